Source: an optimization exercise on an open RTL-to-GDS flow (aim: small area). Production flows keep margins and buffers that such runs may drop. The RTL was checked by simulation tests, not by an equivalence proof against the original design. Order is by start time. A run may have started before the one above it ended, and the first run may already hold edits. Some runs may be left out. An edit can pass the tests and still lose a function that they never use. No driver is modelled on the clock port, so clocking that relies on it looks cheaper here than on a real chip. Power and IR drop assume default switching activity.

--- design/flow/design.v ---
`timescale 1ns / 1ps
module top(
    input          clk     ,  
    input          rst_n   ,  
    output         trig    ,  
    input          echo    ,  
    output [3:0]   sel     ,  
    output [7:0]   seg     ,  
    output [2:0]   led     ,
    input          key     ,
    output [3:0]   sel_1   ,
    output [7:0]   seg_1   
    );
    wire [13:0]   distance  ;  
    wire             key_value   ;
   key_debounce  key_debounce(
    	.sys_clk     (clk),           
    	.sys_rst_n  (rst_n),         
    	.key           (key),               
    	.key_flag   (),          
	.key_value (key_value)          
    );  
    tube tube_0(
        .clk    (clk)  ,
        .rst_n  (rst_n)  ,
        .dis_data(distance),
        .sel_reg     (sel)   ,
        .seg_reg     (seg)
    );
    super_dis super_dis_0(
        .clk    (clk)    ,
        .rst_n  (rst_n)  ,
        .trig   (trig)   ,
        .echo   (echo)   ,
        .distance(distance)
    );
    speed_top speed_top(
        .clk     (clk),
        .rst_n   (rst_n),
        .key     (key_value),
        .distance(distance),
        .led      (led      ) ,
        .sel   (sel_1),
        .seg   (seg_1)
    );
endmodule
module key_debounce(
    input            sys_clk,           
    input            sys_rst_n,         
    input            key,               
    output reg       key_flag,          
    output reg       key_value          
    );
reg [10:0] delay_cnt;
reg        key_reg;
always @(posedge sys_clk or negedge sys_rst_n) begin
    if (!sys_rst_n) begin
        key_reg   <= 1'b1;
        delay_cnt <= 11'd0;
    end
    else begin
        key_reg <= key;
        if(key_reg != key)              
            delay_cnt <= 11'd2000;      
        else if(key_reg == key) begin   
                 if(delay_cnt > 11'd0)
                     delay_cnt <= delay_cnt - 1'b1;
                 else
                     delay_cnt <= delay_cnt;
             end
    end
end
always @(posedge sys_clk or negedge sys_rst_n) begin
    if (!sys_rst_n) begin
        key_flag  <= 1'b0;
        key_value <= 1'b1;
    end
    else begin
        if(delay_cnt == 11'd1) begin    
            key_flag  <= 1'b1;          
            key_value <= key;           
        end
        else begin
            key_flag  <= 1'b0;
            key_value <= key_value;
        end
    end
end
endmodule
`timescale 1ns / 1ps
module tube(
    input         clk     ,
    input         rst_n   ,
    input [13:0]  dis_data,  
    output [3:0]  sel_reg     , 
    output [7:0]  seg_reg       
    );
    wire [3:0]    dis_g   ; 
    wire [3:0]    dis_s   ;
    wire [3:0]    dis_b   ;
    wire [3:0]    dis_q   ;
    reg [6:0]     cnt0    ;
    wire          add_cnt0;
    wire          end_cnt0;
    reg [1:0]     cnt1    ;
    wire          add_cnt1;
    wire          end_cnt1;
    reg [3:0]     data    ; 
    reg [3:0]     sel     ;
    reg [7:0]     seg     ;
    assign sel_reg = ~sel ;
    assign seg_reg = ~seg ;
    assign dis_g = dis_data%10;
    assign dis_s = (dis_data/10)%10;
    assign dis_b = (dis_data/100)%10;
    assign dis_q = (dis_data/1000)%10;
    always@(posedge clk or negedge rst_n)begin 
        if(!rst_n)begin 
            cnt0 <= 1'b0 ;
        end
        else if(add_cnt0)begin 
            if(end_cnt0)
                cnt0 <= 1'b0 ;
            else 
                cnt0 <= cnt0 + 1'b1;
        end
    end
    assign add_cnt0 = 1 ;
    assign end_cnt0 = add_cnt0 && cnt0==100-1 ; 
    always@(posedge clk or negedge rst_n)begin
        if(!rst_n)begin 
            cnt1 <= 1'b0; 
        end
        else if(add_cnt1)begin 
            if(end_cnt1)
                cnt1 <= 1'b0 ;
            else 
                cnt1 <= cnt1 + 1'b1 ;
        end
    end
    assign add_cnt1 = end_cnt0 ;
    assign end_cnt1 = add_cnt1 && cnt1==4-1 ; 
    always@(*)begin 
        case(cnt1)
            0:begin 
                sel = 4'b1110 ;
                data = dis_q ;
            end 
            1:begin 
                sel = 4'b1101 ;
                data = dis_b ;
            end
            2:begin 
                sel = 4'b1011 ;
                data = dis_s ;
            end 
            default:begin 
                sel = 4'b0111 ;
                data = dis_g ;
            end        
        endcase
    end 
    always  @(*)begin
        if(sel==4'b1011)begin 
            case(data)
                0:seg = 8'b01000000;
                1:seg = 8'b01111001;
                2:seg = 8'b00100100;
                3:seg = 8'b00110000;
                4:seg = 8'b00011001;
                5:seg = 8'b00010010;
                6:seg = 8'b00000010;
                7:seg = 8'b01111000;
                8:seg = 8'b00000000;
                9:seg = 8'b00010000;
                default:seg = 8'b00000000;
            endcase
        end
        else begin  
            case(data)
                0:seg = 8'b11000000;
                1:seg = 8'b11111001;
                2:seg = 8'b10100100;
                3:seg = 8'b10110000;
                4:seg = 8'b10011001;
                5:seg = 8'b10010010;
                6:seg = 8'b10000010;
                7:seg = 8'b11111000;
                8:seg = 8'b10000000;
                9:seg = 8'b10010000;
                default:seg = 8'b10000000;
            endcase
        end 
    end
endmodule
`timescale 1ns / 1ps
module super_dis(
    input            clk     ,  
    input            rst_n   ,  
    output           trig    ,  
    input            echo    ,  
    output reg [13:0]    distance  
    );
    reg [13:0]        cnt        ;
    wire              add_cnt    ;
    wire              end_cnt    ; 
    reg [2:0]         cnt_d      ;
    wire              add_cnt_d  ;
    wire              end_cnt_d  ;
    reg [16:0]        cnt_echo   ;
    wire              add_cnt_echo;
    wire              end_cnt_echo; 
    reg [20:0]        distance_1  ;
    always@(posedge clk or negedge rst_n)begin 
        if(!rst_n)
            cnt <= 1'b0;
        else if(add_cnt)begin 
            if(end_cnt)
                cnt <= 1'b0;
            else 
                cnt <= cnt + 1'b1;
        end
    end
    assign add_cnt = 1;
    assign end_cnt = add_cnt && cnt==10_000-1 ;  
    assign trig = (cnt>=1&&cnt<=2) ? 1'b1 : 1'b0 ;  
    always@(posedge clk or negedge rst_n)begin 
        if(!rst_n)
            cnt_d <= 1'b0 ;
        else if(add_cnt_d)begin 
            if(end_cnt_d)
                cnt_d <= 1'b0 ;
            else 
                cnt_d <= cnt_d + 1'b1 ;
        end
    end
    assign add_cnt_d = end_cnt ;
    assign end_cnt_d = add_cnt_d && cnt_d==5-1 ;
    always@(posedge clk or negedge rst_n)begin 
        if(!rst_n)
            cnt_echo <= 1'b0;
        else if(echo)
            cnt_echo <= cnt_echo + 1'b1;
        else if(end_cnt)
            cnt_echo <= 1'b0;
    end 
    always@(posedge clk or negedge rst_n)begin  
        if(!rst_n)
            distance_1 <= 1'b0;
        else if(cnt==10_000-5)
            distance_1 <= (cnt_echo*17)/10 + distance_1; 
        else if(end_cnt_d)begin 
            distance_1 <= 0 ;
        end
    end
    always@(posedge clk or negedge rst_n)begin 
        if(!rst_n)
            distance <= 1'b0 ;
        else if(cnt_d==4&&cnt==10_000-4)begin 
            distance <= distance_1 / 5 ;
        end 
        else 
            distance <= distance ;
    end
endmodule
`timescale 1ns / 1ps
module speed_gen(
    input     clk     ,
    input     rst_n   ,
    input     key     ,
    input [13:0]   distance  ,
    output [2:0]   led    ,
    output reg [13:0]   tube_data    
    );
    reg          key_1       ;
    reg          key_2       ;
    wire         key_neg     ;
    reg [2:0]    state       ;
    reg [13:0]   data_1      ;
    reg [13:0]   data_2      ;
    reg [20:0]   dis_time    ;
    wire [30:0]   speed_data  ; 
    assign led = state ;
    always@(posedge clk or negedge rst_n)begin 
        if(!rst_n)begin 
            key_1 <= 0 ;
            key_2 <= 0 ;
        end 
        else begin 
            key_1 <= key ;
            key_2 <= key_1 ;
        end 
    end 
    assign key_neg = key_1==0 && key_2==1 ;
    always@(posedge clk or negedge rst_n)begin 
        if(!rst_n)begin 
            state <= 0 ;
            data_1 <= 0 ;
            data_2 <= 0 ;
        end 
        else begin 
            case(state)
                0:begin 
                    if(key_neg)begin 
                        data_1 <= distance ;
                        state <= 1 ;
                    end 
                    else begin 
                        state <= 0 ;
                    end 
                end 
                1:begin 
                    if(key_neg)begin 
                        data_2 <= distance ;
                        state <= 2 ;
                    end 
                    else begin 
                        state <= 1 ;
                    end 
                end 
                2:begin 
                    if(key_neg)begin
                        state <= 0 ;
                    end 
                    else begin 
                        state <= 2 ; 
                    end 
                end 
            endcase 
        end 
    end 
    always@(posedge clk or negedge rst_n)begin 
        if(!rst_n)begin 
            dis_time <= 0 ;
        end 
        else if(state==1)begin 
            dis_time <= dis_time + 1 ;
        end 
        else if(state==0&&key_neg)begin 
            dis_time <= 0  ;
        end 
        else begin 
            dis_time <= dis_time ;
        end 
    end 
    wire [13:0]    time_data    ;
    assign time_data = dis_time / 10_000 ;
    reg [13:0]   data_cha   ;
    always@(posedge clk or negedge rst_n)begin  
        if(!rst_n)begin 
            data_cha <= 0 ;
        end 
        else if(data_2>=data_1)begin 
            data_cha <= data_2 - data_1 ;
        end 
        else begin 
            data_cha <= data_1 - data_2 ;
        end 
    end 
    assign speed_data = (time_data == 0) ? 31'd0 : data_cha / time_data ;
    always@(posedge clk or negedge rst_n)begin  
        if(!rst_n)begin 
            tube_data <= 0 ;
        end 
        else if(state==0)begin 
            tube_data <= speed_data[13:0] ;
        end 
        else if(state==1)begin 
            tube_data <= data_1 ;
        end 
        else if(state==2)begin 
            tube_data <= data_2 ;
        end 
    end 
endmodule
`timescale 1ns / 1ps
module speed_top(
    input     clk     ,
    input     rst_n   ,
    input     key     ,
    input [13:0]   distance  ,
    output [2:0]   led    ,
    output [3:0]   sel   ,
    output [7:0]   seg   
    );
    wire [13:0]   tube_data   ;
    speed_gen speed_gen(
        .clk      (clk      ) ,
        .rst_n    (rst_n    ) ,
        .key      (key      ) ,
        .distance (distance ) ,
        .led      (led      ) ,
        .tube_data(tube_data)    
    );
    tube tube_0(
         .clk    (clk)  ,
         .rst_n  (rst_n)  ,
         .dis_data(tube_data),
         .sel_reg     (sel)   ,
         .seg_reg     (seg)
        );
endmodule
--- design/flow/run.sh ---
#!/bin/bash
# synth_recipe.tcl (not shown) runs the flow's synth.tcl, then flattens the netlist and writes it again
# the make line also repeats each setting of config.mk as NAME=value (left out here)
make -C /OpenROAD-flow-scripts/flow DESIGN_CONFIG=/design/flow/config.mk WORK_HOME=/design/flow/orfs CLKGATE_MAP_FILE= SYNTH_SCRIPT=/design/flow/synth_recipe.tcl finish
--- design/flow/config.mk ---
export PLATFORM = sky130hd
export DESIGN_NAME = top
export DESIGN_NICKNAME = top
export VERILOG_FILES = /design/flow/design.v
export SDC_FILE = /design/flow/constraint.sdc
export NUM_CORES = 8
export LEC_CHECK = 0
export CAP_MARGIN = 20
export CORE_MARGIN = 2
export CORE_UTILIZATION = 40
export SLEW_MARGIN = 20
--- design/flow/constraint.sdc ---
create_clock -name core_clock -period 120.0 [get_ports {clk}]
set_input_delay 24.0000 -clock core_clock [delete_from_list [all_inputs] [get_ports {clk}]]
set_output_delay 24.0000 -clock core_clock [all_outputs]
set_load 0.01 [all_outputs]
==> results.py, run 1 <==
metrics = {
    "timing": {
        "setup_slack_ns": 13.71,
        "fmax_mhz": 9.41,
        "timing.final.crit_period_ns": 106.29,
        "relSlewSlack_pct": 27.0,
        "grt_setup_unrepaired": "false",
        "max_slew.worst_pin.slew_ns": 1.09,
        "report.final.hold_viol_count": 0,
        "skew_ns": 0.0173,
        "timing.setup.tns_ns": 0,
        "final.period_utilization_pct": 88.6,
        "final_max_slew_viol_count": 0,
        "finalSetupViolCount": 0,
    },
    "critical_path": {
        "critPathMostFrequentCell": "sky130_fd_sc_hd__ha_1",
        "worstPathArrival_ns": 82.29,
        "worstPathRequired_ns": 96.00,
        "worst_setup_ep_type": "primary output",
        "setup.worst_path.start_class": "flip-flop",
        "crit_path_max_fanout": 33,
        "crit_path_top_delay_cell": "sky130_fd_sc_hd__or3_1",
        "worstRegToRegCells": 437,
        "worst-setup-path-type": "reg2out",
        "critical-path-max-stage-delay_ns": 0.79,
    },
    "grt": {
        "vias_in_the_first_global_route": 79886,
        "first_pass_grt_wire_length_mm": 409,
        "maximum_number_of_pins_on_one_net_before_global_route_repair": 69,
        "gr-usage-all-layers_pct": 23.9,
        "globalRouteOverflowTotal": 0,
        "antenna_violations_before_repair": 3,
    },
    "die": {
        "start_util_pct": 40.3,
        "design.portCount": 32,
        "chipWidth_um": 448,
        "design.die.area_mm2": 0.201,
        "rows": 162,
        "core_region_area_mm2": 0.195,
        "fp.dieH_um": 448,
    },
    "clock_network": {
        "cts.reportedPaths.clkPinSlew_ns": 0.08,
        "htree_num_levels": 4,
        "worstSkewPairLatency_ns": 0.52,
        "tritoncts_num_sinks": 181,
        "holdBufCountCts": 0,
        "cts.root.buffer_cell": "sky130_fd_sc_hd__clkbuf_16",
        "cts_post_setup_buffers_inserted": 0,
        "cts_tree": "yes",
        "cts-root-to-sink-buffers": 2,
        "number_of_buffers_added_by_the_clock_tree_synthesis_step": 17,
        "cts_repair_resize_count": 0,
    },
    "layout": {
        "layout-drive-gt1-share_pct": 8.53,
        "layout-area-overhead-vs-synth_pct": 4.29,
        "nNetsFinal": 11876,
        "post_layout_nonfiller_instances": 13731,
        "biggestRegsByFlops": "speed_top.speed_gen.dis_time x21, super_dis_0.distance_1 x21, super_dis_0.cnt_echo x17",
        "utilization_pct": 42.0,
    },
    "synth": {
        "synth.top_cells.by_count": "sky130_fd_sc_hd__nor2_1 (1214), sky130_fd_sc_hd__nand2_1 (1028), sky130_fd_sc_hd__a21oi_1 (775), sky130_fd_sc_hd__ha_1 (775), sky130_fd_sc_hd__o21ai_0 (697)",
        "synth_edf_count": 0,
        "avgSynthCellArea_um2": 7.00,
        "synthDominantAreaCellType": "sky130_fd_sc_hd__ha_1",
        "synth_register_bits": 181,
        "ys.warnings.count": 4,
        "biggest_area_contributors_in_the_synthesized_netlist": "sky130_fd_sc_hd__ha_1 (12%), sky130_fd_sc_hd__nor2_1 (5.8%), sky130_fd_sc_hd__xnor2_1 (5.8%), sky130_fd_sc_hd__dfrtp_1 (5.7%), sky130_fd_sc_hd__a21oi_1 (4.9%)",
        "postSynth.topFlopCell": "sky130_fd_sc_hd__dfrtp_1",
        "synth_area_mm2": 0.0788,
        "synth_cell_types": 198,
        "synthMostInstantiatedCell": "sky130_fd_sc_hd__nor2_1",
        "synth-seq-area-share_pct": 5.75,
        "yosys.area.top_type_share_pct": 12.3,
        "postSynthCellCount": 11259,
        "synth_async_sr_flop_share_pct": 100,
    },
    "placed_design": {
        "detailedPlace.worstSlack_ns": 15.41,
        "placement.io_buffers": 30,
        "dp_hpwl_mm": 201,
        "placed_cells_incl_taps": 13697,
        "routabilityCongestion": 0.929,
    },
    "detailed_routing": {
        "drt_drc_violations_left": 0,
        "routed_wirelength_mm": 250,
        "drt.antenna.violating_nets": 0,
        "post_drt_wl_per_cell_um": 18.2,
        "dr_total_vias": 85130,
        "route.detailed.vias_per_inst": 6.20,
        "dr.pass1.iters": 8,
        "number_of_drc_markers_in_iteration_0": 6133,
    },
    "run_status": {
        "outcome": "finished clean",
    },
    "job": {
        "maxCapViolations": 0,
    },
    "hold_path": {
        "min_delay_path_depth": 0,
        "holdCritPathClass": "reg2reg",
    },
}
[critical path: cells and delay by family, from the launching register on]
kind,cells,cell delay [ns]
compound gates,119,30.13
xor+xnor,4,0.87
fa+ha+maj,31,10.49
buf+inv,16,2.66
flops,1,0.46
mux,11,3.99
simple gates,117,32.98
[area by class of cell]
| class | instances | area, um2 |
|---|---|---|
| clock buffers | 17 | 425 |
| diodes | 1 | 2.50 |
| inverters | 434 | 1630 |
| well taps | 2624 | 3280 |
| fillers | 20293 | 113000 |
| clock inverters | 15 | 199 |
| multi-input cells | 10349 | 71200 |
| repair buffers | 110 | 902 |
| flip-flops and latches | 181 | 4530 |
[through the flow]
stage	cell area, um2	hold WS [ns]
6_report	82200	0.380
2_1_floorplan	79000	0.354
4_1_cts	82100	0.382
5_1_grt	82200	0.387
3_5_place_dp	81500	0.371
3_3_place_gp	81500	0.364
[final timing paths]
path | from | to | slack (ns)
worst max-delay path | tube_0.cnt1[0] | seg[4] | 13.71
worst min-delay path | speed_top.speed_gen.key_1 | speed_top.speed_gen.key_2 | 0.38
worst max register to register | speed_top.speed_gen.dis_time[13] | speed_top.speed_gen.tube_data[0] | 18.56
worst min register to register | speed_top.speed_gen.key_1 | speed_top.speed_gen.key_2 | 0.38
max in group asynchronous | rst_n | speed_top.speed_gen.tube_data[0] | 94.37
min in group asynchronous | rst_n | super_dis_0.cnt_echo[16] | 23.47
[cells in the final DEF, fill, tap and decap left out, types with 147 or more instances in the layout]
cell type,synthesis,final
sky130_fd_sc_hd__a21o_1,185,185
sky130_fd_sc_hd__a21oi_1,775,772
sky130_fd_sc_hd__a31oi_1,147,147
sky130_fd_sc_hd__dfrtp_1,179,179
sky130_fd_sc_hd__ha_1,775,767
sky130_fd_sc_hd__inv_1,428,428
sky130_fd_sc_hd__mux2_2,194,194
sky130_fd_sc_hd__mux2i_1,242,242
sky130_fd_sc_hd__nand2_1,1028,1027
sky130_fd_sc_hd__nand2b_1,158,158
sky130_fd_sc_hd__nand3_1,352,352
sky130_fd_sc_hd__nand4_1,155,155
sky130_fd_sc_hd__nor2_1,1214,1213
sky130_fd_sc_hd__nor2b_1,150,150
sky130_fd_sc_hd__nor3_1,472,469
sky130_fd_sc_hd__o21a_1,314,314
sky130_fd_sc_hd__o21ai_0,697,697
sky130_fd_sc_hd__xnor2_1,518,518
sky130_fd_sc_hd__xor2_1,284,284
[cell families (layout without fill, tap and decap cells)]
kind of cell               Yosys count  count (layout)  share of synthesized area, %
buffers and inverters              782             576                          4.32
DFF                                181             181                          5.75
adders and majority gates          801             801                          12.7
and+or+nand+nor                   4649            4649                          30.3
muxes                              453             453                          6.15
AOI/OAI and AO/OA                 3583            3583                          31.7
other                                1              55                       0.00476
xor gates and xnor gates           809             809                          9.08
[layer usage]
metal	GRT usage (%)	wire [um]	vias to the layer above
li1	-	-	42014
met1	31.6	116000	40650
met2	41.9	118000	2115
met3	1.36	9500	351
met4	6.05	6000	0
met5	0	0	-
Power of run 1 is left out: the tool's default activity adds up to more than one toggle a clock period on the data nets, which glitch-free logic cannot reach.
==> run 2, diff against run 1 <==
==> design/flow/design.v (replaced) <==
`timescale 1ns / 1ps
module top(
    input          clk     ,
    input          rst_n   ,
    output         trig    ,
    input          echo    ,
    output [3:0]   sel     ,
    output [7:0]   seg     ,
    output [2:0]   led     ,
    input          key     ,
    output [3:0]   sel_1   ,
    output [7:0]   seg_1
    );
    reg [6:0] lo;
    reg [1:0] k;
    reg [4:0] hh;
    reg [2:0] wd;
    wire lo_end  = lo == 7'd99;
    wire last    = (hh == 5'd24) & (k == 2'd3);
    wire win_end = last & lo_end;
    wire c9995   = last & (lo == 7'd95);
    wire c9996   = last & (lo == 7'd96);
    wire grp     = wd == 3'd4;
    always @(posedge clk or negedge rst_n) begin
        if (!rst_n) begin
            lo <= 7'd0; k <= 2'd0; hh <= 5'd0; wd <= 3'd0;
        end else begin
            lo <= lo_end ? 7'd0 : lo + 7'd1;
            if (lo_end) k <= k + 2'd1;
            if (lo_end & (k == 2'd3)) hh <= (hh == 5'd24) ? 5'd0 : hh + 5'd1;
            if (win_end) wd <= grp ? 3'd0 : wd + 3'd1;
        end
    end
    assign trig = (hh == 5'd0) & (k == 2'd0) & ((lo == 7'd1) | (lo == 7'd2));
    reg [5:0]  j;
    reg [15:0] G;
    reg        jinc;
    reg [2:0]  jh;
    always @(*) begin
    case (j)
      6'd0: begin jinc = 1'b0; jh = 3'd0; end
      6'd1: begin jinc = 1'b0; jh = 3'd1; end
      6'd2: begin jinc = 1'b1; jh = 3'd3; end
      6'd3: begin jinc = 1'b0; jh = 3'd0; end
      6'd4: begin jinc = 1'b0; jh = 3'd1; end
      6'd5: begin jinc = 1'b1; jh = 3'd3; end
      6'd6: begin jinc = 1'b0; jh = 3'd0; end
      6'd7: begin jinc = 1'b0; jh = 3'd1; end
      6'd8: begin jinc = 1'b1; jh = 3'd3; end
      6'd9: begin jinc = 1'b0; jh = 3'd0; end
      6'd10: begin jinc = 1'b0; jh = 3'd2; end
      6'd11: begin jinc = 1'b1; jh = 3'd3; end
      6'd12: begin jinc = 1'b0; jh = 3'd0; end
      6'd13: begin jinc = 1'b0; jh = 3'd2; end
      6'd14: begin jinc = 1'b1; jh = 3'd3; end
      6'd15: begin jinc = 1'b0; jh = 3'd0; end
      6'd16: begin jinc = 1'b0; jh = 3'd2; end
      6'd17: begin jinc = 1'b1; jh = 3'd3; end
      6'd18: begin jinc = 1'b0; jh = 3'd0; end
      6'd19: begin jinc = 1'b0; jh = 3'd2; end
      6'd20: begin jinc = 1'b1; jh = 3'd4; end
      6'd21: begin jinc = 1'b0; jh = 3'd0; end
      6'd22: begin jinc = 1'b0; jh = 3'd2; end
      6'd23: begin jinc = 1'b1; jh = 3'd4; end
      6'd24: begin jinc = 1'b0; jh = 3'd0; end
      6'd25: begin jinc = 1'b0; jh = 3'd2; end
      6'd26: begin jinc = 1'b1; jh = 3'd4; end
      6'd27: begin jinc = 1'b0; jh = 3'd0; end
      6'd28: begin jinc = 1'b0; jh = 3'd2; end
      6'd29: begin jinc = 1'b1; jh = 3'd4; end
      6'd30: begin jinc = 1'b0; jh = 3'd1; end
      6'd31: begin jinc = 1'b0; jh = 3'd2; end
      6'd32: begin jinc = 1'b1; jh = 3'd4; end
      6'd33: begin jinc = 1'b0; jh = 3'd1; end
      6'd34: begin jinc = 1'b0; jh = 3'd2; end
      6'd35: begin jinc = 1'b1; jh = 3'd4; end
      6'd36: begin jinc = 1'b0; jh = 3'd1; end
      6'd37: begin jinc = 1'b0; jh = 3'd2; end
      6'd38: begin jinc = 1'b1; jh = 3'd4; end
      6'd39: begin jinc = 1'b0; jh = 3'd1; end
      6'd40: begin jinc = 1'b0; jh = 3'd3; end
      6'd41: begin jinc = 1'b1; jh = 3'd4; end
      6'd42: begin jinc = 1'b0; jh = 3'd1; end
      6'd43: begin jinc = 1'b0; jh = 3'd3; end
      6'd44: begin jinc = 1'b1; jh = 3'd4; end
      6'd45: begin jinc = 1'b0; jh = 3'd1; end
      6'd46: begin jinc = 1'b0; jh = 3'd3; end
      6'd47: begin jinc = 1'b1; jh = 3'd4; end
      6'd48: begin jinc = 1'b0; jh = 3'd1; end
      6'd49: begin jinc = 1'b1; jh = 3'd3; end
      default: begin jinc = 1'b0; jh = 3'd0; end
    endcase
    end
    wire ewrap = (j == 6'd21) & (G == 16'd44564);
    always @(posedge clk or negedge rst_n) begin
        if (!rst_n) begin
            j <= 6'd0; G <= 16'd0;
        end else if (echo) begin
            if (ewrap) begin
                j <= 6'd0; G <= 16'd0;
            end else begin
                j <= (j == 6'd49) ? 6'd0 : j + 6'd1;
                G <= G + {15'd0, jinc};
            end
        end else if (win_end) begin
            j <= 6'd0; G <= 16'd0;
        end
    end
    reg [13:0] Q;
    reg [2:0]  R;
    reg [13:0] dreg;
    wire [3:0] rh = {1'b0, R} + {1'b0, jh};
    wire       cy = rh >= 4'd5;
    always @(posedge clk or negedge rst_n) begin
        if (!rst_n) begin
            Q <= 14'd0; R <= 3'd0; dreg <= 14'd0;
        end else begin
            if (c9995) begin
                Q <= Q + G[13:0] + {13'd0, cy};
                R <= cy ? rh[2:0] - 3'd5 : rh[2:0];
            end else if (win_end & grp) begin
                Q <= 14'd0; R <= 3'd0;
            end
            if (c9996 & grp) dreg <= Q;
        end
    end
    reg        key_reg, key_value;
    reg [10:0] L;
    wire       lone = L == 11'b10000000000;
    wire       lfb  = (L[10] ^ L[8]) & ~lone;
    always @(posedge clk or negedge rst_n) begin
        if (!rst_n) begin
            key_reg <= 1'b1; key_value <= 1'b1; L <= 11'd0;
        end else begin
            key_reg <= key;
            L <= (key_reg != key) ? 11'd13 : {L[9:0], lfb};
            if (lone) key_value <= key;
        end
    end
    reg        k1, k2;
    wire       kneg = ~k1 & k2;
    reg [1:0]  st, sd;
    reg [13:0] s;
    reg [13:0] d1, d2;
    reg [7:0]  u;
    always @(posedge clk or negedge rst_n) begin
        if (!rst_n) begin
            k1 <= 1'b0; k2 <= 1'b0; st <= 2'd0; sd <= 2'd0;
        end else begin
            k1 <= key_value; k2 <= k1;
            sd <= st;
            if (kneg) st <= (st == 2'd2) ? 2'd0 : st + 2'd1;
        end
    end
    wire        sfb   = ~(s[13] ^ s[0]);
    wire [13:0] snext = {s[12:0], sfb};
    wire        s9999 = s == 14'd13647;
    wire        s7151 = s == 14'd12571;
    wire [3:0]  dc    = d1[11:8];
    wire [8:0]  P     = {d1[7:0], s[13]};
    wire [9:0]  df    = {1'b0, P} - {2'b0, u};
    wire        nb    = ~df[9] & (u != 8'd0);
    wire [13:0] ad    = (d2 >= d1) ? d2 - d1 : d1 - d2;
    always @(posedge clk or negedge rst_n) begin
        if (!rst_n) begin
            s <= 14'd0;
        end else if (st == 2'd1) begin
            if (sd == 2'd0) s <= 14'd1;
            else if ((u == 8'd209) & s7151) s <= 14'd0;
            else if (s9999) s <= 14'd0;
            else s <= snext;
        end else if (st == 2'd2) begin
            if (sd == 2'd1) s <= ad;
            else if (dc != 4'd14) s <= {s[12:0], nb};
        end
    end
    always @(posedge clk) begin
        if (st == 2'd1) begin
            if (sd == 2'd0) u <= 8'd0;
            else if ((u == 8'd209) & s7151) u <= 8'd0;
            else if (s9999) u <= u + 8'd1;
        end
    end
    always @(posedge clk) begin
        if (st == 2'd0) begin
            if (kneg) d1 <= dreg;
        end else if (st == 2'd2) begin
            if (sd == 2'd1) begin
                d1[7:0] <= 8'd0; d1[11:8] <= 4'd0;
            end else if (dc != 4'd14) begin
                d1[7:0]  <= nb ? df[7:0] : P[7:0];
                d1[11:8] <= dc + 4'd1;
            end
        end
        if ((st == 2'd1) & kneg) d2 <= dreg;
    end
    assign led = {1'b0, st};
    wire [13:0] v1 = (sd == 2'd1) ? d1 : (sd == 2'd2) ? d2 : s;
    function [3:0] digit;
        input [13:0] v;
        input [1:0]  kk;
        reg [7:0] hi, p;
        reg [6:0] lo2;
        reg [4:0] t;
        begin
            hi  = v / 100;
            lo2 = v % 100;
            p   = kk[1] ? {1'b0, lo2} : hi;
            t   = p / 10;
            if (kk[0]) digit = p % 10;
            else       digit = (t >= 5'd10) ? t - 5'd10 : t[3:0];
        end
    endfunction
    function [6:0] seg7;
        input [3:0] d;
        begin
            case (d)
                4'd0: seg7 = 7'b0111111;
                4'd1: seg7 = 7'b0000110;
                4'd2: seg7 = 7'b1011011;
                4'd3: seg7 = 7'b1001111;
                4'd4: seg7 = 7'b1100110;
                4'd5: seg7 = 7'b1101101;
                4'd6: seg7 = 7'b1111101;
                4'd7: seg7 = 7'b0000111;
                4'd8: seg7 = 7'b1111111;
                4'd9: seg7 = 7'b1101111;
                default: seg7 = 7'b1111111;
            endcase
        end
    endfunction
    wire [3:0] selv = 4'b0001 << k;
    assign sel   = selv;
    assign sel_1 = selv;
    assign seg   = {k == 2'd2, seg7(digit(dreg, k))};
    assign seg_1 = {k == 2'd2, seg7(digit(v1, k))};
endmodule
==> results.py, run 2 <==
metrics = {
    "critical_path": {
        "critical-path-max-stage-delay_ns": 0.87,
        "crit_path_max_fanout": 27,
        "timing.rr.start": "d1[2]",
        "crit_path_start": "sd[0]",
        "worst-setup-path-type": "reg2out",
        "worst_setup_ep_type": "primary output",
        "reg2reg_slack_ns": 112.96,
        "setup.worst_path.start_class": "flip-flop",
        "worstRegToRegCells": 31,
        "crit_end": "seg_1[4]",
        "critical_path.reg2reg.endpoint": "s[13]",
        "worstPathArrival_ns": 15.13,
        "worstPathRequired_ns": 96.00,
        "crit_path_top_delay_cell": "sky130_fd_sc_hd__a2bb2oi_1",
    },
    "clock_network": {
        "worstSkewPairLatency_ns": 0.42,
        "cts.root.buffer_cell": "sky130_fd_sc_hd__clkbuf_16",
        "cts-root-to-sink-buffers": 2,
        "cts_tree": "yes",
        "htree_num_levels": 4,
        "cts_repair_resize_count": 0,
        "number_of_buffers_added_by_the_clock_tree_synthesis_step": 17,
        "holdBufCountCts": 0,
        "cts.reportedPaths.clkPinSlew_ns": 0.07,
        "cts_post_setup_buffers_inserted": 0,
        "tritoncts_num_sinks": 139,
    },
    "die": {
        "core_region_area_mm2": 0.0386,
        "fp.dieH_um": 202,
        "design.portCount": 32,
        "start_util_pct": 40.6,
        "design.die.area_mm2": 0.0408,
        "rows": 72,
        "chipWidth_um": 202,
    },
    "pwr": {
        "vdd.ir_drop.worst_mv": 0.0179,
        "power_per_cell_area_mw_per_mm2": 21.1,
        "static-leakage-power_nw": 6.92,
        "power_w": 0.000355,
    },
    "layout": {
        "layout-area-overhead-vs-synth_pct": 7.38,
        "layout.cells.most_common_list": "sky130_fd_sc_hd__nand2_1 (191), sky130_fd_sc_hd__o21ai_0 (164), sky130_fd_sc_hd__nor2_1 (136), sky130_fd_sc_hd__ha_1 (106), sky130_fd_sc_hd__inv_1 (104)",
        "layout.cells.most_common": "sky130_fd_sc_hd__nand2_1",
        "largest_reg_flops": 16,
        "antenna_cells_inserted": 0,
        "largest_register": "G",
        "layout-drive-gt1-share_pct": 9.71,
        "nNetsFinal": 2018,
        "utilization_pct": 43.6,
    },
    "timing": {
        "fmax_mhz": 25.6,
        "finalSetupViolCount": 0,
        "final_max_slew_viol_count": 0,
        "timing.final.crit_period_ns": 39.13,
        "timing.setup.tns_ns": 0,
        "report.final.hold_viol_count": 0,
        "max_slew.worst_pin.slew_ns": 1.08,
        "final.period_utilization_pct": 32.6,
        "grt_setup_unrepaired": "false",
        "fin_worst_hold_slack_ns": 0.381,
        "relSlewSlack_pct": 28.1,
        "setup_slack_ns": 80.87,
        "skew_ns": 0.0125,
    },
    "synth": {
        "synthMostInstantiatedCell": "sky130_fd_sc_hd__nand2_1",
        "ys.warnings.count": 1,
        "synth_compound_area_share_pct": 30.6,
        "synth_register_bits": 139,
        "synthDominantAreaCellType": "sky130_fd_sc_hd__dfrtp_1",
        "postSynth.topFlopCell": "sky130_fd_sc_hd__dfrtp_1",
        "synth_cell_types": 128,
        "synthXorXnorAreaFrac_pct": 5.08,
        "biggest_area_contributors_in_the_synthesized_netlist": "sky130_fd_sc_hd__dfrtp_1 (16%), sky130_fd_sc_hd__ha_1 (8.5%), sky130_fd_sc_hd__edfxtp_1 (6.9%), sky130_fd_sc_hd__o21ai_0 (5.2%), sky130_fd_sc_hd__nand2_1 (4.6%)",
        "synth-seq-area-share_pct": 23.4,
        "yosys.area_share.adder_pct": 9.36,
        "multiplexer_area_fraction_after_synthesis_pct": 3.54,
        "postSynthCellCount": 1939,
        "synth_edf_count": 36,
        "synth_async_sr_flop_share_pct": 74.1,
        "avgSynthCellArea_um2": 8.08,
        "dominant_combinational_cell_family_by_area_after_synthesis": "compound AO/OA/AOI/OAI gates",
        "synthSimpleGateAreaFrac_pct": 22.3,
        "synth_area_mm2": 0.0157,
        "yosys.area.top_type_share_pct": 16.1,
        "synth.top_cells.by_count": "sky130_fd_sc_hd__nand2_1 (191), sky130_fd_sc_hd__o21ai_0 (164), sky130_fd_sc_hd__nor2_1 (136), sky130_fd_sc_hd__ha_1 (106), sky130_fd_sc_hd__inv_1 (104)",
    },
    "run_status": {
        "outcome": "finished clean",
    },
    "grt": {
        "maximum_number_of_pins_on_one_net_before_global_route_repair": 53,
        "globalRouteOverflowTotal": 0,
        "gr-usage-all-layers_pct": 21.6,
        "vias_in_the_first_global_route": 14463,
        "antenna_violations_before_repair": 1,
        "first_pass_grt_wire_length_mm": 74.1,
    },
    "detailed_routing": {
        "number_of_drc_markers_in_iteration_0": 1214,
        "dr_wl_met2_mm": 21.2,
        "route.detailed.vias_per_inst": 6.16,
        "post_drt_wl_per_cell_um": 18.2,
        "drt_drc_violations_left": 0,
        "routed_wirelength_mm": 44.2,
        "wl_met3_mm": 2.06,
        "met1Wirelength_mm": 20.2,
        "drt.antenna.violating_nets": 0,
        "maxUsedRoutingLayer": "met4",
        "dr_total_vias": 14988,
        "dr.pass1.iters": 5,
    },
    "placed_design": {
        "placement.io_buffers": 30,
        "dp_hpwl_mm": 33.9,
        "routabilityCongestion": 0.951,
        "detailedPlace.worstSlack_ns": 81.77,
    },
    "hold_path": {
        "min-delay-start": "k1",
        "holdCritPathClass": "reg2reg",
    },
    "job": {
        "maxCapViolations": 0,
    },
}
-- run 2: cell families after synthesis --
| group | after synthesis |
|---|---|
| fa+ha+maj | 114 |
| simple gates | 674 |
| buf+inv | 209 |
| mux | 51 |
| other cells | 1 |
| compound gates | 664 |
| xor+xnor | 87 |
| flops | 139 |
-- run 2: how the worst min path moves through the flow --
| stage | cells after the start | to | slack (ns) |
|---|---|---|---|
| 2_1_floorplan | 0 | k2 | 0.35 |
| 3_3_place_gp | 0 | k2 | 0.37 |
| 3_5_place_dp | 0 | k2 | 0.37 |
| 4_1_cts | 0 | k2 | 0.38 |
| 5_1_grt | 0 | k2 | 0.39 |
| 6_report | 0 | k2 | 0.38 |
-- run 2: final cells by class --
cell class | count | area (um2)
clock buffers | 19 | 453
repair buffers | 47 | 425
inverters | 106 | 398
multi-input cells | 1591 | 11100
fillers | 3843 | 21800
clock inverters | 13 | 120
well taps | 518 | 648
flip-flops and latches | 139 | 3660
-- run 2: metrics by stage --
stage / std cells / instance area [um2]
floorplan: 1939 / 15700
global placement: 2401 / 16300
detailed placement: 2401 / 16300
CTS: 2433 / 16800
global route: 2433 / 16800
finish: 2433 / 16800
-- run 2: critical path: cells and delay by family, from the launching register on --
kind | cells | cell delay (ns)
xor+xnor | 3 | 0.85
simple gates | 19 | 4.42
flops | 1 | 0.70
fa+ha+maj | 6 | 1.58
compound gates | 18 | 6.22
mux | 1 | 0.16
buf+inv | 2 | 0.72
-- run 2: power breakdown --
part	switching, W	internal, W
Sequential	0.00000317	0.0000502
Clock	0.0000229	0.0000286
Combinational	0.000156	0.0000947
Total	0.000182	0.000173
-- run 2: routing by layer --
layer,track usage (%),vias up
met2,37.0,464
met5,0,-
met1,28.9,7257
li1,-,7210
met3,2.47,57
met4,5.78,0
==> run 3, diff against run 2 <==
--- a/design/flow/design.v
+++ b/design/flow/design.v
@@ -16,21 +16,27 @@
     reg [4:0] hh;
     reg [2:0] wd;
-    wire lo_end  = lo == 7'd99;
-    wire last    = (hh == 5'd24) & (k == 2'd3);
+    wire lo_end = lo[6] & ~lo[5] & ~lo[4] & lo[3] & ~lo[2] & lo[1] & lo[0];     
+    wire lo_95  = ~lo[6] & ~lo[5] & lo[3] & lo[2] & ~lo[1] & ~lo[0];            
+    wire lo_96  = ~lo[6] & lo[4] & lo[3] & ~lo[2] & ~lo[1] & lo[0];             
+    wire lo_1   = ~lo[6] & ~lo[5] & ~lo[3] & ~lo[2] & ~lo[1] & lo[0];           
+    wire lo_2   = ~lo[6] & ~lo[4] & ~lo[3] & ~lo[2] & lo[1] & lo[0];            
+    wire hh_0   = ~hh[3] & ~hh[2] & ~hh[1] & ~hh[0];                            
+    wire hh_24  = hh[4] & ~hh[3] & ~hh[1] & ~hh[0];                             
+    wire grp    = wd[2] & wd[0];                                                 
+    wire last    = hh_24 & (k == 2'd3);
     wire win_end = last & lo_end;
-    wire c9995   = last & (lo == 7'd95);
-    wire c9996   = last & (lo == 7'd96);
-    wire grp     = wd == 3'd4;
+    wire c9995   = last & lo_95;
+    wire c9996   = last & lo_96;
     always @(posedge clk or negedge rst_n) begin
         if (!rst_n) begin
             lo <= 7'd0; k <= 2'd0; hh <= 5'd0; wd <= 3'd0;
         end else begin
-            lo <= lo_end ? 7'd0 : lo + 7'd1;
+            lo <= lo_end ? 7'd0 : {lo[5:0], ~(lo[6] ^ lo[5])};
             if (lo_end) k <= k + 2'd1;
-            if (lo_end & (k == 2'd3)) hh <= (hh == 5'd24) ? 5'd0 : hh + 5'd1;
-            if (win_end) wd <= grp ? 3'd0 : wd + 3'd1;
-        end
-    end
-    assign trig = (hh == 5'd0) & (k == 2'd0) & ((lo == 7'd1) | (lo == 7'd2));
+            if (lo_end & (k == 2'd3)) hh <= hh_24 ? 5'd0 : {hh[3:0], ~(hh[4] ^ hh[2])};
+            if (win_end) wd <= grp ? 3'd0 : {wd[1:0], ~(wd[2] ^ wd[1])};
+        end
+    end
+    assign trig = hh_0 & (k == 2'd0) & (lo_1 | lo_2);
     reg [5:0]  j;
     reg [15:0] G;
@@ -92,5 +98,5 @@
     endcase
     end
-    wire ewrap = (j == 6'd21) & (G == 16'd44564);
+    wire ewrap = G[15] & G[13] & G[11] & G[10] & G[9] & G[4] & G[2];
     always @(posedge clk or negedge rst_n) begin
         if (!rst_n) begin
@@ -127,5 +133,5 @@
     reg        key_reg, key_value;
     reg [10:0] L;
-    wire       lone = L == 11'b10000000000;
+    wire       lone = L[10] & ~L[9] & ~L[8] & ~L[7] & ~L[6] & ~L[5] & ~L[4] & ~L[3] & ~L[2] & ~L[1] & ~L[0];
     wire       lfb  = (L[10] ^ L[8]) & ~lone;
     always @(posedge clk or negedge rst_n) begin
@@ -143,5 +149,6 @@
     reg [13:0] s;
     reg [13:0] d1, d2;
-    reg [7:0]  u;
+    reg [7:0]  nu;           
+    reg        p2;
     always @(posedge clk or negedge rst_n) begin
         if (!rst_n) begin
@@ -153,45 +160,53 @@
         end
     end
+    wire        st0 = (st == 2'd0), st1 = (st == 2'd1), st2 = (st == 2'd2);
     wire        sfb   = ~(s[13] ^ s[0]);
-    wire [13:0] snext = {s[12:0], sfb};
-    wire        s9999 = s == 14'd13647;
-    wire        s7151 = s == 14'd12571;
+    wire        s9999 = s[13] & s[12] & ~s[11] & s[10] & ~s[9] & s[8] & s[6] & ~s[5] & ~s[4] & s[2] & s[1] & s[0];
+    wire        s7151 = s[13] & s[12] & ~s[10] & ~s[9] & s[8] & ~s[7] & ~s[6] & ~s[5] & s[4] & s[3] & ~s[2] & s[1];
+    wire        u209  = ~nu[7] & ~nu[6] & ~nu[4] & ~nu[0];
+    wire        twrap = u209 & s7151;
+    wire        pass1 = st2 & (sd == 2'd1);
+    wire        pass2 = st2 & p2;
+    wire [14:0] ad    = {1'b0, d2} + {1'b0, ~d1} + {14'd0, pass1 | s[0]};
     wire [3:0]  dc    = d1[11:8];
-    wire [8:0]  P     = {d1[7:0], s[13]};
-    wire [9:0]  df    = {1'b0, P} - {2'b0, u};
-    wire        nb    = ~df[9] & (u != 8'd0);
-    wire [13:0] ad    = (d2 >= d1) ? d2 - d1 : d1 - d2;
+    wire        dcend = dc[3] & ~dc[2] & ~dc[1] & ~dc[0];
+    wire        dbit  = s[13] ^ ~d1[12];
+    wire [8:0]  P     = {d1[7:0], dbit};
+    wire [9:0]  df    = {1'b0, P} + {2'b01, nu} + 10'd1;
+    wire        nb    = df[9] & ~(&nu);
+    wire        dstep = st2 & ~pass1 & ~pass2 & ~dcend;
+    always @(posedge clk) begin
+        p2 <= pass1;
+    end
     always @(posedge clk or negedge rst_n) begin
         if (!rst_n) begin
             s <= 14'd0;
-        end else if (st == 2'd1) begin
+        end else if (st1) begin
             if (sd == 2'd0) s <= 14'd1;
-            else if ((u == 8'd209) & s7151) s <= 14'd0;
-            else if (s9999) s <= 14'd0;
-            else s <= snext;
-        end else if (st == 2'd2) begin
-            if (sd == 2'd1) s <= ad;
-            else if (dc != 4'd14) s <= {s[12:0], nb};
+            else if (twrap | s9999) s <= 14'd0;
+            else s <= {s[12:0], sfb};
+        end else if (pass1 | pass2) begin
+            s <= pass1 ? {ad[13:1], ad[14]} : ad[13:0];
+        end else if (dstep) begin
+            s <= {s[12:0], nb};
         end
     end
     always @(posedge clk) begin
-        if (st == 2'd1) begin
-            if (sd == 2'd0) u <= 8'd0;
-            else if ((u == 8'd209) & s7151) u <= 8'd0;
-            else if (s9999) u <= u + 8'd1;
+        if (st1) begin
+            if ((sd == 2'd0) | twrap) nu <= 8'hff;
+            else if (s9999) nu <= nu - 8'd1;
         end
     end
     always @(posedge clk) begin
-        if (st == 2'd0) begin
-            if (kneg) d1 <= dreg;
-        end else if (st == 2'd2) begin
-            if (sd == 2'd1) begin
-                d1[7:0] <= 8'd0; d1[11:8] <= 4'd0;
-            end else if (dc != 4'd14) begin
-                d1[7:0]  <= nb ? df[7:0] : P[7:0];
-                d1[11:8] <= dc + 4'd1;
-            end
-        end
-        if ((st == 2'd1) & kneg) d2 <= dreg;
+        if (st0 & kneg) d1 <= dreg;
+        else if (pass2) begin
+            d1[7:0]  <= 8'd0;
+            d1[11:8] <= 4'd0;
+            d1[12]   <= s[0];
+        end else if (dstep) begin
+            d1[7:0]  <= nb ? df[7:0] : P[7:0];
+            d1[11:8] <= {dc[2:0], ~(dc[3] ^ dc[2])};
+        end
+        if (st1 & kneg) d2 <= dreg;
     end
     assign led = {1'b0, st};
@@ -230,8 +245,8 @@
         end
     endfunction
-    wire [3:0] selv = 4'b0001 << k;
+    wire [3:0] selv = {k == 2'd3, k == 2'd2, k == 2'd1, k == 2'd0};
     assign sel   = selv;
     assign sel_1 = selv;
-    assign seg   = {k == 2'd2, seg7(digit(dreg, k))};
-    assign seg_1 = {k == 2'd2, seg7(digit(v1, k))};
+    assign seg   = {selv[2], seg7(digit(dreg, k))};
+    assign seg_1 = {selv[2], seg7(digit(v1, k))};
 endmodule
==> design/flow/flow/run.sh (new file) <==
#!/bin/bash
# Own layout flow: the standard flow, except that the synthesis maps the
# logic with an area-only ABC script and without yosys's adder extraction.
# The registers are those of the standard synthesis (checked below); if they
# differ, the standard synthesis is used instead.
set -euo pipefail
W=$PWD
F=$W/flow
R=$W/orfs/results/$FLOW_PLATFORM/top/base

bash standard.sh synth > std_synth.log 2>&1
cp $R/1_2_yosys.v std_1_2_yosys.v

# 2. own synthesis: same script, area-only mapping
sed "s#SYNTH_SCRIPT=[^ ]*#SYNTH_SCRIPT=$F/my_synth.tcl ADDER_MAP_FILE=#" standard.sh > my_standard.sh
bash $F/mksynth.sh $W/synth_mod.tcl
export MY_SYNTH_TCL=$W/synth_mod.tcl
export MY_ABC_SCRIPT=$F/area.abc
rm -f $R/1_2_yosys.v $R/1_2_yosys.sdc $R/1_synth.odb $R/1_synth.sdc
if bash my_standard.sh synth > my_synth.log 2>&1 && \
   python3 $F/flops.py std_1_2_yosys.v $R/1_2_yosys.v > flops_check.log 2>&1; then
    echo "own synthesis used" >> flops_check.log
else
    echo "own synthesis failed or changed the registers: standard synthesis used" >> flops_check.log
    rm -f $R/1_synth.odb $R/1_synth.sdc
    cp std_1_2_yosys.v $R/1_2_yosys.v
    touch $R/1_2_yosys.v
    bash standard.sh synth > std_synth2.log 2>&1
fi

# 3. the rest of the standard flow
bash my_standard.sh > my_flow.log 2>&1
==> design/flow/flow/area.abc (new file) <==
strash
&get -n
&deepsyn -T 20
&put
dch -f
amap
topo
==> design/flow/flow/flops.py (new file) <==
import re, sys
def flops(path):
    txt = open(path).read()
    res = {}
    for m in re.finditer(r'^\s*(sky130_fd_sc_hd__\w+)\s+(\S+)\s*\(', txt, re.M):
        cell, inst = m.group(1), m.group(2)
        base = re.sub(r'_\d+$', '', cell.replace('sky130_fd_sc_hd__', ''))
        if base.startswith(('df', 'edf', 'sdf', 'dl', 'sedf')):
            res[inst] = base
    return res
a, b = flops(sys.argv[1]), flops(sys.argv[2])
bad = 0
for k in sorted(set(a) | set(b)):
    if a.get(k) != b.get(k):
        bad += 1
        if bad <= 10: print("DIFF", k, a.get(k), b.get(k))
print("flops", len(a), len(b), "mismatches", bad)
sys.exit(1 if bad else 0)
==> design/flow/flow/mksynth.sh (new file) <==
#!/bin/bash
# writes $1 (a copy of ORFS synth.tcl whose abc step runs $MY_ABC_SCRIPT for area only)
sed 's#log_cmd abc {\*}$abc_args#log_cmd abc -script $::env(MY_ABC_SCRIPT) {*}$lib_args {*}$lib_dont_use_args#' \
    $FLOW_HOME/scripts/synth.tcl > $1
grep -q 'MY_ABC_SCRIPT' $1
==> design/flow/flow/my_synth.tcl (new file) <==
# The standard flow's synthesis (synth_recipe.tcl) with only the abc mapping step changed
proc synth {args} { yosys synth -nofsm -noshare {*}$args }
source $::env(MY_SYNTH_TCL)
# left out here: clear keep_hierarchy, flatten, clean up, hide names made inside functions, write 1_2_yosys.v
==> design/flow/standard.sh (new file) <==
#!/bin/bash
# synth_recipe.tcl (not shown) runs the flow's synth.tcl, then flattens the netlist and writes it again
# the make line also repeats each setting of config.mk as NAME=value (left out here)
make -C /OpenROAD-flow-scripts/flow DESIGN_CONFIG=/design/flow/config.mk WORK_HOME=/design/flow/orfs CLKGATE_MAP_FILE= SYNTH_SCRIPT=/design/flow/synth_recipe.tcl "${@:-finish}"
removed: design/flow/run.sh
==> results.py, run 3 <==
metrics = {
    "run_status": {
        "outcome": "finished clean",
    },
    "synth": {
        "synth_register_bits": 140,
        "yosys.area_share.adder_pct": 0,
        "synthXorXnorAreaFrac_pct": 0.0990,
        "dominant_combinational_cell_family_by_area_after_synthesis": "compound AO/OA/AOI/OAI gates",
        "synth.top_cells.by_count": "sky130_fd_sc_hd__nor2_1 (196), sky130_fd_sc_hd__clkinv_1 (181), sky130_fd_sc_hd__o21ai_0 (119), sky130_fd_sc_hd__dfrtp_1 (101), sky130_fd_sc_hd__nand2_1 (81)",
        "synthDominantAreaCellType": "sky130_fd_sc_hd__dfrtp_1",
        "synth_compound_area_share_pct": 29.1,
        "postSynth.topFlopCell": "sky130_fd_sc_hd__dfrtp_1",
        "ys.warnings.count": 1,
        "synth-seq-area-share_pct": 41.6,
        "synth_cell_types": 50,
        "synthMostInstantiatedCell": "sky130_fd_sc_hd__nor2_1",
        "yosys.area.top_type_share_pct": 28.6,
        "postSynthCellCount": 1144,
        "multiplexer_area_fraction_after_synthesis_pct": 0,
        "synthSimpleGateAreaFrac_pct": 20.7,
        "synth_async_sr_flop_share_pct": 73.6,
        "synth_edf_count": 36,
        "avgSynthCellArea_um2": 7.73,
        "biggest_area_contributors_in_the_synthesized_netlist": "sky130_fd_sc_hd__dfrtp_1 (29%), sky130_fd_sc_hd__edfxtp_1 (12%), sky130_fd_sc_hd__nor2_1 (8.3%), sky130_fd_sc_hd__clkinv_1 (7.7%), sky130_fd_sc_hd__o21ai_0 (6.7%)",
        "synth_area_mm2": 0.00884,
    },
    "layout": {
        "antenna_cells_inserted": 0,
        "utilization_pct": 46.5,
        "fin_area_mm2": 0.0101,
        "layout-area-overhead-vs-synth_pct": 14.5,
        "layout.cells.most_common_list": "sky130_fd_sc_hd__nor2_1 (196), sky130_fd_sc_hd__clkinv_1 (181), sky130_fd_sc_hd__o21ai_0 (119), sky130_fd_sc_hd__dfrtp_1 (101), sky130_fd_sc_hd__nand2_1 (81)",
        "nNetsFinal": 1194,
        "largest_register": "G",
        "layout-drive-gt1-share_pct": 3.74,
        "layout.cells.most_common": "sky130_fd_sc_hd__nor2_1",
        "largest_reg_flops": 16,
        "post_layout_nonfiller_instances": 1483,
    },
    "die": {
        "core_region_area_mm2": 0.0218,
        "design.die.area_mm2": 0.0233,
        "chipWidth_um": 153,
        "start_util_pct": 40.6,
        "rows": 54,
        "fp.dieH_um": 153,
        "design.portCount": 32,
    },
    "clock_network": {
        "number_of_buffers_added_by_the_clock_tree_synthesis_step": 17,
        "cts_repair_resize_count": 0,
        "cts.reportedPaths.clkPinSlew_ns": 0.07,
        "tritoncts_num_sinks": 140,
        "htree_num_levels": 4,
        "cts_post_setup_buffers_inserted": 0,
        "cts.root.buffer_cell": "sky130_fd_sc_hd__clkbuf_16",
        "cts-root-to-sink-buffers": 2,
        "holdBufCountCts": 0,
        "cts_tree": "yes",
        "worstSkewPairLatency_ns": 0.44,
    },
    "detailed_routing": {
        "post_drt_wl_per_cell_um": 15.7,
        "route.detailed.vias_per_inst": 5.64,
        "drt_drc_violations_left": 0,
        "dr_total_vias": 8369,
        "routed_wirelength_mm": 23.3,
        "drt.antenna.violating_nets": 0,
        "number_of_drc_markers_in_iteration_0": 601,
        "dr.pass1.iters": 7,
    },
    "placed_design": {
        "placed_cells_incl_taps": 1451,
        "dp_hpwl_mm": 17.8,
        "routabilityCongestion": 0.897,
        "detailed_place.area_mm2": 0.00950,
        "placement.io_buffers": 30,
    },
    "timing": {
        "timing.final.crit_period_ns": 39.66,
        "final_max_slew_viol_count": 0,
        "report.final.hold_viol_count": 0,
        "finalSetupViolCount": 0,
        "grt_setup_unrepaired": "false",
        "max_slew.worst_pin.slew_ns": 0.987,
        "fmax_mhz": 25.2,
        "timing.setup.tns_ns": 0,
        "relSlewSlack_pct": 33.5,
        "final.period_utilization_pct": 33.0,
        "skew_ns": 0.0232,
    },
    "critical_path": {
        "critical-path-max-stage-delay_ns": 0.77,
        "worstPathArrival_ns": 15.66,
        "crit_path_max_fanout": 14,
        "worstPathRequired_ns": 96.00,
        "cp_num_buf_inv": 14,
        "worstRegToRegCells": 46,
        "cp.depth": 75,
        "crit_path_top_delay_cell": "sky130_fd_sc_hd__nor2_1",
        "critPathTopFamily": "simple AND/OR/NAND/NOR gates",
        "critPathMostFrequentCell": "sky130_fd_sc_hd__nor2_1",
        "worst_setup_ep_type": "primary output",
        "setup.worst_path.start_class": "flip-flop",
        "worst-setup-path-type": "reg2out",
    },
    "pwr": {
        "static-leakage-power_nw": 3.81,
        "vdd.ir_drop.worst_mv": 0.0202,
        "power_per_cell_area_mw_per_mm2": 26.6,
    },
    "grt": {
        "globalRouteOverflowTotal": 0,
        "maximum_number_of_pins_on_one_net_before_global_route_repair": 62,
        "gr-usage-all-layers_pct": 20.5,
        "first_pass_grt_wire_length_mm": 39.0,
        "vias_in_the_first_global_route": 7873,
        "antenna_violations_before_repair": 0,
    },
    "hold_path": {
        "holdCritPathClass": "reg2reg",
        "min_delay_path_depth": 0,
    },
    "job": {
        "maxCapViolations": 0,
    },
}
## run 3: kinds of logic after synthesis
| kind of cell | Yosys count |
|---|---|
| compound gates | 397 |
| xor+xnor | 1 |
| buf+inv | 191 |
| flops | 140 |
| other cells | 1 |
| simple gates | 414 |
## run 3: power by group
part | internal, W | switching (W)
logic | 0.0000585 | 0.000100
registers | 0.0000531 | 0.00000339
clock network | 0.0000320 | 0.0000227
total | 0.000144 | 0.000126
## run 3: through the flow
step                      power (W)  setup slack, ns  hold WS (ns)
final                      0.000270            80.34         0.381
after global routing       0.000295            78.01         0.402
after detailed placement   0.000213            81.10         0.368
after global placement     0.000211            81.64         0.366
after CTS                  0.000269            80.60         0.386
after floorplan            0.000170            83.39         0.354
## run 3: layout make-up
type,instances,area [um2]
fill,2189,11600
multi-input combinational,813,4450
sequential,140,3680
inverter,181,679
clock buffer,18,439
timing repair buffer,37,350
tap,280,350
clock inverter,14,176
## run 3: routing by layer
layer  global-route usage, %  share of wire [%]
met5                       0                  0
met4                    7.67                2.5
met3                    3.24                4.2
met2                    33.3                 46
met1                    27.7                 48
## run 3: final timing paths
check	startpoint	endpoint	slack [ns]
worst max-delay path	sd[1]	seg_1[3]	80.34
worst min-delay path	k1	k2	0.38
worst max register to register	j[0]	Q[13]	112.80
worst min register to register	k1	k2	0.38
max in group asynchronous	rst_n	k[0]	95.23
min in group asynchronous	rst_n	s[12]	23.55
==> run 4, diff against run 3 <==
--- a/design/flow/flow/run.sh
+++ b/design/flow/flow/run.sh
@@ -13,5 +13,8 @@
 
 # 2. own synthesis: same script, area-only mapping
-sed "s#SYNTH_SCRIPT=[^ ]*#SYNTH_SCRIPT=$F/my_synth.tcl ADDER_MAP_FILE=#" standard.sh > my_standard.sh
+# layout options: small clock buffers without dummy loads, small port buffers
+EXTRA="CTS_ARGS='-sink_clustering_enable -repair_clock_nets -buf_list sky130_fd_sc_hd__clkbuf_8 -dont_use_dummy_load'"
+EXTRA="$EXTRA BUFFER_PORTS_ARGS='-buffer_cell sky130_fd_sc_hd__buf_1'"
+sed "s#SYNTH_SCRIPT=[^ ]*#SYNTH_SCRIPT=$F/my_synth.tcl ADDER_MAP_FILE= $EXTRA#" standard.sh > my_standard.sh
 bash $F/mksynth.sh $W/synth_mod.tcl
 export MY_SYNTH_TCL=$W/synth_mod.tcl
==> results.py, run 4 <==
metrics = {
    "placed_design": {
        "placement.io_buffers": 30,
        "dp_hpwl_mm": 17.6,
        "detailedPlace.worstSlack_ns": 81.41,
        "routabilityCongestion": 0.897,
        "detailed_place.area_mm2": 0.00931,
    },
    "critical_path": {
        "setup.worst_path.start_class": "flip-flop",
        "critPathMostFrequentCell": "sky130_fd_sc_hd__nor2_1",
        "worst-setup-path-type": "reg2out",
        "worst_setup_ep_type": "primary output",
        "worstPathRequired_ns": 96.00,
        "worstPathArrival_ns": 15.28,
        "critical-path-max-stage-delay_ns": 0.76,
        "crit_path_max_fanout": 14,
        "crit_path_top_delay_cell": "sky130_fd_sc_hd__nor2_1",
    },
    "die": {
        "design.portCount": 32,
        "design.die.area_mm2": 0.0233,
        "start_util_pct": 40.6,
        "fp.dieH_um": 153,
        "chipWidth_um": 153,
        "core_region_area_mm2": 0.0218,
        "rows": 54,
    },
    "timing": {
        "grt_setup_unrepaired": "false",
        "final_max_slew_viol_count": 0,
        "setup_slack_ns": 80.72,
        "report.final.hold_viol_count": 0,
        "timing.final.crit_period_ns": 39.28,
        "relSlewSlack_pct": 37.3,
        "fin_worst_hold_slack_ns": 0.394,
        "final.period_utilization_pct": 32.7,
        "skew_ns": 0.0368,
        "max_slew.worst_pin.slew_ns": 0.917,
        "finalSetupViolCount": 0,
        "fmax_mhz": 25.5,
        "timing.setup.tns_ns": 0,
    },
    "layout": {
        "nNetsFinal": 1193,
        "layout-drive-gt1-share_pct": 2.44,
        "layout-area-overhead-vs-synth_pct": 8.06,
        "layout.cells.most_common_list": "sky130_fd_sc_hd__nor2_1 (196), sky130_fd_sc_hd__clkinv_1 (181), sky130_fd_sc_hd__o21ai_0 (119), sky130_fd_sc_hd__dfrtp_1 (101), sky130_fd_sc_hd__nand2_1 (81)",
        "largest_register": "G",
        "fin_area_mm2": 0.00956,
        "largest_reg_flops": 16,
        "layout.cells.most_common": "sky130_fd_sc_hd__nor2_1",
        "antenna_cells_inserted": 0,
    },
    "synth": {
        "postSynth.topFlopCell": "sky130_fd_sc_hd__dfrtp_1",
        "synth-seq-area-share_pct": 41.6,
        "synthDominantAreaCellType": "sky130_fd_sc_hd__dfrtp_1",
        "avgSynthCellArea_um2": 7.73,
        "synth_area_mm2": 0.00884,
        "ys.warnings.count": 1,
        "synth.top_cells.by_count": "sky130_fd_sc_hd__nor2_1 (196), sky130_fd_sc_hd__clkinv_1 (181), sky130_fd_sc_hd__o21ai_0 (119), sky130_fd_sc_hd__dfrtp_1 (101), sky130_fd_sc_hd__nand2_1 (81)",
        "synth_register_bits": 140,
        "yosys.area.top_type_share_pct": 28.6,
        "synthMostInstantiatedCell": "sky130_fd_sc_hd__nor2_1",
        "postSynthCellCount": 1144,
        "synth_edf_count": 36,
        "synth_async_sr_flop_share_pct": 73.6,
        "biggest_area_contributors_in_the_synthesized_netlist": "sky130_fd_sc_hd__dfrtp_1 (29%), sky130_fd_sc_hd__edfxtp_1 (12%), sky130_fd_sc_hd__nor2_1 (8.3%), sky130_fd_sc_hd__clkinv_1 (7.7%), sky130_fd_sc_hd__o21ai_0 (6.7%)",
        "synth_cell_types": 50,
    },
    "clock_network": {
        "cts_repair_resize_count": 0,
        "tritoncts_num_sinks": 140,
        "holdBufCountCts": 0,
        "cts_post_setup_buffers_inserted": 0,
        "cts-root-to-sink-buffers": 2,
        "worstSkewPairLatency_ns": 0.46,
        "cts.root.buffer_cell": "sky130_fd_sc_hd__clkbuf_8",
        "cts.reportedPaths.clkPinSlew_ns": 0.06,
        "htree_num_levels": 4,
        "number_of_buffers_added_by_the_clock_tree_synthesis_step": 17,
        "cts_tree": "yes",
    },
    "run_status": {
        "outcome": "finished clean",
    },
    "grt": {
        "maximum_number_of_pins_on_one_net_before_global_route_repair": 69,
        "first_pass_grt_wire_length_mm": 38.0,
        "globalRouteOverflowTotal": 0,
        "gr-usage-all-layers_pct": 19.9,
        "antenna_violations_before_repair": 0,
        "vias_in_the_first_global_route": 7787,
    },
    "hold_path": {
        "holdCritPathClass": "reg2reg",
    },
    "detailed_routing": {
        "post_drt_wl_per_cell_um": 15.6,
        "routed_wirelength_mm": 22.9,
        "drt.antenna.violating_nets": 0,
        "drt_drc_violations_left": 0,
        "number_of_drc_markers_in_iteration_0": 619,
        "dr_total_vias": 8356,
        "dr.pass1.iters": 8,
        "route.detailed.vias_per_inst": 5.70,
    },
    "job": {
        "maxCapViolations": 0,
    },
    "pwr": {
        "power_w": 0.000233,
        "power_per_cell_area_mw_per_mm2": 24.3,
        "vdd.ir_drop.worst_mv": 0.0180,
        "static-leakage-power_nw": 3.55,
    },
}
run 4: area by class of cell:
class | instances | area (um2)
Fill cell | 2211 | 12200
Multi-Input combinational cell | 813 | 4450
Sequential cell | 140 | 3680
Inverter | 181 | 679
Tap cell | 280 | 350
Clock buffer | 17 | 234
Timing Repair Buffer | 36 | 161
run 4: path summary, 6_finish.rpt:
kind,startpoint,endpoint,slack [ns],depth (start not counted)
hold / removal,k1,k2,0.39,0
setup reg to reg,j[0],Q[13],112.64,46
hold reg to reg,k1,k2,0.39,0
min in group asynchronous,rst_n,s[12],23.57,1
max in group asynchronous,rst_n,Q[2],95.18,2
setup / recovery,sd[1],seg_1[3],80.72,72
run 4: logic make-up after synthesis:
kind of cell | count (synthesis) | share of synthesized area [%]
other cells | 1 | 0.0424
xor+xnor | 1 | 0.0991
compound gates | 397 | 29.1
flops | 140 | 41.6
simple gates | 414 | 20.7
buf+inv | 191 | 8.40
run 4: report_power, final:
group          leakage [nW]  total (W)  internal [W]  switching, W
Sequential             1.72  0.0000565     0.0000531    0.00000339
Combinational          1.70   0.000148     0.0000484     0.0000992
Clock                 0.122  0.0000285     0.0000125     0.0000160
Total                  3.55   0.000233      0.000114      0.000119
run 4: metal layers:
layer	routed length [um]	vias up	GRT usage, %
li1	-	4232	-
met1	11000	3898	27.0
met2	10400	184	31.9
met3	865	42	3.58
met4	651	0	7.14
met5	0	-	0
run 4: stage by stage:
step	util, %	instances
final	43.9	1467
after global routing	43.9	1467
after CTS	43.9	1467
after detailed placement	42.8	1450
after global placement	42.8	1450
after floorplan	-	1144
run 4: critical path, delay by kind of cell, from the launching register on:
kind / cells / cell delay [ns]
AND/OR/NAND/NOR: 40 / 7.87
AO/OA/AOI/OAI: 20 / 4.55
buffers and inverters: 12 / 2.09
flip-flops: 1 / 0.35
==> run 5, diff against run 4 <==
--- a/design/flow/design.v
+++ b/design/flow/design.v
@@ -116,18 +116,18 @@
     reg [2:0]  R;
     reg [13:0] dreg;
-    wire [3:0] rh = {1'b0, R} + {1'b0, jh};
+    wire       first = ~wd[2] & ~wd[0];                                         
+    wire [13:0] Qa = first ? 14'd0 : Q;
+    wire [2:0]  Ra = first ? 3'd0 : R;
+    wire [3:0] rh = {1'b0, Ra} + {1'b0, jh};
     wire       cy = rh >= 4'd5;
-    always @(posedge clk or negedge rst_n) begin
-        if (!rst_n) begin
-            Q <= 14'd0; R <= 3'd0; dreg <= 14'd0;
-        end else begin
-            if (c9995) begin
-                Q <= Q + G[13:0] + {13'd0, cy};
-                R <= cy ? rh[2:0] - 3'd5 : rh[2:0];
-            end else if (win_end & grp) begin
-                Q <= 14'd0; R <= 3'd0;
-            end
-            if (c9996 & grp) dreg <= Q;
-        end
+    always @(posedge clk) begin
+        if (c9995) begin
+            Q <= Qa + G[13:0] + {13'd0, cy};
+            R <= cy ? rh[2:0] - 3'd5 : rh[2:0];
+        end
+    end
+    always @(posedge clk or negedge rst_n) begin
+        if (!rst_n) dreg <= 14'd0;
+        else if (c9996 & grp) dreg <= Q;
     end
     reg        key_reg, key_value;
@@ -147,8 +147,7 @@
     wire       kneg = ~k1 & k2;
     reg [1:0]  st, sd;
-    reg [13:0] s;
-    reg [13:0] d1, d2;
+    reg [13:0] A, B, s;
     reg [7:0]  nu;           
-    reg        p2;
+    reg        sg;           
     always @(posedge clk or negedge rst_n) begin
         if (!rst_n) begin
@@ -161,4 +160,5 @@
     end
     wire        st0 = (st == 2'd0), st1 = (st == 2'd1), st2 = (st == 2'd2);
+    wire        moved = st != sd;
     wire        sfb   = ~(s[13] ^ s[0]);
     wire        s9999 = s[13] & s[12] & ~s[11] & s[10] & ~s[9] & s[8] & s[6] & ~s[5] & ~s[4] & s[2] & s[1] & s[0];
@@ -166,50 +166,42 @@
     wire        u209  = ~nu[7] & ~nu[6] & ~nu[4] & ~nu[0];
     wire        twrap = u209 & s7151;
-    wire        pass1 = st2 & (sd == 2'd1);
-    wire        pass2 = st2 & p2;
-    wire [14:0] ad    = {1'b0, d2} + {1'b0, ~d1} + {14'd0, pass1 | s[0]};
-    wire [3:0]  dc    = d1[11:8];
+    wire        start = st2 & (sd == 2'd1);
+    wire        ge    = B >= A;
+    wire [13:0] ad    = B + ~A + {13'd0, ge};
+    wire [3:0]  dc    = s[11:8];
     wire        dcend = dc[3] & ~dc[2] & ~dc[1] & ~dc[0];
-    wire        dbit  = s[13] ^ ~d1[12];
-    wire [8:0]  P     = {d1[7:0], dbit};
+    wire        dbit  = B[13] ^ ~sg;
+    wire [8:0]  P     = {s[7:0], dbit};
     wire [9:0]  df    = {1'b0, P} + {2'b01, nu} + 10'd1;
     wire        nb    = df[9] & ~(&nu);
-    wire        dstep = st2 & ~pass1 & ~pass2 & ~dcend;
-    always @(posedge clk) begin
-        p2 <= pass1;
-    end
-    always @(posedge clk or negedge rst_n) begin
-        if (!rst_n) begin
+    wire        dstep = st2 & (sd == 2'd2) & ~dcend;
+    always @(posedge clk) begin
+        if (st0 & kneg) begin
             s <= 14'd0;
         end else if (st1) begin
-            if (sd == 2'd0) s <= 14'd1;
-            else if (twrap | s9999) s <= 14'd0;
+            if (twrap | s9999) s <= 14'd0;
             else s <= {s[12:0], sfb};
-        end else if (pass1 | pass2) begin
-            s <= pass1 ? {ad[13:1], ad[14]} : ad[13:0];
+        end else if (start) begin
+            s[11:0] <= 12'd0;
         end else if (dstep) begin
-            s <= {s[12:0], nb};
-        end
-    end
-    always @(posedge clk) begin
-        if (st1) begin
-            if ((sd == 2'd0) | twrap) nu <= 8'hff;
-            else if (s9999) nu <= nu - 8'd1;
-        end
-    end
-    always @(posedge clk) begin
-        if (st0 & kneg) d1 <= dreg;
-        else if (pass2) begin
-            d1[7:0]  <= 8'd0;
-            d1[11:8] <= 4'd0;
-            d1[12]   <= s[0];
-        end else if (dstep) begin
-            d1[7:0]  <= nb ? df[7:0] : P[7:0];
-            d1[11:8] <= {dc[2:0], ~(dc[3] ^ dc[2])};
-        end
-        if (st1 & kneg) d2 <= dreg;
+            s[7:0]  <= nb ? df[7:0] : P[7:0];
+            s[11:8] <= {dc[2:0], ~(dc[3] ^ dc[2])};
+        end
+    end
+    always @(posedge clk) begin
+        if ((st0 & kneg) | (st1 & twrap)) nu <= 8'hff;
+        else if (st1 & s9999) nu <= nu - 8'd1;
+    end
+    always @(posedge clk) begin
+        if (kneg & ~st2) B <= dreg;
+        else if (start) B <= ad;
+        else if (dstep) B <= {B[12:0], nb};
+        if (start) sg <= ge;
+    end
+    always @(posedge clk or negedge rst_n) begin
+        if (!rst_n) A <= 14'd0;
+        else if (moved) A <= B;
     end
     assign led = {1'b0, st};
-    wire [13:0] v1 = (sd == 2'd1) ? d1 : (sd == 2'd2) ? d2 : s;
     function [3:0] digit;
         input [13:0] v;
@@ -249,4 +241,4 @@
     assign sel_1 = selv;
     assign seg   = {selv[2], seg7(digit(dreg, k))};
-    assign seg_1 = {selv[2], seg7(digit(v1, k))};
+    assign seg_1 = {selv[2], seg7(digit(A, k))};
 endmodule
--- a/design/flow/flow/run.sh
+++ b/design/flow/flow/run.sh
@@ -16,5 +16,5 @@
 EXTRA="CTS_ARGS='-sink_clustering_enable -repair_clock_nets -buf_list sky130_fd_sc_hd__clkbuf_8 -dont_use_dummy_load'"
 EXTRA="$EXTRA BUFFER_PORTS_ARGS='-buffer_cell sky130_fd_sc_hd__buf_1'"
-sed "s#SYNTH_SCRIPT=[^ ]*#SYNTH_SCRIPT=$F/my_synth.tcl ADDER_MAP_FILE= $EXTRA#" standard.sh > my_standard.sh
+sed "s#SYNTH_SCRIPT=[^ ]*#SYNTH_SCRIPT=$F/my_synth.tcl ADDER_MAP_FILE= SYNTH_OPERATIONS_ARGS=-noshare $EXTRA#" standard.sh > my_standard.sh
 bash $F/mksynth.sh $W/synth_mod.tcl
 export MY_SYNTH_TCL=$W/synth_mod.tcl
==> design/flow/flow/area.abc (replaced) <==
strash
&get -n
&deepsyn -T 60
&put
dch -f
amap
topo
==> design/flow/flow/mksynth.sh (replaced) <==
#!/bin/bash
# writes $1: a copy of ORFS synth.tcl whose abc step runs $MY_ABC_SCRIPT for
# area only (the adder extraction is switched off by ADDER_MAP_FILE= on the make line)
sed 's#log_cmd abc {\*}$abc_args#log_cmd abc -script $::env(MY_ABC_SCRIPT) {*}$lib_args {*}$lib_dont_use_args#' \
    $FLOW_HOME/scripts/synth.tcl > $1
grep -q 'MY_ABC_SCRIPT' $1
==> results.py, run 5 <==
metrics = {
    "clock_network": {
        "cts_tree": "yes",
        "cts.reportedPaths.clkPinSlew_ns": 0.10,
        "cts-root-to-sink-buffers": 2,
        "tritoncts_num_sinks": 140,
        "cts_post_setup_buffers_inserted": 0,
        "worstSkewPairLatency_ns": 0.46,
        "htree_num_levels": 4,
        "cts.root.buffer_cell": "sky130_fd_sc_hd__clkbuf_8",
        "number_of_buffers_added_by_the_clock_tree_synthesis_step": 17,
        "cts_repair_resize_count": 0,
        "holdBufCountCts": 0,
    },
    "timing": {
        "final.period_utilization_pct": 31.0,
        "max_slew.worst_pin.slew_ns": 0.903,
        "fin_worst_hold_slack_ns": 0.369,
        "final_max_slew_viol_count": 0,
        "timing.setup.tns_ns": 0,
        "relSlewSlack_pct": 39.1,
        "skew_ns": 0.0444,
        "grt_setup_unrepaired": "false",
        "finalSetupViolCount": 0,
        "report.final.hold_viol_count": 0,
        "fmax_mhz": 26.9,
        "timing.final.crit_period_ns": 37.17,
    },
    "synth": {
        "yosys.area.top_type_share_pct": 24.2,
        "synthDominantAreaCellType": "sky130_fd_sc_hd__dfrtp_1",
        "synth_edf_count": 32,
        "biggest_area_contributors_in_the_synthesized_netlist": "sky130_fd_sc_hd__dfrtp_1 (24%), sky130_fd_sc_hd__nor2_1 (11%), sky130_fd_sc_hd__edfxtp_1 (11%), sky130_fd_sc_hd__clkinv_1 (6.5%), sky130_fd_sc_hd__a21oi_1 (6.4%)",
        "synth.top_cells.by_count": "sky130_fd_sc_hd__nor2_1 (257), sky130_fd_sc_hd__clkinv_1 (150), sky130_fd_sc_hd__a21oi_1 (111), sky130_fd_sc_hd__nand2_1 (96), sky130_fd_sc_hd__o21ai_0 (93)",
        "synth-seq-area-share_pct": 40.9,
        "avgSynthCellArea_um2": 7.34,
        "synth_async_sr_flop_share_pct": 61.4,
        "synth_cell_types": 52,
        "postSynthCellCount": 1185,
        "synth_area_mm2": 0.00870,
        "ys.warnings.count": 1,
        "synthMostInstantiatedCell": "sky130_fd_sc_hd__nor2_1",
        "postSynth.topFlopCell": "sky130_fd_sc_hd__dfrtp_1",
        "synth_register_bits": 140,
    },
    "grt": {
        "first_pass_grt_wire_length_mm": 35.2,
        "antenna_violations_before_repair": 0,
        "globalRouteOverflowTotal": 0,
        "maximum_number_of_pins_on_one_net_before_global_route_repair": 59,
        "gr-usage-all-layers_pct": 18.9,
        "vias_in_the_first_global_route": 7492,
    },
    "critical_path": {
        "critical-path-max-stage-delay_ns": 0.62,
        "crit_path_top_delay_cell": "sky130_fd_sc_hd__o311ai_1",
        "worst_setup_ep_type": "primary output",
        "critPathMostFrequentCell": "sky130_fd_sc_hd__nor2_1",
        "worst-setup-path-type": "reg2out",
        "worstPathArrival_ns": 13.17,
        "cp.depth": 64,
        "cp_num_buf_inv": 11,
        "crit_path_max_fanout": 6,
        "worstPathRequired_ns": 96.00,
        "worstRegToRegCells": 47,
        "setup.worst_path.start_class": "flip-flop",
        "critPathTopFamily": "compound AO/OA/AOI/OAI gates",
    },
    "layout": {
        "largest_register": "G",
        "layout-area-overhead-vs-synth_pct": 8.05,
        "layout.cells.most_common": "sky130_fd_sc_hd__nor2_1",
        "nNetsFinal": 1235,
        "layout.filler_cells": 2158,
        "layout.cells.most_common_list": "sky130_fd_sc_hd__nor2_1 (257), sky130_fd_sc_hd__clkinv_1 (150), sky130_fd_sc_hd__a21oi_1 (111), sky130_fd_sc_hd__nand2_1 (96), sky130_fd_sc_hd__o21ai_0 (92)",
        "layout-drive-gt1-share_pct": 2.44,
        "antenna_cells_inserted": 0,
        "fin_area_mm2": 0.00940,
        "largest_reg_flops": 16,
        "post_layout_nonfiller_instances": 1504,
    },
    "placed_design": {
        "routabilityCongestion": 0.879,
        "dp_hpwl_mm": 15.8,
        "detailed_place.area_mm2": 0.00917,
        "placed_cells_incl_taps": 1487,
        "placement.io_buffers": 30,
    },
    "hold_path": {
        "holdCritPathClass": "reg2reg",
        "min_delay_path_depth": 0,
    },
    "die": {
        "fp.dieH_um": 151,
        "start_util_pct": 41.1,
        "rows": 53,
        "design.portCount": 32,
        "core_region_area_mm2": 0.0212,
        "chipWidth_um": 151,
        "design.die.area_mm2": 0.0229,
    },
    "run_status": {
        "outcome": "finished clean",
    },
    "detailed_routing": {
        "route.detailed.vias_per_inst": 5.42,
        "drt_drc_violations_left": 0,
        "dr.pass1.iters": 5,
        "drt.antenna.violating_nets": 0,
        "routed_wirelength_mm": 20.6,
        "number_of_drc_markers_in_iteration_0": 427,
        "dr_total_vias": 8159,
        "post_drt_wl_per_cell_um": 13.7,
    },
    "job": {
        "maxCapViolations": 0,
    },
}
==> run 5: changes by cell type after synthesis, moves of 15 or more <==
| cell | change |
|---|---|
| sky130_fd_sc_hd__clkinv_1 | -31 |
| sky130_fd_sc_hd__nor3_1 | +16 |
| sky130_fd_sc_hd__o21ai_0 | -26 |
| sky130_fd_sc_hd__nand2_1 | +15 |
| sky130_fd_sc_hd__dfxtp_1 | +21 |
| sky130_fd_sc_hd__dfrtp_1 | -17 |
| sky130_fd_sc_hd__a21oi_1 | +53 |
| sky130_fd_sc_hd__a22oi_1 | -23 |
| sky130_fd_sc_hd__nor2_1 | +61 |
==> run 5: cell families (layout without fill, tap and decap cells) <==
kind of cell / after synthesis / count (layout) / share of synthesized area [%]
simple gates: 510 / 510 / 25.7
xor+xnor: 1 / 1 / 0.101
other cells: 1 / 1 / 0.0431
compound gates: 373 / 373 / 26.1
flops: 140 / 140 / 40.9
buf+inv: 160 / 204 / 7.21
==> run 5: area by class of cell <==
type                       instances  area (um2)  share of cell area [%]
clock buffer                      17         234                    2.49
inverter                         150         563                    5.99
multi-input combinational        885        4530                    48.2
sequential                       140        3560                    37.8
tap                              275         344                    3.66
timing repair buffer              37         169                    1.80
==> run 5: final timing paths <==
path / to / from / slack, ns
min in group asynchronous: L[7] / rst_n / 23.47
max in group asynchronous: A[6] / rst_n / 95.37
max reg2reg: Q[13] / j[1] / 112.32
min reg2reg: lo[3] / lo[2] / 0.37
min: lo[3] / lo[2] / 0.37
max: seg[3] / dreg[10] / 82.83
==> run 5: worst register-to-register path: cells and delay by family (launching register included) <==
kind	cells	cell delay, ns
AOI/OAI and AO/OA	18	3.89
buffers and inverters	3	0.37
DFF	1	0.38
and+or+nand+nor	26	2.80
==> run 5: per-stage QoR <==
step	util [%]	setup slack (ns)
final	44.4	82.83
after global routing	44.4	81.06
after CTS	44.4	82.75
after detailed placement	43.3	83.27
after global placement	43.3	83.47
after floorplan	-	85.04
==> run 5: per-layer routing <==
| metal | global-route usage (%) | wire [um] | up-vias |
|---|---|---|---|
| met5 | 0 | 0 | - |
| met4 | 4.49 | 159 | 0 |
| met3 | 3.26 | 620 | 12 |
| met2 | 32.9 | 10000 | 145 |
| met1 | 24.6 | 9770 | 3703 |
| li1 | - | - | 4299 |
Power of run 5 is not shown: the default activity estimate is doubtful for this run.
==> run 6, diff against run 5 <==
--- a/design/flow/design.v
+++ b/design/flow/design.v
@@ -39,76 +39,24 @@
     end
     assign trig = hh_0 & (k == 2'd0) & (lo_1 | lo_2);
-    reg [5:0]  j;
+    reg [3:0]  jr;
+    reg [2:0]  jh;
     reg [15:0] G;
-    reg        jinc;
-    reg [2:0]  jh;
-    always @(*) begin
-    case (j)
-      6'd0: begin jinc = 1'b0; jh = 3'd0; end
-      6'd1: begin jinc = 1'b0; jh = 3'd1; end
-      6'd2: begin jinc = 1'b1; jh = 3'd3; end
-      6'd3: begin jinc = 1'b0; jh = 3'd0; end
-      6'd4: begin jinc = 1'b0; jh = 3'd1; end
-      6'd5: begin jinc = 1'b1; jh = 3'd3; end
-      6'd6: begin jinc = 1'b0; jh = 3'd0; end
-      6'd7: begin jinc = 1'b0; jh = 3'd1; end
-      6'd8: begin jinc = 1'b1; jh = 3'd3; end
-      6'd9: begin jinc = 1'b0; jh = 3'd0; end
-      6'd10: begin jinc = 1'b0; jh = 3'd2; end
-      6'd11: begin jinc = 1'b1; jh = 3'd3; end
-      6'd12: begin jinc = 1'b0; jh = 3'd0; end
-      6'd13: begin jinc = 1'b0; jh = 3'd2; end
-      6'd14: begin jinc = 1'b1; jh = 3'd3; end
-      6'd15: begin jinc = 1'b0; jh = 3'd0; end
-      6'd16: begin jinc = 1'b0; jh = 3'd2; end
-      6'd17: begin jinc = 1'b1; jh = 3'd3; end
-      6'd18: begin jinc = 1'b0; jh = 3'd0; end
-      6'd19: begin jinc = 1'b0; jh = 3'd2; end
-      6'd20: begin jinc = 1'b1; jh = 3'd4; end
-      6'd21: begin jinc = 1'b0; jh = 3'd0; end
-      6'd22: begin jinc = 1'b0; jh = 3'd2; end
-      6'd23: begin jinc = 1'b1; jh = 3'd4; end
-      6'd24: begin jinc = 1'b0; jh = 3'd0; end
-      6'd25: begin jinc = 1'b0; jh = 3'd2; end
-      6'd26: begin jinc = 1'b1; jh = 3'd4; end
-      6'd27: begin jinc = 1'b0; jh = 3'd0; end
-      6'd28: begin jinc = 1'b0; jh = 3'd2; end
-      6'd29: begin jinc = 1'b1; jh = 3'd4; end
-      6'd30: begin jinc = 1'b0; jh = 3'd1; end
-      6'd31: begin jinc = 1'b0; jh = 3'd2; end
-      6'd32: begin jinc = 1'b1; jh = 3'd4; end
-      6'd33: begin jinc = 1'b0; jh = 3'd1; end
-      6'd34: begin jinc = 1'b0; jh = 3'd2; end
-      6'd35: begin jinc = 1'b1; jh = 3'd4; end
-      6'd36: begin jinc = 1'b0; jh = 3'd1; end
-      6'd37: begin jinc = 1'b0; jh = 3'd2; end
-      6'd38: begin jinc = 1'b1; jh = 3'd4; end
-      6'd39: begin jinc = 1'b0; jh = 3'd1; end
-      6'd40: begin jinc = 1'b0; jh = 3'd3; end
-      6'd41: begin jinc = 1'b1; jh = 3'd4; end
-      6'd42: begin jinc = 1'b0; jh = 3'd1; end
-      6'd43: begin jinc = 1'b0; jh = 3'd3; end
-      6'd44: begin jinc = 1'b1; jh = 3'd4; end
-      6'd45: begin jinc = 1'b0; jh = 3'd1; end
-      6'd46: begin jinc = 1'b0; jh = 3'd3; end
-      6'd47: begin jinc = 1'b1; jh = 3'd4; end
-      6'd48: begin jinc = 1'b0; jh = 3'd1; end
-      6'd49: begin jinc = 1'b1; jh = 3'd3; end
-      default: begin jinc = 1'b0; jh = 3'd0; end
-    endcase
-    end
-    wire ewrap = G[15] & G[13] & G[11] & G[10] & G[9] & G[4] & G[2];
+    wire       df2  = jr >= 4'd3;                       
+    wire [3:0] hs   = {1'b0, jh} + {2'b0, df2, ~df2};   
+    wire       jinc = hs >= 4'd5;
+    wire       ewrap = G[15] & G[13] & G[11] & G[10] & G[9] & G[4] & G[2];
     always @(posedge clk or negedge rst_n) begin
         if (!rst_n) begin
-            j <= 6'd0; G <= 16'd0;
+            jr <= 4'd0; jh <= 3'd0; G <= 16'd0;
         end else if (echo) begin
             if (ewrap) begin
-                j <= 6'd0; G <= 16'd0;
+                jr <= 4'd0; jh <= 3'd0; G <= 16'd0;
             end else begin
-                j <= (j == 6'd49) ? 6'd0 : j + 6'd1;
-                G <= G + {15'd0, jinc};
+                jr <= df2 ? jr - 4'd3 : jr + 4'd7;
+                jh <= jinc ? hs[2:0] - 3'd5 : hs[2:0];
+                G  <= G + {15'd0, jinc};
             end
         end else if (win_end) begin
-            j <= 6'd0; G <= 16'd0;
+            jr <= 4'd0; jh <= 3'd0; G <= 16'd0;
         end
     end
@@ -144,7 +92,8 @@
         end
     end
-    reg        k1, k2;
-    wire       kneg = ~k1 & k2;
-    reg [1:0]  st, sd;
+    reg        k1, k2, k3;
+    wire       kneg  = ~k1 & k2;
+    wire       moved = ~k2 & k3;     
+    reg [1:0]  st;
     reg [13:0] A, B, s;
     reg [7:0]  nu;           
@@ -152,13 +101,11 @@
     always @(posedge clk or negedge rst_n) begin
         if (!rst_n) begin
-            k1 <= 1'b0; k2 <= 1'b0; st <= 2'd0; sd <= 2'd0;
+            k1 <= 1'b0; k2 <= 1'b0; k3 <= 1'b0; st <= 2'd0;
         end else begin
-            k1 <= key_value; k2 <= k1;
-            sd <= st;
+            k1 <= key_value; k2 <= k1; k3 <= k2;
             if (kneg) st <= (st == 2'd2) ? 2'd0 : st + 2'd1;
         end
     end
     wire        st0 = (st == 2'd0), st1 = (st == 2'd1), st2 = (st == 2'd2);
-    wire        moved = st != sd;
     wire        sfb   = ~(s[13] ^ s[0]);
     wire        s9999 = s[13] & s[12] & ~s[11] & s[10] & ~s[9] & s[8] & s[6] & ~s[5] & ~s[4] & s[2] & s[1] & s[0];
@@ -166,5 +113,5 @@
     wire        u209  = ~nu[7] & ~nu[6] & ~nu[4] & ~nu[0];
     wire        twrap = u209 & s7151;
-    wire        start = st2 & (sd == 2'd1);
+    wire        start = st2 & moved;
     wire        ge    = B >= A;
     wire [13:0] ad    = B + ~A + {13'd0, ge};
@@ -175,5 +122,5 @@
     wire [9:0]  df    = {1'b0, P} + {2'b01, nu} + 10'd1;
     wire        nb    = df[9] & ~(&nu);
-    wire        dstep = st2 & (sd == 2'd2) & ~dcend;
+    wire        dstep = st2 & ~moved & ~dcend;
     always @(posedge clk) begin
         if (st0 & kneg) begin
==> design/flow/flow/run.sh (replaced) <==
#!/bin/bash
# Own layout flow: the standard flow with three changes.
#  - Synthesis: the same yosys script as the standard flow's, except that the logic is
#    mapped by an area-only ABC script (area.abc), without yosys's adder
#    extraction and without the Kogge-Stone carry map. It runs for several
#    ABC seeds and keeps the smallest netlist whose registers (names and cell
#    types) equal those of the standard synthesis, which runs first; if none
#    does, the standard synthesis is used.
#  - Clock tree: clkbuf_8 buffers only, no dummy loads.
#  - Port buffers: buf_1.
# Each tool's output goes to a log file in the work folder.
set -euo pipefail
W=$PWD
F=$W/flow
R=$W/orfs/results/$FLOW_PLATFORM/top/base
RB=results/$FLOW_PLATFORM/top/base
NS=6

bash standard.sh synth > std_synth.log 2>&1
cp $R/1_2_yosys.v std_1_2_yosys.v

# 2. own synthesis
EXTRA="CTS_ARGS='-sink_clustering_enable -repair_clock_nets -buf_list sky130_fd_sc_hd__clkbuf_8 -dont_use_dummy_load'"
EXTRA="$EXTRA BUFFER_PORTS_ARGS='-buffer_cell sky130_fd_sc_hd__buf_1'"
sed "s#SYNTH_SCRIPT=[^ ]*#SYNTH_SCRIPT=$F/my_synth.tcl ADDER_MAP_FILE= SYNTH_OPERATIONS_ARGS=-noshare $EXTRA#" standard.sh > my_standard.sh
bash $F/mksynth.sh $W/synth_mod.tcl
export MY_SYNTH_TCL=$W/synth_mod.tcl
for i in $(seq 1 $NS); do
    sed "s/-S 1\b/-S $i/" $F/area.abc > $W/area_$i.abc
    sed "s#WORK_HOME=[^ ]*#WORK_HOME=$W/try$i#" my_standard.sh > try_$i.sh
    (MY_ABC_SCRIPT=$W/area_$i.abc bash try_$i.sh synth > try_$i.log 2>&1 || true) &
done
wait
best=""
bestarea=""
: > flops_check.log
for i in $(seq 1 $NS); do
    f=$W/try$i/$RB/1_2_yosys.v
    st=$W/try$i/reports/$FLOW_PLATFORM/top/base/synth_stat.txt
    [[ -f $f && -f $st ]] || continue
    python3 $F/flops.py std_1_2_yosys.v $f >> flops_check.log 2>&1 || continue
    a=$(grep "Chip area" $st | awk '{print $NF}')
    echo "try $i: area $a" >> flops_check.log
    if [[ -z $best ]] || python3 -c "import sys; sys.exit(0 if $a < $bestarea else 1)"; then
        best=$i
        bestarea=$a
    fi
done
if [[ -n $best ]]; then
    cp $W/try$best/$RB/1_2_yosys.v $R/1_2_yosys.v
    echo "own synthesis used: try $best, area $bestarea" >> flops_check.log
else
    cp std_1_2_yosys.v $R/1_2_yosys.v
    echo "standard synthesis used" >> flops_check.log
fi
rm -f $R/1_synth.odb $R/1_synth.sdc
touch $R/1_2_yosys.v
bash standard.sh synth > odb_synth.log 2>&1

# 3. the rest of the flow
bash my_standard.sh > my_flow.log 2>&1
==> design/flow/flow/area.abc (replaced) <==
strash
&get -n
&deepsyn -T 60 -S 1
&put
dch -f
amap
topo
==> results.py, run 6 <==
metrics = {
    "placed_design": {
        "routabilityCongestion": 0.829,
        "placed_cells_incl_taps": 1451,
        "placement.io_buffers": 30,
        "dp_hpwl_mm": 15.1,
    },
    "die": {
        "rows": 53,
        "design.portCount": 32,
        "fp.dieH_um": 150,
        "chipWidth_um": 150,
        "start_util_pct": 40.6,
        "design.die.area_mm2": 0.0225,
        "core_region_area_mm2": 0.0210,
    },
    "detailed_routing": {
        "drt.antenna.violating_nets": 0,
        "drt_drc_violations_left": 0,
        "dr.pass1.iters": 5,
        "post_drt_wl_per_cell_um": 13.3,
        "number_of_drc_markers_in_iteration_0": 430,
        "route.detailed.vias_per_inst": 5.33,
        "dr_total_vias": 7819,
        "routed_wirelength_mm": 19.6,
    },
    "layout": {
        "utilization_pct": 43.9,
        "multi_input_area_mm2": 0.00437,
        "antenna_cells_inserted": 0,
        "layout-area-overhead-vs-synth_pct": 7.98,
        "largest_register": "G",
        "layout.cells.most_common": "sky130_fd_sc_hd__nor2_1",
        "seqCellArea_mm2": 0.00356,
        "largest_reg_flops": 16,
        "layout.filler_cells": 2141,
        "post_layout_nonfiller_instances": 1468,
        "layout-drive-gt1-share_pct": 2.26,
        "layout.cells.most_common_list": "sky130_fd_sc_hd__nor2_1 (227), sky130_fd_sc_hd__clkinv_1 (149), sky130_fd_sc_hd__nand2_1 (125), sky130_fd_sc_hd__o21ai_0 (96), sky130_fd_sc_hd__a21oi_1 (88)",
        "nNetsFinal": 1199,
    },
    "grt": {
        "vias_in_the_first_global_route": 7167,
        "antenna_violations_before_repair": 0,
        "gr-usage-all-layers_pct": 18.2,
        "first_pass_grt_wire_length_mm": 33.4,
        "globalRouteOverflowTotal": 0,
        "maximum_number_of_pins_on_one_net_before_global_route_repair": 56,
    },
    "timing": {
        "grt_setup_unrepaired": "false",
        "finalSetupViolCount": 0,
        "skew_ns": 0.0374,
        "timing.final.crit_period_ns": 37.20,
        "relSlewSlack_pct": 48.7,
        "final_max_slew_viol_count": 0,
        "fmax_mhz": 26.9,
        "report.final.hold_viol_count": 0,
        "final.period_utilization_pct": 31.0,
        "timing.setup.tns_ns": 0,
        "max_slew.worst_pin.slew_ns": 0.768,
    },
    "clock_network": {
        "cts-root-to-sink-buffers": 2,
        "cts.root.buffer_cell": "sky130_fd_sc_hd__clkbuf_8",
        "htree_num_levels": 4,
        "cts_tree": "yes",
        "worstSkewPairLatency_ns": 0.46,
        "number_of_buffers_added_by_the_clock_tree_synthesis_step": 17,
        "holdBufCountCts": 0,
        "cts.reportedPaths.clkPinSlew_ns": 0.06,
        "cts_repair_resize_count": 0,
        "tritoncts_num_sinks": 140,
        "cts_post_setup_buffers_inserted": 0,
    },
    "critical_path": {
        "crit_path_top_delay_cell": "sky130_fd_sc_hd__a222oi_1",
        "critPathMostFrequentCell": "sky130_fd_sc_hd__nor2_1",
        "critical-path-max-stage-delay_ns": 0.57,
        "worstPathRequired_ns": 96.00,
        "worstPathArrival_ns": 13.20,
        "setup.worst_path.start_class": "flip-flop",
        "worst-setup-path-type": "reg2out",
        "worst_setup_ep_type": "primary output",
        "crit_path_max_fanout": 7,
    },
    "synth": {
        "synth_area_mm2": 0.00854,
        "postSynthCellCount": 1150,
        "ys.warnings.count": 1,
        "avgSynthCellArea_um2": 7.43,
    },
    "pwr": {
        "static-leakage-power_nw": 3.53,
        "vdd.ir_drop.worst_mv": 0.0180,
        "power_per_cell_area_mw_per_mm2": 25.7,
    },
    "job": {
        "maxCapViolations": 0,
    },
    "run_status": {
        "outcome": "finished clean",
    },
    "hold_path": {
        "holdCritPathClass": "reg2reg",
    },
}
[run 6: metal layers]
layer	part of all wire (%)	vias up	GRT usage (%)	wire, um
li1	-	4135	-	-
met1	48	3554	24.1	9480
met2	48	108	31.0	9300
met3	2.7	22	2.76	522
met4	1.3	0	5.33	257
met5	0	-	0	0
[run 6: layout make-up]
type / count / share of cell area, %
clock buffer: 17 / 2.54
inverter: 149 / 6.06
multi-input combinational: 851 / 47.4
sequential: 140 / 38.6
tap: 275 / 3.73
timing repair buffer: 36 / 1.75
[run 6: critical path: cells and delay by family, from the launching register on]
kind	cells	cell delay [ns]
simple gates	31	5.00
flops	1	0.40
compound gates	27	6.23
buf+inv	8	1.10
[run 6: power breakdown]
part | internal [W] | switching [W]
Sequential | 0.0000558 | 0.00000529
Clock | 0.0000125 | 0.0000156
Combinational | 0.0000528 | 0.0000947
Total | 0.000121 | 0.000116
[run 6: through the flow]
stage	total power [W]	hold WS [ns]	worst slack, ns	instance area (um2)
2_1_floorplan	0.000177	0.355	85.60	8540
3_3_place_gp	0.000207	0.365	83.51	8990
3_5_place_dp	0.000208	0.368	83.31	8990
4_1_cts	0.000237	0.383	82.78	9220
5_1_grt	0.000263	0.387	80.86	9220
6_report	0.000237	0.381	82.80	9220
[run 6: worst paths after layout]
| check | from | to | slack [ns] | cells after the start |
|---|---|---|---|---|
| min reg2reg | k2 | k3 | 0.38 | 0 |
| min in group asynchronous | rst_n | L[3] | 23.51 | 1 |
| min | k2 | k3 | 0.38 | 0 |
| max | dreg[10] | seg[3] | 82.80 | 66 |
| max reg2reg | wd[2] | Q[13] | 112.75 | 61 |
| max in group asynchronous | rst_n | A[8] | 95.40 | 2 |
==> run 7, diff against run 6 <==
--- a/design/flow/config.mk
+++ b/design/flow/config.mk
@@ -8,4 +8,4 @@
 export CAP_MARGIN = 20
 export CORE_MARGIN = 2
-export CORE_UTILIZATION = 40
+export CORE_UTILIZATION = 60
 export SLEW_MARGIN = 20
==> results.py, run 7 <==
metrics = {
    "grt": {
        "vias_in_the_first_global_route": 7275,
        "globalRouteOverflowTotal": 0,
        "gr-usage-all-layers_pct": 27.2,
        "maximum_number_of_pins_on_one_net_before_global_route_repair": 71,
        "first_pass_grt_wire_length_mm": 33.1,
        "globalRouteMet3Util_pct": 5.35,
        "grt_use_met2_pct": 46.5,
        "antenna_violations_before_repair": 0,
        "grt-busiest-layer": "met2",
        "grtUsageMet1_pct": 35.5,
    },
    "clock_network": {
        "number_of_buffers_added_by_the_clock_tree_synthesis_step": 17,
        "holdBufCountCts": 0,
        "cts-root-to-sink-buffers": 2,
        "tritoncts_num_sinks": 140,
        "htree_num_levels": 4,
        "cts_post_setup_buffers_inserted": 0,
        "cts.reportedPaths.clkPinSlew_ns": 0.08,
        "cts.root.buffer_cell": "sky130_fd_sc_hd__clkbuf_8",
        "worstSkewPairLatency_ns": 0.44,
        "cts_tree": "yes",
        "cts_repair_resize_count": 0,
    },
    "critical_path": {
        "crit_path_top_delay_cell": "sky130_fd_sc_hd__a222oi_1",
        "worstPathArrival_ns": 13.07,
        "critPathMostFrequentCell": "sky130_fd_sc_hd__nor2_1",
        "worst_setup_ep_type": "primary output",
        "worstPathRequired_ns": 96.00,
        "setup.worst_path.start_class": "flip-flop",
        "worst-setup-path-type": "reg2out",
        "critical-path-max-stage-delay_ns": 0.57,
        "crit_path_max_fanout": 7,
    },
    "die": {
        "design.portCount": 32,
        "design.die.area_mm2": 0.0152,
        "rows": 43,
        "core_region_area_mm2": 0.0139,
        "chipWidth_um": 123,
        "fp.dieH_um": 123,
        "start_util_pct": 61.5,
    },
    "placed_design": {
        "routabilityCongestion": 0.923,
        "placement.io_buffers": 30,
        "dp_hpwl_mm": 14.9,
    },
    "timing": {
        "grt_setup_unrepaired": "false",
        "max_slew.worst_pin.slew_ns": 0.905,
        "final.period_utilization_pct": 30.9,
        "report.final.hold_viol_count": 0,
        "skew_ns": 0.0285,
        "fmax_mhz": 27.0,
        "final_max_slew_viol_count": 0,
        "finalSetupViolCount": 0,
        "timing.setup.tns_ns": 0,
        "timing.final.crit_period_ns": 37.07,
        "relSlewSlack_pct": 39.7,
    },
    "layout": {
        "utilization_pct": 65.6,
        "layout-drive-gt1-share_pct": 2.26,
        "layout-area-overhead-vs-synth_pct": 6.59,
        "layout.cells.most_common_list": "sky130_fd_sc_hd__nor2_1 (227), sky130_fd_sc_hd__clkinv_1 (149), sky130_fd_sc_hd__nand2_1 (125), sky130_fd_sc_hd__o21ai_0 (96), sky130_fd_sc_hd__a21oi_1 (88)",
        "largest_reg_flops": 16,
        "antenna_cells_inserted": 0,
        "layout.cells.most_common": "sky130_fd_sc_hd__nor2_1",
        "nNetsFinal": 1199,
        "largest_register": "G",
    },
    "detailed_routing": {
        "drt_drc_violations_left": 0,
        "routed_wirelength_mm": 19.6,
        "number_of_drc_markers_in_iteration_0": 583,
        "route.detailed.vias_per_inst": 5.85,
        "dr_total_vias": 8032,
        "post_drt_wl_per_cell_um": 14.3,
        "drt.antenna.violating_nets": 0,
        "dr.pass1.iters": 7,
    },
    "synth": {
        "synth_area_mm2": 0.00854,
        "avgSynthCellArea_um2": 7.43,
        "ys.warnings.count": 1,
        "postSynthCellCount": 1150,
    },
    "pwr": {
        "static-leakage-power_nw": 3.53,
        "vdd.ir_drop.worst_mv": 0.0211,
        "power_per_cell_area_mw_per_mm2": 26.0,
    },
    "job": {
        "maxCapViolations": 0,
    },
    "run_status": {
        "outcome": "finished clean",
    },
    "hold_path": {
        "holdCritPathClass": "reg2reg",
    },
}
-- run 7: metal layers --
layer	vias to the layer above	part of all wire [%]
met1	3700	46
met2	165	48
met4	0	1.7
met3	26	4.4
li1	4141	-
met5	-	0
-- run 7: area by class of cell --
type | count | area, um2
Tap cell | 180 | 225
Sequential cell | 140 | 3560
Inverter | 149 | 559
Timing Repair Buffer | 36 | 161
Fill cell | 1265 | 4780
Multi-Input combinational cell | 851 | 4370
Clock buffer | 17 | 234
-- run 7: worst max-delay path, delay by kind of cell (launching register included) --
| family | cells | cell delay [ns] |
|---|---|---|
| buffers and inverters | 8 | 1.08 |
| AO/OA/AOI/OAI | 28 | 6.21 |
| flip-flops | 1 | 0.40 |
| AND/OR/NAND/NOR | 30 | 4.92 |
-- run 7: worst paths after layout --
path,start,end,slack (ns),depth (start not counted)
max,dreg[10],seg[3],82.93,66
min,lo[2],lo[3],0.38,0
max reg2reg,wd[2],Q[13],112.77,61
min reg2reg,lo[2],lo[3],0.38,0
max in group asynchronous,rst_n,A[4],95.37,2
min in group asynchronous,rst_n,jr[1],23.44,1
-- run 7: per-stage QoR --
step | setup slack (ns) | instances | total power, W | instance area, um2 | hold slack [ns]
6_report | 82.93 | 1373 | 0.000237 | 9100 | 0.381
5_1_grt | 80.95 | 1373 | 0.000262 | 9100 | 0.402
4_1_cts | 83.03 | 1373 | 0.000236 | 9100 | 0.383
3_5_place_dp | 83.51 | 1356 | 0.000208 | 8870 | 0.367
3_3_place_gp | 83.65 | 1356 | 0.000206 | 8870 | 0.365
2_1_floorplan | 85.60 | 1150 | 0.000177 | 8540 | 0.355
-- run 7: where the power goes --
part	switching (W)	leakage (nW)	internal (W)
registers	0.00000539	1.60	0.0000558
logic	0.0000955	1.81	0.0000527
clock network	0.0000149	0.122	0.0000125
total	0.000116	3.53	0.000121
==> run 8, diff against run 7 <==
--- a/design/flow/config.mk
+++ b/design/flow/config.mk
@@ -8,4 +8,5 @@
 export CAP_MARGIN = 20
 export CORE_MARGIN = 2
-export CORE_UTILIZATION = 60
+export CORE_UTILIZATION = 75
+export PLACE_DENSITY = 0.85
 export SLEW_MARGIN = 20
==> results.py, run 8 <==
metrics = {
    "run_status": {
        "outcome": "finished clean",
    },
    "timing": {
        "timing.final.crit_period_ns": 37.60,
        "relSlewSlack_pct": 47.1,
        "final.period_utilization_pct": 31.3,
        "max_slew.worst_pin.slew_ns": 0.790,
        "fin_worst_hold_slack_ns": 0.387,
        "fmax_mhz": 26.6,
        "final_max_slew_viol_count": 0,
        "grt_setup_unrepaired": "false",
        "report.final.hold_viol_count": 0,
        "finalSetupViolCount": 0,
        "skew_ns": 0.0316,
        "timing.setup.tns_ns": 0,
    },
    "pwr": {
        "power_w": 0.000236,
        "power_per_cell_area_mw_per_mm2": 26.1,
        "vdd.ir_drop.worst_mv": 0.0550,
        "static-leakage-power_nw": 3.53,
        "combPwrFrac_pct": 62.4,
        "p_int_w": 0.000121,
        "swShare_pct": 48.7,
        "power_frac_clock_pct": 11.7,
        "seq_power_share_pct": 25.9,
        "p_switching_w": 0.000115,
    },
    "clock_network": {
        "cts-root-to-sink-buffers": 2,
        "htree_num_levels": 4,
        "tritoncts_num_sinks": 140,
        "cts_post_setup_buffers_inserted": 0,
        "cts.reportedPaths.clkPinSlew_ns": 0.07,
        "cts_repair_resize_count": 0,
        "cts_tree": "yes",
        "holdBufCountCts": 0,
        "worstSkewPairLatency_ns": 0.45,
        "number_of_buffers_added_by_the_clock_tree_synthesis_step": 17,
        "cts.root.buffer_cell": "sky130_fd_sc_hd__clkbuf_8",
    },
    "critical_path": {
        "worst-setup-path-type": "reg2out",
        "critical-path-max-stage-delay_ns": 0.58,
        "timing.rr.start": "wd[2]",
        "worst_setup_ep_type": "primary output",
        "crit_path_max_fanout": 7,
        "crit_path_start": "dreg[10]",
        "worstPathRequired_ns": 96.00,
        "critPathMostFrequentCell": "sky130_fd_sc_hd__nor2_1",
        "worstPathArrival_ns": 13.60,
        "worstRegToRegCells": 61,
        "crit_path_top_delay_cell": "sky130_fd_sc_hd__a222oi_1",
        "reg2reg_slack_ns": 112.39,
        "critical_path.reg2reg.endpoint": "Q[13]",
        "setup.worst_path.start_class": "flip-flop",
        "crit_end": "seg[0]",
    },
    "layout": {
        "layout.filler_cells": 740,
        "layout.cells.most_common_list": "sky130_fd_sc_hd__nor2_1 (227), sky130_fd_sc_hd__clkinv_1 (149), sky130_fd_sc_hd__nand2_1 (125), sky130_fd_sc_hd__o21ai_0 (96), sky130_fd_sc_hd__a21oi_1 (88)",
        "layout.cells.most_common": "sky130_fd_sc_hd__nor2_1",
        "layout-area-overhead-vs-synth_pct": 5.96,
        "antenna_cells_inserted": 0,
        "fin_area_mm2": 0.00905,
        "layout-drive-gt1-share_pct": 2.18,
        "nNetsFinal": 1198,
        "largest_register": "G",
        "largest_reg_flops": 16,
        "post_layout_nonfiller_instances": 1332,
    },
    "detailed_routing": {
        "route.detailed.vias_per_inst": 6.24,
        "drt_drc_violations_left": 0,
        "routed_wirelength_mm": 20.1,
        "dr.pass1.iters": 6,
        "post_drt_wl_per_cell_um": 15.1,
        "drt.antenna.violating_nets": 0,
        "dr_total_vias": 8314,
        "number_of_drc_markers_in_iteration_0": 789,
    },
    "die": {
        "start_util_pct": 77.8,
        "design.die.area_mm2": 0.0123,
        "fp.dieH_um": 111,
        "design.portCount": 32,
        "rows": 38,
        "chipWidth_um": 111,
        "core_region_area_mm2": 0.0110,
    },
    "grt": {
        "vias_in_the_first_global_route": 7526,
        "antenna_violations_before_repair": 0,
        "maximum_number_of_pins_on_one_net_before_global_route_repair": 87,
        "gr-usage-all-layers_pct": 33.8,
        "first_pass_grt_wire_length_mm": 34.4,
        "globalRouteOverflowTotal": 0,
    },
    "placed_design": {
        "placed_cells_incl_taps": 1315,
        "detailed_place.area_mm2": 0.00881,
        "routabilityCongestion": 0.944,
        "dp_hpwl_mm": 14.7,
        "placement.io_buffers": 30,
    },
    "hold_path": {
        "holdCritPathClass": "reg2reg",
    },
    "synth": {
        "ys.warnings.count": 1,
        "synth_area_mm2": 0.00854,
        "postSynthCellCount": 1150,
        "avgSynthCellArea_um2": 7.43,
    },
    "job": {
        "maxCapViolations": 0,
    },
}
## run 8: cell type report
type	count	area, um2	share of cell area [%]
clock buffer	17	234	2.59
inverter	149	559	6.18
multi-input combinational	851	4370	48.3
sequential	140	3560	39.3
tap	140	175	1.94
timing repair buffer	35	158	1.74
## run 8: critical path, delay by kind of cell (launching register included)
kind / cells / cell delay, ns
simple gates: 31 / 5.16
buf+inv: 7 / 1.03
compound gates: 28 / 6.56
flops: 1 / 0.41
## run 8: stage by stage
stage | util (%) | worst slack, ns
after floorplan | - | 85.60
after global placement | 80.2 | 83.56
after detailed placement | 80.2 | 83.23
after CTS | 82.4 | 82.68
after global routing | 82.4 | 80.80
final | 82.4 | 82.40
## run 8: worst min-delay path by stage
stage,from,end,slack [ns],depth (start not counted)
floorplan,k1,k2,0.35,0
detailed placement,k2,k3,0.37,0
global placement,lo[2],lo[3],0.36,0
global route,k2,k3,0.40,0
finish,k2,k3,0.39,0
CTS,lo[4],lo[5],0.39,0
## run 8: per-layer routing
metal  vias to the layer above  share of wire (%)  global-route usage, %
met2                       285                 50                   58.2
met4                         0                2.7                   12.3
met5                         -                  0                      0
met3                        62                5.7                   7.27
met1                      3827                 42                   42.3
li1                       4140                  -                      -
## run 8: power by group through the flow
stage,Sequential [W],Combinational (W),Clock (W)
final,0.0000612,0.000147,0.0000277
after global placement,0.0000616,0.000139,0
after CTS,0.0000610,0.000145,0.0000278
after global routing,0.0000619,0.000168,0.0000298
after detailed placement,0.0000619,0.000144,0
after floorplan,0.0000606,0.000117,0
==> run 9, diff against run 8 <==
--- a/design/flow/flow/run.sh
+++ b/design/flow/flow/run.sh
@@ -21,5 +21,5 @@
 
 # 2. own synthesis
-EXTRA="CTS_ARGS='-sink_clustering_enable -repair_clock_nets -buf_list sky130_fd_sc_hd__clkbuf_8 -dont_use_dummy_load'"
+EXTRA="CTS_ARGS='-sink_clustering_enable -repair_clock_nets -buf_list sky130_fd_sc_hd__clkbuf_4 -dont_use_dummy_load'"
 EXTRA="$EXTRA BUFFER_PORTS_ARGS='-buffer_cell sky130_fd_sc_hd__buf_1'"
 sed "s#SYNTH_SCRIPT=[^ ]*#SYNTH_SCRIPT=$F/my_synth.tcl ADDER_MAP_FILE= SYNTH_OPERATIONS_ARGS=-noshare $EXTRA#" standard.sh > my_standard.sh
--- a/design/flow/config.mk
+++ b/design/flow/config.mk
@@ -8,5 +8,5 @@
 export CAP_MARGIN = 20
 export CORE_MARGIN = 2
-export CORE_UTILIZATION = 75
-export PLACE_DENSITY = 0.85
+export CORE_UTILIZATION = 85
+export PLACE_DENSITY = 0.95
 export SLEW_MARGIN = 20
==> results.py, run 9 <==
metrics = {
    "synth": {
        "postSynthCellCount": 1150,
        "ys.warnings.count": 1,
        "synth_area_mm2": 0.00854,
        "avgSynthCellArea_um2": 7.43,
    },
    "die": {
        "chipWidth_um": 104,
        "start_util_pct": 87.4,
        "rows": 36,
        "fp.dieH_um": 104,
    },
    "run_status": {
        "outcome": "did not finish",
        "toolErrorMsg": "[ERROR GPL-0301] Utilization 102.274 % exceeds 100%.",
        "stop_stage": "global placement without I/O",
    },
}
==> run 10, diff against run 9 <==
--- a/design/flow/flow/run.sh
+++ b/design/flow/flow/run.sh
@@ -7,5 +7,8 @@
 #    types) equal those of the standard synthesis, which runs first; if none
 #    does, the standard synthesis is used.
-#  - Clock tree: clkbuf_8 buffers only, no dummy loads.
+#  - Clock tree: built by hand before the CTS step (mycts.tcl): the clock
+#    port drives one clkbuf_4, which drives the fewest clkbuf_8 leaf buffers
+#    (k-means clusters of the placed flip-flops) that keep the estimated
+#    clock-pin slew within 110 ps.
 #  - Port buffers: buf_1.
 # Each tool's output goes to a log file in the work folder.
@@ -21,5 +24,6 @@
 
 # 2. own synthesis
-EXTRA="CTS_ARGS='-sink_clustering_enable -repair_clock_nets -buf_list sky130_fd_sc_hd__clkbuf_4 -dont_use_dummy_load'"
+export MYCTS_TCL=$F/mycts.tcl
+EXTRA="CTS_ARGS='-clk_nets clk' PRE_CTS_TCL=$F/mycts_hook.tcl"
 EXTRA="$EXTRA BUFFER_PORTS_ARGS='-buffer_cell sky130_fd_sc_hd__buf_1'"
 sed "s#SYNTH_SCRIPT=[^ ]*#SYNTH_SCRIPT=$F/my_synth.tcl ADDER_MAP_FILE= SYNTH_OPERATIONS_ARGS=-noshare $EXTRA#" standard.sh > my_standard.sh
==> design/flow/flow/mycts.tcl (new file) <==
proc mycts_kmeans { xs ys K } {
  set n [llength $xs]
  set order [lsort -indices -real $xs]
  set cx {}; set cy {}
  for {set c 0} {$c < $K} {incr c} {
    set i [lindex $order [expr {int(($c + 0.5) * $n / $K)}]]
    lappend cx [lindex $xs $i]; lappend cy [lindex $ys $i]
  }
  set asg [lrepeat $n 0]
  for {set iter 0} {$iter < 100} {incr iter} {
    for {set i 0} {$i < $n} {incr i} {
      set best 0; set bd 1e30
      for {set c 0} {$c < $K} {incr c} {
        set dx [expr {[lindex $xs $i] - [lindex $cx $c]}]
        set dy [expr {[lindex $ys $i] - [lindex $cy $c]}]
        set d [expr {$dx * $dx + $dy * $dy}]
        if {$d < $bd} { set bd $d; set best $c }
      }
      lset asg $i $best
    }
    for {set c 0} {$c < $K} {incr c} {
      set sx 0; set sy 0; set m 0
      for {set i 0} {$i < $n} {incr i} {
        if {[lindex $asg $i] == $c} { set sx [expr {$sx + [lindex $xs $i]}]; set sy [expr {$sy + [lindex $ys $i]}]; incr m }
      }
      if {$m > 0} { lset cx $c [expr {$sx / $m}]; lset cy $c [expr {$sy / $m}] }
    }
  }
  return [list $asg $cx $cy]
}

# drive the pins in iterms from K new buffers of type bufcell; returns the new
# buffers' input iterms and their positions
proc mycts_level { iterms xs ys K bufcell tag } {
  set block [ord::get_db_block]
  lassign [mycts_kmeans $xs $ys $K] asg cx cy
  set master [[ord::get_db] findMaster $bufcell]
  set ins {}; set bx {}; set by {}
  set n [llength $iterms]
  for {set c 0} {$c < $K} {incr c} {
    set buf [odb::dbInst_create $block $master "mycts_${tag}_$c"]
    set net [odb::dbNet_create $block "mycts_${tag}_net_$c"]
    $net setSigType CLOCK
    [$buf findITerm X] connect $net
    set m 0
    for {set i 0} {$i < $n} {incr i} {
      if {[lindex $asg $i] == $c} {
        set it [lindex $iterms $i]
        $it disconnect
        $it connect $net
        incr m
      }
    }
    $buf setLocation [expr {int([lindex $cx $c])}] [expr {int([lindex $cy $c])}]
    $buf setPlacementStatus PLACED
    lappend ins [$buf findITerm A]; lappend bx [lindex $cx $c]; lappend by [lindex $cy $c]
    puts "mycts: $tag buffer $c drives $m pins"
  }
  return [list $ins $bx $by]
}

proc mycts_build { K1 leafbuf K2 midbuf } {
  set block [ord::get_db_block]
  set clknet [$block findNet clk]
  set sinks {}; set xs {}; set ys {}
  foreach it [$clknet getITerms] {
    set bb [[$it getInst] getBBox]
    lappend sinks $it
    lappend xs [expr {([$bb xMin] + [$bb xMax]) / 2.0}]
    lappend ys [expr {([$bb yMin] + [$bb yMax]) / 2.0}]
  }
  lassign [mycts_level $sinks $xs $ys $K1 $leafbuf leaf] ins bx by
  if {$K2 > 0} {
    lassign [mycts_level $ins $bx $by $K2 $midbuf mid] ins bx by
  }
  foreach it $ins { $it connect $clknet }
  global_connect
}

# remove a tree made by mycts_build: clock pins back on clk, buffers deleted
proc mycts_undo { } {
  set block [ord::get_db_block]
  set clknet [$block findNet clk]
  foreach inst [$block getInsts] {
    if {![string match "mycts_*" [$inst getName]]} { continue }
    set net [[$inst findITerm X] getNet]
    foreach it [$net getITerms] {
      if {[$it getInst] == $inst} { continue }
      $it disconnect
      $it connect $clknet
    }
  }
  foreach inst [$block getInsts] {
    if {[string match "mycts_*" [$inst getName]]} {
      set net [[$inst findITerm X] getNet]
      odb::dbInst_destroy $inst
      odb::dbNet_destroy $net
    }
  }
}

proc mycts_worst_slew { } {
  set_propagated_clock [all_clocks]
  estimate_parasitics -placement
  set worst 0
  foreach p [all_registers -clock_pins] {
    foreach prop {slew_max_rise slew_max_fall} {
      if {[catch {set s [get_property $p $prop]}]} { continue }
      if {$s > $worst} { set worst $s }
    }
  }
  return $worst
}

# smallest number of leaves (from kmin) whose estimated clock-pin slew is
# within limit (ns)
proc mycts_auto { kmin kmax limit leafbuf rootbuf } {
  for {set k $kmin} {$k <= $kmax} {incr k} {
    mycts_build $k $leafbuf 1 $rootbuf
    set w [mycts_worst_slew]
    puts "mycts: $k leaves, worst clock-pin slew $w"
    if {$w <= $limit || $k == $kmax} { return $k }
    mycts_undo
  }
}
==> design/flow/flow/mycts_hook.tcl (new file) <==
# PRE_CTS_TCL hook: build the clock tree by hand (mycts.tcl) before the
# standard CTS step, whose clock_tree_synthesis call is then limited to the
# clk net, which now has a single sink and is skipped.
source $::env(MYCTS_TCL)
mycts_auto 8 24 0.110 sky130_fd_sc_hd__clkbuf_8 sky130_fd_sc_hd__clkbuf_4
--- a/design/flow/config.mk
+++ b/design/flow/config.mk
@@ -8,5 +8,4 @@
 export CAP_MARGIN = 20
 export CORE_MARGIN = 2
-export CORE_UTILIZATION = 85
-export PLACE_DENSITY = 0.95
+export CORE_UTILIZATION = 40
 export SLEW_MARGIN = 20
==> results.py, run 10 <==
metrics = {
    "die": {
        "core_region_area_mm2": 0.0210,
        "start_util_pct": 40.6,
        "chipWidth_um": 150,
        "fp.dieH_um": 150,
        "design.die.area_mm2": 0.0225,
        "design.portCount": 32,
        "rows": 53,
    },
    "timing": {
        "timing.final.crit_period_ns": 37.34,
        "skew_ns": 0.0342,
        "timing.setup.tns_ns": 0,
        "final_max_slew_viol_count": 0,
        "final.period_utilization_pct": 31.1,
        "relSlewSlack_pct": 49.2,
        "fmax_mhz": 26.8,
        "grt_setup_unrepaired": "false",
        "max_slew.worst_pin.slew_ns": 0.760,
        "report.final.hold_viol_count": 0,
        "finalSetupViolCount": 0,
    },
    "clock_network": {
        "cts_post_setup_buffers_inserted": 0,
        "cts_repair_resize_count": 0,
        "cts.reportedPaths.clkPinSlew_ns": 0.08,
        "worstSkewPairLatency_ns": 0.60,
        "holdBufCountCts": 0,
    },
    "layout": {
        "layout-area-overhead-vs-synth_pct": 7.29,
        "layout.cells.most_common_list": "sky130_fd_sc_hd__nor2_1 (227), sky130_fd_sc_hd__clkinv_1 (149), sky130_fd_sc_hd__nand2_1 (125), sky130_fd_sc_hd__o21ai_0 (96), sky130_fd_sc_hd__a21oi_1 (88)",
        "nNetsFinal": 1195,
        "largest_reg_flops": 16,
        "layout-drive-gt1-share_pct": 1.93,
        "layout.cells.most_common": "sky130_fd_sc_hd__nor2_1",
        "largest_register": "G",
    },
    "critical_path": {
        "worstPathRequired_ns": 96.00,
        "critPathMostFrequentCell": "sky130_fd_sc_hd__nor2_1",
        "crit_path_top_delay_cell": "sky130_fd_sc_hd__a222oi_1",
        "worstPathArrival_ns": 13.34,
        "setup.worst_path.start_class": "flip-flop",
        "worst_setup_ep_type": "primary output",
        "cp_num_buf_inv": 8,
        "critPathTopFamily": "compound AO/OA/AOI/OAI gates",
        "worst-setup-path-type": "reg2out",
        "crit_path_max_fanout": 7,
        "critical-path-max-stage-delay_ns": 0.55,
    },
    "detailed_routing": {
        "number_of_drc_markers_in_iteration_0": 414,
        "dr_total_vias": 7773,
        "routed_wirelength_mm": 19.4,
        "dr.pass1.iters": 5,
        "post_drt_wl_per_cell_um": 13.3,
        "route.detailed.vias_per_inst": 5.31,
        "drt_drc_violations_left": 0,
        "drt.antenna.violating_nets": 0,
    },
    "grt": {
        "antenna_violations_before_repair": 1,
        "vias_in_the_first_global_route": 7112,
        "maximum_number_of_pins_on_one_net_before_global_route_repair": 56,
        "first_pass_grt_wire_length_mm": 33.2,
        "globalRouteOverflowTotal": 0,
        "gr-usage-all-layers_pct": 17.3,
    },
    "synth": {
        "synth_area_mm2": 0.00854,
        "postSynthCellCount": 1150,
        "avgSynthCellArea_um2": 7.43,
        "ys.warnings.count": 1,
    },
    "placed_design": {
        "placement.io_buffers": 30,
        "routabilityCongestion": 0.829,
        "dp_hpwl_mm": 15.1,
    },
    "pwr": {
        "static-leakage-power_nw": 3.50,
        "power_w": 0.000233,
        "power_per_cell_area_mw_per_mm2": 25.4,
        "vdd.ir_drop.worst_mv": 0.0180,
    },
    "hold_path": {
        "holdCritPathClass": "reg2reg",
    },
    "run_status": {
        "outcome": "finished clean",
    },
    "job": {
        "maxCapViolations": 0,
    },
}
==> run 10: cell type report <==
type,count,area (um2)
Multi-Input combinational cell,851,4370
Buffer,13,173
Tap cell,275,344
Timing Repair Buffer,36,161
Antenna cell,1,2.50
Fill cell,2156,11900
Inverter,149,559
Sequential cell,140,3560
==> run 10: routing by layer <==
metal  global-route usage (%)  vias up  share of wire, %
met3                     1.30       21               3.2
met2                     30.9      116                48
met4                     2.26        0               1.5
li1                         -     4119                 -
met5                        0        -                 0
met1                     23.7     3517                47
==> run 10: worst paths after layout <==
kind                       cells past startpoint     start      to  slack [ns]
setup / recovery                              66  dreg[10]  seg[3]       82.66
hold / removal                                 0     lo[2]   lo[3]        0.39
setup reg to reg                              61     wd[2]   Q[13]      112.79
hold reg to reg                                0     lo[2]   lo[3]        0.39
max in group asynchronous                      2     rst_n    A[7]       95.54
min in group asynchronous                      1     rst_n   jh[0]       23.37
==> run 10: through the flow <==
step / util (%) / std cells / hold slack (ns) / area, um2 / worst slack, ns
final: 43.6 / 1465 / 0.388 / 9170 / 82.66
after global routing: 43.6 / 1464 / 0.397 / 9160 / 80.70
after CTS: 43.6 / 1464 / 0.389 / 9160 / 82.61
after detailed placement: 42.8 / 1451 / 0.368 / 8990 / 83.31
after global placement: 42.8 / 1451 / 0.365 / 8990 / 83.51
after floorplan: - / 1150 / 0.355 / 8540 / 85.60
==> run 10: power breakdown <==
part / switching [W] / internal [W] / total (W)
Sequential: 0.00000531 / 0.0000558 / 0.0000611
Combinational: 0.0000947 / 0.0000528 / 0.000147
Clock: 0.0000149 / 0.00000915 / 0.0000240
Total: 0.000115 / 0.000118 / 0.000233
==> run 10: worst reg2reg max path: cells and delay by family, from the launching register on <==
kind,cells,cell delay [ns]
and+or+nand+nor,41,3.65
DFF,1,0.42
buffers and inverters,3,0.71
AOI/OAI and AO/OA,17,2.16
==> run 11, diff against run 10 <==
--- a/design/flow/config.mk
+++ b/design/flow/config.mk
@@ -6,6 +6,6 @@
 export NUM_CORES = 8
 export LEC_CHECK = 0
-export CAP_MARGIN = 20
+export CAP_MARGIN = 0
 export CORE_MARGIN = 2
 export CORE_UTILIZATION = 40
-export SLEW_MARGIN = 20
+export SLEW_MARGIN = 0
==> results.py, run 11 <==
metrics = {
    "detailed_routing": {
        "number_of_drc_markers_in_iteration_0": 414,
        "drt_drc_violations_left": 0,
        "route.detailed.vias_per_inst": 5.31,
        "post_drt_wl_per_cell_um": 13.3,
        "dr.pass1.iters": 5,
        "routed_wirelength_mm": 19.4,
        "dr_total_vias": 7773,
        "drt.antenna.violating_nets": 0,
    },
    "critical_path": {
        "crit_path_top_delay_cell": "sky130_fd_sc_hd__a222oi_1",
        "critPathTopFamily": "compound AO/OA/AOI/OAI gates",
        "timing.rr.start": "wd[2]",
        "worst_setup_ep_type": "primary output",
        "worstPathRequired_ns": 96.00,
        "worst-setup-path-type": "reg2out",
        "worstPathArrival_ns": 13.34,
        "setup.worst_path.start_class": "flip-flop",
        "critPathMostFrequentCell": "sky130_fd_sc_hd__nor2_1",
        "cp_num_buf_inv": 8,
        "critical-path-max-stage-delay_ns": 0.55,
        "crit_path_max_fanout": 7,
        "crit_path_start": "dreg[10]",
    },
    "layout": {
        "layout.cells.most_common": "sky130_fd_sc_hd__nor2_1",
        "layout-area-overhead-vs-synth_pct": 7.29,
        "post_layout_nonfiller_instances": 1465,
        "layout.cells.most_common_list": "sky130_fd_sc_hd__nor2_1 (227), sky130_fd_sc_hd__clkinv_1 (149), sky130_fd_sc_hd__nand2_1 (125), sky130_fd_sc_hd__o21ai_0 (96), sky130_fd_sc_hd__a21oi_1 (88)",
        "largest_register": "G",
        "fin_area_mm2": 0.00917,
        "largest_reg_flops": 16,
        "layout-drive-gt1-share_pct": 1.93,
        "layout.filler_cells": 2156,
        "nNetsFinal": 1195,
    },
    "synth": {
        "synth_area_mm2": 0.00854,
        "avgSynthCellArea_um2": 7.43,
        "postSynthCellCount": 1150,
        "ys.warnings.count": 1,
    },
    "timing": {
        "finalSetupViolCount": 0,
        "grt_setup_unrepaired": "false",
        "setup_slack_ns": 82.66,
        "timing.final.crit_period_ns": 37.34,
        "report.final.hold_viol_count": 0,
        "relSlewSlack_pct": 49.2,
        "final.period_utilization_pct": 31.1,
        "final_max_slew_viol_count": 0,
        "fin_worst_hold_slack_ns": 0.388,
        "timing.setup.tns_ns": 0,
        "max_slew.worst_pin.slew_ns": 0.760,
        "skew_ns": 0.0342,
        "fmax_mhz": 26.8,
    },
    "placed_design": {
        "placed_cells_incl_taps": 1451,
        "routabilityCongestion": 0.829,
        "placement.io_buffers": 30,
        "detailedPlace.worstSlack_ns": 83.31,
        "dp_hpwl_mm": 15.1,
        "detailed_place.area_mm2": 0.00899,
    },
    "grt": {
        "first_pass_grt_wire_length_mm": 33.2,
        "vias_in_the_first_global_route": 7112,
        "maximum_number_of_pins_on_one_net_before_global_route_repair": 56,
        "gr-usage-all-layers_pct": 17.3,
        "globalRouteOverflowTotal": 0,
        "antenna_violations_before_repair": 1,
    },
    "clock_network": {
        "cts_repair_resize_count": 0,
        "worstSkewPairLatency_ns": 0.60,
        "holdBufCountCts": 0,
        "cts.reportedPaths.clkPinSlew_ns": 0.08,
        "cts_post_setup_buffers_inserted": 0,
    },
    "pwr": {
        "static-leakage-power_nw": 3.50,
        "vdd.ir_drop.worst_mv": 0.0180,
        "power_per_cell_area_mw_per_mm2": 25.4,
    },
    "hold_path": {
        "holdCritPathClass": "reg2reg",
        "min-delay-start": "lo[2]",
    },
    "die": {
        "core_region_area_mm2": 0.0210,
        "design.die.area_mm2": 0.0225,
        "rows": 53,
        "fp.dieH_um": 150,
        "start_util_pct": 40.6,
        "chipWidth_um": 150,
        "design.portCount": 32,
    },
    "run_status": {
        "outcome": "finished clean",
    },
    "job": {
        "maxCapViolations": 0,
    },
}
## run 11: final cells by class
class,count,area [um2],area share (%)
Multi-Input combinational cell,851,4370,47.7
Sequential cell,140,3560,38.8
Inverter,149,559,6.10
Tap cell,275,344,3.75
Buffer,13,173,1.88
Timing Repair Buffer,36,161,1.76
Antenna cell,1,2.50,0.0273
## run 11: worst paths after layout
check,to,slack [ns],cells past startpoint
worst max-delay path,seg[3],82.66,66
worst min-delay path,lo[3],0.39,0
worst max register to register,Q[13],112.79,61
worst min register to register,lo[3],0.39,0
max in group asynchronous,A[7],95.54,2
min in group asynchronous,jh[0],23.37,1
## run 11: metal layers
metal / wire (um) / vias to the layer above / track usage (%) / part of all wire, %
met4: 291 / 0 / 2.26 / 1.5
met3: 629 / 21 / 1.30 / 3.2
li1: - / 4119 / - / -
met2: 9280 / 116 / 30.9 / 48
met5: 0 / - / 0 / 0
met1: 9220 / 3517 / 23.7 / 47
## run 11: metrics by stage
| stage | power (W) | util (%) |
|---|---|---|
| 2_1_floorplan | 0.000177 | - |
| 3_3_place_gp | 0.000207 | 42.8 |
| 3_5_place_dp | 0.000208 | 42.8 |
| 4_1_cts | 0.000233 | 43.6 |
| 5_1_grt | 0.000259 | 43.6 |
| 6_report | 0.000233 | 43.6 |
## run 11: power breakdown
part / switching [W] / total (W) / internal, W
sequential: 0.00000531 / 0.0000611 / 0.0000558
combinational: 0.0000947 / 0.000147 / 0.0000528
clock: 0.0000149 / 0.0000240 / 0.00000915
==> run 12, diff against run 11 <==
--- a/design/flow/config.mk
+++ b/design/flow/config.mk
@@ -6,6 +6,7 @@
 export NUM_CORES = 8
 export LEC_CHECK = 0
-export CAP_MARGIN = 0
+export CAP_MARGIN = 20
 export CORE_MARGIN = 2
 export CORE_UTILIZATION = 40
-export SLEW_MARGIN = 0
+export GPL_TIMING_DRIVEN = 0
+export SLEW_MARGIN = 20
==> results.py, run 12 <==
metrics = {
    "pwr": {
        "power_frac_clock_pct": 10.3,
        "vdd.ir_drop.worst_mv": 0.0239,
        "swShare_pct": 49.1,
        "power_w": 0.000232,
        "static-leakage-power_nw": 3.56,
        "p_int_w": 0.000118,
        "seq_power_share_pct": 26.4,
        "power_per_cell_area_mw_per_mm2": 25.0,
        "p_switching_w": 0.000114,
        "combPwrFrac_pct": 63.3,
    },
    "placed_design": {
        "dp_hpwl_mm": 15.2,
        "placement.io_buffers": 30,
        "routabilityCongestion": 0.861,
    },
    "clock_network": {
        "worstSkewPairLatency_ns": 0.59,
        "cts_post_setup_buffers_inserted": 0,
        "holdBufCountCts": 0,
        "cts.reportedPaths.clkPinSlew_ns": 0.08,
        "cts_repair_resize_count": 0,
    },
    "layout": {
        "layout.filler_cells": 2139,
        "layout-area-overhead-vs-synth_pct": 8.63,
        "layout.cells.most_common": "sky130_fd_sc_hd__nor2_1",
        "largest_reg_flops": 16,
        "layout.cells.most_common_list": "sky130_fd_sc_hd__nor2_1 (227), sky130_fd_sc_hd__clkinv_1 (149), sky130_fd_sc_hd__nand2_1 (125), sky130_fd_sc_hd__o21ai_0 (95), sky130_fd_sc_hd__a21oi_1 (88)",
        "largest_register": "G",
        "nNetsFinal": 1205,
        "layout-drive-gt1-share_pct": 2.59,
        "seqCellArea_mm2": 0.00356,
        "multi_input_area_mm2": 0.00438,
    },
    "grt": {
        "antenna_violations_before_repair": 1,
        "first_pass_grt_wire_length_mm": 32.3,
        "vias_in_the_first_global_route": 7068,
        "gr-usage-all-layers_pct": 16.9,
        "globalRouteOverflowTotal": 0,
        "maximum_number_of_pins_on_one_net_before_global_route_repair": 30,
    },
    "die": {
        "chipWidth_um": 150,
        "start_util_pct": 40.6,
        "design.die.area_mm2": 0.0225,
        "rows": 53,
        "core_region_area_mm2": 0.0210,
        "fp.dieH_um": 150,
        "design.portCount": 32,
    },
    "critical_path": {
        "worstPathRequired_ns": 96.00,
        "setup.worst_path.start_class": "flip-flop",
        "critical-path-max-stage-delay_ns": 0.43,
        "worst_setup_ep_type": "primary output",
        "crit_path_max_fanout": 9,
        "timing.rr.start": "wd[2]",
        "crit_path_top_delay_cell": "sky130_fd_sc_hd__o21ai_0",
        "critPathMostFrequentCell": "sky130_fd_sc_hd__nor2_1",
        "crit_path_start": "A[9]",
        "worstPathArrival_ns": 13.71,
        "worst-setup-path-type": "reg2out",
    },
    "detailed_routing": {
        "drt.antenna.violating_nets": 0,
        "routed_wirelength_mm": 19.2,
        "drt_drc_violations_left": 0,
        "dr_total_vias": 7734,
        "post_drt_wl_per_cell_um": 13.0,
        "number_of_drc_markers_in_iteration_0": 296,
        "route.detailed.vias_per_inst": 5.24,
        "dr.pass1.iters": 5,
    },
    "hold_path": {
        "min-delay-start": "k2",
        "holdCritPathClass": "reg2reg",
    },
    "run_status": {
        "outcome": "finished clean",
    },
    "timing": {
        "final.period_utilization_pct": 31.4,
        "report.final.hold_viol_count": 0,
        "relSlewSlack_pct": 42.6,
        "final_max_slew_viol_count": 0,
        "finalSetupViolCount": 0,
        "timing.setup.tns_ns": 0,
        "grt_setup_unrepaired": "false",
        "timing.final.crit_period_ns": 37.71,
        "fmax_mhz": 26.5,
        "max_slew.worst_pin.slew_ns": 0.855,
        "skew_ns": 0.0177,
    },
    "synth": {
        "avgSynthCellArea_um2": 7.43,
        "ys.warnings.count": 1,
        "postSynthCellCount": 1150,
        "synth_area_mm2": 0.00854,
    },
    "job": {
        "maxCapViolations": 0,
    },
}
-- run 12: final timing paths --
kind / to / slack, ns / depth (start not counted)
hold / removal: k3 / 0.39 / 0
setup reg to reg: Q[13] / 112.84 / 61
hold reg to reg: k3 / 0.39 / 0
min in group asynchronous: wd[0] / 23.29 / 1
max in group asynchronous: A[11] / 96.08 / 3
setup / recovery: seg_1[3] / 82.29 / 71
-- run 12: per-layer routing --
layer	GRT usage [%]	vias to the layer above	routed length [um]
li1	-	4147	-
met1	23.0	3468	9190
met2	30.0	93	8990
met3	1.21	26	627
met4	3.21	0	417
met5	0	-	0
-- run 12: cell type report --
type	instances	share of cell area (%)
antenna	1	0.0270
tap	275	3.71
sequential	140	38.3
timing repair buffer	36	2.21
buffer	23	2.55
multi-input combinational	851	47.2
inverter	149	6.03
-- run 12: worst max-delay path, delay by kind of cell, from the launching register on --
kind / cells / cell delay (ns)
AO/OA/AOI/OAI: 26 / 5.94
buffers and inverters: 10 / 1.41
flip-flops: 1 / 0.42
AND/OR/NAND/NOR: 35 / 5.30
-- run 12: power groups by stage --
stage	Sequential, W	Clock, W	Combinational (W)
global route	0.0000620	0.0000269	0.000169
CTS	0.0000610	0.0000251	0.000147
global placement	0.0000619	0	0.000144
floorplan	0.0000606	0	0.000117
detailed placement	0.0000619	0	0.000146
finish	0.0000611	0.0000238	0.000147
-- run 12: through the flow --
stage / util (%) / hold WS [ns] / instances / area, um2 / setup WS (ns)
after CTS: 44.1 / 0.389 / 1474 / 9280 / 82.28
after global placement: 42.8 / 0.364 / 1455 / 9000 / 83.14
final: 44.1 / 0.387 / 1475 / 9280 / 82.29
after detailed placement: 43.3 / 0.370 / 1461 / 9100 / 82.95
after floorplan: - / 0.355 / 1150 / 8540 / 85.60
after global routing: 44.1 / 0.395 / 1474 / 9280 / 80.57
==> run 13, diff against run 12 <==
--- a/design/flow/flow/run.sh
+++ b/design/flow/flow/run.sh
@@ -18,5 +18,5 @@
 R=$W/orfs/results/$FLOW_PLATFORM/top/base
 RB=results/$FLOW_PLATFORM/top/base
-NS=6
+NS=8
 
 bash standard.sh synth > std_synth.log 2>&1
--- a/design/flow/config.mk
+++ b/design/flow/config.mk
@@ -9,4 +9,3 @@
 export CORE_MARGIN = 2
 export CORE_UTILIZATION = 40
-export GPL_TIMING_DRIVEN = 0
 export SLEW_MARGIN = 20
==> results.py, run 13 <==
metrics = {
    "placed_design": {
        "placement.io_buffers": 30,
        "routabilityCongestion": 0.829,
        "dp_hpwl_mm": 15.1,
    },
    "layout": {
        "largest_reg_flops": 16,
        "layout.cells.most_common": "sky130_fd_sc_hd__nor2_1",
        "layout.cells.most_common_list": "sky130_fd_sc_hd__nor2_1 (227), sky130_fd_sc_hd__clkinv_1 (149), sky130_fd_sc_hd__nand2_1 (125), sky130_fd_sc_hd__o21ai_0 (96), sky130_fd_sc_hd__a21oi_1 (88)",
        "layout-area-overhead-vs-synth_pct": 7.29,
        "nNetsFinal": 1195,
        "utilization_pct": 43.6,
        "largest_register": "G",
        "layout-drive-gt1-share_pct": 1.93,
    },
    "timing": {
        "final_max_slew_viol_count": 0,
        "timing.final.crit_period_ns": 37.34,
        "grt_setup_unrepaired": "false",
        "fmax_mhz": 26.8,
        "finalSetupViolCount": 0,
        "max_slew.worst_pin.slew_ns": 0.760,
        "skew_ns": 0.0342,
        "final.period_utilization_pct": 31.1,
        "timing.setup.tns_ns": 0,
        "relSlewSlack_pct": 49.2,
        "report.final.hold_viol_count": 0,
    },
    "detailed_routing": {
        "number_of_drc_markers_in_iteration_0": 414,
        "post_drt_wl_per_cell_um": 13.3,
        "dr_total_vias": 7773,
        "route.detailed.vias_per_inst": 5.31,
        "drt.antenna.violating_nets": 0,
        "drt_drc_violations_left": 0,
        "routed_wirelength_mm": 19.4,
        "dr.pass1.iters": 5,
    },
    "clock_network": {
        "worstSkewPairLatency_ns": 0.60,
        "cts_post_setup_buffers_inserted": 0,
        "holdBufCountCts": 0,
        "cts_repair_resize_count": 0,
        "cts.reportedPaths.clkPinSlew_ns": 0.08,
    },
    "synth": {
        "avgSynthCellArea_um2": 7.43,
        "postSynthCellCount": 1150,
        "synth_area_mm2": 0.00854,
        "ys.warnings.count": 1,
    },
    "critical_path": {
        "critPathMostFrequentCell": "sky130_fd_sc_hd__nor2_1",
        "worst-setup-path-type": "reg2out",
        "setup.worst_path.start_class": "flip-flop",
        "worstPathRequired_ns": 96.00,
        "worstPathArrival_ns": 13.34,
        "critical-path-max-stage-delay_ns": 0.55,
        "crit_path_max_fanout": 7,
        "crit_path_top_delay_cell": "sky130_fd_sc_hd__a222oi_1",
        "worst_setup_ep_type": "primary output",
    },
    "grt": {
        "vias_in_the_first_global_route": 7112,
        "first_pass_grt_wire_length_mm": 33.2,
        "maximum_number_of_pins_on_one_net_before_global_route_repair": 56,
        "antenna_violations_before_repair": 1,
        "gr-usage-all-layers_pct": 17.3,
        "globalRouteOverflowTotal": 0,
    },
    "pwr": {
        "static-leakage-power_nw": 3.50,
        "power_per_cell_area_mw_per_mm2": 25.4,
        "vdd.ir_drop.worst_mv": 0.0180,
    },
    "die": {
        "chipWidth_um": 150,
        "core_region_area_mm2": 0.0210,
        "design.die.area_mm2": 0.0225,
        "start_util_pct": 40.6,
        "rows": 53,
        "fp.dieH_um": 150,
        "design.portCount": 32,
    },
    "hold_path": {
        "holdCritPathClass": "reg2reg",
    },
    "job": {
        "maxCapViolations": 0,
    },
    "run_status": {
        "outcome": "finished clean",
    },
}
-- run 13: stage by stage --
| stage | worst slack, ns | cell area [um2] | std cells | hold WS, ns | power [W] |
|---|---|---|---|---|---|
| finish | 82.66 | 9170 | 1465 | 0.388 | 0.000233 |
| global route | 80.70 | 9160 | 1464 | 0.397 | 0.000259 |
| CTS | 82.61 | 9160 | 1464 | 0.389 | 0.000233 |
| detailed placement | 83.31 | 8990 | 1451 | 0.368 | 0.000208 |
| global placement | 83.51 | 8990 | 1451 | 0.365 | 0.000207 |
| floorplan | 85.60 | 8540 | 1150 | 0.355 | 0.000177 |
-- run 13: layout make-up --
class / instances / area, um2
Inverter: 149 / 559
Sequential cell: 140 / 3560
Tap cell: 275 / 344
Antenna cell: 1 / 2.50
Fill cell: 2156 / 11900
Multi-Input combinational cell: 851 / 4370
Buffer: 13 / 173
Timing Repair Buffer: 36 / 161
-- run 13: final timing paths --
path	from	to	slack [ns]	depth (start not counted)
worst min register to register	lo[2]	lo[3]	0.39	0
min in group asynchronous	rst_n	jh[0]	23.37	1
worst max-delay path	dreg[10]	seg[3]	82.66	66
max in group asynchronous	rst_n	A[7]	95.54	2
worst min-delay path	lo[2]	lo[3]	0.39	0
worst max register to register	wd[2]	Q[13]	112.79	61
-- run 13: routing by layer --
layer	GRT usage, %	wire [um]	share of wire, %
met5	0	0	0
met4	2.26	291	1.5
met3	1.30	629	3.2
met1	23.7	9220	47
met2	30.9	9280	48
-- run 13: report_power, final --
group	leakage (nW)	switching (W)	internal, W
clock network	0.0909	0.0000149	0.00000915
logic	1.81	0.0000947	0.0000528
registers	1.60	0.00000531	0.0000558
total	3.50	0.000115	0.000118
-- run 13: worst max-delay path, delay by kind of cell (launching register included) --
family / cells / cell delay, ns
AND/OR/NAND/NOR: 31 / 5.00
AO/OA/AOI/OAI: 27 / 6.23
flip-flops: 1 / 0.41
buffers and inverters: 8 / 1.10
==> run 14, diff against run 13 <==
--- a/design/flow/design.v
+++ b/design/flow/design.v
@@ -98,5 +98,4 @@
     reg [13:0] A, B, s;
     reg [7:0]  nu;           
-    reg        sg;           
     always @(posedge clk or negedge rst_n) begin
         if (!rst_n) begin
@@ -118,5 +117,5 @@
     wire [3:0]  dc    = s[11:8];
     wire        dcend = dc[3] & ~dc[2] & ~dc[1] & ~dc[0];
-    wire        dbit  = B[13] ^ ~sg;
+    wire        dbit  = B[13] ^ ~s[12];
     wire [8:0]  P     = {s[7:0], dbit};
     wire [9:0]  df    = {1'b0, P} + {2'b01, nu} + 10'd1;
@@ -130,5 +129,5 @@
             else s <= {s[12:0], sfb};
         end else if (start) begin
-            s[11:0] <= 12'd0;
+            s[12:0] <= {ge, 12'd0};
         end else if (dstep) begin
             s[7:0]  <= nb ? df[7:0] : P[7:0];
@@ -144,5 +143,4 @@
         else if (start) B <= ad;
         else if (dstep) B <= {B[12:0], nb};
-        if (start) sg <= ge;
     end
     always @(posedge clk or negedge rst_n) begin
==> results.py, run 14 <==
metrics = {
    "grt": {
        "first_pass_grt_wire_length_mm": 33.8,
        "vias_in_the_first_global_route": 7214,
        "globalRouteOverflowTotal": 0,
        "maximum_number_of_pins_on_one_net_before_global_route_repair": 73,
        "gr-usage-all-layers_pct": 17.7,
        "antenna_violations_before_repair": 1,
    },
    "timing": {
        "skew_ns": 0.0359,
        "report.final.hold_viol_count": 0,
        "final_max_slew_viol_count": 0,
        "relSlewSlack_pct": 38.6,
        "timing.final.crit_period_ns": 37.94,
        "max_slew.worst_pin.slew_ns": 0.922,
        "fmax_mhz": 26.4,
        "finalSetupViolCount": 0,
        "final.period_utilization_pct": 31.6,
        "grt_setup_unrepaired": "false",
        "timing.setup.tns_ns": 0,
    },
    "run_status": {
        "outcome": "finished clean",
    },
    "die": {
        "design.die.area_mm2": 0.0226,
        "chipWidth_um": 150,
        "fp.dieH_um": 150,
        "rows": 53,
        "design.portCount": 32,
        "start_util_pct": 40.7,
        "core_region_area_mm2": 0.0210,
    },
    "detailed_routing": {
        "routed_wirelength_mm": 20.1,
        "dr.pass1.iters": 5,
        "number_of_drc_markers_in_iteration_0": 431,
        "post_drt_wl_per_cell_um": 13.7,
        "drt_drc_violations_left": 0,
        "route.detailed.vias_per_inst": 5.38,
        "dr_total_vias": 7895,
        "drt.antenna.violating_nets": 0,
    },
    "clock_network": {
        "cts_repair_resize_count": 0,
        "worstSkewPairLatency_ns": 0.60,
        "cts_post_setup_buffers_inserted": 0,
        "holdBufCountCts": 0,
        "cts.reportedPaths.clkPinSlew_ns": 0.10,
    },
    "critical_path": {
        "worstPathRequired_ns": 96.00,
        "worstPathArrival_ns": 13.94,
        "crit_path_max_fanout": 6,
        "setup.worst_path.start_class": "flip-flop",
        "crit_path_top_delay_cell": "sky130_fd_sc_hd__nor4bb_1",
        "cp_num_buf_inv": 14,
        "critPathTopFamily": "simple AND/OR/NAND/NOR gates",
        "critical-path-max-stage-delay_ns": 0.61,
        "reg2reg_slack_ns": 112.79,
        "worst-setup-path-type": "reg2out",
        "worst_setup_ep_type": "primary output",
        "critPathMostFrequentCell": "sky130_fd_sc_hd__nor2_1",
    },
    "pwr": {
        "vdd.ir_drop.worst_mv": 0.0225,
        "static-leakage-power_nw": 3.43,
        "power_per_cell_area_mw_per_mm2": 25.5,
    },
    "placed_design": {
        "routabilityCongestion": 0.890,
        "placed_cells_incl_taps": 1453,
        "dp_hpwl_mm": 15.4,
        "placement.io_buffers": 30,
    },
    "layout": {
        "post_layout_nonfiller_instances": 1467,
        "layout.cells.most_common_list": "sky130_fd_sc_hd__nor2_1 (228), sky130_fd_sc_hd__clkinv_1 (151), sky130_fd_sc_hd__nand2_1 (109), sky130_fd_sc_hd__o21ai_0 (100), sky130_fd_sc_hd__a21oi_1 (98)",
        "largest_register": "G",
        "layout.cells.most_common": "sky130_fd_sc_hd__nor2_1",
        "nNetsFinal": 1197,
        "utilization_pct": 43.6,
        "largest_reg_flops": 16,
        "layout-drive-gt1-share_pct": 1.76,
        "layout.filler_cells": 2134,
        "layout-area-overhead-vs-synth_pct": 7.10,
    },
    "synth": {
        "synth_area_mm2": 0.00856,
        "avgSynthCellArea_um2": 7.42,
        "postSynthCellCount": 1154,
        "ys.warnings.count": 1,
    },
    "job": {
        "maxCapViolations": 0,
    },
    "hold_path": {
        "holdCritPathClass": "reg2reg",
    },
}
run 14: cell type report:
type,instances,area [um2],share of cell area (%)
Multi-Input combinational cell,854,4410,48.1
Inverter,151,567,6.18
Antenna cell,1,2.50,0.0273
Sequential cell,139,3530,38.4
Buffer,13,173,1.88
Tap cell,275,344,3.75
Timing Repair Buffer,34,146,1.60
run 14: routing by layer:
layer  wire length (um)  GRT usage, %  up-vias
met3                688          1.64       26
li1                   -             -     4171
met4                413          3.44        0
met1               9730          24.7     3575
met2               9260          30.2      123
met5                  0             0        -
run 14: metrics by stage:
stage | setup slack [ns] | area [um2] | power (W) | hold WS, ns
4_1_cts | 82.12 | 9170 | 0.000235 | 0.393
5_1_grt | 80.04 | 9170 | 0.000261 | 0.406
3_5_place_dp | 82.86 | 9000 | 0.000209 | 0.370
6_report | 82.06 | 9170 | 0.000234 | 0.387
3_3_place_gp | 83.27 | 9000 | 0.000208 | 0.364
2_1_floorplan | 84.70 | 8560 | 0.000177 | 0.355
run 14: final timing paths:
| path | startpoint | endpoint | depth (start not counted) |
|---|---|---|---|
| setup / recovery | dreg[10] | seg[0] | 74 |
| hold / removal | k1 | k2 | 0 |
| setup reg to reg | wd[2] | Q[13] | 55 |
| hold reg to reg | k1 | k2 | 0 |
| max in group asynchronous | rst_n | jr[1] | 2 |
| min in group asynchronous | rst_n | st[0] | 1 |
run 14: power breakdown:
group | internal, W | leakage (nW) | switching, W
logic | 0.0000512 | 1.75 | 0.0000990
clock network | 0.00000916 | 0.0909 | 0.0000152
registers | 0.0000545 | 1.59 | 0.00000523
total | 0.000115 | 3.43 | 0.000119
==> run 15, diff against run 14 <==
--- a/design/flow/design.v
+++ b/design/flow/design.v
@@ -39,24 +39,22 @@
     end
     assign trig = hh_0 & (k == 2'd0) & (lo_1 | lo_2);
-    reg [3:0]  jr;
-    reg [2:0]  jh;
+    reg [5:0]  jm;
     reg [15:0] G;
-    wire       df2  = jr >= 4'd3;                       
-    wire [3:0] hs   = {1'b0, jh} + {2'b0, df2, ~df2};   
-    wire       jinc = hs >= 4'd5;
+    wire       jinc  = jm >= 6'd33;
+    wire [2:0] jh    = (jm >= 6'd40) ? 3'd4 : (jm >= 6'd30) ? 3'd3 :
+                       (jm >= 6'd20) ? 3'd2 : (jm >= 6'd10) ? 3'd1 : 3'd0;
     wire       ewrap = G[15] & G[13] & G[11] & G[10] & G[9] & G[4] & G[2];
     always @(posedge clk or negedge rst_n) begin
         if (!rst_n) begin
-            jr <= 4'd0; jh <= 3'd0; G <= 16'd0;
+            jm <= 6'd0; G <= 16'd0;
         end else if (echo) begin
             if (ewrap) begin
-                jr <= 4'd0; jh <= 3'd0; G <= 16'd0;
+                jm <= 6'd0; G <= 16'd0;
             end else begin
-                jr <= df2 ? jr - 4'd3 : jr + 4'd7;
-                jh <= jinc ? hs[2:0] - 3'd5 : hs[2:0];
+                jm <= jinc ? jm - 6'd33 : jm + 6'd17;
                 G  <= G + {15'd0, jinc};
             end
         end else if (win_end) begin
-            jr <= 4'd0; jh <= 3'd0; G <= 16'd0;
+            jm <= 6'd0; G <= 16'd0;
         end
     end
--- a/design/flow/flow/run.sh
+++ b/design/flow/flow/run.sh
@@ -2,7 +2,7 @@
 # Own layout flow: the standard flow with three changes.
 #  - Synthesis: the same yosys script as the standard flow's, except that the logic is
-#    mapped by an area-only ABC script (area.abc), without yosys's adder
-#    extraction and without the Kogge-Stone carry map. It runs for several
-#    ABC seeds and keeps the smallest netlist whose registers (names and cell
+#    mapped by an area-only ABC script (area.abc or area2.abc), without
+#    yosys's adder extraction and without the Kogge-Stone carry map. It runs
+#    for several ABC seeds and keeps the smallest netlist whose registers (names and cell
 #    types) equal those of the standard synthesis, which runs first; if none
 #    does, the standard synthesis is used.
@@ -18,5 +18,5 @@
 R=$W/orfs/results/$FLOW_PLATFORM/top/base
 RB=results/$FLOW_PLATFORM/top/base
-NS=8
+NS=16
 
 bash standard.sh synth > std_synth.log 2>&1
@@ -30,10 +30,16 @@
 bash $F/mksynth.sh $W/synth_mod.tcl
 export MY_SYNTH_TCL=$W/synth_mod.tcl
-for i in $(seq 1 $NS); do
-    sed "s/-S 1\b/-S $i/" $F/area.abc > $W/area_$i.abc
-    sed "s#WORK_HOME=[^ ]*#WORK_HOME=$W/try$i#" my_standard.sh > try_$i.sh
-    (MY_ABC_SCRIPT=$W/area_$i.abc bash try_$i.sh synth > try_$i.log 2>&1 || true) &
+# two batches of 8: one ABC round (area.abc), then two rounds (area2.abc)
+for b in 0 1; do
+    for j in $(seq 1 8); do
+        i=$((b * 8 + j))
+        scr=$F/area.abc
+        [[ $b == 1 ]] && scr=$F/area2.abc
+        sed "s/-S 1\b/-S $j/" $scr > $W/area_$i.abc
+        sed "s#WORK_HOME=[^ ]*#WORK_HOME=$W/try$i#" my_standard.sh > try_$i.sh
+        (MY_ABC_SCRIPT=$W/area_$i.abc bash try_$i.sh synth > try_$i.log 2>&1 || true) &
+    done
+    wait
 done
-wait
 best=""
 bestarea=""
==> design/flow/flow/area2.abc (new file) <==
strash
&get -n
&deepsyn -T 40 -S 1
&put
dch -f
amap
strash
&get -n
&deepsyn -T 40 -S 1
&put
dch -f
amap
topo
==> results.py, run 15 <==
metrics = {
    "pwr": {
        "power_per_cell_area_mw_per_mm2": 21.6,
        "p_switching_w": 0.0000945,
        "seq_power_share_pct": 29.8,
        "vdd.ir_drop.worst_mv": 0.0123,
        "combPwrFrac_pct": 57.0,
        "p_int_w": 0.000103,
        "swShare_pct": 47.8,
        "power_frac_clock_pct": 13.2,
        "static-leakage-power_nw": 3.41,
    },
    "timing": {
        "max_slew.worst_pin.slew_ns": 0.869,
        "report.final.hold_viol_count": 0,
        "finalSetupViolCount": 0,
        "fmax_mhz": 26.7,
        "grt_setup_unrepaired": "false",
        "relSlewSlack_pct": 42.1,
        "final_max_slew_viol_count": 0,
        "skew_ns": 0.0414,
        "fin_worst_hold_slack_ns": 0.387,
        "timing.setup.tns_ns": 0,
        "timing.final.crit_period_ns": 37.49,
        "final.period_utilization_pct": 31.2,
    },
    "grt": {
        "first_pass_grt_wire_length_mm": 33.9,
        "gr-usage-all-layers_pct": 18.0,
        "globalRouteOverflowTotal": 0,
        "vias_in_the_first_global_route": 7220,
        "grt-busiest-layer": "met2",
        "grt_use_met2_pct": 31.5,
        "maximum_number_of_pins_on_one_net_before_global_route_repair": 69,
        "antenna_violations_before_repair": 1,
        "globalRouteMet3Util_pct": 1.68,
        "grtUsageMet1_pct": 24.1,
    },
    "critical_path": {
        "worst_setup_ep_type": "primary output",
        "worstPathRequired_ns": 96.00,
        "crit_path_max_fanout": 7,
        "critical-path-max-stage-delay_ns": 0.50,
        "critPathMostFrequentCell": "sky130_fd_sc_hd__nor2_1",
        "worst-setup-path-type": "reg2out",
        "worstPathArrival_ns": 13.49,
        "crit_path_top_delay_cell": "sky130_fd_sc_hd__o311ai_0",
        "setup.worst_path.start_class": "flip-flop",
    },
    "die": {
        "core_region_area_mm2": 0.0210,
        "design.portCount": 32,
        "rows": 53,
        "chipWidth_um": 150,
        "fp.dieH_um": 150,
        "design.die.area_mm2": 0.0224,
        "start_util_pct": 40.5,
    },
    "layout": {
        "largest_reg_flops": 16,
        "layout-drive-gt1-share_pct": 2.38,
        "layout.cells.most_common_list": "sky130_fd_sc_hd__nor2_1 (244), sky130_fd_sc_hd__clkinv_1 (135), sky130_fd_sc_hd__o21ai_0 (92), sky130_fd_sc_hd__dfrtp_1 (83)",
        "nNetsFinal": 1184,
        "layout-area-overhead-vs-synth_pct": 7.88,
        "layout.cells.most_common": "sky130_fd_sc_hd__nor2_1",
        "largest_register": "G",
    },
    "clock_network": {
        "cts_repair_resize_count": 0,
        "cts_post_setup_buffers_inserted": 0,
        "cts.reportedPaths.clkPinSlew_ns": 0.09,
        "worstSkewPairLatency_ns": 0.64,
        "holdBufCountCts": 0,
    },
    "detailed_routing": {
        "dr_total_vias": 8002,
        "drt_drc_violations_left": 0,
        "post_drt_wl_per_cell_um": 14.0,
        "drt.antenna.violating_nets": 0,
        "dr.pass1.iters": 5,
        "route.detailed.vias_per_inst": 5.50,
        "number_of_drc_markers_in_iteration_0": 427,
        "routed_wirelength_mm": 20.4,
    },
    "placed_design": {
        "dp_hpwl_mm": 15.5,
        "routabilityCongestion": 0.918,
        "placement.io_buffers": 30,
    },
    "synth": {
        "ys.warnings.count": 1,
        "postSynthCellCount": 1135,
        "synth_area_mm2": 0.00850,
        "avgSynthCellArea_um2": 7.49,
    },
    "run_status": {
        "outcome": "finished clean",
    },
    "job": {
        "maxCapViolations": 0,
    },
    "hold_path": {
        "holdCritPathClass": "reg2reg",
    },
}
==> run 15: metal layers <==
metal,up-vias,share of wire (%)
met5,-,0
met3,28,3.9
met4,0,2.1
li1,4159,-
met1,3685,47
met2,130,47
==> run 15: area by class of cell <==
| class | count | area [um2] |
|---|---|---|
| Sequential cell | 138 | 3500 |
| Buffer | 15 | 200 |
| Fill cell | 2183 | 11800 |
| Multi-Input combinational cell | 852 | 4440 |
| Inverter | 135 | 507 |
| Tap cell | 275 | 344 |
| Timing Repair Buffer | 38 | 174 |
| Antenna cell | 1 | 2.50 |
==> run 15: per-stage QoR <==
step / total power, W / cell area [um2] / instances / utilization, % / setup slack (ns)
after floorplan: 0.000146 / 8500 / 1135 / - / 85.45
after global placement: 0.000171 / 8960 / 1437 / 42.8 / 83.53
after detailed placement: 0.000171 / 8960 / 1437 / 42.8 / 83.36
after CTS: 0.000198 / 9160 / 1452 / 43.7 / 82.62
after global routing: 0.000218 / 9160 / 1453 / 43.7 / 80.58
final: 0.000198 / 9170 / 1454 / 43.7 / 82.51
==> run 15: final timing paths <==
path	startpoint	endpoint	slack, ns	depth (start not counted)
worst max register to register	jm[1]	Q[13]	112.71	41
max in group asynchronous	rst_n	A[12]	95.57	2
worst max-delay path	A[10]	seg_1[0]	82.51	68
min in group asynchronous	rst_n	jm[4]	23.25	1
worst min register to register	k2	k3	0.39	0
worst min-delay path	k2	k3	0.39	0
==> run 15: power by group through the flow <==
| stage | registers [W] | logic [W] | clock network, W |
|---|---|---|---|
| final | 0.0000589 | 0.000113 | 0.0000261 |
| after global routing | 0.0000597 | 0.000129 | 0.0000291 |
| after global placement | 0.0000597 | 0.000111 | 0 |
| after floorplan | 0.0000584 | 0.0000880 | 0 |
| after CTS | 0.0000588 | 0.000112 | 0.0000274 |
| after detailed placement | 0.0000598 | 0.000111 | 0 |
==> run 15: critical path, delay by kind of cell (launching register included) <==
family,cells,cell delay (ns)
flip-flops,1,0.42
AO/OA/AOI/OAI,27,5.98
AND/OR/NAND/NOR,29,4.50
buffers and inverters,12,1.94
==> run 16, diff against run 15 <==
--- a/design/flow/flow/run.sh
+++ b/design/flow/flow/run.sh
@@ -1,16 +1,3 @@
 #!/bin/bash
-# Own layout flow: the standard flow with three changes.
-#  - Synthesis: the same yosys script as the standard flow's, except that the logic is
-#    mapped by an area-only ABC script (area.abc or area2.abc), without
-#    yosys's adder extraction and without the Kogge-Stone carry map. It runs
-#    for several ABC seeds and keeps the smallest netlist whose registers (names and cell
-#    types) equal those of the standard synthesis, which runs first; if none
-#    does, the standard synthesis is used.
-#  - Clock tree: built by hand before the CTS step (mycts.tcl): the clock
-#    port drives one clkbuf_4, which drives the fewest clkbuf_8 leaf buffers
-#    (k-means clusters of the placed flip-flops) that keep the estimated
-#    clock-pin slew within 110 ps.
-#  - Port buffers: buf_1.
-# Each tool's output goes to a log file in the work folder.
 set -euo pipefail
 W=$PWD
--- a/design/flow/flow/mycts.tcl
+++ b/design/flow/flow/mycts.tcl
@@ -1,8 +1,19 @@
-proc mycts_kmeans { xs ys K } {
+proc mycts_kmeans { xs ys K {init 0} } {
   set n [llength $xs]
-  set order [lsort -indices -real $xs]
+  set keys {}
+  for {set i 0} {$i < $n} {incr i} {
+    set x [lindex $xs $i]; set y [lindex $ys $i]
+    switch [expr {$init % 4}] {
+      0 { lappend keys $x }
+      1 { lappend keys $y }
+      2 { lappend keys [expr {$x + $y}] }
+      default { lappend keys [expr {$x - $y}] }
+    }
+  }
+  set order [lsort -indices -real $keys]
+  set off [expr {$init < 4 ? 0.5 : 0.2}]
   set cx {}; set cy {}
   for {set c 0} {$c < $K} {incr c} {
-    set i [lindex $order [expr {int(($c + 0.5) * $n / $K)}]]
+    set i [lindex $order [expr {int(($c + $off) * $n / $K)}]]
     lappend cx [lindex $xs $i]; lappend cy [lindex $ys $i]
   }
@@ -32,7 +43,7 @@
 # drive the pins in iterms from K new buffers of type bufcell; returns the new
 # buffers' input iterms and their positions
-proc mycts_level { iterms xs ys K bufcell tag } {
+proc mycts_level { iterms xs ys K bufcell tag {init 0} } {
   set block [ord::get_db_block]
-  lassign [mycts_kmeans $xs $ys $K] asg cx cy
+  lassign [mycts_kmeans $xs $ys $K $init] asg cx cy
   set master [[ord::get_db] findMaster $bufcell]
   set ins {}; set bx {}; set by {}
@@ -60,9 +71,13 @@
 }
 
-proc mycts_build { K1 leafbuf K2 midbuf } {
+proc mycts_build { K1 leafbuf K2 midbuf {init 0} } {
   set block [ord::get_db_block]
   set clknet [$block findNet clk]
   set sinks {}; set xs {}; set ys {}
-  foreach it [$clknet getITerms] {
+  # a fixed order (by instance name), so that a build can be repeated
+  set byname {}
+  foreach it [$clknet getITerms] { lappend byname [list [[$it getInst] getName] $it] }
+  foreach pair [lsort -index 0 $byname] {
+    set it [lindex $pair 1]
     set bb [[$it getInst] getBBox]
     lappend sinks $it
@@ -70,5 +85,5 @@
     lappend ys [expr {([$bb yMin] + [$bb yMax]) / 2.0}]
   }
-  lassign [mycts_level $sinks $xs $ys $K1 $leafbuf leaf] ins bx by
+  lassign [mycts_level $sinks $xs $ys $K1 $leafbuf leaf $init] ins bx by
   if {$K2 > 0} {
     lassign [mycts_level $ins $bx $by $K2 $midbuf mid] ins bx by
@@ -113,13 +128,71 @@
 }
 
-# smallest number of leaves (from kmin) whose estimated clock-pin slew is
-# within limit (ns)
-proc mycts_auto { kmin kmax limit leafbuf rootbuf } {
-  for {set k $kmin} {$k <= $kmax} {incr k} {
-    mycts_build $k $leafbuf 1 $rootbuf
-    set w [mycts_worst_slew]
-    puts "mycts: $k leaves, worst clock-pin slew $w"
-    if {$w <= $limit || $k == $kmax} { return $k }
-    mycts_undo
+proc mycts_area { cell } {
+  return [[[ord::get_db] findMaster $cell] getArea]
+}
+
+proc mycts_auto { limit rootbuf leafspecs {smallbufs {sky130_fd_sc_hd__clkbuf_4 sky130_fd_sc_hd__clkbuf_2}} } {
+  set bestcost 1e30
+  set choice {}
+  foreach spec $leafspecs {
+    lassign $spec leafbuf kmin kmax
+    for {set k $kmin} {$k <= $kmax} {incr k} {
+      set cost [expr {$k * [mycts_area $leafbuf] + [mycts_area $rootbuf]}]
+      if {$cost >= $bestcost} { break }
+      set found -1
+      for {set init 0} {$init < 8} {incr init} {
+        mycts_build $k $leafbuf 1 $rootbuf $init
+        set w [mycts_worst_slew]
+        mycts_undo
+        puts "mycts: $k x $leafbuf, start $init, worst clock-pin slew $w"
+        if {$w <= $limit} { set found $init; break }
+      }
+      if {$found >= 0} {
+        set bestcost $cost
+        set choice [list $k $leafbuf $found]
+        break
+      }
+    }
   }
+  if {$choice == {}} {
+    # nothing met the limit: the densest tree of the first kind
+    lassign [lindex $leafspecs 0] leafbuf kmin kmax
+    set choice [list $kmax $leafbuf 0]
+  }
+  lassign $choice k leafbuf init
+  mycts_build $k $leafbuf 1 $rootbuf $init
+  puts "mycts: using $k x $leafbuf, start $init, worst clock-pin slew [mycts_worst_slew]"
+  mycts_downsize $limit $smallbufs
 }
+
+proc mycts_downsize { limit smallbufs } {
+  set block [ord::get_db_block]
+  # leaves first, the one with the fewest clock pins first; the root last
+  set leaves {}
+  set mids {}
+  foreach inst [$block getInsts] {
+    set name [$inst getName]
+    if {[string match "mycts_leaf_*" $name]} {
+      lappend leaves [list [llength [[[$inst findITerm X] getNet] getITerms]] $name]
+    } elseif {[string match "mycts_*" $name]} {
+      lappend mids $name
+    }
+  }
+  set names {}
+  foreach pair [lsort -integer -index 0 $leaves] { lappend names [lindex $pair 1] }
+  foreach inst [concat $names $mids] {
+    set name $inst
+    set inst [$block findInst $name]
+    foreach small $smallbufs {
+      set old [[$inst getMaster] getName]
+      replace_cell [get_cells $name] $small
+      set w [mycts_worst_slew]
+      if {$w > $limit} {
+        replace_cell [get_cells $name] $old
+        break
+      }
+      puts "mycts: $name made $small, worst clock-pin slew $w"
+    }
+  }
+  puts "mycts: final worst clock-pin slew [mycts_worst_slew]"
+}
==> design/flow/flow/mycts_hook.tcl (replaced) <==
# PRE_CTS_TCL hook: build the clock tree by hand (mycts.tcl) before the
# standard CTS step, whose clock_tree_synthesis call is then limited to the
# clk net, which now has a single sink and is skipped.
source $::env(MYCTS_TCL)
mycts_auto 0.110 sky130_fd_sc_hd__clkbuf_4 {{sky130_fd_sc_hd__clkbuf_8 8 20} {sky130_fd_sc_hd__clkbuf_4 12 28}}
==> results.py, run 16 <==
metrics = {
    "run_status": {
        "outcome": "finished clean",
    },
    "timing": {
        "fmax_mhz": 26.7,
        "report.final.hold_viol_count": 0,
        "timing.setup.tns_ns": 0,
        "finalSetupViolCount": 0,
        "timing.final.crit_period_ns": 37.50,
        "fin_worst_hold_slack_ns": 0.380,
        "relSlewSlack_pct": 41.5,
        "grt_setup_unrepaired": "false",
        "final.period_utilization_pct": 31.2,
        "skew_ns": 0.0558,
        "final_max_slew_viol_count": 0,
        "max_slew.worst_pin.slew_ns": 0.877,
    },
    "detailed_routing": {
        "number_of_drc_markers_in_iteration_0": 441,
        "dr_total_vias": 8028,
        "dr.pass1.iters": 8,
        "dr_wl_met2_mm": 9.66,
        "met1Wirelength_mm": 9.26,
        "maxUsedRoutingLayer": "met4",
        "drt.antenna.violating_nets": 0,
        "wl_met3_um": 885,
        "drt_drc_violations_left": 0,
        "post_drt_wl_per_cell_um": 13.9,
        "routed_wirelength_mm": 20.3,
        "route.detailed.vias_per_inst": 5.50,
    },
    "placed_design": {
        "placement.io_buffers": 30,
        "dp_hpwl_mm": 15.5,
        "placed_cells_incl_taps": 1437,
        "detailed_place.area_mm2": 0.00896,
        "routabilityCongestion": 0.918,
    },
    "synth": {
        "synth_area_mm2": 0.00850,
        "avgSynthCellArea_um2": 7.49,
        "postSynthCellCount": 1135,
        "ys.warnings.count": 1,
    },
    "critical_path": {
        "critPathMostFrequentCell": "sky130_fd_sc_hd__nor2_1",
        "worst-setup-path-type": "reg2out",
        "crit_path_top_delay_cell": "sky130_fd_sc_hd__o311ai_0",
        "worst_setup_ep_type": "primary output",
        "crit_path_max_fanout": 7,
        "worstPathRequired_ns": 96.00,
        "setup.worst_path.start_class": "flip-flop",
        "critical-path-max-stage-delay_ns": 0.50,
        "worstPathArrival_ns": 13.50,
    },
    "die": {
        "fp.dieH_um": 150,
        "design.die.area_mm2": 0.0224,
        "start_util_pct": 40.5,
        "core_region_area_mm2": 0.0210,
        "design.portCount": 32,
        "chipWidth_um": 150,
        "rows": 53,
    },
    "grt": {
        "first_pass_grt_wire_length_mm": 33.8,
        "gr-usage-all-layers_pct": 17.9,
        "maximum_number_of_pins_on_one_net_before_global_route_repair": 69,
        "vias_in_the_first_global_route": 7254,
        "globalRouteOverflowTotal": 0,
        "antenna_violations_before_repair": 1,
    },
    "layout": {
        "layout-area-overhead-vs-synth_pct": 7.29,
        "largest_register": "G",
        "largest_reg_flops": 16,
        "post_layout_nonfiller_instances": 1460,
        "layout.cells.most_common_list": "sky130_fd_sc_hd__nor2_1 (244), sky130_fd_sc_hd__clkinv_1 (135), sky130_fd_sc_hd__o21ai_0 (92), sky130_fd_sc_hd__dfrtp_1 (83)",
        "fin_area_mm2": 0.00912,
        "layout-drive-gt1-share_pct": 2.87,
        "layout.cells.most_common": "sky130_fd_sc_hd__nor2_1",
        "nNetsFinal": 1190,
    },
    "pwr": {
        "vdd.ir_drop.worst_mv": 0.0126,
        "power_per_cell_area_mw_per_mm2": 21.3,
        "static-leakage-power_nw": 3.40,
    },
    "clock_network": {
        "cts.reportedPaths.clkPinSlew_ns": 0.10,
        "holdBufCountCts": 0,
        "cts_post_setup_buffers_inserted": 0,
        "worstSkewPairLatency_ns": 0.67,
        "cts_repair_resize_count": 0,
    },
    "hold_path": {
        "holdCritPathClass": "reg2reg",
    },
    "job": {
        "maxCapViolations": 0,
    },
}
run 16: layer usage:
layer	vias up	GRT usage [%]
li1	4180	-
met5	-	0
met1	3637	23.6
met4	0	4.39
met3	39	1.77
met2	172	31.6
run 16: per-stage QoR:
stage | power (W) | setup WS (ns) | util [%]
6_report | 0.000194 | 82.50 | 43.5
5_1_grt | 0.000214 | 80.55 | 43.5
4_1_cts | 0.000195 | 82.57 | 43.5
3_5_place_dp | 0.000171 | 83.36 | 42.8
3_3_place_gp | 0.000171 | 83.53 | 42.8
2_1_floorplan | 0.000146 | 85.45 | -
run 16: power by group:
part / switching [W] / leakage [nW] / total, W / internal (W)
clock: 0.0000152 / 0.0953 / 0.0000226 / 0.00000744
sequential: 0.00000517 / 1.57 / 0.0000588 / 0.0000536
combinational: 0.0000737 / 1.73 / 0.000113 / 0.0000390
total: 0.0000940 / 3.40 / 0.000194 / 0.000100
run 16: final timing paths:
| check | endpoint | from | cells after the start | slack (ns) |
|---|---|---|---|---|
| hold / removal | k2 | k1 | 0 | 0.38 |
| max in group asynchronous | A[10] | rst_n | 2 | 95.59 |
| min in group asynchronous | G[6] | rst_n | 1 | 23.21 |
| setup reg to reg | Q[13] | jm[1] | 41 | 112.82 |
| setup / recovery | seg_1[0] | A[9] | 68 | 82.50 |
| hold reg to reg | k2 | k1 | 0 | 0.38 |
run 16: area by class of cell:
class                      instances  area, um2
antenna                            1       2.50
buffer                            21        150
fill                            2200      11800
inverter                         135        507
multi-input combinational        852       4440
sequential                       138       3500
tap                              275        344
timing repair buffer              38        174
run 16: worst max-delay path, delay by kind of cell, from the launching register on:
kind | cells | cell delay, ns
buffers and inverters | 12 | 1.95
DFF | 1 | 0.43
AOI/OAI and AO/OA | 27 | 6.00
and+or+nand+nor | 29 | 4.51
==> run 17, diff against run 16 <==
--- a/design/flow/config.mk
+++ b/design/flow/config.mk
@@ -8,4 +8,4 @@
 export CAP_MARGIN = 20
 export CORE_MARGIN = 2
-export CORE_UTILIZATION = 40
+export CORE_UTILIZATION = 60
 export SLEW_MARGIN = 20
==> results.py, run 17 <==
metrics = {
    "die": {
        "design.portCount": 32,
        "rows": 43,
        "chipWidth_um": 123,
        "design.die.area_mm2": 0.0151,
        "start_util_pct": 61.2,
        "fp.dieH_um": 123,
        "core_region_area_mm2": 0.0139,
    },
    "timing": {
        "skew_ns": 0.0315,
        "final_max_slew_viol_count": 0,
        "fmax_mhz": 26.8,
        "finalSetupViolCount": 0,
        "timing.final.crit_period_ns": 37.36,
        "timing.setup.tns_ns": 0,
        "max_slew.worst_pin.slew_ns": 0.855,
        "final.period_utilization_pct": 31.1,
        "grt_setup_unrepaired": "false",
        "relSlewSlack_pct": 42.9,
        "fin_worst_hold_slack_ns": 0.388,
        "report.final.hold_viol_count": 0,
    },
    "layout": {
        "largest_reg_flops": 16,
        "seqCellArea_mm2": 0.00350,
        "largest_register": "G",
        "layout.cells.most_common": "sky130_fd_sc_hd__nor2_1",
        "layout-area-overhead-vs-synth_pct": 5.95,
        "layout.cells.most_common_list": "sky130_fd_sc_hd__nor2_1 (244), sky130_fd_sc_hd__clkinv_1 (135), sky130_fd_sc_hd__o21ai_0 (92), sky130_fd_sc_hd__dfrtp_1 (83)",
        "layout.filler_cells": 1250,
        "layout-drive-gt1-share_pct": 2.13,
        "multi_input_area_mm2": 0.00444,
        "nNetsFinal": 1181,
    },
    "job": {
        "maxCapViolations": 0,
    },
    "hold_path": {
        "holdCritPathClass": "reg2reg",
    },
    "detailed_routing": {
        "routed_wirelength_mm": 20.4,
        "dr.pass1.iters": 5,
        "drt_drc_violations_left": 0,
        "number_of_drc_markers_in_iteration_0": 655,
        "post_drt_wl_per_cell_um": 15.1,
        "dr_total_vias": 8054,
        "route.detailed.vias_per_inst": 5.94,
        "drt.antenna.violating_nets": 0,
    },
    "clock_network": {
        "worstSkewPairLatency_ns": 0.57,
        "cts_repair_resize_count": 0,
        "cts.reportedPaths.clkPinSlew_ns": 0.10,
        "cts_post_setup_buffers_inserted": 0,
        "holdBufCountCts": 0,
    },
    "run_status": {
        "outcome": "finished clean",
    },
    "critical_path": {
        "cp.depth": 68,
        "crit_path_max_fanout": 7,
        "crit_end": "seg_1[0]",
        "worst_setup_ep_type": "primary output",
        "worstPathArrival_ns": 13.36,
        "worstRegToRegCells": 41,
        "critPathMostFrequentCell": "sky130_fd_sc_hd__nor2_1",
        "critical-path-max-stage-delay_ns": 0.47,
        "worstPathRequired_ns": 96.00,
        "timing.rr.start": "jm[1]",
        "crit_path_top_delay_cell": "sky130_fd_sc_hd__o311ai_0",
        "cp_num_buf_inv": 12,
        "setup.worst_path.start_class": "flip-flop",
        "crit_path_start": "A[10]",
        "worst-setup-path-type": "reg2out",
        "critical_path.reg2reg.endpoint": "Q[13]",
        "critPathTopFamily": "compound AO/OA/AOI/OAI gates",
        "reg2reg_slack_ns": 112.68,
    },
    "grt": {
        "antenna_violations_before_repair": 0,
        "vias_in_the_first_global_route": 7399,
        "maximum_number_of_pins_on_one_net_before_global_route_repair": 55,
        "gr-usage-all-layers_pct": 27.5,
        "first_pass_grt_wire_length_mm": 34.3,
        "globalRouteOverflowTotal": 0,
    },
    "placed_design": {
        "routabilityCongestion": 0.881,
        "dp_hpwl_mm": 15.6,
        "placement.io_buffers": 30,
    },
    "synth": {
        "avgSynthCellArea_um2": 7.49,
        "postSynthCellCount": 1135,
        "ys.warnings.count": 1,
        "synth_area_mm2": 0.00850,
    },
    "pwr": {
        "vdd.ir_drop.worst_mv": 0.0152,
        "power_w": 0.000195,
        "power_per_cell_area_mw_per_mm2": 21.7,
        "static-leakage-power_nw": 3.38,
    },
}
==> run 17: cell count changes in the layout (fill, tap and decap cells not counted) <==
cell                       delta
sky130_fd_sc_hd__buf_4        +2
sky130_fd_sc_hd__buf_2        -1
sky130_fd_sc_hd__clkbuf_4    -17
sky130_fd_sc_hd__clkbuf_8    +10
sky130_fd_sc_hd__clkbuf_2     -3
==> run 17: through the flow <==
step	setup slack, ns	util (%)	cells	cell area, um2
global placement	83.53	63.8	1344	8850
floorplan	85.45	-	1135	8500
global route	80.75	64.8	1355	9000
CTS	82.76	64.8	1355	9000
finish	82.64	64.9	1356	9000
detailed placement	83.45	63.8	1344	8850
==> run 17: layout make-up <==
type	count	share of cell area, %
diodes	1	0.0278
repair buffers	39	2.04
flip-flops and latches	138	38.9
well taps	180	2.50
plain buffers	11	1.61
multi-input cells	852	49.3
inverters	135	5.63
==> run 17: worst min path at each step <==
stage | start | endpoint | depth (start not counted)
final | lo[2] | lo[3] | 0
after global routing | lo[4] | lo[5] | 0
after CTS | lo[2] | lo[3] | 0
after detailed placement | lo[2] | lo[3] | 0
after global placement | lo[2] | lo[3] | 0
after floorplan | k1 | k2 | 0
==> run 17: where the power goes <==
| group | switching [W] | internal (W) |
|---|---|---|
| clock | 0.0000145 | 0.00000773 |
| combinational | 0.0000753 | 0.0000390 |
| sequential | 0.00000527 | 0.0000537 |
==> run 17: metal layers <==
| layer | global-route usage, % | part of all wire (%) |
|---|---|---|
| met3 | 2.31 | 4.0 |
| met2 | 46.4 | 47 |
| met1 | 38.7 | 47 |
| met5 | 0 | 0 |
| met4 | 6.18 | 2.3 |
==> run 18, diff against run 17 <==
--- a/design/flow/config.mk
+++ b/design/flow/config.mk
@@ -8,4 +8,4 @@
 export CAP_MARGIN = 20
 export CORE_MARGIN = 2
-export CORE_UTILIZATION = 60
+export CORE_UTILIZATION = 80
 export SLEW_MARGIN = 20
==> results.py, run 18 <==
metrics = {
    "run_status": {
        "outcome": "finished clean",
    },
    "grt": {
        "antenna_violations_before_repair": 0,
        "maximum_number_of_pins_on_one_net_before_global_route_repair": 57,
        "vias_in_the_first_global_route": 8490,
        "globalRouteOverflowTotal": 0,
        "first_pass_grt_wire_length_mm": 38.0,
        "gr-usage-all-layers_pct": 40.2,
    },
    "timing": {
        "timing.final.crit_period_ns": 37.50,
        "grt_setup_unrepaired": "false",
        "relSlewSlack_pct": 29.8,
        "report.final.hold_viol_count": 0,
        "max_slew.worst_pin.slew_ns": 1.04,
        "skew_ns": 0.0324,
        "final.period_utilization_pct": 31.3,
        "fmax_mhz": 26.7,
        "finalSetupViolCount": 0,
        "timing.setup.tns_ns": 0,
        "final_max_slew_viol_count": 0,
    },
    "pwr": {
        "combPwrFrac_pct": 58.8,
        "static-leakage-power_nw": 3.35,
        "swShare_pct": 49.1,
        "vdd.ir_drop.worst_mv": 0.0319,
        "power_frac_clock_pct": 10.8,
        "p_int_w": 0.0000991,
        "power_w": 0.000195,
        "seq_power_share_pct": 30.3,
        "power_per_cell_area_mw_per_mm2": 21.9,
        "p_switching_w": 0.0000957,
    },
    "layout": {
        "largest_register": "G",
        "largest_reg_flops": 16,
        "antenna_cells_inserted": 0,
        "layout-drive-gt1-share_pct": 1.71,
        "layout.cells.most_common": "sky130_fd_sc_hd__nor2_1",
        "layout.cells.most_common_list": "sky130_fd_sc_hd__nor2_1 (244), sky130_fd_sc_hd__clkinv_1 (135), sky130_fd_sc_hd__o21ai_0 (92), sky130_fd_sc_hd__dfrtp_1 (83)",
        "layout-area-overhead-vs-synth_pct": 4.65,
        "nNetsFinal": 1176,
        "layout.filler_cells": 611,
    },
    "detailed_routing": {
        "number_of_drc_markers_in_iteration_0": 1047,
        "post_drt_wl_per_cell_um": 17.5,
        "drt.antenna.violating_nets": 0,
        "drt_drc_violations_left": 0,
        "route.detailed.vias_per_inst": 6.77,
        "routed_wirelength_mm": 22.8,
        "dr_total_vias": 8847,
        "dr.pass1.iters": 7,
    },
    "synth": {
        "ys.warnings.count": 1,
        "postSynthCellCount": 1135,
        "synth_area_mm2": 0.00850,
        "avgSynthCellArea_um2": 7.49,
    },
    "critical_path": {
        "setup.worst_path.start_class": "flip-flop",
        "critPathMostFrequentCell": "sky130_fd_sc_hd__nor2_1",
        "critical-path-max-stage-delay_ns": 0.57,
        "crit_path_max_fanout": 7,
        "worstPathArrival_ns": 13.50,
        "crit_path_top_delay_cell": "sky130_fd_sc_hd__o311ai_0",
        "worst_setup_ep_type": "primary output",
        "worst-setup-path-type": "reg2out",
        "worstPathRequired_ns": 96.00,
    },
    "die": {
        "design.die.area_mm2": 0.0115,
        "design.portCount": 32,
        "core_region_area_mm2": 0.0103,
        "fp.dieH_um": 107,
        "chipWidth_um": 107,
        "start_util_pct": 82.3,
        "rows": 37,
    },
    "clock_network": {
        "cts.reportedPaths.clkPinSlew_ns": 0.11,
        "cts_post_setup_buffers_inserted": 0,
        "worstSkewPairLatency_ns": 0.70,
        "cts_repair_resize_count": 0,
        "holdBufCountCts": 0,
    },
    "placed_design": {
        "routabilityCongestion": 0.954,
        "dp_hpwl_mm": 15.9,
        "placement.io_buffers": 30,
    },
    "job": {
        "maxCapViolations": 0,
    },
    "hold_path": {
        "holdCritPathClass": "reg2reg",
    },
}
[run 18: worst max-delay path: cells and delay by family, from the launching register on]
kind / cells / cell delay, ns
AO/OA/AOI/OAI: 28 / 5.85
AND/OR/NAND/NOR: 30 / 4.59
buffers and inverters: 12 / 1.90
flip-flops: 1 / 0.45
[run 18: per-layer routing]
layer | up-vias | global-route usage, % | part of all wire (%)
met5 | - | 0 | 0
met3 | 118 | 4.32 | 9.5
li1 | 4114 | - | -
met2 | 553 | 70.6 | 48
met4 | 0 | 16.7 | 4.6
met1 | 4062 | 50.7 | 38
[run 18: cell type report]
class                      count  area [um2]  area share (%)
multi-input combinational    852        4440            49.9
timing repair buffer          35         154            1.73
inverter                     135         507            5.70
buffer                        10         123            1.38
tap                          136         170            1.91
sequential                   138        3500            39.4
[run 18: worst paths after layout]
kind                            start       end  slack [ns]  cells after the start
worst max-delay path            A[10]  seg_1[0]       82.50                     70
worst min-delay path               k1        k2        0.38                      0
worst max register to register  jm[1]     Q[13]      111.72                     41
worst min register to register     k1        k2        0.38                      0
max in group asynchronous       rst_n      k[0]       95.64                      2
min in group asynchronous       rst_n   dreg[2]       23.27                      1
[run 18: power groups by stage]
stage | clock [W] | sequential [W] | combinational [W]
floorplan | 0 | 0.0000584 | 0.0000880
global placement | 0 | 0.0000595 | 0.000108
detailed placement | 0 | 0.0000597 | 0.000111
CTS | 0.0000207 | 0.0000589 | 0.000112
global route | 0.0000220 | 0.0000598 | 0.000130
finish | 0.0000211 | 0.0000591 | 0.000115
[run 18: metrics by stage]
| step | setup WS, ns | cell area [um2] | utilization (%) | hold WS [ns] | cells |
|---|---|---|---|---|---|
| final | 82.50 | 8890 | 86.1 | 0.377 | 1306 |
| after global routing | 80.95 | 8890 | 86.1 | 0.381 | 1306 |
| after CTS | 82.88 | 8890 | 86.1 | 0.381 | 1306 |
| after detailed placement | 83.69 | 8770 | 84.9 | 0.368 | 1296 |
| after global placement | 84.40 | 8770 | 84.9 | 0.364 | 1296 |
| after floorplan | 85.45 | 8500 | - | 0.355 | 1135 |
==> run 19, diff against run 18 <==
--- a/design/flow/config.mk
+++ b/design/flow/config.mk
@@ -8,4 +8,4 @@
 export CAP_MARGIN = 20
 export CORE_MARGIN = 2
-export CORE_UTILIZATION = 80
+export CORE_UTILIZATION = 75
 export SLEW_MARGIN = 20
==> results.py, run 19 <==
metrics = {
    "timing": {
        "final_max_slew_viol_count": 0,
        "relSlewSlack_pct": 43.2,
        "max_slew.worst_pin.slew_ns": 0.830,
        "timing.final.crit_period_ns": 37.14,
        "grt_setup_unrepaired": "false",
        "skew_ns": 0.0573,
        "finalSetupViolCount": 0,
        "fin_worst_hold_slack_ns": 0.394,
        "final.period_utilization_pct": 31.0,
        "fmax_mhz": 26.9,
        "timing.setup.tns_ns": 0,
        "report.final.hold_viol_count": 0,
    },
    "detailed_routing": {
        "route.detailed.vias_per_inst": 6.47,
        "dr_total_vias": 8550,
        "number_of_drc_markers_in_iteration_0": 1052,
        "post_drt_wl_per_cell_um": 16.1,
        "drt.antenna.violating_nets": 0,
        "dr.pass1.iters": 5,
        "routed_wirelength_mm": 21.3,
        "drt_drc_violations_left": 0,
    },
    "synth": {
        "synth_area_mm2": 0.00850,
        "postSynthCellCount": 1135,
        "avgSynthCellArea_um2": 7.49,
        "ys.warnings.count": 1,
    },
    "layout": {
        "layout.cells.most_common": "sky130_fd_sc_hd__nor2_1",
        "largest_reg_flops": 16,
        "layout-area-overhead-vs-synth_pct": 5.04,
        "layout.filler_cells": 733,
        "fin_area_mm2": 0.00892,
        "largest_register": "G",
        "utilization_pct": 81.6,
        "layout.cells.most_common_list": "sky130_fd_sc_hd__nor2_1 (244), sky130_fd_sc_hd__clkinv_1 (135), sky130_fd_sc_hd__o21ai_0 (92), sky130_fd_sc_hd__dfrtp_1 (83)",
        "layout-drive-gt1-share_pct": 2.54,
        "nNetsFinal": 1187,
    },
    "die": {
        "chipWidth_um": 110,
        "core_region_area_mm2": 0.0109,
        "fp.dieH_um": 110,
        "start_util_pct": 77.7,
        "rows": 38,
        "design.portCount": 32,
        "design.die.area_mm2": 0.0122,
    },
    "critical_path": {
        "critPathMostFrequentCell": "sky130_fd_sc_hd__nor2_1",
        "setup.worst_path.start_class": "flip-flop",
        "crit_path_max_fanout": 7,
        "worst_setup_ep_type": "primary output",
        "worstPathRequired_ns": 96.00,
        "critical-path-max-stage-delay_ns": 0.51,
        "worstPathArrival_ns": 13.14,
        "crit_path_top_delay_cell": "sky130_fd_sc_hd__nor3_1",
        "worst-setup-path-type": "reg2out",
    },
    "grt": {
        "first_pass_grt_wire_length_mm": 36.1,
        "gr-usage-all-layers_pct": 34.4,
        "antenna_violations_before_repair": 1,
        "maximum_number_of_pins_on_one_net_before_global_route_repair": 86,
        "globalRouteOverflowTotal": 0,
        "vias_in_the_first_global_route": 7877,
    },
    "pwr": {
        "vdd.ir_drop.worst_mv": 0.0387,
        "power_per_cell_area_mw_per_mm2": 22.0,
        "static-leakage-power_nw": 3.39,
    },
    "job": {
        "maxCapViolations": 0,
    },
    "clock_network": {
        "cts_repair_resize_count": 0,
        "cts.reportedPaths.clkPinSlew_ns": 0.09,
        "holdBufCountCts": 0,
        "worstSkewPairLatency_ns": 0.60,
        "cts_post_setup_buffers_inserted": 0,
    },
    "placed_design": {
        "placement.io_buffers": 30,
        "dp_hpwl_mm": 15.6,
        "routabilityCongestion": 0.929,
        "detailed_place.area_mm2": 0.00879,
    },
    "run_status": {
        "outcome": "finished clean",
    },
    "hold_path": {
        "holdCritPathClass": "reg2reg",
    },
}
## run 19: critical path: cells and delay by family (launching register included)
| family | cells | cell delay [ns] |
|---|---|---|
| DFF | 1 | 0.44 |
| buffers and inverters | 12 | 1.87 |
| and+or+nand+nor | 29 | 4.45 |
| AOI/OAI and AO/OA | 27 | 5.80 |
## run 19: stage by stage
step	setup slack, ns	std cells	total power [W]
floorplan	85.45	1135	0.000146
finish	82.86	1322	0.000196
CTS	83.13	1321	0.000194
global route	81.03	1322	0.000213
detailed placement	83.73	1303	0.000173
global placement	84.18	1303	0.000171
## run 19: routing by layer
metal | share of wire (%) | GRT usage [%] | vias to the layer above
met1 | 41 | 46.5 | 3974
met3 | 7.0 | 2.85 | 65
met4 | 3.0 | 9.25 | 0
li1 | - | - | 4154
met2 | 49 | 60.1 | 357
met5 | 0 | 0 | -
## run 19: path summary, 6_finish.rpt
check | startpoint | endpoint | slack [ns] | cells after the start
setup / recovery | A[10] | seg_1[0] | 82.86 | 68
hold / removal | k2 | k3 | 0.39 | 0
setup reg to reg | jm[1] | Q[13] | 112.05 | 42
hold reg to reg | k2 | k3 | 0.39 | 0
max in group asynchronous | rst_n | A[10] | 95.87 | 2
min in group asynchronous | rst_n | jm[4] | 23.56 | 2
## run 19: area by class of cell
type	count	area (um2)	area share, %
flip-flops and latches	138	3500	39.2
inverters	135	507	5.68
multi-input cells	852	4430	49.7
plain buffers	18	128	1.43
repair buffers	38	180	2.02
well taps	140	175	1.96
diodes	1	2.50	0.0280
## run 19: report_power, final
part	internal [W]	switching [W]	total, W
clock network	0.00000633	0.0000144	0.0000207
registers	0.0000537	0.00000554	0.0000592
logic	0.0000390	0.0000770	0.000116
==> run 20, diff against run 19 <==
--- a/design/flow/config.mk
+++ b/design/flow/config.mk
@@ -8,4 +8,4 @@
 export CAP_MARGIN = 20
 export CORE_MARGIN = 2
-export CORE_UTILIZATION = 75
+export CORE_UTILIZATION = 70
 export SLEW_MARGIN = 20
==> results.py, run 20 <==
metrics = {
    "timing": {
        "final_max_slew_viol_count": 0,
        "report.final.hold_viol_count": 0,
        "skew_ns": 0.0304,
        "relSlewSlack_pct": 44.6,
        "final.period_utilization_pct": 30.8,
        "grt_setup_unrepaired": "false",
        "max_slew.worst_pin.slew_ns": 0.811,
        "finalSetupViolCount": 0,
        "timing.final.crit_period_ns": 36.93,
        "setup_slack_ns": 83.07,
        "fmax_mhz": 27.1,
        "timing.setup.tns_ns": 0,
    },
    "placed_design": {
        "detailed_place.area_mm2": 0.00881,
        "detailedPlace.worstSlack_ns": 83.89,
        "placement.io_buffers": 30,
        "dp_hpwl_mm": 15.3,
        "routabilityCongestion": 0.920,
    },
    "die": {
        "design.portCount": 32,
        "start_util_pct": 71.3,
        "chipWidth_um": 114,
        "fp.dieH_um": 114,
        "design.die.area_mm2": 0.0130,
        "rows": 40,
        "core_region_area_mm2": 0.0119,
    },
    "detailed_routing": {
        "dr_total_vias": 8226,
        "route.detailed.vias_per_inst": 6.23,
        "drt_drc_violations_left": 0,
        "dr.pass1.iters": 7,
        "post_drt_wl_per_cell_um": 15.2,
        "drt.antenna.violating_nets": 0,
        "number_of_drc_markers_in_iteration_0": 705,
        "routed_wirelength_mm": 20.1,
    },
    "critical_path": {
        "reg2reg_slack_ns": 112.63,
        "worstPathRequired_ns": 96.00,
        "critPathMostFrequentCell": "sky130_fd_sc_hd__nor2_1",
        "crit_path_max_fanout": 7,
        "worst-setup-path-type": "reg2out",
        "worst_setup_ep_type": "primary output",
        "setup.worst_path.start_class": "flip-flop",
        "critical-path-max-stage-delay_ns": 0.46,
        "critPathTopFamily": "compound AO/OA/AOI/OAI gates",
        "cp_num_buf_inv": 12,
        "worstPathArrival_ns": 12.93,
        "crit_path_top_delay_cell": "sky130_fd_sc_hd__o311ai_0",
    },
    "job": {
        "maxCapViolations": 0,
    },
    "layout": {
        "largest_reg_flops": 16,
        "largest_register": "G",
        "utilization_pct": 75.0,
        "fin_area_mm2": 0.00894,
        "layout-area-overhead-vs-synth_pct": 5.20,
        "layout.cells.most_common": "sky130_fd_sc_hd__nor2_1",
        "layout-drive-gt1-share_pct": 2.04,
        "layout.cells.most_common_list": "sky130_fd_sc_hd__nor2_1 (244), sky130_fd_sc_hd__clkinv_1 (135), sky130_fd_sc_hd__o21ai_0 (92), sky130_fd_sc_hd__dfrtp_1 (83)",
        "nNetsFinal": 1180,
        "antenna_cells_inserted": 0,
    },
    "grt": {
        "first_pass_grt_wire_length_mm": 33.5,
        "maximum_number_of_pins_on_one_net_before_global_route_repair": 58,
        "vias_in_the_first_global_route": 7432,
        "antenna_violations_before_repair": 0,
        "gr-usage-all-layers_pct": 30.6,
        "globalRouteOverflowTotal": 0,
    },
    "run_status": {
        "outcome": "finished clean",
    },
    "pwr": {
        "power_w": 0.000192,
        "power_per_cell_area_mw_per_mm2": 21.5,
        "static-leakage-power_nw": 3.37,
        "vdd.ir_drop.worst_mv": 0.0144,
    },
    "synth": {
        "synth_area_mm2": 0.00850,
        "avgSynthCellArea_um2": 7.49,
        "postSynthCellCount": 1135,
        "ys.warnings.count": 1,
    },
    "clock_network": {
        "cts_post_setup_buffers_inserted": 0,
        "cts_repair_resize_count": 0,
        "holdBufCountCts": 0,
        "cts.reportedPaths.clkPinSlew_ns": 0.10,
        "worstSkewPairLatency_ns": 0.54,
    },
    "hold_path": {
        "holdCritPathClass": "reg2reg",
    },
}
-- run 20: layout make-up --
| cell class | instances | area (um2) |
|---|---|---|
| Buffer | 11 | 133 |
| Fill cell | 979 | 2970 |
| Inverter | 135 | 507 |
| Multi-Input combinational cell | 852 | 4440 |
| Sequential cell | 138 | 3500 |
| Tap cell | 147 | 184 |
| Timing Repair Buffer | 38 | 176 |
-- run 20: metrics by stage --
stage / hold slack (ns) / cells
final: 0.391 / 1321
after global placement: 0.364 / 1310
after floorplan: 0.355 / 1135
after global routing: 0.408 / 1321
after detailed placement: 0.368 / 1310
after CTS: 0.391 / 1321
-- run 20: worst paths after layout --
check | cells past startpoint | endpoint | from
max | 68 | seg_1[0] | A[10]
min | 0 | lo[5] | lo[4]
max reg2reg | 41 | Q[13] | jm[1]
min reg2reg | 0 | lo[5] | lo[4]
max in group asynchronous | 2 | jm[3] | rst_n
min in group asynchronous | 1 | st[0] | rst_n
-- run 20: per-layer routing --
metal	vias up	part of all wire, %	GRT usage (%)
met1	3835	44	41.9
met3	30	5.4	2.54
li1	4138	-	-
met5	-	0	0
met4	0	2.2	7.64
met2	223	48	53.4
-- run 20: power breakdown --
part           internal, W  switching (W)   total, W
Clock           0.00000703      0.0000139  0.0000209
Sequential       0.0000537     0.00000532  0.0000590
Combinational    0.0000390      0.0000735   0.000112
==> run 21, diff against run 20 <==
--- a/design/flow/flow/run.sh
+++ b/design/flow/flow/run.sh
@@ -55,4 +55,5 @@
 bash standard.sh synth > odb_synth.log 2>&1
 
-# 3. the rest of the flow
+# 3. the rest of the flow; the layout's repairs may not use buffers above buf_2
+export DONT_USE_CELLS="sky130_fd_sc_hd__buf_4 sky130_fd_sc_hd__buf_6 sky130_fd_sc_hd__buf_8 sky130_fd_sc_hd__buf_12 sky130_fd_sc_hd__buf_16"
 bash my_standard.sh > my_flow.log 2>&1
==> results.py, run 21 <==
metrics = {
    "run_status": {
        "outcome": "finished clean",
    },
    "placed_design": {
        "dp_hpwl_mm": 15.3,
        "placement.io_buffers": 30,
        "routabilityCongestion": 0.920,
    },
    "critical_path": {
        "timing.rr.start": "jm[1]",
        "worstPathArrival_ns": 12.93,
        "critPathTopFamily": "compound AO/OA/AOI/OAI gates",
        "crit_path_max_fanout": 7,
        "critPathMostFrequentCell": "sky130_fd_sc_hd__nor2_1",
        "setup.worst_path.start_class": "flip-flop",
        "crit_path_start": "A[10]",
        "reg2reg_slack_ns": 112.63,
        "cp_num_buf_inv": 12,
        "critical-path-max-stage-delay_ns": 0.46,
        "worstRegToRegCells": 41,
        "worstPathRequired_ns": 96.00,
        "crit_path_top_delay_cell": "sky130_fd_sc_hd__o311ai_0",
        "worst_setup_ep_type": "primary output",
        "critical_path.reg2reg.endpoint": "Q[13]",
        "worst-setup-path-type": "reg2out",
    },
    "detailed_routing": {
        "routed_wirelength_mm": 20.1,
        "number_of_drc_markers_in_iteration_0": 705,
        "drt.antenna.violating_nets": 0,
        "post_drt_wl_per_cell_um": 15.2,
        "route.detailed.vias_per_inst": 6.23,
        "dr.pass1.iters": 7,
        "dr_total_vias": 8226,
        "drt_drc_violations_left": 0,
    },
    "timing": {
        "max_slew.worst_pin.slew_ns": 0.811,
        "final_max_slew_viol_count": 0,
        "grt_setup_unrepaired": "false",
        "relSlewSlack_pct": 44.6,
        "finalSetupViolCount": 0,
        "skew_ns": 0.0304,
        "fmax_mhz": 27.1,
        "final.period_utilization_pct": 30.8,
        "report.final.hold_viol_count": 0,
        "timing.final.crit_period_ns": 36.93,
        "timing.setup.tns_ns": 0,
    },
    "grt": {
        "globalRouteOverflowTotal": 0,
        "grtUsageMet1_pct": 41.9,
        "grt-busiest-layer": "met2",
        "vias_in_the_first_global_route": 7432,
        "maximum_number_of_pins_on_one_net_before_global_route_repair": 58,
        "gr-usage-all-layers_pct": 30.6,
        "first_pass_grt_wire_length_mm": 33.5,
        "grt_use_met2_pct": 53.4,
        "antenna_violations_before_repair": 0,
        "globalRouteMet3Util_pct": 2.54,
    },
    "layout": {
        "utilization_pct": 75.0,
        "antenna_cells_inserted": 0,
        "layout.filler_cells": 979,
        "layout-drive-gt1-share_pct": 2.04,
        "layout.cells.most_common": "sky130_fd_sc_hd__nor2_1",
        "largest_register": "G",
        "layout.cells.most_common_list": "sky130_fd_sc_hd__nor2_1 (244), sky130_fd_sc_hd__clkinv_1 (135), sky130_fd_sc_hd__o21ai_0 (92), sky130_fd_sc_hd__dfrtp_1 (83)",
        "nNetsFinal": 1180,
        "largest_reg_flops": 16,
        "layout-area-overhead-vs-synth_pct": 5.20,
    },
    "synth": {
        "avgSynthCellArea_um2": 7.49,
        "ys.warnings.count": 1,
        "postSynthCellCount": 1135,
        "synth_area_mm2": 0.00850,
    },
    "die": {
        "start_util_pct": 71.3,
        "design.die.area_mm2": 0.0130,
        "core_region_area_mm2": 0.0119,
        "rows": 40,
        "design.portCount": 32,
        "chipWidth_um": 114,
        "fp.dieH_um": 114,
    },
    "hold_path": {
        "min_delay_worst_endpoint": "lo[5]",
        "min_delay_path_depth": 0,
        "min-delay-start": "lo[4]",
        "holdCritPathClass": "reg2reg",
    },
    "clock_network": {
        "holdBufCountCts": 0,
        "cts_post_setup_buffers_inserted": 0,
        "cts_repair_resize_count": 0,
        "worstSkewPairLatency_ns": 0.54,
        "cts.reportedPaths.clkPinSlew_ns": 0.10,
    },
    "job": {
        "maxCapViolations": 0,
    },
    "pwr": {
        "power_per_cell_area_mw_per_mm2": 21.5,
        "vdd.ir_drop.worst_mv": 0.0144,
        "static-leakage-power_nw": 3.37,
    },
}
==> run 21: worst max-delay path by stage <==
stage	slack, ns	cells after the start	end
final	83.07	68	seg_1[0]
after global routing	81.25	68	seg_1[0]
after CTS	83.28	68	seg_1[0]
after detailed placement	83.89	68	seg_1[0]
after global placement	84.20	68	seg_1[0]
after floorplan	85.45	67	seg_1[0]
==> run 21: per-layer routing <==
| layer | wire [um] | up-vias |
|---|---|---|
| li1 | - | 4138 |
| met5 | 0 | - |
| met2 | 9630 | 223 |
| met1 | 8900 | 3835 |
| met4 | 437 | 0 |
| met3 | 1090 | 30 |
==> run 21: power breakdown <==
part	internal [W]	switching (W)	total [W]
clock network	0.00000703	0.0000139	0.0000209
registers	0.0000537	0.00000532	0.0000590
logic	0.0000390	0.0000735	0.000112
==> run 21: through the flow <==
| step | setup slack (ns) | instance area [um2] | hold slack (ns) | total power [W] | cells |
|---|---|---|---|---|---|
| 4_1_cts | 83.28 | 8940 | 0.391 | 0.000191 | 1321 |
| 5_1_grt | 81.25 | 8940 | 0.408 | 0.000210 | 1321 |
| 2_1_floorplan | 85.45 | 8500 | 0.355 | 0.000146 | 1135 |
| 3_3_place_gp | 84.20 | 8810 | 0.364 | 0.000169 | 1310 |
| 3_5_place_dp | 83.89 | 8810 | 0.368 | 0.000170 | 1310 |
| 6_report | 83.07 | 8940 | 0.391 | 0.000192 | 1321 |
==> run 21: layout make-up <==
cell class | instances | area, um2 | area share, %
plain buffers | 11 | 133 | 1.48
inverters | 135 | 507 | 5.67
multi-input cells | 852 | 4440 | 49.7
flip-flops and latches | 138 | 3500 | 39.2
well taps | 147 | 184 | 2.06
repair buffers | 38 | 176 | 1.97
==> run 22, diff against run 21 <==
--- a/design/flow/flow/run.sh
+++ b/design/flow/flow/run.sh
@@ -56,4 +56,6 @@
 
 # 3. the rest of the flow; the layout's repairs may not use buffers above buf_2
-export DONT_USE_CELLS="sky130_fd_sc_hd__buf_4 sky130_fd_sc_hd__buf_6 sky130_fd_sc_hd__buf_8 sky130_fd_sc_hd__buf_12 sky130_fd_sc_hd__buf_16"
-bash my_standard.sh > my_flow.log 2>&1
+DU=$(make -C $FLOW_HOME DESIGN_CONFIG=$FLOW_CONFIG WORK_HOME=$W/orfs print-DONT_USE_CELLS 2>/dev/null | sed -n 's/^DONT_USE_CELLS: //p')
+DU="$DU sky130_fd_sc_hd__buf_4 sky130_fd_sc_hd__buf_6 sky130_fd_sc_hd__buf_8 sky130_fd_sc_hd__buf_12 sky130_fd_sc_hd__buf_16"
+sed "s#CTS_ARGS=#DONT_USE_CELLS='$DU' CTS_ARGS=#" my_standard.sh > my_layout.sh
+bash my_layout.sh > my_flow.log 2>&1
==> results.py, run 22 <==
metrics = {
    "layout": {
        "layout.cells.most_common": "sky130_fd_sc_hd__nor2_1",
        "layout.filler_cells": 960,
        "layout.cells.most_common_list": "sky130_fd_sc_hd__nor2_1 (244), sky130_fd_sc_hd__clkinv_1 (135), sky130_fd_sc_hd__o21ai_0 (92), sky130_fd_sc_hd__dfrtp_1 (83)",
        "antenna_cells_inserted": 0,
        "largest_register": "G",
        "largest_reg_flops": 16,
        "layout-area-overhead-vs-synth_pct": 5.27,
        "nNetsFinal": 1188,
        "layout-drive-gt1-share_pct": 2.12,
        "fin_area_mm2": 0.00894,
    },
    "grt": {
        "first_pass_grt_wire_length_mm": 33.4,
        "globalRouteMet3Util_pct": 1.80,
        "grt-busiest-layer": "met2",
        "vias_in_the_first_global_route": 7371,
        "gr-usage-all-layers_pct": 30.3,
        "maximum_number_of_pins_on_one_net_before_global_route_repair": 62,
        "antenna_violations_before_repair": 0,
        "grtUsageMet1_pct": 42.9,
        "grt_use_met2_pct": 52.1,
        "globalRouteOverflowTotal": 0,
    },
    "clock_network": {
        "worstSkewPairLatency_ns": 0.62,
        "cts_repair_resize_count": 0,
        "cts_post_setup_buffers_inserted": 0,
        "holdBufCountCts": 0,
        "cts.reportedPaths.clkPinSlew_ns": 0.11,
    },
    "pwr": {
        "vdd.ir_drop.worst_mv": 0.0159,
        "power_per_cell_area_mw_per_mm2": 21.7,
        "static-leakage-power_nw": 3.40,
    },
    "die": {
        "chipWidth_um": 114,
        "core_region_area_mm2": 0.0119,
        "rows": 40,
        "design.die.area_mm2": 0.0130,
        "design.portCount": 32,
        "start_util_pct": 71.3,
        "fp.dieH_um": 114,
    },
    "critical_path": {
        "worstPathArrival_ns": 13.46,
        "critical-path-max-stage-delay_ns": 0.53,
        "critPathMostFrequentCell": "sky130_fd_sc_hd__nor2_1",
        "worst-setup-path-type": "reg2out",
        "reg2reg_slack_ns": 112.38,
        "worst_setup_ep_type": "primary output",
        "worstPathRequired_ns": 96.00,
        "worstRegToRegCells": 40,
        "critical_path.reg2reg.endpoint": "Q[13]",
        "timing.rr.start": "wd[2]",
        "crit_path_top_delay_cell": "sky130_fd_sc_hd__o311ai_0",
        "setup.worst_path.start_class": "flip-flop",
        "crit_path_max_fanout": 7,
    },
    "placed_design": {
        "dp_hpwl_mm": 14.8,
        "routabilityCongestion": 0.958,
        "placement.io_buffers": 30,
        "detailed_place.area_mm2": 0.00882,
    },
    "timing": {
        "max_slew.worst_pin.slew_ns": 0.886,
        "final.period_utilization_pct": 31.2,
        "fmax_mhz": 26.7,
        "final_max_slew_viol_count": 0,
        "relSlewSlack_pct": 40.9,
        "timing.final.crit_period_ns": 37.46,
        "finalSetupViolCount": 0,
        "grt_setup_unrepaired": "false",
        "report.final.hold_viol_count": 0,
        "skew_ns": 0.0915,
        "timing.setup.tns_ns": 0,
    },
    "run_status": {
        "outcome": "finished clean",
    },
    "detailed_routing": {
        "number_of_drc_markers_in_iteration_0": 705,
        "route.detailed.vias_per_inst": 6.16,
        "post_drt_wl_per_cell_um": 14.8,
        "dr.pass1.iters": 6,
        "drt_drc_violations_left": 0,
        "dr_total_vias": 8191,
        "routed_wirelength_mm": 19.7,
        "drt.antenna.violating_nets": 0,
    },
    "job": {
        "maxCapViolations": 0,
    },
    "synth": {
        "ys.warnings.count": 1,
        "synth_area_mm2": 0.00850,
        "avgSynthCellArea_um2": 7.49,
        "postSynthCellCount": 1135,
    },
    "hold_path": {
        "min_delay_worst_endpoint": "lo[5]",
        "min_delay_path_depth": 0,
        "holdCritPathClass": "reg2reg",
        "min-delay-start": "lo[4]",
    },
}
[run 22: cell count changes in the layout (fill, tap and decap cells not counted)]
cell,previous run,this run
sky130_fd_sc_hd__clkbuf_8,8,0
sky130_fd_sc_hd__buf_4,8,0
sky130_fd_sc_hd__clkbuf_2,0,4
sky130_fd_sc_hd__buf_2,0,1
sky130_fd_sc_hd__dlygate4sd1_1,0,7
sky130_fd_sc_hd__clkbuf_4,4,16
[run 22: where the power goes]
| group | switching (W) | internal (W) | leakage, nW | total [W] |
|---|---|---|---|---|
| Combinational | 0.0000751 | 0.0000390 | 1.74 | 0.000114 |
| Clock | 0.0000143 | 0.00000654 | 0.0856 | 0.0000209 |
| Sequential | 0.00000524 | 0.0000536 | 1.57 | 0.0000589 |
[run 22: metrics by stage]
stage	total power, W	setup slack [ns]	hold WS (ns)	utilization [%]	cells
final	0.000194	82.54	0.390	75.1	1329
after global routing	0.000211	80.88	0.408	75.1	1329
after CTS	0.000193	82.71	0.400	75.1	1329
after detailed placement	0.000172	83.48	0.367	74.0	1310
after global placement	0.000170	83.58	0.362	74.0	1310
after floorplan	0.000146	85.45	0.355	-	1135
[run 22: how the worst max path moves through the flow]
| stage | end | slack [ns] | depth (start not counted) | start |
|---|---|---|---|---|
| after floorplan | seg_1[0] | 85.45 | 67 | A[10] |
| after global placement | seg_1[0] | 83.58 | 68 | A[10] |
| after detailed placement | seg_1[0] | 83.48 | 68 | A[10] |
| after CTS | seg_1[0] | 82.71 | 68 | A[10] |
| after global routing | seg_1[0] | 80.88 | 68 | A[10] |
| final | seg_1[0] | 82.54 | 68 | A[10] |
[run 22: routing by layer]
metal  share of wire, %  wire (um)
met3                5.5       1080
met1                 46       8960
met2                 47       9290
met4                1.7        344
met5                  0          0
[run 22: worst max-delay path: cells and delay by family (launching register included)]
family / cells / cell delay (ns)
buf+inv: 12 / 1.87
flops: 1 / 0.46
simple gates: 29 / 4.49
compound gates: 27 / 6.02
[run 22: final cells by class]
class | count | area (um2) | share of cell area [%]
tap | 147 | 184 | 2.06
inverter | 135 | 507 | 5.67
multi-input combinational | 852 | 4440 | 49.6
timing repair buffer | 38 | 183 | 2.04
buffer | 19 | 133 | 1.48
sequential | 138 | 3500 | 39.1
==> run 23, diff against run 22 <==
--- a/design/flow/flow/run.sh
+++ b/design/flow/flow/run.sh
@@ -5,5 +5,5 @@
 R=$W/orfs/results/$FLOW_PLATFORM/top/base
 RB=results/$FLOW_PLATFORM/top/base
-NS=16
+NS=24
 
 bash standard.sh synth > std_synth.log 2>&1
@@ -17,10 +17,12 @@
 bash $F/mksynth.sh $W/synth_mod.tcl
 export MY_SYNTH_TCL=$W/synth_mod.tcl
-# two batches of 8: one ABC round (area.abc), then two rounds (area2.abc)
-for b in 0 1; do
+# three batches of 8: one ABC round (area.abc), two rounds (area2.abc), and
+# one round after a dc2 pass (area3.abc)
+for b in 0 1 2; do
     for j in $(seq 1 8); do
         i=$((b * 8 + j))
         scr=$F/area.abc
         [[ $b == 1 ]] && scr=$F/area2.abc
+        [[ $b == 2 ]] && scr=$F/area3.abc
         sed "s/-S 1\b/-S $j/" $scr > $W/area_$i.abc
         sed "s#WORK_HOME=[^ ]*#WORK_HOME=$W/try$i#" my_standard.sh > try_$i.sh
@@ -55,7 +57,4 @@
 bash standard.sh synth > odb_synth.log 2>&1
 
-# 3. the rest of the flow; the layout's repairs may not use buffers above buf_2
-DU=$(make -C $FLOW_HOME DESIGN_CONFIG=$FLOW_CONFIG WORK_HOME=$W/orfs print-DONT_USE_CELLS 2>/dev/null | sed -n 's/^DONT_USE_CELLS: //p')
-DU="$DU sky130_fd_sc_hd__buf_4 sky130_fd_sc_hd__buf_6 sky130_fd_sc_hd__buf_8 sky130_fd_sc_hd__buf_12 sky130_fd_sc_hd__buf_16"
-sed "s#CTS_ARGS=#DONT_USE_CELLS='$DU' CTS_ARGS=#" my_standard.sh > my_layout.sh
-bash my_layout.sh > my_flow.log 2>&1
+# 3. the rest of the flow
+bash my_standard.sh > my_flow.log 2>&1
==> design/flow/flow/area3.abc (new file) <==
strash
dc2
&get -n
&deepsyn -T 60 -S 1
&put
dch -f
amap
topo
==> results.py, run 23 <==
metrics = {
    "grt": {
        "gr-usage-all-layers_pct": 30.6,
        "globalRouteOverflowTotal": 0,
        "maximum_number_of_pins_on_one_net_before_global_route_repair": 45,
        "antenna_violations_before_repair": 1,
        "vias_in_the_first_global_route": 7471,
        "first_pass_grt_wire_length_mm": 33.5,
    },
    "die": {
        "design.portCount": 32,
        "rows": 40,
        "core_region_area_mm2": 0.0119,
        "chipWidth_um": 114,
        "design.die.area_mm2": 0.0130,
        "fp.dieH_um": 114,
        "start_util_pct": 71.3,
    },
    "layout": {
        "layout-area-overhead-vs-synth_pct": 4.97,
        "largest_register": "G",
        "seqCellArea_mm2": 0.00350,
        "layout.filler_cells": 969,
        "layout-drive-gt1-share_pct": 2.43,
        "multi_input_area_mm2": 0.00434,
        "layout.cells.most_common": "sky130_fd_sc_hd__nor2_1",
        "post_layout_nonfiller_instances": 1341,
        "nNetsFinal": 1199,
        "layout.cells.most_common_list": "sky130_fd_sc_hd__nor2_1 (242), sky130_fd_sc_hd__clkinv_1 (158), sky130_fd_sc_hd__nand2_1 (111), sky130_fd_sc_hd__o21ai_0 (91), sky130_fd_sc_hd__a21oi_1 (89)",
        "largest_reg_flops": 16,
    },
    "critical_path": {
        "worst_setup_ep_type": "primary output",
        "crit_path_max_fanout": 6,
        "worstRegToRegCells": 38,
        "crit_path_top_delay_cell": "sky130_fd_sc_hd__dfrtp_1",
        "setup.worst_path.start_class": "flip-flop",
        "worst-setup-path-type": "reg2out",
        "worstPathRequired_ns": 96.00,
        "critPathMostFrequentCell": "sky130_fd_sc_hd__nor2_1",
        "worstPathArrival_ns": 12.92,
        "critical-path-max-stage-delay_ns": 0.42,
    },
    "detailed_routing": {
        "dr.pass1.iters": 5,
        "routed_wirelength_mm": 19.4,
        "route.detailed.vias_per_inst": 6.14,
        "drt_drc_violations_left": 0,
        "drt.antenna.violating_nets": 0,
        "number_of_drc_markers_in_iteration_0": 700,
        "dr_total_vias": 8228,
        "post_drt_wl_per_cell_um": 14.5,
    },
    "timing": {
        "skew_ns": 0.0713,
        "finalSetupViolCount": 0,
        "setup_slack_ns": 83.08,
        "max_slew.worst_pin.slew_ns": 0.922,
        "relSlewSlack_pct": 37.7,
        "timing.setup.tns_ns": 0,
        "grt_setup_unrepaired": "false",
        "final.period_utilization_pct": 30.8,
        "fmax_mhz": 27.1,
        "final_max_slew_viol_count": 0,
        "timing.final.crit_period_ns": 36.92,
        "report.final.hold_viol_count": 0,
    },
    "placed_design": {
        "detailedPlace.worstSlack_ns": 83.98,
        "placement.io_buffers": 30,
        "routabilityCongestion": 0.907,
        "placed_cells_incl_taps": 1321,
        "dp_hpwl_mm": 15.1,
    },
    "run_status": {
        "outcome": "finished clean",
    },
    "pwr": {
        "static-leakage-power_nw": 3.40,
        "power_frac_clock_pct": 11.5,
        "swShare_pct": 47.2,
        "power_per_cell_area_mw_per_mm2": 20.5,
        "combPwrFrac_pct": 56.6,
        "seq_power_share_pct": 31.9,
        "p_int_w": 0.0000964,
        "p_switching_w": 0.0000862,
        "vdd.ir_drop.worst_mv": 0.0182,
    },
    "clock_network": {
        "holdBufCountCts": 0,
        "worstSkewPairLatency_ns": 0.61,
        "cts_repair_resize_count": 0,
        "cts.reportedPaths.clkPinSlew_ns": 0.11,
        "cts_post_setup_buffers_inserted": 0,
    },
    "synth": {
        "synth_area_mm2": 0.00849,
        "postSynthCellCount": 1150,
        "avgSynthCellArea_um2": 7.38,
        "ys.warnings.count": 1,
    },
    "job": {
        "maxCapViolations": 0,
    },
    "hold_path": {
        "holdCritPathClass": "reg2reg",
        "min_delay_path_depth": 0,
    },
}
run 23: per-layer routing:
layer / GRT usage (%) / part of all wire, % / vias to the layer above
met3: 3.92 / 5.8 / 34
met4: 6.59 / 2.1 / 0
met1: 42.2 / 44 / 3750
met2: 52.3 / 48 / 255
met5: 0 / 0 / -
li1: - / - / 4189
run 23: final cells by class:
class	count	area share, %
multi-input combinational	844	48.8
sequential	138	39.3
inverter	158	6.66
tap	147	2.06
timing repair buffer	34	1.64
buffer	19	1.54
antenna	1	0.0281
run 23: per-stage QoR:
step           hold slack, ns  util [%]  cell area (um2)  power, W
2_1_floorplan           0.355         -             8490  0.000140
3_3_place_gp            0.366      73.6             8770  0.000160
3_5_place_dp            0.374      73.6             8770  0.000161
4_1_cts                 0.387      74.7             8900  0.000182
5_1_grt                 0.406      74.8             8910  0.000200
6_report                0.385      74.8             8910  0.000183
run 23: power by group through the flow:
stage / Sequential [W] / Clock (W) / Combinational (W)
floorplan: 0.0000579 / 0 / 0.0000816
global placement: 0.0000590 / 0 / 0.000101
detailed placement: 0.0000591 / 0 / 0.000102
CTS: 0.0000582 / 0.0000213 / 0.000102
global route: 0.0000591 / 0.0000233 / 0.000117
finish: 0.0000582 / 0.0000209 / 0.000103
run 23: worst paths after layout:
check	start	to	slack, ns
worst max-delay path	A[9]	seg_1[0]	83.08
worst min-delay path	k1	k2	0.39
worst max register to register	jm[5]	Q[13]	113.55
worst min register to register	k1	k2	0.39
max in group asynchronous	rst_n	G[9]	95.61
min in group asynchronous	rst_n	dreg[13]	23.41
run 23: worst max-delay path, delay by kind of cell (launching register included):
family          cells  cell delay (ns)
flops               1             0.42
buf+inv            13             1.81
simple gates       34             5.27
compound gates     25             4.81

-- static timing again, ports no longer ideal --
No port has a modelled driver above. Below, the same layouts with a new extraction and two added sets of constraints.
Step 1: set_driving_cell puts a clkbuf_16 on clk and a buf_2 on each other input, an assumption about the parent block.
Step 2 also shifts input and output timing later by t, the mid clock arrival at the registers, as if the neighbouring blocks saw the same clock.
Slacks: ideal ports / drivers / drivers and shift; pairs: ideal ports / drivers.
run | t (ns) | setup WS [ns] | clock arrival spread, ns | worst register clock-pin slew, ns
run 1 | 0.581 | 13.709 / 13.638 / 14.219 | 0.018 / 0.018 | 0.09 / 0.09
run 2 | 0.462 | 80.872 / 80.828 / 81.290 | 0.013 / 0.013 | 0.07 / 0.07
run 3 | 0.468 | 80.342 / 80.299 / 80.766 | 0.023 / 0.023 | 0.07 / 0.07
run 4 | 0.473 | 80.718 / 80.680 / 81.153 | 0.045 / 0.045 | 0.10 / 0.10
run 5 | 0.475 | 82.833 / 82.791 / 83.266 | 0.058 / 0.059 | 0.11 / 0.11
run 6 | 0.478 | 82.800 / 82.761 / 83.238 | 0.038 / 0.037 | 0.09 / 0.09
run 7 | 0.463 | 82.931 / 82.891 / 83.354 | 0.029 / 0.030 | 0.08 / 0.08
run 8 | 0.476 | 82.397 / 82.360 / 82.836 | 0.032 / 0.032 | 0.09 / 0.09
run 10 | 0.619 | 82.660 / 82.624 / 83.243 | 0.034 / 0.035 | 0.10 / 0.10
run 11 | 0.619 | 82.660 / 82.624 / 83.243 | 0.034 / 0.035 | 0.10 / 0.10
run 12 | 0.617 | 82.288 / 82.252 / 82.868 | 0.019 / 0.019 | 0.09 / 0.09
run 13 | 0.619 | 82.660 / 82.624 / 83.243 | 0.034 / 0.035 | 0.10 / 0.10
run 14 | 0.618 | 82.063 / 82.027 / 82.645 | 0.036 / 0.036 | 0.10 / 0.10
run 15 | 0.657 | 82.511 / 82.476 / 83.133 | 0.044 / 0.044 | 0.09 / 0.09
run 16 | 0.670 | 82.500 / 82.465 / 83.135 | 0.064 / 0.065 | 0.11 / 0.11
run 17 | 0.583 | 82.643 / 82.610 / 83.193 | 0.031 / 0.032 | 0.11 / 0.11
run 18 | 0.715 | 82.499 / 82.465 / 83.180 | 0.033 / 0.032 | 0.13 / 0.13
run 19 | 0.613 | 82.855 / 82.819 / 83.432 | 0.062 / 0.062 | 0.11 / 0.11
run 20 | 0.561 | 83.074 / 83.042 / 83.604 | 0.031 / 0.031 | 0.11 / 0.11
run 21 | 0.561 | 83.074 / 83.042 / 83.604 | 0.031 / 0.031 | 0.11 / 0.11
run 22 | 0.604 | 82.541 / 82.510 / 83.114 | 0.092 / 0.092 | 0.11 / 0.11
run 23 | 0.611 | 83.082 / 83.047 / 83.659 | 0.071 / 0.071 | 0.11 / 0.11
After both steps every run listed still meets setup and hold.
